Context: an optimization exercise on an open-source flow, tuned for small area. The choices shown serve that exercise and are no tape-out recipe.
Where RTL was checked, it was by simulation tests only, not by an equivalence proof against the original.
Runs are listed by start time; runs that overlapped did not see each other's results, and the first one shown may already differ from the original design.
Not every run is shown, and edits may drop behaviour that the tests do not exercise.
Only the layout flow was run in runs 3, 4 and 9; the RTL was not checked for function there.

==> flow/design.v <==
`timescale 1ns / 1ps
module SincronizadorVGA(
  input wire clk,reset,
  output wire hsync,vsync,video_on,
  output wire [9:0] pixelx,pixely
  );
localparam HD=10'd640;  
localparam HF=10'd48; 
localparam HB=10'd16; 
localparam HR=10'd96; 
localparam VD=10'd480; 
localparam VF=10'd10; 
localparam VB=10'd33; 
localparam VR=10'd2; 
reg [1:0] mod4_reg;  
reg [9:0] hcount_reg,hcount_next; 
reg [9:0] vcount_reg,vcount_next; 
reg vsync_reg,hsync_reg;
wire vsync_next,hsync_next;
wire h_end,v_end; 
reg pixel_tick;
always @(posedge clk,posedge reset)
if (reset) 
begin
vcount_reg<=0;
hcount_reg<=0;
vsync_reg<=1'b0;
hsync_reg<=1'b0;
end
else 
begin
vcount_reg<=vcount_next;
hcount_reg<=hcount_next;
vsync_reg<=vsync_next;
hsync_reg<=hsync_next;
end
always @(posedge clk,posedge reset)
if (reset)
begin
pixel_tick<=0;
mod4_reg<=2'b00;
end
else if (mod4_reg== 2'b11) 
begin
pixel_tick<=0;
mod4_reg<=2'b00;
end
else 
begin
if (mod4_reg== 2'b10)
begin
pixel_tick<=~pixel_tick;  
mod4_reg<=mod4_reg+1;
end
else
begin
pixel_tick<=0;
mod4_reg<=mod4_reg+1;
end
end
assign h_end=(hcount_reg==(HD+HF+HB+HR-1)); 
assign v_end=(vcount_reg==(VD+VF+VB+VR-1)); 
always @*
if (pixel_tick) 
if (h_end)  
hcount_next=0;
else
hcount_next=hcount_reg+1; 
else
hcount_next=hcount_reg; 
always @*
if (pixel_tick & h_end) 
if (v_end)  
vcount_next=0;
else
vcount_next=vcount_reg+1; 
else
vcount_next=vcount_reg;  
assign hsync_next=~(hcount_reg>=(HD+HB) && hcount_reg<=(HD+HB+HR-1));
assign vsync_next=~(vcount_reg>=(VD+VB-23) && vcount_reg<=(VD+VB+VR-1-23));
assign video_on=(hcount_reg<HD) && (vcount_reg<VD); 
assign hsync=hsync_reg;
assign vsync=vsync_reg;
assign pixelx=hcount_reg;
assign pixely=vcount_reg;
endmodule
`timescale 1ns / 1ps
module ImpresionDatos
    (
    input wire clk,ProgramarCrono,
    input wire instrucciones,
    input wire [6:0] SegundosU,SegundosD,minutosU,minutosD,horasU,horasD,
    fechaU,mesU,anoU,diaSemanaU, numeroSemanaU,fechaD,mesD,anoD,diaSemanaD,
    numeroSemanaD,
    input wire [6:0] SegundosUT,minutosUT,horasUT,
    input wire [6:0] SegundosDT,minutosDT,horasDT,
    input wire Escribir, 
    input wire [7:0] cursor, 
    input wire [9:0] pixelx,  
    input wire [9:0] pixely, 
    output wire [18:0] rom_addr, 
    output wire [2:0] color_addro,  
    output wire dpo, 
    output wire graficosO 
 );
reg dp; 
reg [6:0] char_addr;  
reg [2:0] color_addr; 
reg [19:0] address; 
reg graficos; 
reg [5:0] contadorx;
reg [9:0] contadorxcambio;
reg [9:0] contadory;
reg numG;
reg numP;
reg cuadros;
reg sem;
reg cron;
reg dias;
reg anoo20;
reg instr;
parameter ancho_NumG=62;
parameter ancho_NumP=8;
parameter anchoCursor=124; 
parameter alto_NumG=105;  
parameter alto_NumP=15;  
localparam IsegundosD=10'd459; 
localparam IsegundosU=10'd524; 
localparam ARsegundos=10'd197; 
localparam IminutosD=10'd260;
localparam IminutosU=10'd324;
localparam ARminutos=10'd197;
localparam IhorasD=10'd59; 
localparam IhorasU=10'd123;
localparam ARhoras=10'd197;
localparam IdiaD=10'd448; 
localparam IanoD=488;
localparam IanoU=496;
localparam ARanoo=419;
localparam IsemanaD=10'd360;
localparam IsemanaU=10'd367;
localparam ARsemana=10'd14;
localparam IfechaD=464;
localparam IfechaU=471;
localparam ARfecha=10'd454;
localparam ImesD=496; 
localparam ImesU=503;
localparam cronoHoras=10'd127;
localparam cronoMinutos=10'd152;
localparam cronoSegundos=10'd176;
localparam textoSemana=10'd272;
localparam textoCronometro= 10'd19 ;
localparam ARano=433;
always @(posedge clk)
  if (pixely >= 244  && (pixely <= 247)) begin
        dp<=1'd1;color_addr<=3'd1;graficos<=1'd0;end
  else if ((pixelx >= IsegundosD) && (pixelx<=IsegundosD+ancho_NumG) && (pixely >= ARsegundos) & (pixely<=ARsegundos+alto_NumG))begin
        char_addr <= SegundosD;  
        graficos<=1'd1;
        numG<=1;
        dias<=0;
        anoo20<=0;
        instr<=0;
        dp<=1'd1; end
    else if ((pixelx >= IsegundosU) && (pixelx<=IsegundosU+ancho_NumG) && (pixely >= ARsegundos) && (pixely<=ARsegundos+alto_NumG))begin
        char_addr <= SegundosU;  
        graficos<=1'd1;
        numG<=1;
        dias<=0;
        anoo20<=0;
        instr<=0;
        dp<=1'd1;end
    else if ((cursor==8'h21) &&( Escribir) && (pixelx >= IsegundosD) && (pixelx<=IsegundosD+anchoCursor) && (pixely >= ARsegundos+alto_NumG + 10'd4) && (pixely<=ARsegundos+alto_NumG + 10'd6))begin
        color_addr<=4'd2; 
        graficos<=1'd0;
        dp<=1'd1;end
  else if ((pixelx >= IminutosD) && (pixelx<=IminutosD+ancho_NumG) && (pixely >= ARminutos) && (pixely<=ARminutos+alto_NumG))begin
      char_addr <= minutosD;  
      graficos<=1'd1;
      numG<=1;
      dias<=0;
      anoo20<=0;
      instr<=0;
      dp<=1'd1;end
  else if ((pixelx >= IminutosU) && (pixelx<=IminutosU+ancho_NumG) && (pixely >= ARminutos) && (pixely<=ARminutos+alto_NumG))begin
      char_addr <= minutosU;  
      graficos<=1'd1;
      numG<=1;
      dias<=0;
      anoo20<=0;
      instr<=0;
      dp<=1'd1;end
   else if ((cursor==8'h22) &&( Escribir) && (pixelx >= IminutosD) && (pixelx<=IminutosD+anchoCursor) && (pixely >= ARminutos+alto_NumG + 10'd4) && (pixely<=ARminutos+alto_NumG+ 10'd6))begin
      color_addr<=4'd2;
      graficos<=1'd0;
      dp<=1'd1;end
 else if ((pixelx >= IhorasD) && (pixelx<=IhorasD+ancho_NumG) && (pixely >= ARhoras) && (pixely<=ARhoras+alto_NumG))begin
    char_addr <= horasD;  
    graficos<=1'd1;
    numG<=1;
    dias<=0;
    anoo20<=0;
    instr<=0;
    dp<=1'd1; end
    else if ((pixelx >= IhorasU) && (pixelx<=IhorasU+ancho_NumG) && (pixely >= ARhoras) && (pixely<=ARhoras+alto_NumG))begin
        char_addr <= horasU; 
        graficos<=1'd1;
        numG<=1;
        dias<=0;
        anoo20<=0;
        instr<=0;
        dp<=1'd1;end
     else if ((cursor==8'h23) &&( Escribir) && (pixelx >= IhorasD) && (pixelx<=IhorasD+anchoCursor) && (pixely >= ARhoras+alto_NumG + 10'd4) && (pixely<=ARhoras+alto_NumG+ 10'd6))begin
        color_addr<=4'd2; 
        graficos<=1'd0;
        dp<=1'd1;end 
   else if ((pixelx >= IsemanaU) && (pixelx<=IsemanaU+ancho_NumP) && (pixely >= ARsemana) && (pixely<=ARsemana+alto_NumP))begin
        char_addr <= numeroSemanaU; 
        graficos<=1'd1;
        numG<=0;
        numP<=1;
        dias<=0;
        anoo20<=0;
        instr<=0;
        dp<=1'd1;end
   else if ((pixelx >= IsemanaD) && (pixelx<=IsemanaD+ancho_NumP) && (pixely >= ARsemana) && (pixely<=ARsemana+alto_NumP))begin
        char_addr <= numeroSemanaD; 
        graficos<=1'd1;
        numG<=0;
        numP<=1;
        dias<=0;
        anoo20<=0;
        instr<=0;
        dp<=1'd1;end
     else if ((cursor==8'h28) &&( Escribir) && (pixelx >= IsemanaD) && (pixelx<=IsemanaD+2*ancho_NumP) && (pixely >= ARsemana +alto_NumP+ 10'd2) && (pixely<=ARsemana +alto_NumP+ 10'd3))begin
        color_addr<=4'd2; 
        graficos<=1'd0;
        dp<=1'd1;end
else if ((pixelx >= textoSemana) && (pixelx<=textoSemana+63) && (pixely >= ARsemana) && (pixely<=ARsemana+14))begin
   graficos<=1'd1;
   numG<=0;
   numP<=0;
   cuadros<=0;
   sem<=1;
   dias<=0;
   anoo20<=0;
   instr<=0;
   dp<=1'd1; end
else if ((pixelx >= textoCronometro) && (pixelx<=textoCronometro+101) && (pixely >= ARano) && (pixely<=ARano+alto_NumP))begin
   graficos<=1'd1;
   numG<=0;
   cuadros<=0;
   numP<=0;
   sem<=0;
   cron<=1;
   dias<=0;
   anoo20<=0;
   instr<=0;
   dp<=1'd1; end
     else if ((pixelx >= 472) && (pixelx<=486) && (pixely >= ARanoo+1) && (pixely<=ARanoo+alto_NumP+1))begin
     char_addr <= 7'h30; 
       graficos<=1;
       numG<=0;
       cuadros<=0;
       numP<=0;
       sem<=0;
       cron<=0;
       dias<=0;
       anoo20<=1;
       instr<=0;
       dp<=1'd1;end 
 else if ((pixelx >= cronoHoras) && (pixelx<cronoHoras+ancho_NumP) && (pixely >= ARano+3) & (pixely<=ARano+alto_NumP))begin
     char_addr <= horasDT;  
     graficos<=1;
     numG<=0;
     cuadros<=0;
     sem<=0;
     numP<=1;
     dias<=0;
     anoo20<=0;
     instr<=0;
     dp<=1'd1; end
 else if ((pixelx >= cronoHoras+ancho_NumP) && (pixelx<cronoHoras+ 2*ancho_NumP) && (pixely >= ARano+3) && (pixely<=ARano+alto_NumP))begin
     char_addr <= horasUT;  
     graficos<=1;
     numG<=0;
     cuadros<=0;
     sem<=0;
     numP<=1;
     dias<=0;
     anoo20<=0;
     instr<=0;
     dp<=1'd1;end
  else if ((cursor==8'h43) &&( ProgramarCrono) && (pixelx >= cronoHoras) && (pixelx<=cronoHoras+ 2*ancho_NumP) && (pixely >= ARano+alto_NumP + 10'd2) && (pixely<=ARano+alto_NumP+ 10'd3))begin
     color_addr<=4'd2; 
     graficos<=1'd0;
     dp<=1'd1;end
else if ((pixelx >= cronoMinutos) && (pixelx<cronoMinutos+ancho_NumP) && (pixely >= ARano+3) && (pixely<=ARano+alto_NumP))begin
   char_addr <= minutosDT;  
   graficos<=1;
   numG<=0;
   cuadros<=0;
   sem<=0;
   numP<=1;
   dias<=0;
   anoo20<=0;
   instr<=0;
   dp<=1'd1;end
else if ((pixelx >= cronoMinutos+ancho_NumP ) && (pixelx<cronoMinutos+ 2*ancho_NumP) && (pixely >= ARano+3) && (pixely<=ARano+alto_NumP))begin
   char_addr <= minutosUT;  
   graficos<=1;
   numG<=0;
   cuadros<=0;
   sem<=0;
   numP<=1;
   dias<=0;
   anoo20<=0;
   instr<=0;
   dp<=1'd1;end
else if ((cursor==8'h42) && ( ProgramarCrono) && (pixelx >= cronoMinutos) && (pixelx<=cronoMinutos+ 2*ancho_NumP) && (pixely >= ARano+alto_NumP + 10'd2) && (pixely<=ARano+alto_NumP+ 10'd3))begin
   color_addr<=4'd2; 
   graficos<=1'd0;
   dp<=1'd1;end 
else if ((pixelx >= cronoSegundos ) && (pixelx<cronoSegundos+ancho_NumP) && (pixely >= ARano+3) && (pixely<=ARano+alto_NumP))begin
 char_addr <= SegundosDT;  
 graficos<=1;
 numG<=0;
 cuadros<=0;
 sem<=0;
 numP<=1;
 dias<=0;
 anoo20<=0;
 instr<=0;
 dp<=1'd1; end
 else if ((pixelx >= cronoSegundos+ancho_NumP ) && (pixelx<cronoSegundos+ 2*ancho_NumP) && (pixely >= ARano+3) && (pixely<=ARano+alto_NumP))begin
     char_addr <= SegundosUT; 
     graficos<=1;
     numG<=0;
     cuadros<=0;
     sem<=0;
     numP<=1;
     dias<=0;
     anoo20<=0;
     instr<=0;
     dp<=1'd1;end
     else if ((cursor==8'h41) &&( ProgramarCrono) && (pixelx >= cronoSegundos) && (pixelx<=cronoSegundos+ 2*ancho_NumP) && (pixely >= ARano+alto_NumP + 10'd2) && (pixely<=ARano+alto_NumP+ 10'd3))begin
     color_addr<=4'd2; 
     graficos<=1'd0;
     dp<=1'd1;end 
        else if ((pixelx >= IdiaD) && (pixelx<=IdiaD+64) && (pixely >= ARano) && (pixely<=ARano+alto_NumP))begin  
            char_addr <= diaSemanaU;
            graficos<=1;
            numG<=0;
            cuadros<=0;
            sem<=0;
            numP<=0;
            cron<=0;
            dias<=1;
            anoo20<=0;
            instr<=0;
            dp<=1'd1;end
      else if ((cursor==8'h27) &&( Escribir) && (pixelx >= IdiaD) && (pixelx<=533) && (pixely >= ARano+alto_NumP + 10'd2) && (pixely<=ARano+alto_NumP + 10'd3))begin
            color_addr<=4'd2; 
            graficos<=1'd0;
            dp<=1'd1;end
        else if ((pixelx >= IanoD) && (pixelx<=IanoD+ancho_NumP) && (pixely >= ARanoo) && (pixely<=ARanoo+alto_NumP-3))begin
            char_addr <= anoD; 
            graficos<=1;
            numG<=0;
            cuadros<=0;
            sem<=0;
            numP<=1;
            cron<=0;
            dias<=0;
            anoo20<=0;
            instr<=0;
            dp<=1'd1;end
        else if ((pixelx >= IanoU) && (pixelx<=IanoU+ancho_NumP) && (pixely >= ARanoo) && (pixely<=ARanoo+alto_NumP-3))begin
            char_addr <= anoU; 
            graficos<=1;
            numG<=0;
            cuadros<=0;
            sem<=0;
            numP<=1;
            cron<=0;
            dias<=0;
            anoo20<=0;
            instr<=0;
            dp<=1'd1;end
        else if ((cursor==8'h26) &&( Escribir) && (pixelx >= IanoD) && (pixelx<=IanoD +2*ancho_NumP) && (pixely >= ARanoo+alto_NumP + 10'd2) && (pixely<=ARanoo+alto_NumP + 10'd3))begin
            char_addr <= 7'h0a;  
            graficos<=1'd0;
            dp<=1'd1;end
          else if ((pixelx >= IfechaD) && (pixelx<=IfechaD+ancho_NumP) && (pixely >= ARfecha) && (pixely<=ARfecha+alto_NumP-3))begin
              char_addr <= fechaD; 
              graficos<=1;
              numG<=0;
              cuadros<=0;
              sem<=0;
              numP<=1;
              cron<=0;
              dias<=0;
              anoo20<=0;
              instr<=0;
              dp<=1'd1;end
          else if ((pixelx >= IfechaU) && (pixelx<=IfechaU+ancho_NumP) && (pixely >= ARfecha) && (pixely<=ARfecha+alto_NumP-3))begin
              char_addr <= fechaU; 
              graficos<=1;
              numG<=0;
              cuadros<=0;
              sem<=0;
              numP<=1;
              cron<=0;
              dias<=0;
              anoo20<=0;
              instr<=0;
              dp<=1'd1;end
          else if ((cursor==8'h24) &&( Escribir) && (pixelx >= IfechaD) && (pixelx<=IfechaD+2*ancho_NumP) && (pixely >= ARfecha+alto_NumP + 10'd2) && (pixely<=ARfecha+alto_NumP+ 10'd3))begin
               color_addr<=4'd2; 
               graficos<=1'd0;
               dp<=1'd1;end 
           else if ((pixelx >= ImesD) && (pixelx<=ImesD+ancho_NumP) && (pixely >= ARfecha) && (pixely<=ARfecha+alto_NumP-3))begin
               char_addr <=mesD; 
               graficos<=1;
               numG<=0;
               cuadros<=0;
               sem<=0;
               numP<=1;
               cron<=0;
               dias<=0;
               anoo20<=0;
               instr<=0;
               dp<=1'd1;end
           else if ((pixelx >= ImesU) && (pixelx<=ImesU+ancho_NumP) && (pixely >= ARfecha) && (pixely<=ARfecha+alto_NumP-3))begin
               char_addr <= mesU; 
               graficos<=1;
               numG<=0;
               cuadros<=0;
               sem<=0;
               numP<=1;
               cron<=0;
               dias<=0;
               anoo20<=0;
               instr<=0;
               dp<=1'd1;end
           else if ((cursor==8'h25) &&( Escribir) && (pixelx >= ImesD) && (pixelx<=ImesD+2*ancho_NumP) && (pixely >= ARfecha+alto_NumP + 10'd2) && (pixely<=ARfecha+alto_NumP + 10'd3))begin
               char_addr <= 7'h0a;  
               graficos<=1'd0;
               dp<=1'd1;end
 else
begin
if ((instrucciones) && (pixely >=50) && (pixely<=125) && (50<pixelx) && (pixelx<575) )begin
cuadros<=0;
numG<=0;
numP<=0;
sem<=0;
cron<=0;
dias<=0;
anoo20<=0;
graficos<=1'd1;
instr<=1;
dp<=1'd1; end
else if ((pixely >= 423) && (pixely<=466) && (pixelx>559))begin
cuadros<=0;
numG<=0;
numP<=0;
sem<=0;
dias<=0;
cron<=0;
anoo20<=0;
graficos<=1'd1;
instr<=1;
dp<=1'd1; end
else if ((pixely >= 10'd0) && (pixely<=10'd140))begin
color_addr<=4'd0; 
graficos<=1'd0;
dp<=1'd1; end
else if ((pixely >= 10'd141) && (pixely<=157))begin
cuadros<=1;
numG<=0;
numP<=0;
sem<=0;
cron<=0;
anoo20<=0;
graficos<=1'd1;
instr<=0;
dp<=1'd1; end
else if ((pixelx <=28) && (pixely >= 158) && (pixely <= 264))begin
dp<=1'd1;color_addr<=3'd1;graficos<=1'd0;end
else if ((pixelx <=29) && (pixely >= 158)  && (pixely <= 264)) begin
dp<=1'd1;color_addr<=3'd5;graficos<=1'd0;end
else if ((pixelx <=212) && (pixely >= 158)  && (pixely <= 264)) begin
dp<=1'd1;color_addr<=3'd3;graficos<=1'd0;end
else if ((pixelx <=213) && (pixely >= 158)  && (pixely <= 264)) begin
dp<=1'd1;color_addr<=3'd5;graficos<=1'd0;end
else if ((pixelx <=228) && (pixely >= 158)  && (pixely <= 264)) begin
dp<=1'd1;color_addr<=3'd1;graficos<=1'd0;end
else if ((pixelx <=229) && (pixely >= 158)  && (pixely <= 264)) begin
dp<=1'd1;color_addr<=3'd5;graficos<=1'd0;end
else if ((pixelx <=412) && (pixely >= 158 ) && (pixely <= 264)) begin
dp<=1'd1;color_addr<=3'd3;graficos<=1'd0;end
else if ((pixelx <=413) && (pixely >= 158)  && (pixely <= 264)) begin
dp<=1'd1;color_addr<=3'd5;graficos<=1'd0;end
else if ((pixelx <=428) && (pixely >= 158)  && (pixely <= 264)) begin
dp<=1'd1;color_addr<=3'd1;graficos<=1'd0;end
else if ((pixelx <=429) && (pixely >= 158)  && (pixely <= 264)) begin
dp<=1'd1;color_addr<=3'd5;graficos<=1'd0;end
else if ((pixelx <=612) && (pixely >= 158)  && (pixely <= 264)) begin
dp<=1'd1;color_addr<=3'd3;graficos<=1'd0;end
else if ((pixelx <=613) && (pixely >= 158)  && (pixely <= 264)) begin
dp<=1'd1;color_addr<=3'd5;graficos<=1'd0;end
else if ((pixelx <=800) && (pixely >= 158)  && (pixely <= 264)) begin
dp<=1'd1;color_addr<=3'd1;graficos<=1'd0;end
else if ((pixely >=265) && (pixely<=10'd348))begin
cuadros<=1;
numG<=0;
numP<=0;
sem<=0;
cron<=0;
anoo20<=0;
graficos<=1'd1;
instr<=0;
dp<=1'd1; end
else if ((pixely >= 10'd349) && (pixely<=10'd351))begin
color_addr<=4'd0; 
graficos<=1'd0;
dp<=1'd1; end
else if ((pixely >= 10'd352) && (pixely<=10'd353))begin
color_addr<=4'd1; 
graficos<=1'd0;
dp<=1'd1; end
else if ((pixely >= 10'd354) && (pixely<=10'd472))begin
color_addr<=4'd0; 
graficos<=1'd0;
dp<=1'd1; end
else if ((pixely >= 10'd473) && (pixely<= 10'd480))begin
color_addr<=4'd2; 
graficos<=1'd0;
dp<=1'd1; end
else begin
color_addr<=4'd0;
graficos<=1'd0;
numG<=0;
cuadros<=0;
numP<=0;
dp<=1'd0; end
end
always @*
if (dias) begin
contadorx=pixelx[5:0];
end
else if (numG)begin
 if (pixelx< 10'd212) begin
contadorx=(pixelx[5:0] + 6'd5);
end
else if (pixelx< 10'd412) begin
contadorx=(pixelx[5:0] - 6'd4);
end
else if (pixelx< 10'd640) begin
contadorx=(pixelx[5:0] - 6'd12);
end
else begin
contadorx=(pixelx[5:0] + 6'd5);  
end
end
else begin
contadorx=pixelx[2:0];
end
always @* begin
contadory=10'd0;
contadorxcambio=10'd0;
if (numG) begin
contadory=pixely-192;  
case (char_addr)
7'h30:contadorxcambio=0;
7'h31:contadorxcambio=67;
7'h32:contadorxcambio=127;
7'h33:contadorxcambio=192;
7'h34:contadorxcambio=253;
7'h35:contadorxcambio=320;
7'h36:contadorxcambio=383;
7'h37:contadorxcambio=450;
7'h38:contadorxcambio=511;
7'h39:contadorxcambio=576;
default: contadorxcambio = 0;
endcase
address=contadorx+(contadory*640)+contadorxcambio;
end
else if (numP) begin
if (pixely>=ARsemana && pixely<=ARsemana+alto_NumP)begin
contadory=pixely+312;  
end
else if (pixely>=436 && pixely<=453)begin
contadory=pixely-109;  
end
else if (pixely>=419 && pixely<=431) begin
contadory=pixely-93;  
  end
else if (pixely>=454 && pixely<=466) begin
contadory=pixely-128;  
end
case (char_addr)
7'h30:contadorxcambio=1;
7'h31:contadorxcambio=10;
7'h32:contadorxcambio=21;
7'h33:contadorxcambio=31;
7'h34:contadorxcambio=40;
7'h35:contadorxcambio=51;
7'h36:contadorxcambio=60;
7'h37:contadorxcambio=71;
7'h38:contadorxcambio=80;
7'h39:contadorxcambio=90;
default: contadorxcambio = 0;
endcase
address=contadorx+(contadory*640)+contadorxcambio;
end
else if (dias) begin
contadory=pixely-88;  
case (char_addr)
7'h30:contadorxcambio=0;
7'h31:contadorxcambio=81;
7'h32:contadorxcambio=170;
7'h33:contadorxcambio=279;
7'h34:contadorxcambio=365;
7'h35:contadorxcambio=458;
7'h36:contadorxcambio=554;
default: contadorxcambio = 0;
endcase
address=contadorx+(contadory*640)+contadorxcambio;
end
else if(cuadros) begin
contadory=pixely-29;
address=pixelx+(contadory*640); 
end
else if(sem) begin
contadory=pixely+313;
address=pixelx+(contadory*640)+72; 
end
else if(cron) begin
contadory=pixely-109; 
address=pixelx+(contadory*640)+90; 
end
else if(instr) begin
if (pixely >= 423) begin
contadory=pixely-254; 
address=pixelx+(contadory*640)+15; 
end
else begin
contadory=pixely+108; 
address=pixelx+(contadory*640-50); 
end
end
else if(anoo20) begin
contadory=pixely-93;
address=pixelx+(contadory*640)-44; 
end
else begin
address=0;
end
end
assign rom_addr = address;
assign graficosO=graficos;
assign dpo=dp;
assign color_addro=color_addr;
endmodule
`timescale 1ns / 1ps
module Interfaz(
    input wire clk,reset,
    input wire instrucciones,ProgramarCrono,ring, 
    input wire [7:0] cursor, 
    input wire Escribir, 
    output wire  [11:0] rgbO, 
    output wire hsync,vsync, 
    output wire video_on,
    input wire [7:0] datos0,datos1,datos2,datos3,datos4,datos5,datos6,datos7,datos8,
    datos9,datos10,
    output wire [18:0] mem_addr,
    output wire mem_en,
    input wire [11:0] mem_data
    );
wire [9:0] pixelx, pixely;
reg tick; 
reg [6:0] SegundosU, minutosU,horasU, fechaU,mesU,anoU,diaSemanaU, numeroSemanaU;
reg [6:0] SegundosD,minutosD,horasD,fechaD,mesD,anoD,diaSemanaD,numeroSemanaD;
reg [6:0] SegundosUT,minutosUT,horasUT;
reg [6:0] SegundosDT,minutosDT,horasDT;
wire [11:0] datoMemoria;    
wire [18:0] address;       
wire graficos;             
wire dp; 
wire [2:0] color_addr;     
reg [11:0] color;
reg [11:0] colorMux;
localparam [11:0] colorAlarma=12'hf00;
reg [11:0] rgb;
always @(posedge clk) 
if (pixely>=10'd480)  
begin
  tick<=1;
end
else
begin
  tick<=0;
end
always @(posedge clk, posedge reset)
if (reset)begin  
SegundosU <= 7'h00;
SegundosD<= 7'h00;
minutosU <= 7'h00;
minutosD <= 7'h00;
horasU <= 7'h00;
horasD <= 7'h00;
fechaU <= 7'h00;
fechaD <= 7'h00;
mesU <= 7'h00;
mesD <= 7'h00;
anoU <= 7'h00;
anoD <= 7'h00;
diaSemanaU <= 7'h00;
diaSemanaD <= 7'h00;
numeroSemanaU <= 7'h00;
numeroSemanaD <= 7'h00;
SegundosUT <= 7'h00;
SegundosDT <= 7'h00;
minutosUT <= 7'h00;
minutosDT <= 7'h00;
horasUT <= 7'h00;
horasDT <= 7'h00;
end
else begin
if (tick)begin  
SegundosU <= {4'h3,datos0[3:0]};
SegundosD <= {4'h3,datos0[7:4]};
minutosU <= {4'h3,datos1[3:0]};
minutosD <= {4'h3,datos1[7:4]};
horasU <= {4'h3,datos2[3:0]};
horasD <= {4'h3,datos2[7:4]};
fechaU <= {4'h3,datos3[3:0]};
fechaD <= {4'h3,datos3[7:4]};
mesU <= {4'h3,datos4[3:0]};
mesD <= {4'h3,datos4[7:4]};
anoU <= {4'h3,datos5[3:0]};
anoD <= {4'h3,datos5[7:4]};
diaSemanaU <= {4'h3,datos6[3:0]};
diaSemanaD <= {4'h3,datos6[7:4]};
numeroSemanaU <= {4'h3,datos7[3:0]};
numeroSemanaD <= {4'h3,datos7[7:4]};
SegundosUT <= {4'h3,datos8[3:0]};
SegundosDT <= {4'h3,datos8[7:4]};
minutosUT <= {4'h3,datos9[3:0]};
minutosDT <= {4'h3,datos9[7:4]};
horasUT <= {4'h3,datos10[3:0]};
horasDT <= {4'h3,datos10[7:4]};
end
else begin  
SegundosU <= SegundosU;
SegundosD <= SegundosD;
minutosU <= minutosU;
minutosD <= minutosD;
horasU <= horasU;
horasD <= horasD;
fechaU <= fechaU;
fechaD <= fechaD;
mesU <= mesU;
mesD <= mesD;
anoU <= anoU;
anoD <= anoD;
diaSemanaU <= diaSemanaU;
diaSemanaD <= diaSemanaD;
numeroSemanaU <= numeroSemanaU;
numeroSemanaD <= numeroSemanaD;
SegundosUT <= SegundosUT;
SegundosDT <= SegundosDT;
minutosUT <= minutosUT;
minutosDT <= minutosDT;
horasUT <= horasUT;
horasDT <= horasDT;
end
end
ImpresionDatos ImpresionDatos_unit
    (
    .clk(clk),.pixelx(pixelx),.pixely(pixely),.rom_addr(address),
    .color_addro(color_addr),
    .SegundosU(SegundosU),.SegundosD(SegundosD),.minutosU(minutosU)
    ,.minutosD(minutosD),.horasU(horasU),.horasD(horasD),.dpo(dp)
    ,.fechaU(fechaU),.mesU(mesU),.anoU(anoU),.diaSemanaU(diaSemanaU),
     .numeroSemanaU(numeroSemanaU),.fechaD(fechaD),.mesD(mesD),.anoD(anoD),.diaSemanaD(diaSemanaD),
     .numeroSemanaD(numeroSemanaD),.graficosO(graficos),
     .SegundosUT(SegundosUT),.minutosUT(minutosUT),.horasUT(horasUT),
     .SegundosDT(SegundosDT),.minutosDT(minutosDT),.horasDT(horasDT),.cursor(cursor)
     ,.Escribir(Escribir),.ProgramarCrono(ProgramarCrono),.instrucciones(instrucciones)
    );
     SincronizadorVGA SincronizadorVGA_unit(
               .clk(clk),.reset(reset),
               .hsync(hsync),.vsync(vsync),.video_on(video_on),
               .pixelx(pixelx),.pixely(pixely)
               );
assign mem_addr = address;
assign mem_en = graficos;
reg [11:0] douta_reg;
always @(posedge clk)
  if (reset)
    douta_reg <= 12'h000;
  else
    douta_reg <= mem_data;
assign datoMemoria = douta_reg;
always @*
case (color_addr)  
3'd0: color = 12'h032; 
3'd1:  color = 12'h000; 
3'd2: color = 12'hFFE; 
3'd3: color = 12'h111;
3'd4: color = 12'h222;
3'd5: color = 12'h333;
3'd6: color = 12'h032;
3'd7: color = 12'h120;
default: color = 12'h111;
endcase
always @*
if (graficos)begin
colorMux=datoMemoria;
end
else if (ring  && (pixely >= 10'd473) && (pixely<= 10'd480) ) begin
colorMux= colorAlarma; end  
else begin
colorMux=color;
end
always @(posedge clk)  
    if (video_on && dp)   
        rgb<=colorMux;
 else
    rgb <= 12'h0f7;
assign rgbO=rgb;
endmodule
==> flow/run.sh <==
#!/bin/bash
# synth_recipe.tcl (not shown) runs the flow's synth.tcl, then flattens the netlist and writes it again
# the make line also repeats each setting of config.mk as NAME=value (left out here)
make -C /OpenROAD-flow-scripts/flow DESIGN_CONFIG=/design/flow/config.mk WORK_HOME=/design/flow/orfs CLKGATE_MAP_FILE= SYNTH_SCRIPT=/design/flow/synth_recipe.tcl finish
==> flow/config.mk <==
export PLATFORM = sky130hd
export DESIGN_NAME = Interfaz
export DESIGN_NICKNAME = Interfaz
export VERILOG_FILES = /design/flow/design.v
export SDC_FILE = /design/flow/constraint.sdc
export NUM_CORES = 4
export LEC_CHECK = 0
export CAP_MARGIN = 20
export CORE_MARGIN = 2
export CORE_UTILIZATION = 40
export PLACE_DENSITY = 0.6
export SLEW_MARGIN = 20
==> flow/constraint.sdc <==
create_clock -name core_clock -period 10.0 [get_ports {clk}]
set_input_delay 2.0000 -clock core_clock [delete_from_list [all_inputs] [get_ports {clk}]]
set_output_delay 2.0000 -clock core_clock [all_outputs]
set_load 0.01 [all_outputs]
==> out/qor.yml, run 1 <==
drv_cap: 0
crit_path_top_delay_cell: "dfrtp_1"
syn-num-nets: 3103
grt_pass1_vias: 21400
pre_cts_ws_ps: 1150
clk_pin_slew_ps: 80
rrSetupSlack_ps: 4530
insertion_delay_ps: 470
ys_warn_count: 3
finalCritPeriodShare_pct: 93.9
fp.dieArea_um2: 56000
root_buffer: "clkbuf_16"
ant_nets: 0
seq_area_frac_synth_pct: 18.0
critPathArrivalTime_ps: 7390
synth_cells: 2721
cts_setup_buffers: 0
path_max_fanout: 16
cts_tree: "done"
grt.total_usage_pct: 29.2
clk_path_buf_depth: 2
post_cts_resized: 0
synth_top_cell_area_share_pct: 14.7
htreeDepth: 4
start_util_pct: 40.4
endpoint_kind: "output port"
r2r-end: "color[1]$_DFF_P_"
synth_largest_area_cell: "ha_1"
grt_antenna_before_repair: 0
hold_path_depth: 2
finalNetCount: 3183
layout.cells.non_filler: 3510
drc: 0
fin_skew_ps: 13.0
slowest_delay_ps: 820
cts_made_buffers: 17
grt_overflow_total: 0
die_x_um: 237
holdPathEnd: "rgb[2]$_SDFF_PN1_"
grt_max_degree: 68
viasPerCell: 6.23
vias: 21900
placementRows: 85
place_inst: 3478
hp-start: "douta_reg[2]$_SDFF_PP0_"
synth-async-reset-ratio_pct: 68.8
drive_gt1_share_pct: 8.56
yosysMostFrequentCell: "ha_1"
crit_path_start_kind: "register"
crit_type: "reg2out"
clkSinkCount: 160
synthTopCellsByCount: "ha_1, nand2_1, a21oi_1"
critPathRequiredTime_ps: 8000
area_growth_pct: 12.6
setup_viol: 0
wl_per_cell_um: 23.7
ys.flop_type: "dfrtp_1"
drt_iter0_markers: 1877
die_h_um: 237
ys_types: 106
critPathBufInv: 4
hold_class: "reg2reg"
synth.avg_cell_area_um2: 7.95
status: "finished clean"
fin_ws_ps: 605
io_buffers: 144
ctsHoldBuffers: 0
hpwl_um: 66100
synth_area_leaders: "ha_1, dfrtp_1, xnor2_1"
final_area_um2: 24400
crit_family: "compound AO/OA/AOI/OAI gates"
max_slew_margin_pct: 19.5
worst_pin_slew_ps: 1200
synth-edff-count: 13
antenna_cells: 0
routed_wl_um: 83000
tns_ps: 0
slew_violations: 0
ios: 149
reg2reg_depth: 12
fmax_ghz: 0.106
synth-seq-cells: 160
r2r-start: "SincronizadorVGA_unit.hcount_reg[0]$_DFFE_PP0P_"
grt_pass1_wl_um: 127000
hold_viol: 0
gp_congestion: 0.994
synth_area_um2: 21600
cp_common_cell: "o21ai_0"
rsz0062_at_grt: "no"
dpl_cell_area_um2: 23700
core_region_area_um2: 53600
dr.pass1.iters: 7
period_needed_ps: 9390
==> metal layers <==
| layer | GRT usage [%] | part of all wire [%] | vias to the layer above |
|---|---|---|---|
| met5 | 0 | 0 | - |
| met4 | 18.6 | 6.8 | 0 |
| met3 | 3.98 | 6.1 | 220 |
| met2 | 47.6 | 46 | 962 |
| met1 | 36.4 | 41 | 10500 |
| li1 | - | - | 10200 |
==> stage by stage <==
stage	util (%)	hold WS, ps
6_report	45.4	429
5_1_grt	45.4	464
4_1_cts	45.4	429
3_5_place_dp	44.3	412
3_3_place_gp	44.3	414
2_1_floorplan	-	404
==> worst max path at each step <==
stage                                                     from      endpoint  slack (ps)  depth (start not counted)
3_5_place_dp   SincronizadorVGA_unit.vcount_reg[7]$_DFFE_PP0P_  mem_addr[17]        1150                         25
2_1_floorplan  SincronizadorVGA_unit.hcount_reg[3]$_DFFE_PP0P_  mem_addr[16]        2620                         21
5_1_grt        SincronizadorVGA_unit.vcount_reg[7]$_DFFE_PP0P_  mem_addr[17]          90                         25
3_3_place_gp   SincronizadorVGA_unit.vcount_reg[7]$_DFFE_PP0P_  mem_addr[17]        1220                         25
4_1_cts        SincronizadorVGA_unit.vcount_reg[7]$_DFFE_PP0P_  mem_addr[17]         600                         25
6_report       SincronizadorVGA_unit.vcount_reg[7]$_DFFE_PP0P_  mem_addr[17]         610                         25
==> layout by cell type (no fill, tap or decap), types with 28 or more instances in the layout <==
cell               n
dfxtp_1           36
mux2_2            81
nor3_1            65
a21oi_1          200
nand2b_1          34
a211oi_1          35
a31oi_1           42
a21o_1            38
nand2_1          224
xor2_1            68
nor2b_1           50
o31ai_1           29
clkdlybuf4s50_1  144
xnor2_1          158
o21ai_0          151
ha_1             254
buf_4             57
dfrtp_1          110
and2_1            28
nand3_1           77
nor2_1           190
inv_1            139
==> layout make-up <==
| cell class | instances | area, um^2 |
|---|---|---|
| fill | 5405 | 29200 |
| multi-input combinational | 2275 | 16600 |
| sequential | 160 | 3890 |
| timing repair buffer | 201 | 1870 |
| tap | 696 | 871 |
| inverter | 146 | 553 |
| clock buffer | 18 | 450 |
| clock inverter | 14 | 163 |
==> cells by family after synthesis <==
family,share of synthesized area (%)
AO/OA/AOI/OAI,25.3
XOR/XNOR,9.26
adder cells (fa/ha/maj),16.0
buffers and inverters,5.46
flip-flops,18.0
multiplexers,5.28
AND/OR/NAND/NOR,20.8
==> worst min-delay path, stage by stage (launching register included) <==
cell and delay (ps):
dfxtp_1 310, nand2_1 40, nand2_1 50
Power of run 1 is not shown: the default activity estimate is doubtful for this run.
==> run 2, diff against run 1 <==
==> flow/design.v (replaced) <==
`timescale 1ns / 1ps
module SincronizadorVGA(
  input wire clk, reset,
  output reg hsync, vsync,
  output reg tick,            
  output wire video_on,
  output wire [9:0] pixelx, pixely
  );
reg [1:0] mod4_reg;
reg [9:0] hcount_reg, vcount_reg;
wire pixel_tick = &mod4_reg;
wire h_end = hcount_reg[9] & hcount_reg[8] & (&hcount_reg[4:0]);
wire v_end = vcount_reg[9] & vcount_reg[3] & vcount_reg[2];
always @(posedge clk, posedge reset)
  if (reset) begin
    mod4_reg <= 2'b00;
    hcount_reg <= 10'd0;
    vcount_reg <= 10'd0;
  end else begin
    mod4_reg <= mod4_reg + 2'd1;
    if (pixel_tick) begin
      hcount_reg <= h_end ? 10'd0 : hcount_reg + 10'd1;
      if (h_end)
        vcount_reg <= v_end ? 10'd0 : vcount_reg + 10'd1;
    end
  end
always @(posedge clk) begin
  hsync <= ~(hcount_reg >= 10'd656 && hcount_reg <= 10'd751);
  vsync <= ~(vcount_reg >= 10'd490 && vcount_reg <= 10'd491);
  tick  <= (vcount_reg >= 10'd480);
end
assign video_on = (hcount_reg < 10'd640) && (vcount_reg < 10'd480);
assign pixelx = hcount_reg;
assign pixely = vcount_reg;
endmodule
`timescale 1ns / 1ps
module ImpresionDatos(
    input wire clk,
    input wire [9:0] pixelx, pixely,
    input wire loaded,
    input wire [3:0] segU, segD, minU, minD, horU, horD, fecU, fecD, mesU, mesD,
                     anoU, anoD, diaU, semU, semD, segUT, segDT, minUT, minDT,
                     horUT, horDT,
    input wire [7:0] cursor,
    input wire Escribir, ProgramarCrono, instrucciones,
    output reg graficos,
    output reg [2:0] color,
    output wire [18:0] rom_addr
    );
localparam [3:0] M_GH=0, M_GM=1, M_GS=2, M_D=3, M_PSEM=4, M_PCRO=5, M_PANO=6,
                 M_PFEC=7, M_C=8, M_S=9, M_R=10, M_II=11, M_IT=12, M_A=13;
localparam [2:0] C_NEGRO=3'b000, C_VERDE=3'b001, C_111=3'b010, C_333=3'b011,
                 C_BLANCO=3'b100;
wire [9:0] x = pixelx, y = pixely;
reg g_n;
reg [3:0] m_n, d_n;
wire [2:0] c_n;
wire y_sem  = y >= 14 && y <= 29;
wire y_ins  = y >= 50 && y <= 125;
wire y_c1   = y >= 141 && y <= 157;
wire y_pc   = y >= 158 && y <= 264;
wire y_g    = y >= 197 && y <= 302;
wire y_raya = y >= 244 && y <= 247;
wire y_c2   = y >= 265 && y <= 348;
wire y_cur  = y >= 306 && y <= 308;
wire y_ano  = y >= 419 && y <= 431;
wire y_A    = y >= 420 && y <= 435;
wire y_RD   = y >= 433 && y <= 448;
wire y_cro  = y >= 436 && y <= 448;
wire y_tec  = y >= 423 && y <= 466;
wire y_fec  = y >= 454 && y <= 466;
wire x_hD = x >= 59 && x <= 121,  x_hU = x >= 123 && x <= 185;
wire x_mD = x >= 260 && x <= 322, x_mU = x >= 324 && x <= 386;
wire x_sD = x >= 459 && x <= 521, x_sU = x >= 524 && x <= 586;
wire x_G = x_hD | x_hU | x_mD | x_mU | x_sD | x_sU;
wire eE = Escribir, eP = ProgramarCrono;
wire curG = (cursor == 8'h21 && eE && x >= 459 && x <= 583) ||
            (cursor == 8'h22 && eE && x >= 260 && x <= 384) ||
            (cursor == 8'h23 && eE && x >= 59 && x <= 183);
wire x_cro = (x >= 127 && x <= 142) || (x >= 152 && x <= 167) || (x >= 176 && x <= 191);
always @* begin
  g_n = y_c1 | (y_c2 & !(y_cur & curG)) | (y_g & !y_raya & x_G)
      | (y_sem & ((x >= 360 && x <= 375) || (y <= 28 && x >= 272 && x <= 335)))
      | (instrucciones & y_ins & x >= 51 && x <= 574)
      | (y_tec & x >= 560)
      | (y_RD & ((x >= 19 && x <= 120) || (x >= 448 && x <= 512)))
      | (y_A & x >= 472 && x <= 486)
      | (y_cro & x_cro)
      | (y_ano & x >= 488 && x <= 504)
      | (y_fec & ((x >= 464 && x <= 479) || (x >= 496 && x <= 511)));
end
always @* begin
  d_n = diaU;
  if (y < 30) begin
    m_n = (x[6] & x[5]) ? M_PSEM : M_S;
    d_n = (x >= 367) ? semU : semD;
  end else if (y < 141) m_n = M_II;
  else if (y < 197) m_n = M_C;
  else if (y < 303) begin
    m_n = !x_G ? M_C : (x < 256) ? M_GH : (x < 448) ? M_GM : M_GS;
    d_n = (x < 122) ? horD : (x < 256) ? horU : (x < 323) ? minD : (x < 448) ? minU :
          (x < 523) ? segD : segU;
  end else if (y < 419) m_n = M_C;
  else if (x >= 560) m_n = M_IT;
  else if (x <= 120) m_n = M_R;
  else if (x < 448) begin
    m_n = M_PCRO;
    d_n = (x < 135) ? horDT : (x < 143) ? horUT : (x < 160) ? minDT : (x < 168) ? minUT :
          (x < 184) ? segDT : segUT;
  end
  else if (x >= 472 && x <= 486 && y <= 435) m_n = M_A;
  else if (y >= 454) begin
    m_n = M_PFEC;
    d_n = (x < 473) ? fecD : (x < 480) ? fecU : (x < 505) ? mesD : mesU;
  end
  else if (y >= 433) m_n = M_D;
  else begin
    m_n = M_PANO;
    d_n = (x >= 497) ? anoU : anoD;
  end
  if (!loaded) d_n = 4'hf;
end
wire cw = (y >= 473) | y_cur
        | (y >= 31 && y <= 32 && cursor == 8'h28 && eE && x >= 360 && x <= 376)
        | (y >= 450 && y <= 451 && ((cursor == 8'h43 && eP && x >= 127 && x <= 143) ||
                                     (cursor == 8'h42 && eP && x >= 152 && x <= 168) ||
                                     (cursor == 8'h41 && eP && x >= 176 && x <= 192) ||
                                     (cursor == 8'h27 && eE && x >= 448 && x <= 533)))
        | (y >= 471 && y <= 472 && cursor == 8'h24 && eE && x >= 464 && x <= 480);
wire pc = y_pc & !y_raya;
wire xb = x == 29 || x == 213 || x == 229 || x == 413 || x == 429 || x == 613;
wire xs = (x >= 29 && x <= 213) || (x >= 229 && x <= 413) || (x >= 429 && x <= 613);
wire cs = pc & xs;
wire ct = !(y_pc | (y >= 352 && y <= 353)) | (pc & xb);
assign c_n = {cw, cs, ct};
reg [3:0] modo, dig;
always @(posedge clk) begin
  graficos <= g_n;
  modo <= m_n;
  dig <= d_n;
  color <= c_n;
end
reg [9:0] xpart;
always @*
  case (modo)
    M_GH: xpart = {4'd0, x[5:0] + 6'd5};
    M_GM: xpart = {4'd0, x[5:0] - 6'd4};
    M_GS: xpart = {4'd0, x[5:0] - 6'd12};
    M_D:  xpart = {4'd0, x[5:0]};
    M_PSEM, M_PCRO, M_PANO, M_PFEC: xpart = {7'd0, x[2:0]};
    default: xpart = x;
  endcase
wire [9:0] cG = dig == 4'd0 ? 10'd0   : dig == 4'd1 ? 10'd67  : dig == 4'd2 ? 10'd127 :
                dig == 4'd3 ? 10'd192 : dig == 4'd4 ? 10'd253 : dig == 4'd5 ? 10'd320 :
                dig == 4'd6 ? 10'd383 : dig == 4'd7 ? 10'd450 : dig == 4'd8 ? 10'd511 :
                dig == 4'd9 ? 10'd576 : 10'd0;
wire [9:0] cP = dig == 4'd0 ? 10'd1   : dig == 4'd1 ? 10'd10  : dig == 4'd2 ? 10'd21  :
                dig == 4'd3 ? 10'd31  : dig == 4'd4 ? 10'd40  : dig == 4'd5 ? 10'd51  :
                dig == 4'd6 ? 10'd60  : dig == 4'd7 ? 10'd71  : dig == 4'd8 ? 10'd80  :
                dig == 4'd9 ? 10'd90  : 10'd0;
wire [9:0] cD = dig == 4'd0 ? 10'd0   : dig == 4'd1 ? 10'd81  : dig == 4'd2 ? 10'd170 :
                dig == 4'd3 ? 10'd279 : dig == 4'd4 ? 10'd365 : dig == 4'd5 ? 10'd458 :
                dig == 4'd6 ? 10'd554 : 10'd0;
reg [9:0] oy; reg [9:0] c;
always @*
  case (modo)
    M_GH, M_GM, M_GS: begin oy = -10'd192;  c = cG; end
    M_D:    begin oy = -10'd88;  c = cD; end
    M_PSEM: begin oy = 10'd312;  c = cP; end
    M_PCRO: begin oy = -10'd109;  c = cP; end
    M_PANO: begin oy = -10'd93;  c = cP; end
    M_PFEC: begin oy = -10'd128;  c = cP; end
    M_C:    begin oy = -10'd29;  c = 10'd0; end
    M_S:    begin oy = 10'd313;  c = 10'd72; end
    M_R:    begin oy = -10'd109;  c = 10'd90; end
    M_II:   begin oy = 10'd108;   c = -10'd50; end
    M_IT:   begin oy = -10'd254; c = 10'd15; end
    default: begin oy = -10'd93; c = -10'd44; end
  endcase
wire [9:0] L = xpart + c;
wire [9:0] Y = y + oy;
wire [11:0] Q = {2'b0, Y} + {Y, 2'b0} + L[9:7];
assign rom_addr = {Q, L[6:0]};
endmodule
`timescale 1ns / 1ps
module Interfaz(
    input wire clk,reset,
    input wire instrucciones,ProgramarCrono,ring,
    input wire [7:0] cursor,
    input wire Escribir,
    output wire  [11:0] rgbO,
    output wire hsync,vsync,
    output wire video_on,
    input wire [7:0] datos0,datos1,datos2,datos3,datos4,datos5,datos6,datos7,datos8,
    datos9,datos10,
    output wire [18:0] mem_addr,
    output wire mem_en,
    input wire [11:0] mem_data
    );
wire [9:0] pixelx, pixely;
wire tick;
SincronizadorVGA SincronizadorVGA_unit(
  .clk(clk), .reset(reset),
  .hsync(hsync), .vsync(vsync), .tick(tick), .video_on(video_on),
  .pixelx(pixelx), .pixely(pixely));
reg loaded;
always @(posedge clk, posedge reset)
  if (reset) loaded <= 1'b0;
  else if (tick) loaded <= 1'b1;
reg [3:0] segU, segD, minU, minD, horU, horD, fecU, fecD, mesU, mesD, anoU, anoD,
          diaU, semU, semD, segUT, segDT, minUT, minDT, horUT, horDT;
always @(posedge clk)
  if (tick) begin
    segU <= datos0[3:0];  segD <= datos0[7:4];
    minU <= datos1[3:0];  minD <= datos1[7:4];
    horU <= datos2[3:0];  horD <= datos2[7:4];
    fecU <= datos3[3:0];  fecD <= datos3[7:4];
    mesU <= datos4[3:0];  mesD <= datos4[7:4];
    anoU <= datos5[3:0];  anoD <= datos5[7:4];
    diaU <= datos6[3:0];
    semU <= datos7[3:0];  semD <= datos7[7:4];
    segUT <= datos8[3:0]; segDT <= datos8[7:4];
    minUT <= datos9[3:0]; minDT <= datos9[7:4];
    horUT <= datos10[3:0]; horDT <= datos10[7:4];
  end
wire graficos;
wire [2:0] color;    
wire [18:0] address;
ImpresionDatos ImpresionDatos_unit(
  .clk(clk), .pixelx(pixelx), .pixely(pixely), .loaded(loaded),
  .segU(segU), .segD(segD), .minU(minU), .minD(minD), .horU(horU), .horD(horD),
  .fecU(fecU), .fecD(fecD), .mesU(mesU), .mesD(mesD), .anoU(anoU), .anoD(anoD),
  .diaU(diaU), .semU(semU), .semD(semD), .segUT(segUT), .segDT(segDT),
  .minUT(minUT), .minDT(minDT), .horUT(horUT), .horDT(horDT),
  .cursor(cursor), .Escribir(Escribir), .ProgramarCrono(ProgramarCrono),
  .instrucciones(instrucciones),
  .graficos(graficos), .color(color), .rom_addr(address));
assign mem_addr = address;
assign mem_en = graficos;
reg [11:0] douta_reg;
always @(posedge clk)
  douta_reg <= mem_data;
wire cw = color[2], cs = color[1], ct = color[0];
wire [11:0] colorTab = {cw, cw, cw | (cs & ct), cw | cs,
                        cw, cw, cw | ct, cw | cs | ct,
                        cw, cw, cw | ct, cs};
wire alarm = ring && (pixely >= 10'd473) && (pixely <= 10'd480);
reg [11:0] rgb;
always @(posedge clk)
  if (video_on && !tick)
    rgb <= graficos ? douta_reg : alarm ? 12'hf00 : colorTab;
  else
    rgb <= 12'h0f7;
assign rgbO = rgb;
endmodule
==> out/qor.yml, run 2 <==
ys.flop_type: "edfxtp_1"
worst_pin_slew_ps: 1090
grt_overflow_total: 0
drc: 0
root_buffer: "clkbuf_16"
tns_ps: 0
grt_pass1_wl_um: 47700
synth_area_leaders: "edfxtp_1, dfxtp_1, ha_1"
finalCritPeriodShare_pct: 90.4
hold_viol: 0
hpwl_um: 22000
crit_type: "reg2out"
fin_util_pct: 49.8
path_max_fanout: 21
fin_ws_ps: 960
drive_gt1_share_pct: 5.28
rsz0062_at_grt: "no"
die_x_um: 161
ys_warn_count: 3
seq_area_frac_synth_pct: 39.5
critPathRequiredTime_ps: 8000
synth_cells: 1116
final_common_cell: "clkdlybuf4s50_1"
pre_cts_ws_ps: 1420
cts_made_buffers: 17
critPathArrivalTime_ps: 7040
start_util_pct: 40.5
routed_wl_um: 30200
regArea_um2: 3880
vias: 9225
fp.dieArea_um2: 25800
insertion_delay_ps: 430
dr.pass1.iters: 6
grt_antenna_before_repair: 1
endpoint_kind: "output port"
ant_nets: 0
clkSinkCount: 146
htreeDepth: 4
clk_path_buf_depth: 2
cts_setup_buffers: 0
synth_area_um2: 9830
crit_path_start_kind: "register"
n_fill_cell: 2347
period_needed_ps: 9040
synth_largest_area_cell: "edfxtp_1"
clk_pin_slew_ps: 70
max_slew_margin_pct: 27.2
grt.total_usage_pct: 23.3
fmax_ghz: 0.111
io_buffers: 144
cts_tree: "done"
ys_types: 80
synth-async-reset-ratio_pct: 15.8
wl_per_cell_um: 19.4
drt_iter0_markers: 982
grt_pass1_vias: 8774
multi_input_area_um2: 5510
synth-edff-count: 84
yosysMostFrequentCell: "nand2_1"
ios: 149
syn-num-nets: 1282
hold_class: "reg2reg"
area_growth_pct: 22.9
rrSetupSlack_ps: 6020
gp_congestion: 0.927
slew_violations: 0
synth_top_cell_area_share_pct: 25.7
status: "finished clean"
setup_viol: 0
synth.avg_cell_area_um2: 8.80
die_h_um: 161
viasPerCell: 5.93
drv_cap: 0
grt_max_degree: 87
finalNetCount: 1384
final_cell_mix: "clkdlybuf4s50_1, nand2_1, o21ai_0, a21oi_1, nor2_1"
ctsHoldBuffers: 0
placementRows: 57
post_cts_resized: 0
synthTopCellsByCount: "nand2_1, o21ai_0, a21oi_1"
core_region_area_um2: 24200
synth-seq-cells: 146
fin_skew_ps: 15.1
==> run 2: changes by cell type in the layout (fill, tap and decap cells not counted), moves of 49 or more <==
cell      delta
xnor2_1    -134
nor2_1     -105
xor2_1      -59
a21oi_1    -107
buf_4       -49
dfrtp_1     -87
edfxtp_1    +71
mux2_2      -78
nand2_1    -120
o21ai_0     -51
inv_1      -101
ha_1       -207
==> run 2: path summary, 6_finish.rpt <==
| kind | start | cells after the start | endpoint |
|---|---|---|---|
| worst max-delay path | ImpresionDatos_unit.modo[2]$_DFF_P_ | 25 | mem_addr[17] |
| worst min-delay path | douta_reg[2]$_DFF_P_ | 2 | rgb[2]$_SDFF_PN1_ |
| worst max register to register | SincronizadorVGA_unit.vcount_reg[1]$_DFFE_PP0P_ | 10 | ImpresionDatos_unit.dig[2]$_SDFF_PN1_ |
| worst min register to register | douta_reg[2]$_DFF_P_ | 2 | rgb[2]$_SDFF_PN1_ |
| max in group asynchronous | reset | 3 | loaded$_DFFE_PP0P_ |
| min in group asynchronous | reset | 2 | SincronizadorVGA_unit.hcount_reg[8]$_DFFE_PP0P_ |
==> run 2: layout make-up <==
cell class              instances  share of cell area [%]
flip-flops and latches        146                    32.1
diodes                          1                  0.0207
well taps                     324                    3.36
clock buffers                  18                    3.64
multi-input cells             859                    45.6
repair buffers                153                    12.7
inverters                      41                    1.27
clock inverters                14                    1.35
==> run 2: routing by layer <==
| layer | share of wire (%) | global-route usage [%] |
|---|---|---|
| met1 | 44 | 31.7 |
| met2 | 46 | 37.4 |
| met3 | 7.5 | 4.55 |
| met4 | 2.6 | 7.35 |
| met5 | 0.043 | 0 |
==> run 2: per-stage QoR <==
| stage | hold slack, ps | cells | cell area, um^2 |
|---|---|---|---|
| floorplan | 404 | 1116 | 9830 |
| global placement | 410 | 1522 | 11400 |
| detailed placement | 414 | 1522 | 11400 |
| CTS | 431 | 1554 | 12100 |
| global route | 449 | 1555 | 12100 |
| finish | 428 | 1556 | 12100 |
==> run 2: cells by family after synthesis <==
family	after synthesis	synth area share [%]
mux	21	2.18
buf+inv	111	4.50
compound gates	376	24.5
fa+ha+maj	52	7.00
xor+xnor	33	2.94
flops	146	39.5
simple gates	377	19.4
==> run 2: critical path, stage by stage (launching register included) <==
cell,delay (ps)
dfxtp_1,780
clkinv_1,470
nor3_1,470
o21ai_0,160
nand3_1,230
ha_1,260
a21o_1,150
a21oi_1,220
o21bai_1,90
a21oi_1,220
o21ai_0,220
a21o_1,220
a21oi_1,160
xnor2_1,100
fa_1,540
inv_1,60
ha_1,290
a21o_1,170
a21oi_1,210
o21ai_0,100
a21oi_1,230
o21ai_0,170
a21o_1,210
a21oi_1,170
xnor2_1,140
clkdlybuf4s50_1,550
Power of run 2 is not shown: the default activity estimate is doubtful for this run.
==> run 3, diff against run 2 <==
--- a/flow/design.v
+++ b/flow/design.v
@@ -8,7 +8,13 @@
   );
+function [11:0] inc12; input [11:0] a; input ci; integer i; reg c; begin
+  c = ci;
+  for (i = 0; i < 12; i = i + 1) begin inc12[i] = a[i] ^ c; c = a[i] & c; end
+end endfunction
 reg [1:0] mod4_reg;
 reg [9:0] hcount_reg, vcount_reg;
-wire pixel_tick = &mod4_reg;
 wire h_end = hcount_reg[9] & hcount_reg[8] & (&hcount_reg[4:0]);
 wire v_end = vcount_reg[9] & vcount_reg[3] & vcount_reg[2];
+wire [11:0] hm_inc = inc12({hcount_reg, mod4_reg}, 1'b1);
+wire [11:0] v_inc = inc12({2'b0, vcount_reg}, 1'b1);
+wire line_end = h_end & (&mod4_reg);
 always @(posedge clk, posedge reset)
@@ -19,8 +25,6 @@
   end else begin
-    mod4_reg <= mod4_reg + 2'd1;
-    if (pixel_tick) begin
-      hcount_reg <= h_end ? 10'd0 : hcount_reg + 10'd1;
-      if (h_end)
-        vcount_reg <= v_end ? 10'd0 : vcount_reg + 10'd1;
-    end
+    mod4_reg <= hm_inc[1:0];
+    hcount_reg <= line_end ? 10'd0 : hm_inc[11:2];
+    if (line_end)
+      vcount_reg <= v_end ? 10'd0 : v_inc[9:0];
   end
@@ -51,4 +55,2 @@
                  M_PFEC=7, M_C=8, M_S=9, M_R=10, M_II=11, M_IT=12, M_A=13;
-localparam [2:0] C_NEGRO=3'b000, C_VERDE=3'b001, C_111=3'b010, C_333=3'b011,
-                 C_BLANCO=3'b100;
 wire [9:0] x = pixelx, y = pixely;
@@ -92,32 +94,50 @@
 always @* begin
-  d_n = diaU;
-  if (y < 30) begin
-    m_n = (x[6] & x[5]) ? M_PSEM : M_S;
-    d_n = (x >= 367) ? semU : semD;
-  end else if (y < 141) m_n = M_II;
+  if (y < 30) m_n = (x[6] & x[5]) ? M_PSEM : M_S;
+  else if (y < 141) m_n = M_II;
   else if (y < 197) m_n = M_C;
-  else if (y < 303) begin
-    m_n = !x_G ? M_C : (x < 256) ? M_GH : (x < 448) ? M_GM : M_GS;
-    d_n = (x < 122) ? horD : (x < 256) ? horU : (x < 323) ? minD : (x < 448) ? minU :
-          (x < 523) ? segD : segU;
-  end else if (y < 419) m_n = M_C;
+  else if (y < 303) m_n = !x_G ? M_C : (x < 256) ? M_GH : (x < 448) ? M_GM : M_GS;
+  else if (y < 419) m_n = M_C;
   else if (x >= 560) m_n = M_IT;
   else if (x <= 120) m_n = M_R;
-  else if (x < 448) begin
-    m_n = M_PCRO;
-    d_n = (x < 135) ? horDT : (x < 143) ? horUT : (x < 160) ? minDT : (x < 168) ? minUT :
-          (x < 184) ? segDT : segUT;
-  end
+  else if (x < 448) m_n = M_PCRO;
   else if (x >= 472 && x <= 486 && y <= 435) m_n = M_A;
-  else if (y >= 454) begin
-    m_n = M_PFEC;
-    d_n = (x < 473) ? fecD : (x < 480) ? fecU : (x < 505) ? mesD : mesU;
-  end
+  else if (y >= 454) m_n = M_PFEC;
   else if (y >= 433) m_n = M_D;
-  else begin
-    m_n = M_PANO;
-    d_n = (x >= 497) ? anoU : anoD;
-  end
-  if (!loaded) d_n = 4'hf;
-end
+  else m_n = M_PANO;
+end
+wire b_sem = y < 30;
+wire b_g   = y >= 197 && y < 303;
+wire b_low = y >= 419;
+wire b_ano = b_low && y < 433;
+wire b_cro = b_low && y >= 433 && y < 454;
+wire b_fec = y >= 454;
+wire [20:0] sel;
+assign sel[0]  = b_sem & (x >= 367);             
+assign sel[1]  = b_sem & (x < 367);              
+assign sel[2]  = b_g & (x < 122);                
+assign sel[3]  = b_g & (x >= 122) & (x < 256);   
+assign sel[4]  = b_g & (x >= 256) & (x < 323);   
+assign sel[5]  = b_g & (x >= 323) & (x < 448);   
+assign sel[6]  = b_g & (x >= 448) & (x < 523);   
+assign sel[7]  = b_g & (x >= 523);               
+assign sel[8]  = b_cro & (x < 135);              
+assign sel[9]  = b_cro & (x >= 135) & (x < 143);
+assign sel[10] = b_cro & (x >= 143) & (x < 160);
+assign sel[11] = b_cro & (x >= 160) & (x < 168);
+assign sel[12] = b_cro & (x >= 168) & (x < 184);
+assign sel[13] = b_cro & (x >= 184) & (x < 448);
+assign sel[14] = b_cro & (x >= 448);             
+assign sel[15] = b_ano & (x < 497);              
+assign sel[16] = b_ano & (x >= 497);             
+assign sel[17] = b_fec & (x < 473);              
+assign sel[18] = b_fec & (x >= 473) & (x < 480);
+assign sel[19] = b_fec & (x >= 480) & (x < 505);
+assign sel[20] = b_fec & (x >= 505);             
+wire [3:0] dm = ({4{sel[0]}} & semU) | ({4{sel[1]}} & semD) | ({4{sel[2]}} & horD) |
+  ({4{sel[3]}} & horU) | ({4{sel[4]}} & minD) | ({4{sel[5]}} & minU) | ({4{sel[6]}} & segD) |
+  ({4{sel[7]}} & segU) | ({4{sel[8]}} & horDT) | ({4{sel[9]}} & horUT) | ({4{sel[10]}} & minDT) |
+  ({4{sel[11]}} & minUT) | ({4{sel[12]}} & segDT) | ({4{sel[13]}} & segUT) | ({4{sel[14]}} & diaU) |
+  ({4{sel[15]}} & anoD) | ({4{sel[16]}} & anoU) | ({4{sel[17]}} & fecD) | ({4{sel[18]}} & fecU) |
+  ({4{sel[19]}} & mesD) | ({4{sel[20]}} & mesU);
+always @* d_n = dm | {4{!loaded}};
 wire cw = (y >= 473) | y_cur
@@ -142,2 +162,15 @@
 end
+function [11:0] add12; input [11:0] p, q; integer i; reg c; reg [11:0] s; begin
+  c = 1'b0;
+  for (i = 0; i < 12; i = i + 1) begin
+    s[i] = p[i] ^ q[i] ^ c; c = (p[i] & q[i]) | (c & (p[i] ^ q[i])); end
+  add12 = s; end endfunction
+reg [5:0] off;
+always @*
+  case (modo)
+    M_GH: off = 6'd5;
+    M_GM: off = 6'd60;
+    default: off = 6'd52;
+  endcase
+wire [11:0] gx = add12({6'd0, x[5:0]}, {6'd0, off});
 reg [9:0] xpart;
@@ -145,5 +178,3 @@
   case (modo)
-    M_GH: xpart = {4'd0, x[5:0] + 6'd5};
-    M_GM: xpart = {4'd0, x[5:0] - 6'd4};
-    M_GS: xpart = {4'd0, x[5:0] - 6'd12};
+    M_GH, M_GM, M_GS: xpart = {4'd0, gx[5:0]};
     M_D:  xpart = {4'd0, x[5:0]};
@@ -179,5 +210,6 @@
   endcase
-wire [9:0] L = xpart + c;
-wire [9:0] Y = y + oy;
-wire [11:0] Q = {2'b0, Y} + {Y, 2'b0} + L[9:7];
+wire [11:0] L = add12({2'd0, xpart}, {2'd0, c});
+wire [11:0] Y = add12({2'd0, y}, {2'd0, oy});
+wire [11:0] Q5 = add12({2'd0, Y[9:0]}, {Y[9:0], 2'b0});
+wire [11:0] Q = add12(Q5, {9'd0, L[9:7]});
 assign rom_addr = {Q, L[6:0]};
==> flow/flow/run.sh (new file) <==
#!/bin/bash
# Standard ORFS layout with two changes: the port buffers use the smallest
# buffer cell, and clock tree synthesis adds no dummy loads and builds the
# tree from small clock buffers. Every tool's log stays under orfs/logs/.
set -euo pipefail
export BUFFER_PORTS_ARGS="-buffer_cell sky130_fd_sc_hd__buf_1"
export CTS_ARGS="-sink_clustering_enable -repair_clock_nets -dont_use_dummy_load -buf_list sky130_fd_sc_hd__clkbuf_8"
bash standard.sh finish > flow_make.log 2>&1
==> flow/standard.sh (new file) <==
#!/bin/bash
# synth_recipe.tcl (not shown) runs the flow's synth.tcl, then flattens the netlist and writes it again
# the make line also repeats each setting of config.mk as NAME=value (left out here)
make -C /OpenROAD-flow-scripts/flow DESIGN_CONFIG=/design/flow/config.mk WORK_HOME=/design/flow/orfs CLKGATE_MAP_FILE= SYNTH_SCRIPT=/design/flow/synth_recipe.tcl "${@:-finish}"
--- a/flow/config.mk
+++ b/flow/config.mk
@@ -10,2 +10,3 @@
 export CORE_UTILIZATION = 40
+export GPL_TIMING_DRIVEN = 0
 export PLACE_DENSITY = 0.6
removed: flow/run.sh
==> out/qor.yml, run 3 <==
gp_congestion: 0.996
cts_setup_buffers: 0
drv_cap: 0
max_slew_margin_pct: 32.8
wl_met3_um: 2100
synth_top_cell_area_share_pct: 26.6
met1_length_um: 12800
finalCritPeriodShare_pct: 95.7
drive_gt1_share_pct: 9.97
syn-num-nets: 1163
grt_max_degree: 60
path_max_fanout: 10
rsz0062_at_grt: "no"
grt_overflow_total: 0
hold_viol: 0
clk_path_buf_depth: 2
htreeDepth: 4
synth_cells: 986
ys_types: 94
period_needed_ps: 9570
critPathArrivalTime_ps: 7570
grt.total_usage_pct: 24.7
routed_wl_um: 30300
crit_path_top_delay_cell: "fa_1"
dpl_cell_area_um2: 10400
synth_largest_area_cell: "edfxtp_1"
synth-async-reset-ratio_pct: 15.8
ctsHoldBuffers: 0
setup_viol: 0
ys.flop_type: "edfxtp_1"
placementRows: 56
synthTopCellsByCount: "nand2_1, edfxtp_1, nor2_1"
root_buffer: "clkbuf_8"
crit_type: "reg2out"
synth-edff-count: 84
fp.dieArea_um2: 24900
seq_area_frac_synth_pct: 40.9
slowest_delay_ps: 490
cts_made_buffers: 17
grt_antenna_before_repair: 0
die_x_um: 158
finalNetCount: 1323
slew_violations: 0
worst_pin_slew_ps: 999
fin_skew_ps: 37.4
final_cell_mix: "buf_1, nand2_1, edfxtp_1, nor2_1, inv_1"
cts_tree: "done"
dr.pass1.iters: 6
wl_per_cell_um: 20.7
wl_met2_um: 14100
die_h_um: 158
synth_area_um2: 9480
grt_pass1_vias: 8285
final_area_um2: 10700
ant_nets: 0
synth-seq-cells: 146
ys_warn_count: 3
endpoint_kind: "output port"
n_fill_cell: 2311
antenna_cells: 0
io_buffers: 144
tns_ps: 0
grt_pass1_wl_um: 46300
crit_path_start_kind: "register"
synth.avg_cell_area_um2: 9.61
yosysMostFrequentCell: "nand2_1"
insertion_delay_ps: 450
ios: 149
area_growth_pct: 13.2
cp_common_cell: "ha_1"
drt_iter0_markers: 739
hpwl_um: 23500
core_region_area_um2: 23300
vias: 8545
clkSinkCount: 146
status: "finished clean"
hold_class: "reg2reg"
fmax_ghz: 0.105
start_util_pct: 40.6
viasPerCell: 5.84
critPathRequiredTime_ps: 8000
drc: 0
clk_pin_slew_ps: 90
top_layer_used: "met4"
final_common_cell: "buf_1"
synth_area_leaders: "edfxtp_1, dfxtp_1, dfrtp_1"
==> run 3: logic make-up (layout without fill, tap and decap cells) <==
family / after synthesis / count (layout) / synth area share, %
AO/OA/AOI/OAI: 266 / 266 / 20.1
flip-flops: 146 / 146 / 40.9
adder cells (fa/ha/maj): 63 / 63 / 10.5
AND/OR/NAND/NOR: 358 / 358 / 19.7
buffers and inverters: 125 / 283 / 5.93
multiplexers: 14 / 14 / 1.58
XOR/XNOR: 14 / 14 / 1.29
==> run 3: worst max-delay path, delay by kind of cell, from the launching register on <==
kind	cells	cell delay, ps
AO/OA/AOI/OAI	1	70
adder cells (fa/ha/maj)	20	5100
XOR/XNOR	2	310
flip-flops	1	370
AND/OR/NAND/NOR	2	450
buffers and inverters	9	840
==> run 3: path summary, 6_finish.rpt <==
check / end / depth (start not counted) / slack (ps) / from
setup / recovery: mem_addr[18] / 34 / 430 / ImpresionDatos_unit.modo[3]$_DFF_P_
hold / removal: rgb[2]$_SDFF_PN1_ / 1 / 410 / douta_reg[2]$_DFF_P_
setup reg to reg: ImpresionDatos_unit.dig[0]$_DFF_P_ / 9 / 6650 / SincronizadorVGA_unit.vcount_reg[1]$_DFFE_PP0P_
hold reg to reg: rgb[2]$_SDFF_PN1_ / 1 / 410 / douta_reg[2]$_DFF_P_
max in group asynchronous: SincronizadorVGA_unit.hcount_reg[0]$_DFF_PP0_ / 2 / 7700 / reset
min in group asynchronous: SincronizadorVGA_unit.vcount_reg[3]$_DFFE_PP0P_ / 2 / 1720 / reset
==> run 3: cell type report <==
type,instances,area (um^2),share of cell area [%]
inverter,55,206,1.92
sequential,146,3890,36.2
multi-input combinational,715,5080,47.3
timing repair buffer,145,569,5.31
tap,319,399,3.72
clock buffer,17,234,2.18
buffer,66,352,3.28
==> run 3: stage by stage <==
stage / worst slack (ps) / cells / util [%] / hold slack (ps)
after global routing: 13.1 / 1463 / 46.0 / 428
after global placement: 585 / 1449 / 44.6 / 411
after CTS: 44.9 / 1467 / 45.8 / 414
after floorplan: 1140 / 986 / - / 401
final: 432 / 1463 / 46.0 / 413
after detailed placement: 467 / 1450 / 44.8 / 414
==> run 3: timing repair <==
action,in CTS,in global routing
setup endpoints to repair,1,3
cloned,0,0
pin swaps,0,3
resized for setup,1,31
==> run 3: routing by layer <==
layer  track usage [%]  vias to the layer above
li1                  -                     3976
met3              4.57                       88
met4              11.7                        0
met1              32.6                     4068
met2              39.4                      413
met5                 0                        -
Power of run 3 is not shown: the default activity estimate is doubtful for this run.
==> run 4, diff against run 3 <==
==> flow/flow/run.sh (replaced) <==
#!/bin/bash
# Standard ORFS layout with these changes:
#  - synthesis is the standard flow's own script, except that ABC maps the logic with an
#    area-oriented script (flow/abc_area.script); registers are untouched;
#  - the port buffers use the smallest buffer cell;
#  - clock tree synthesis adds no dummy loads and uses small clock buffers.
# Every tool's log stays under orfs/logs/; make's output goes to flow_make.log.
set -euo pipefail
W=$(pwd)
{
  head -n 1 synth_recipe.tcl
  cat <<EOT
proc abc {args} {
  set i [lsearch -exact \$args -script]
  if {\$i >= 0} { lset args [expr {\$i + 1}] $W/flow/abc_area.script }
  yosys abc {*}\$args
}
EOT
  tail -n +2 synth_recipe.tcl
} > own_synth.tcl
sed "s|SYNTH_SCRIPT=[^ ]*|SYNTH_SCRIPT=$W/own_synth.tcl|" standard.sh > own_standard.sh
export BUFFER_PORTS_ARGS="-buffer_cell sky130_fd_sc_hd__buf_1"
export CTS_ARGS="-sink_clustering_enable -repair_clock_nets -dont_use_dummy_load -buf_list sky130_fd_sc_hd__clkbuf_8"
bash own_standard.sh finish > flow_make.log 2>&1
==> flow/flow/abc_area.script (new file) <==
&get -n
&st
&deepsyn -T 60
&st
&dch -f
&nf -R 1000
&put
--- a/flow/config.mk
+++ b/flow/config.mk
@@ -7,7 +7,6 @@
 export LEC_CHECK = 0
-export CAP_MARGIN = 20
+export CAP_MARGIN = 0
 export CORE_MARGIN = 2
 export CORE_UTILIZATION = 40
-export GPL_TIMING_DRIVEN = 0
 export PLACE_DENSITY = 0.6
-export SLEW_MARGIN = 20
+export SLEW_MARGIN = 0
==> out/qor.yml, run 4 <==
synth_cells: 782
path_max_fanout: 3
crit_path_top_delay_cell: "fa_1"
clkSinkCount: 146
hold_viol: 0
worst_pin_slew_ps: 1230
insertion_delay_ps: 460
grt_antenna_before_repair: 0
die_h_um: 145
grt_pass1_vias: 6430
slew_violations: 0
seq_area_frac_synth_pct: 48.9
synthTopCellsByCount: "nand2_1, edfxtp_1, nor2_1"
ant_nets: 0
final_cell_mix: "buf_1, nand2_1, edfxtp_1, nor2_1, clkinv_1"
period_needed_ps: 9810
finalNetCount: 1169
htreeDepth: 4
synth-edff-count: 84
ios: 149
cts_tree: "done"
final_common_cell: "buf_1"
grt.busiest_layer: "met2"
synth_top_cell_area_share_pct: 31.8
cts_made_buffers: 17
viasPerCell: 5.56
setup_viol: 0
pre_cts_ws_ps: 127
synth-seq-cells: 146
r2r-start: "SincronizadorVGA_unit.vcount_reg[3]$_DFFE_PP0P_"
gp_congestion: 0.987
hp-start: "douta_reg[11]$_DFF_P_"
antenna_cells: 0
synth_area_leaders: "edfxtp_1, dfxtp_1, dfrtp_1"
ys.flop_type: "edfxtp_1"
fin_util_pct: 49.3
fmax_ghz: 0.102
finalCritPeriodShare_pct: 98.1
status: "finished clean"
n_fill_cell: 1877
critPathBufInv: 21
grt_pass1_wl_um: 35500
syn-num-nets: 959
synth-async-reset-ratio_pct: 15.8
critPathArrivalTime_ps: 7810
synth.avg_cell_area_um2: 10.1
grt_max_degree: 88
hpwl_um: 17900
area_growth_pct: 21.0
ys_types: 49
drive_gt1_share_pct: 10.6
use_met1_pct: 30.4
root_buffer: "clkbuf_8"
io_buffers: 144
critPathRequiredTime_ps: 8000
clk_path_buf_depth: 2
wl_per_cell_um: 19.0
crit_path_start_kind: "register"
hold_class: "reg2reg"
vias: 6975
ys_warn_count: 3
fin_ws_ps: 190
synth_area_um2: 7930
drc: 0
routed_wl_um: 23900
slowest_delay_ps: 560
drv_cap: 0
max_slew_margin_pct: 17.7
grt.total_usage_pct: 22.7
fin_skew_ps: 51.6
gr-usage-met2_pct: 37.0
clk_pin_slew_ps: 100
start_util_pct: 40.7
synth_largest_area_cell: "edfxtp_1"
die_x_um: 145
crit_type: "reg2out"
grt_overflow_total: 0
gr-usage-met3_pct: 4.21
endpoint_kind: "output port"
drt_iter0_markers: 727
rsz0062_at_grt: "yes"
placementRows: 51
cp_common_cell: "buf_4"
fp.dieArea_um2: 21000
ctsHoldBuffers: 0
core_region_area_um2: 19500
yosysMostFrequentCell: "nand2_1"
dr.pass1.iters: 6
crit_family: "adder cells"
startpoint: "ImpresionDatos_unit.dig[3]$_DFF_P_"
## run 4: cell types whose count changed in the layout (fill, tap and decap cells not counted), moves of 15 or more
cell and change:
o21ai_0 -15, clkbuf_1 -21, inv_1 -53, buf_4 +37, clkinv_1 +48, a22oi_1 +19
nand2_1 -19, buf_2 -22
## run 4: worst paths after layout
kind / to / slack, ps / cells after the start
worst max-delay path: mem_addr[18] / 190 / 46
max in group asynchronous: SincronizadorVGA_unit.hcount_reg[7]$_DFF_PP0_ / 8000 / 2
worst max register to register: ImpresionDatos_unit.dig[0]$_DFF_P_ / 5880 / 8
worst min register to register: rgb[11]$_SDFF_PN0_ / 430 / 2
min in group asynchronous: SincronizadorVGA_unit.vcount_reg[6]$_DFFE_PP0P_ / 1590 / 2
worst min-delay path: rgb[11]$_SDFF_PN0_ / 430 / 2
## run 4: area by class of cell
| cell class | instances | area [um^2] | area share (%) |
|---|---|---|---|
| clock buffers | 17 | 234 | 2.44 |
| inverters | 55 | 206 | 2.15 |
| multi-input cells | 581 | 4030 | 42.1 |
| flip-flops and latches | 146 | 3890 | 40.6 |
| well taps | 265 | 332 | 3.46 |
| repair buffers | 191 | 895 | 9.33 |
## run 4: stage by stage
stage / setup TNS, ps / std cells / area (um^2) / hold slack [ps]
finish: 0 / 1255 / 9590 / 432
global route: -79.0 / 1255 / 9590 / 448
CTS: 0 / 1250 / 9400 / 434
detailed placement: 0 / 1213 / 8970 / 420
global placement: 0 / 1213 / 8970 / 409
floorplan: 0 / 782 / 7930 / 404
## run 4: timing repair
item	CTS	global route
cloned	0	0
setup buffers	20	5
resized for setup	16	41
endpoints found under the setup margin	2	3
pin swaps	3	18
## run 4: tightest hold or removal path: stages (launching register included)
cell	delay (ps)
dfxtp_1	310
clkinv_1	30
a21oi_1	50
## run 4: kinds of logic after synthesis
| logic type | count (synthesis) | synth area share [%] |
|---|---|---|
| multiplexers | 1 | 0.142 |
| buffers and inverters | 55 | 2.60 |
| AND/OR/NAND/NOR | 326 | 19.9 |
| flip-flops | 146 | 48.9 |
| adder cells (fa/ha/maj) | 63 | 12.5 |
| XOR/XNOR | 12 | 1.33 |
| AO/OA/AOI/OAI | 179 | 14.6 |
## run 4: layer usage
layer	share of wire, %	vias up
met4	2.9	0
met5	0	-
met2	48	390
met3	7.7	66
met1	42	3229
li1	-	3290
Power of run 4 is not shown: the default activity estimate is doubtful for this run.
==> run 5, diff against run 4 <==
--- a/flow/design.v
+++ b/flow/design.v
@@ -213,3 +213,14 @@
 wire [11:0] Q5 = add12({2'd0, Y[9:0]}, {Y[9:0], 2'b0});
-wire [11:0] Q = add12(Q5, {9'd0, L[9:7]});
+wire [11:0] Qlo = add12({9'd0, Q5[2:0]}, {9'd0, L[9:7]});
+reg [11:0] Q;
+reg pa;
+integer qi;
+always @* begin
+  Q[2:0] = Qlo[2:0];
+  pa = Qlo[3];
+  for (qi = 3; qi < 12; qi = qi + 1) begin
+    Q[qi] = Q5[qi] ^ pa;
+    pa = pa & Q5[qi];
+  end
+end
 assign rom_addr = {Q, L[6:0]};
==> out/qor.yml, run 5 <==
grt_max_degree: 88
ys.flop_type: "edfxtp_1"
fp.dieArea_um2: 20800
cts_made_buffers: 17
final_common_cell: "buf_1"
crit_path_start_kind: "register"
synth_cells: 752
max_slew_margin_pct: 26.8
synth_area_um2: 7870
wl_per_cell_um: 18.9
clk_path_buf_depth: 2
holdPathEnd: "rgb[5]$_SDFF_PN1_"
synth-simple-area-share_pct: 18.6
gp_congestion: 0.958
dpl_cell_area_um2: 8930
rsz0062_at_grt: "yes"
finalCritPeriodShare_pct: 97.1
synth-seq-cells: 146
synthTopCellsByCount: "nand2_1, edfxtp_1, clkinv_1, nor2_1, dfxtp_1"
period_needed_ps: 9710
final_area_um2: 9480
drive_gt1_share_pct: 10.4
worst_pin_slew_ps: 1080
r2r-start: "SincronizadorVGA_unit.vcount_reg[4]$_DFFE_PP0P_"
slew_violations: 0
critPathBufInv: 8
critPathArrivalTime_ps: 7710
critPathRequiredTime_ps: 8000
rrSetupSlack_ps: 6260
clkSinkCount: 146
io_buffers: 144
core_region_area_um2: 19400
root_buffer: "clkbuf_8"
path_max_fanout: 7
die_x_um: 144
setup_viol: 0
hold_class: "reg2reg"
area_growth_pct: 20.5
hpwl_um: 17100
ctsHoldBuffers: 0
tns_ps: 0
grt_overflow_total: 0
ant_nets: 0
synth-async-reset-ratio_pct: 15.8
synth_top_cell_area_share_pct: 32.1
fmax_ghz: 0.103
synth-edff-count: 84
ys_warn_count: 3
status: "finished clean"
yosysMostFrequentCell: "nand2_1"
grt_pass1_wl_um: 35500
synth_fa_ha_area_share_pct: 12.6
hold_path_depth: 2
drt_iter0_markers: 614
hp-start: "douta_reg[5]$_DFF_P_"
grt_pass1_vias: 6574
placementRows: 51
vias: 6740
ys_types: 53
grt_antenna_before_repair: 0
fin_skew_ps: 30.5
viasPerCell: 5.56
r2r-end: "ImpresionDatos_unit.dig[0]$_DFF_P_"
htreeDepth: 4
cts_tree: "done"
insertion_delay_ps: 460
yosys.area_share.xor_xnor_pct: 1.11
die_h_um: 144
synth_top_family_by_area: "simple AND/OR/NAND/NOR gates"
crit_path_top_delay_cell: "fa_1"
crit_type: "reg2out"
reg2reg_depth: 10
endpoint_kind: "output port"
slowest_delay_ps: 510
whs_ps: 428
finalNetCount: 1127
synth_compound_area_share_pct: 15.2
syn-num-nets: 929
seq_area_frac_synth_pct: 49.3
hold_viol: 0
synth_area_leaders: "edfxtp_1, dfxtp_1, dfrtp_1"
grt.total_usage_pct: 22.6
antenna_cells: 0
dr.pass1.iters: 6
start_util_pct: 40.5
drv_cap: 0
drc: 0
final_cell_mix: "buf_1, nand2_1, edfxtp_1, nor2_1, clkinv_1"
synthMuxAreaShare_pct: 0.541
clk_pin_slew_ps: 80
synth_largest_area_cell: "edfxtp_1"
ios: 149
synth.avg_cell_area_um2: 10.5
cp_common_cell: "fa_2"
routed_wl_um: 22900
crit_family: "adder cells"
run 5: cells by family (layout without fill, tap and decap cells):
logic type / Yosys count / count (layout)
compound gates: 175 / 175
xor+xnor: 10 / 10
mux: 4 / 4
simple gates: 299 / 299
buf+inv: 55 / 251
flops: 146 / 146
fa+ha+maj: 63 / 63
run 5: what timing repair did:
item	4_1_cts	5_1_grt
pin swaps	24	23
setup endpoints to repair	3	3
setup buffers	5	5
gates cloned	0	0
resized for setup	54	15
run 5: routing by layer:
layer  GRT usage [%]  share of wire (%)
met2            36.0                 47
met1            29.5                 43
met3            4.67                6.1
met5               0                  0
met4            11.0                3.8
run 5: how the worst max path moves through the flow:
stage / startpoint / endpoint / slack, ps / cells past startpoint
after floorplan: ImpresionDatos_unit.modo[3]$_DFF_P_ / mem_addr[18] / 340 / 37
after global placement: ImpresionDatos_unit.modo[2]$_DFF_P_ / mem_addr[18] / 30 / 40
after detailed placement: ImpresionDatos_unit.modo[2]$_DFF_P_ / mem_addr[18] / -10 / 40
after CTS: ImpresionDatos_unit.modo[2]$_DFF_P_ / mem_addr[18] / -40 / 40
after global routing: ImpresionDatos_unit.modo[3]$_DFF_P_ / mem_addr[18] / -8 / 40
final: ImpresionDatos_unit.modo[3]$_DFF_P_ / mem_addr[18] / 290 / 40
run 5: area by class of cell:
class / instances / area [um^2]
fillers: 1869 / 9920
multi-input cells: 551 / 3990
flip-flops and latches: 146 / 3900
repair buffers: 179 / 805
well taps: 265 / 332
clock buffers: 17 / 234
inverters: 55 / 218
run 5: worst min-delay path, stage by stage, from the launching register on:
cell     delay (ps)
dfxtp_1         310
nand2_1          40
nand2_1          50
run 5: stage by stage:
stage / setup slack, ps / utilization, % / std cells
finish: 291 / 48.9 / 1213
global route: -7.75 / 48.9 / 1213
CTS: -36.3 / 48.4 / 1208
detailed placement: -14.9 / 46.0 / 1186
global placement: 28.9 / 46.0 / 1186
floorplan: 340 / - / 752
Power of run 5 is not shown: the default activity estimate is doubtful for this run.
==> run 6, diff against run 5 <==
--- a/flow/design.v
+++ b/flow/design.v
@@ -45,4 +45,5 @@
     input wire [3:0] segU, segD, minU, minD, horU, horD, fecU, fecD, mesU, mesD,
-                     anoU, anoD, diaU, semU, semD, segUT, segDT, minUT, minDT,
+                     anoU, anoD, semU, semD, segUT, segDT, minUT, minDT,
                      horUT, horDT,
+    input wire [2:0] diaU,           
     input wire [7:0] cursor,
@@ -50,3 +51,3 @@
     output reg graficos,
-    output reg [2:0] color,
+    output wire [2:0] color,
     output wire [18:0] rom_addr
@@ -138,3 +139,3 @@
   ({4{sel[7]}} & segU) | ({4{sel[8]}} & horDT) | ({4{sel[9]}} & horUT) | ({4{sel[10]}} & minDT) |
-  ({4{sel[11]}} & minUT) | ({4{sel[12]}} & segDT) | ({4{sel[13]}} & segUT) | ({4{sel[14]}} & diaU) |
+  ({4{sel[11]}} & minUT) | ({4{sel[12]}} & segDT) | ({4{sel[13]}} & segUT) | ({4{sel[14]}} & {1'b0, diaU}) |
   ({4{sel[15]}} & anoD) | ({4{sel[16]}} & anoU) | ({4{sel[17]}} & fecD) | ({4{sel[18]}} & fecU) |
@@ -158,6 +159,6 @@
   graficos <= g_n;
-  modo <= m_n;
+  modo <= g_n ? m_n : {1'b0, c_n};
   dig <= d_n;
-  color <= c_n;
-end
+end
+assign color = modo[2:0];
 function [11:0] add12; input [11:0] p, q; integer i; reg c; reg [11:0] s; begin
@@ -252,4 +253,5 @@
   else if (tick) loaded <= 1'b1;
+reg [2:0] diaU;    
 reg [3:0] segU, segD, minU, minD, horU, horD, fecU, fecD, mesU, mesD, anoU, anoD,
-          diaU, semU, semD, segUT, segDT, minUT, minDT, horUT, horDT;
+          semU, semD, segUT, segDT, minUT, minDT, horUT, horDT;
 always @(posedge clk)
@@ -262,3 +264,3 @@
     anoU <= datos5[3:0];  anoD <= datos5[7:4];
-    diaU <= datos6[3:0];
+    diaU <= (datos6[3] | (&datos6[2:0])) ? 3'd7 : datos6[2:0];
     semU <= datos7[3:0];  semD <= datos7[7:4];
--- a/flow/flow/run.sh
+++ b/flow/flow/run.sh
@@ -22,3 +22,3 @@
 export BUFFER_PORTS_ARGS="-buffer_cell sky130_fd_sc_hd__buf_1"
-export CTS_ARGS="-sink_clustering_enable -repair_clock_nets -dont_use_dummy_load -buf_list sky130_fd_sc_hd__clkbuf_8"
+export CTS_ARGS="-sink_clustering_enable -repair_clock_nets -dont_use_dummy_load -buf_list sky130_fd_sc_hd__clkbuf_8 -sink_clustering_size 24 -sink_clustering_max_diameter 120"
 bash own_standard.sh finish > flow_make.log 2>&1
--- a/flow/config.mk
+++ b/flow/config.mk
@@ -10,2 +10,3 @@
 export CORE_UTILIZATION = 40
+export GPL_TIMING_DRIVEN = 0
 export PLACE_DENSITY = 0.6
==> out/qor.yml, run 6 <==
htreeDepth: 4
root_buffer: "clkbuf_8"
synth_area_um2: 7830
r2r-start: "SincronizadorVGA_unit.hcount_reg[3]$_DFF_PP0_"
ys_warn_count: 3
grt.total_usage_pct: 21.5
use_met1_pct: 29.5
hpwl_um: 16500
holdPathEnd: "rgb[8]$_SDFF_PN0_"
rrSetupSlack_ps: 6330
finalCritPeriodShare_pct: 96.2
dr.pass1.iters: 5
die_x_um: 144
crit_type: "reg2out"
grt_pass1_vias: 6327
synth_top_cell_area_share_pct: 31.9
critPathArrivalTime_ps: 7620
grt_antenna_before_repair: 0
cts_tree: "done"
grt_overflow_total: 0
synth-seq-cells: 142
critPathRequiredTime_ps: 8000
hold_viol: 0
final_common_cell: "buf_1"
gr-usage-met2_pct: 35.0
start_util_pct: 40.5
insertion_delay_ps: 450
area_growth_pct: 16.1
io_buffers: 144
period_needed_ps: 9620
clk_pin_slew_ps: 50
drv_cap: 0
synth-edff-count: 83
fmax_ghz: 0.104
crit_path_top_delay_cell: "fa_1"
ant_nets: 0
cts_made_buffers: 17
grt_pass1_wl_um: 33800
final_cell_mix: "buf_1, nand2_1, edfxtp_1, nor2_1, clkinv_1"
endpoint_kind: "output port"
clk_path_buf_depth: 2
seq_area_frac_synth_pct: 48.4
synth_area_leaders: "edfxtp_1, dfxtp_1, dfrtp_1"
die_h_um: 144
ys.flop_type: "edfxtp_1"
syn-num-nets: 942
synth_largest_area_cell: "edfxtp_1"
fin_skew_ps: 35.3
placementRows: 51
synthTopCellsByCount: "nand2_1, edfxtp_1, nor2_1"
crit_path_start_kind: "register"
reg2reg_depth: 12
gr-usage-met3_pct: 3.63
slowest_delay_ps: 490
vias: 6700
setup_viol: 0
drive_gt1_share_pct: 5.04
hold_path_depth: 2
core_region_area_um2: 19300
drc: 0
cp_common_cell: "ha_1"
ios: 149
path_max_fanout: 6
rsz0062_at_grt: "no"
max_slew_margin_pct: 21.3
synth-async-reset-ratio_pct: 16.2
gp_congestion: 0.961
viasPerCell: 5.59
ctsHoldBuffers: 0
tns_ps: 0
grt.busiest_layer: "met2"
hp-start: "douta_reg[8]$_DFF_P_"
grt_max_degree: 49
synth_cells: 765
drt_iter0_markers: 565
synth.avg_cell_area_um2: 10.2
worst_pin_slew_ps: 1170
fp.dieArea_um2: 20700
routed_wl_um: 21600
r2r-end: "ImpresionDatos_unit.modo[2]$_DFF_P_"
status: "finished clean"
slew_violations: 0
yosysMostFrequentCell: "nand2_1"
ys_types: 50
hold_class: "reg2reg"
n_fill_cell: 1917
antenna_cells: 0
wl_per_cell_um: 18.0
finalNetCount: 1112
clkSinkCount: 142
-- run 6: cell types whose count changed after synthesis, moves of 4 or more --
cell / before / now
or4_1: 4 / 0
nand2_1: 96 / 86
o22ai_1: 1 / 6
nand4_1: 18 / 8
a21oi_1: 37 / 54
a22oi_1: 19 / 14
a221oi_1: 8 / 13
o21a_1: 0 / 5
a21boi_0: 4 / 0
o21bai_1: 4 / 0
nor4_1: 5 / 10
and3_1: 5 / 10
o41ai_1: 0 / 5
nor2_1: 55 / 73
-- run 6: cell type report --
class	count	area [um^2]	area share (%)
clock buffer	17	234	2.58
inverter	55	206	2.27
multi-input combinational	568	3890	42.9
sequential	142	3800	41.9
tap	265	332	3.65
timing repair buffer	151	614	6.76
-- run 6: kinds of logic after synthesis --
kind of cell | count (synthesis) | synth area share [%]
adder cells (fa/ha/maj) | 63 | 12.7
AO/OA/AOI/OAI | 196 | 16.6
XOR/XNOR | 12 | 1.34
flip-flops | 142 | 48.4
buffers and inverters | 55 | 2.64
AND/OR/NAND/NOR | 293 | 17.8
multiplexers | 4 | 0.560
-- run 6: timing repair --
item / 4_1_cts / 5_1_grt
endpoints found under the setup margin: 3 / 3
pin swaps: 0 / 5
gates resized for setup: 10 / 20
buffers inserted: 0 / 6
-- run 6: worst max-delay path by stage --
stage,startpoint,end,slack (ps)
6_report,ImpresionDatos_unit.modo[3]$_SDFF_PP0_,mem_addr[18],380
5_1_grt,ImpresionDatos_unit.dig[2]$_DFF_P_,mem_addr[18],20
2_1_floorplan,ImpresionDatos_unit.modo[2]$_DFF_P_,mem_addr[18],930
3_5_place_dp,ImpresionDatos_unit.modo[1]$_DFF_P_,mem_addr[18],8
4_1_cts,ImpresionDatos_unit.modo[2]$_DFF_P_,mem_addr[18],1
3_3_place_gp,ImpresionDatos_unit.modo[1]$_DFF_P_,mem_addr[18],10
-- run 6: per-stage QoR --
stage	util, %	setup slack, ps	instances	hold WS (ps)	cell area (um^2)
after global placement	45.0	11.9	1174	413	8700
after CTS	46.4	1.13	1192	424	8980
after detailed placement	45.1	8.47	1175	415	8730
after global routing	47.0	19.1	1198	439	9080
final	47.0	381	1198	423	9080
after floorplan	-	926	765	403	7830
-- run 6: layer usage --
metal	share of wire (%)	vias to the layer above
met4	1.8	0
met2	48	300
met1	44	3187
li1	-	3182
met5	0	-
met3	6.4	31
-- run 6: critical path, delay by kind of cell, from the launching register on --
| family | cells | cell delay [ps] |
|---|---|---|
| adder cells (fa/ha/maj) | 20 | 5000 |
| AND/OR/NAND/NOR | 3 | 820 |
| buffers and inverters | 8 | 650 |
| flip-flops | 1 | 350 |
| XOR/XNOR | 2 | 310 |
| AO/OA/AOI/OAI | 1 | 80 |
Power of run 6 is not shown: the default activity estimate is doubtful for this run.
==> run 7, diff against run 6 <==
--- a/flow/flow/run.sh
+++ b/flow/flow/run.sh
@@ -22,3 +22,3 @@
 export BUFFER_PORTS_ARGS="-buffer_cell sky130_fd_sc_hd__buf_1"
-export CTS_ARGS="-sink_clustering_enable -repair_clock_nets -dont_use_dummy_load -buf_list sky130_fd_sc_hd__clkbuf_8 -sink_clustering_size 24 -sink_clustering_max_diameter 120"
+export CTS_ARGS="-sink_clustering_enable -repair_clock_nets -dont_use_dummy_load -buf_list sky130_fd_sc_hd__clkbuf_8"
 bash own_standard.sh finish > flow_make.log 2>&1
==> flow/flow/abc_area.script (replaced) <==
&get -n
&st
&deepsyn -J 200 -T 900
&st
&dch -f
&nf -R 1000
&put
--- a/flow/config.mk
+++ b/flow/config.mk
@@ -9,5 +9,5 @@
 export CORE_MARGIN = 2
-export CORE_UTILIZATION = 40
+export CORE_UTILIZATION = 65
 export GPL_TIMING_DRIVEN = 0
-export PLACE_DENSITY = 0.6
+export PLACE_DENSITY = 0.8
 export SLEW_MARGIN = 0
==> out/qor.yml, run 7 <==
core_region_area_um2: 11900
pre_cts_ws_ps: 44.6
wl_per_cell_um: 20.0
crit_path_top_delay_cell: "fa_1"
syn-num-nets: 942
synth-simple-area-share_pct: 17.8
synth-edff-count: 83
cts_tree: "done"
grt_max_degree: 85
drc: 0
synth_cells: 765
reg2reg_depth: 11
crit_type: "reg2out"
final_cell_mix: "buf_1, nand2_1, edfxtp_1, nor2_1"
grt_pass1_wl_um: 33300
clk_pin_slew_ps: 70
final_common_cell: "buf_1"
ys_types: 50
fin_ws_ps: 329
fmax_ghz: 0.103
antenna_cells: 0
routed_wl_um: 21700
placementRows: 40
grt.total_usage_pct: 33.8
n_fill_cell: 821
rrSetupSlack_ps: 6240
drt_iter0_markers: 945
synth_top_family_by_area: "simple AND/OR/NAND/NOR gates"
dr.pass1.iters: 8
crit_path_start_kind: "register"
synth_fa_ha_area_share_pct: 12.7
r2r-end: "ImpresionDatos_unit.modo[3]$_SDFF_PP0_"
cts_made_buffers: 17
slew_violations: 0
synthMuxAreaShare_pct: 0.560
path_max_fanout: 6
drv_cap: 0
finalNetCount: 1117
finalCritPeriodShare_pct: 96.7
die_x_um: 114
period_needed_ps: 9670
die_h_um: 114
clkSinkCount: 142
synth_area_um2: 7830
synth.avg_cell_area_um2: 10.2
gp_congestion: 1.04
endpoint_kind: "output port"
r2r-start: "SincronizadorVGA_unit.hcount_reg[1]$_DFF_PP0_"
max_slew_margin_pct: 15.2
ys_warn_count: 3
synth_top_cell_area_share_pct: 31.9
worst_pin_slew_ps: 1260
critPathArrivalTime_ps: 7670
start_util_pct: 66.0
synth-seq-cells: 142
clk_path_buf_depth: 2
hold_viol: 0
status: "finished clean"
cp_common_cell: "ha_1"
ant_nets: 0
vias: 7057
holdPathEnd: "rgb[8]$_SDFF_PN0_"
synth-async-reset-ratio_pct: 16.2
grt_antenna_before_repair: 0
area_growth_pct: 14.7
seq_area_frac_synth_pct: 48.4
hp-start: "douta_reg[8]$_DFF_P_"
hold_class: "reg2reg"
startpoint: "ImpresionDatos_unit.modo[3]$_SDFF_PP0_"
io_buffers: 144
htreeDepth: 4
grt_overflow_total: 0
slowest_delay_ps: 510
synthTopCellsByCount: "nand2_1, edfxtp_1, nor2_1"
ios: 149
hold_path_depth: 2
yosysMostFrequentCell: "nand2_1"
synth_largest_area_cell: "edfxtp_1"
grt_pass1_vias: 6673
critPathRequiredTime_ps: 8000
hpwl_um: 15900
root_buffer: "clkbuf_8"
fp.dieArea_um2: 12900
setup_viol: 0
insertion_delay_ps: 440
viasPerCell: 6.50
ys.flop_type: "edfxtp_1"
fin_skew_ps: 28.4
drive_gt1_share_pct: 5.76
synth_compound_area_share_pct: 16.6
yosys.area_share.xor_xnor_pct: 1.34
synth_area_leaders: "edfxtp_1, dfxtp_1, dfrtp_1"
## run 7: cell counts after synthesis
Identical to the previous run, type by type.
## run 7: how the worst max path moves through the flow
| stage | to | slack [ps] | cells after the start |
|---|---|---|---|
| after detailed placement | mem_addr[18] | 40 | 34 |
| after floorplan | mem_addr[18] | 930 | 33 |
| final | mem_addr[18] | 330 | 34 |
| after global routing | mem_addr[18] | -30 | 35 |
| after CTS | mem_addr[18] | 8 | 34 |
| after global placement | mem_addr[18] | 230 | 34 |
## run 7: per-stage QoR
stage                     utilization, %  setup TNS [ps]  hold slack [ps]  cell area, um^2  cells
after floorplan                        -               0              403             7830    765
after global placement              72.1               0              408             8550   1056
after detailed placement            72.3               0              420             8580   1057
after CTS                           74.5               0              430             8840   1074
after global routing                75.7           -27.8              444             8980   1085
final                               75.7               0              428             8980   1085
## run 7: kinds of logic after synthesis
| logic type | count (synthesis) |
|---|---|
| compound gates | 196 |
| fa+ha+maj | 63 |
| xor+xnor | 12 |
| flops | 142 |
| mux | 4 |
| simple gates | 293 |
| buf+inv | 55 |
## run 7: critical path: cells and delay by family (launching register included)
family,cells,cell delay (ps)
DFF,1,370
buffers and inverters,8,620
xor gates and xnor gates,2,350
adders and majority gates,20,5060
AOI/OAI and AO/OA,1,80
and+or+nand+nor,3,780
## run 7: final cells by class
type                       count  area [um^2]  area share (%)
timing repair buffer         156          652            7.26
clock buffer                  17          234            2.61
inverter                      55          206            2.30
tap                          147          184            2.05
multi-input combinational    568         3900            43.4
sequential                   142         3800            42.4
## run 7: layer usage
layer | vias up | GRT usage, % | part of all wire [%]
met1 | 3342 | 42.4 | 38
met4 | 0 | 18.5 | 4.9
met2 | 450 | 55.6 | 48
li1 | 3186 | - | -
met3 | 79 | 6.70 | 8.5
met5 | - | 0 | 0
## run 7: what timing repair did
action / 4_1_cts / 5_1_grt
gates resized for setup: 12 / 19
setup buffers: 0 / 11
hold buffers: 0 / 0
endpoints found under the hold margin: 0 / 0
endpoints found under the setup margin: 3 / 2
pin swaps: 0 / 10
Power of run 7 is not shown: the default activity estimate is doubtful for this run.
==> run 8, diff against run 7 <==
--- a/flow/flow/run.sh
+++ b/flow/flow/run.sh
@@ -22,3 +22,3 @@
 export BUFFER_PORTS_ARGS="-buffer_cell sky130_fd_sc_hd__buf_1"
-export CTS_ARGS="-sink_clustering_enable -repair_clock_nets -dont_use_dummy_load -buf_list sky130_fd_sc_hd__clkbuf_8"
+export CTS_ARGS="-sink_clustering_enable -repair_clock_nets -dont_use_dummy_load -root_buf sky130_fd_sc_hd__clkbuf_8 -buf_list sky130_fd_sc_hd__clkbuf_4"
 bash own_standard.sh finish > flow_make.log 2>&1
==> out/qor.yml, run 8 <==
endpoint_kind: "output port"
synth_top_cell_area_share_pct: 31.9
start_util_pct: 66.0
wl_met2_um: 10300
gp_congestion: 1.04
cts_tree: "done"
synth-async-reset-ratio_pct: 16.2
synth-seq-cells: 142
whs_ps: 435
antenna_cells: 0
yosysMostFrequentCell: "nand2_1"
drv_cap: 0
synth_area_um2: 7830
crit_path_start_kind: "register"
placementRows: 40
io_buffers: 144
ios: 149
crit_family: "adder cells"
critPathBufInv: 7
insertion_delay_ps: 440
synth_area_leaders: "edfxtp_1, dfxtp_1, dfrtp_1"
synthTopCellsByCount: "nand2_1, edfxtp_1, nor2_1"
tns_ps: 0
cts_made_buffers: 17
rsz0062_at_grt: "no"
viasPerCell: 6.45
clk_pin_slew_ps: 100
synth_largest_area_cell: "edfxtp_1"
critPathRequiredTime_ps: 8000
hold_viol: 0
routed_wl_um: 21300
path_max_fanout: 11
syn-num-nets: 942
status: "finished clean"
met1_length_um: 8310
grt_max_degree: 85
hold_path_depth: 2
worst_pin_slew_ps: 1220
seq_area_frac_synth_pct: 48.4
crit_path_top_delay_cell: "dfxtp_2"
wl_per_cell_um: 19.7
grt_pass1_wl_um: 32900
grt_pass1_vias: 6696
finalCritPeriodShare_pct: 96.8
fp.dieArea_um2: 12900
core_region_area_um2: 11900
vias: 6993
htreeDepth: 4
cp_common_cell: "ha_1"
synth_cells: 765
finalNetCount: 1117
ys_warn_count: 3
ys_types: 50
fmax_ghz: 0.103
period_needed_ps: 9680
drc: 0
max_slew_margin_pct: 18.2
final_common_cell: "buf_1"
setup_viol: 0
synth.avg_cell_area_um2: 10.2
dr.pass1.iters: 9
area_growth_pct: 13.4
fin_skew_ps: 41.6
drive_gt1_share_pct: 5.44
drt_iter0_markers: 909
path_depth: 34
clkSinkCount: 142
slowest_delay_ps: 450
top_layer_used: "met4"
root_buffer: "clkbuf_8"
grt.total_usage_pct: 33.4
crit_type: "reg2out"
slew_violations: 0
grt_overflow_total: 0
final_cell_mix: "buf_1, nand2_1, edfxtp_1, nor2_1"
die_x_um: 114
critPathArrivalTime_ps: 7680
hold_class: "reg2reg"
synth-edff-count: 83
hpwl_um: 15900
reg2reg_depth: 11
ys.flop_type: "edfxtp_1"
grt_antenna_before_repair: 0
ant_nets: 0
die_h_um: 114
rrSetupSlack_ps: 6240
wl_met3_um: 1870
clk_path_buf_depth: 2
-- run 8: final timing paths --
check | start | end
max | ImpresionDatos_unit.modo[0]$_DFF_P_ | mem_addr[18]
min | douta_reg[8]$_DFF_P_ | rgb[8]$_SDFF_PN0_
max reg2reg | SincronizadorVGA_unit.hcount_reg[1]$_DFF_PP0_ | ImpresionDatos_unit.modo[3]$_SDFF_PP0_
min reg2reg | douta_reg[8]$_DFF_P_ | rgb[8]$_SDFF_PN0_
max in group asynchronous | reset | SincronizadorVGA_unit.vcount_reg[0]$_DFFE_PP0P_
min in group asynchronous | reset | SincronizadorVGA_unit.hcount_reg[7]$_DFF_PP0_
-- run 8: metal layers --
metal	GRT usage (%)	vias to the layer above
met1	42.1	3317
met5	0	-
li1	-	3188
met3	7.44	75
met2	55.1	413
met4	16.3	0
-- run 8: metrics by stage --
step           worst slack [ps]  std cells  cell area [um^2]  util, %
3_5_place_dp               44.6       1057              8580     72.3
4_1_cts                    27.4       1074              8740     73.7
5_1_grt                    5.65       1085              8880     74.8
3_3_place_gp                230       1056              8550     72.1
2_1_floorplan               926        765              7830        -
6_report                    316       1085              8880     74.8
-- run 8: layout make-up --
type | instances | area (um^2)
multi-input combinational | 568 | 3890
sequential | 142 | 3810
fill | 831 | 2990
timing repair buffer | 156 | 657
inverter | 55 | 206
tap | 147 | 184
clock buffer | 17 | 134
-- run 8: kinds of logic (layout without fill, tap and decap cells) --
| family | after synthesis | after routing | share of synthesized area, % |
|---|---|---|---|
| xor+xnor | 12 | 12 | 1.34 |
| compound gates | 196 | 196 | 16.6 |
| simple gates | 293 | 293 | 17.8 |
| fa+ha+maj | 63 | 63 | 12.7 |
| buf+inv | 55 | 228 | 2.64 |
| mux | 4 | 4 | 0.560 |
| flops | 142 | 142 | 48.4 |
-- run 8: repair_timing --
action | in CTS | in global routing
resized for setup | 13 | 16
hold endpoints to repair | 0 | 0
hold buffers | 0 | 0
setup endpoints to repair | 3 | 2
setup buffers | 0 | 11
pin swaps | 0 | 11
-- run 8: tightest hold or removal path: stages (launching register included) --
cell	delay, ps
dfxtp_1	310
clkinv_1	30
a21oi_1	50
Power of run 8 is not shown: the default activity estimate is doubtful for this run.
==> run 9, diff against run 8 <==
--- a/flow/design.v
+++ b/flow/design.v
@@ -168,10 +168,4 @@
   add12 = s; end endfunction
-reg [5:0] off;
-always @*
-  case (modo)
-    M_GH: off = 6'd5;
-    M_GM: off = 6'd60;
-    default: off = 6'd52;
-  endcase
-wire [11:0] gx = add12({6'd0, x[5:0]}, {6'd0, off});
+wire gw = (modo == M_GH) ? (x[5:0] >= 6'd59) : (modo == M_GM) ? (x[5:0] >= 6'd4) :
+          (x[5:0] >= 6'd12);
 reg [9:0] xpart;
@@ -179,4 +173,3 @@
   case (modo)
-    M_GH, M_GM, M_GS: xpart = {4'd0, gx[5:0]};
-    M_D:  xpart = {4'd0, x[5:0]};
+    M_GH, M_GM, M_GS, M_D: xpart = {4'd0, x[5:0]};
     M_PSEM, M_PCRO, M_PANO, M_PFEC: xpart = {7'd0, x[2:0]};
@@ -184,6 +177,64 @@
   endcase
-wire [9:0] cG = dig == 4'd0 ? 10'd0   : dig == 4'd1 ? 10'd67  : dig == 4'd2 ? 10'd127 :
-                dig == 4'd3 ? 10'd192 : dig == 4'd4 ? 10'd253 : dig == 4'd5 ? 10'd320 :
-                dig == 4'd6 ? 10'd383 : dig == 4'd7 ? 10'd450 : dig == 4'd8 ? 10'd511 :
-                dig == 4'd9 ? 10'd576 : 10'd0;
+wire [9:0] cGH0 = dig == 4'd0 ? 10'd5 :
+                dig == 4'd1 ? 10'd72 :
+                dig == 4'd2 ? 10'd132 :
+                dig == 4'd3 ? 10'd197 :
+                dig == 4'd4 ? 10'd258 :
+                dig == 4'd5 ? 10'd325 :
+                dig == 4'd6 ? 10'd388 :
+                dig == 4'd7 ? 10'd455 :
+                dig == 4'd8 ? 10'd516 :
+                dig == 4'd9 ? 10'd581 : 10'd5;
+wire [9:0] cGH1 = dig == 4'd0 ? 10'd965 :
+                dig == 4'd1 ? 10'd8 :
+                dig == 4'd2 ? 10'd68 :
+                dig == 4'd3 ? 10'd133 :
+                dig == 4'd4 ? 10'd194 :
+                dig == 4'd5 ? 10'd261 :
+                dig == 4'd6 ? 10'd324 :
+                dig == 4'd7 ? 10'd391 :
+                dig == 4'd8 ? 10'd452 :
+                dig == 4'd9 ? 10'd517 : 10'd965;
+wire [9:0] cGM0 = dig == 4'd0 ? 10'd60 :
+                dig == 4'd1 ? 10'd127 :
+                dig == 4'd2 ? 10'd187 :
+                dig == 4'd3 ? 10'd252 :
+                dig == 4'd4 ? 10'd313 :
+                dig == 4'd5 ? 10'd380 :
+                dig == 4'd6 ? 10'd443 :
+                dig == 4'd7 ? 10'd510 :
+                dig == 4'd8 ? 10'd571 :
+                dig == 4'd9 ? 10'd636 : 10'd60;
+wire [9:0] cGM1 = dig == 4'd0 ? 10'd1020 :
+                dig == 4'd1 ? 10'd63 :
+                dig == 4'd2 ? 10'd123 :
+                dig == 4'd3 ? 10'd188 :
+                dig == 4'd4 ? 10'd249 :
+                dig == 4'd5 ? 10'd316 :
+                dig == 4'd6 ? 10'd379 :
+                dig == 4'd7 ? 10'd446 :
+                dig == 4'd8 ? 10'd507 :
+                dig == 4'd9 ? 10'd572 : 10'd1020;
+wire [9:0] cGS0 = dig == 4'd0 ? 10'd52 :
+                dig == 4'd1 ? 10'd119 :
+                dig == 4'd2 ? 10'd179 :
+                dig == 4'd3 ? 10'd244 :
+                dig == 4'd4 ? 10'd305 :
+                dig == 4'd5 ? 10'd372 :
+                dig == 4'd6 ? 10'd435 :
+                dig == 4'd7 ? 10'd502 :
+                dig == 4'd8 ? 10'd563 :
+                dig == 4'd9 ? 10'd628 : 10'd52;
+wire [9:0] cGS1 = dig == 4'd0 ? 10'd1012 :
+                dig == 4'd1 ? 10'd55 :
+                dig == 4'd2 ? 10'd115 :
+                dig == 4'd3 ? 10'd180 :
+                dig == 4'd4 ? 10'd241 :
+                dig == 4'd5 ? 10'd308 :
+                dig == 4'd6 ? 10'd371 :
+                dig == 4'd7 ? 10'd438 :
+                dig == 4'd8 ? 10'd499 :
+                dig == 4'd9 ? 10'd564 : 10'd1012;
+wire [9:0] cG = (modo == M_GH) ? (gw ? cGH1 : cGH0) : (modo == M_GM) ? (gw ? cGM1 : cGM0) :
+                (gw ? cGS1 : cGS0);
 wire [9:0] cP = dig == 4'd0 ? 10'd1   : dig == 4'd1 ? 10'd10  : dig == 4'd2 ? 10'd21  :
--- a/flow/flow/run.sh
+++ b/flow/flow/run.sh
@@ -22,3 +22,3 @@
 export BUFFER_PORTS_ARGS="-buffer_cell sky130_fd_sc_hd__buf_1"
-export CTS_ARGS="-sink_clustering_enable -repair_clock_nets -dont_use_dummy_load -root_buf sky130_fd_sc_hd__clkbuf_8 -buf_list sky130_fd_sc_hd__clkbuf_4"
+export CTS_ARGS="-sink_clustering_enable -repair_clock_nets -dont_use_dummy_load -buf_list sky130_fd_sc_hd__clkbuf_8"
 bash own_standard.sh finish > flow_make.log 2>&1
--- a/flow/config.mk
+++ b/flow/config.mk
@@ -9,5 +9,5 @@
 export CORE_MARGIN = 2
-export CORE_UTILIZATION = 65
+export CORE_UTILIZATION = 55
 export GPL_TIMING_DRIVEN = 0
-export PLACE_DENSITY = 0.8
+export PLACE_DENSITY = 0.75
 export SLEW_MARGIN = 0
==> out/qor.yml, run 9 <==
multi_input_area_um2: 4100
setup_viol: 1
fp.dieArea_um2: 15200
dr.pass1.iters: 6
r2r-start: "SincronizadorVGA_unit.hcount_reg[5]$_DFF_PP0_"
core_region_area_um2: 13900
grt_pass1_wl_um: 34000
crit_family: "adder cells"
grt_antenna_before_repair: 0
crit_path_start_kind: "register"
hold_viol: 0
yosysMostFrequentCell: "nand2_1"
finalCritPeriodShare_pct: 101
ant_nets: 0
drc: 0
period_needed_ps: 10130
synth_area_um2: 7810
root_buffer: "clkbuf_8"
clkSinkCount: 142
hpwl_um: 15400
grt_overflow_total: 0
synth-async-reset-ratio_pct: 16.2
tns_ps: -134
final_cell_mix: "buf_1, nand2_1, edfxtp_1, nor2_1, a21oi_1"
routed_wl_um: 21900
fin_skew_ps: 23.3
fmax_ghz: 0.0987
crit_type: "reg2out"
vias: 7062
wl_per_cell_um: 19.4
io_buffers: 144
hold_class: "reg2reg"
hold_path_depth: 2
synth_cells: 764
status: "failed layout checks"
ctsHoldBuffers: 0
final_common_cell: "buf_1"
critPathBufInv: 8
rsz0062_at_grt: "yes"
die_h_um: 123
insertion_delay_ps: 460
cts_tree: "done"
ios: 149
grt.total_usage_pct: 29.6
gp_congestion: 1.05
regArea_um2: 3820
endpoint_kind: "output port"
synth_area_leaders: "edfxtp_1, dfxtp_1, dfrtp_1"
cts_made_buffers: 17
synthTopCellsByCount: "nand2_1, edfxtp_1, nor2_1"
grt_max_degree: 81
die_x_um: 123
clk_pin_slew_ps: 70
finalNetCount: 1125
drv_cap: 0
grt_pass1_vias: 6802
ys_warn_count: 3
critPathRequiredTime_ps: 8000
n_fill_cell: 1107
startpoint: "ImpresionDatos_unit.dig[1]$_DFF_P_"
start_util_pct: 56.2
synth_top_cell_area_share_pct: 31.9
synth_largest_area_cell: "edfxtp_1"
synth-seq-cells: 142
slowest_delay_ps: 530
htreeDepth: 4
so_faults: "setup timing"
viasPerCell: 6.24
synth-edff-count: 83
hp-start: "douta_reg[11]$_DFF_P_"
syn-num-nets: 936
clk_path_buf_depth: 2
synth.avg_cell_area_um2: 10.2
ys.flop_type: "edfxtp_1"
drt_iter0_markers: 822
ys_types: 55
fin_ws_ps: -134
crit_path_top_delay_cell: "fa_1"
drive_gt1_share_pct: 10.5
worst_pin_slew_ps: 894
slew_violations: 0
seq_area_frac_synth_pct: 48.5
area_growth_pct: 19.8
critPathArrivalTime_ps: 8130
path_max_fanout: 6
max_slew_margin_pct: 40.4
path_depth: 38
placementRows: 43
reg2reg_depth: 12
cp_common_cell: "fa_2"
antenna_cells: 0
## run 9: path summary, 6_finish.rpt
path | slack, ps | endpoint
worst max-delay path | -130 | mem_addr[18]
worst min-delay path | 420 | rgb[11]$_SDFF_PN0_
worst max register to register | 5990 | ImpresionDatos_unit.dig[2]$_DFF_P_
worst min register to register | 420 | rgb[11]$_SDFF_PN0_
max in group asynchronous | 8020 | SincronizadorVGA_unit.hcount_reg[2]$_DFF_PP0_
min in group asynchronous | 1580 | SincronizadorVGA_unit.vcount_reg[4]$_DFFE_PP0P_
## run 9: logic make-up (layout without fill, tap and decap cells)
family                     after synthesis  in the layout  synth area share [%]
and+or+nand+nor                        306            306                  18.8
AOI/OAI and AO/OA                      193            193                  17.0
DFF                                    142            142                  48.5
adders and majority gates               58             58                  11.7
buffers and inverters                   51            238                  2.45
xor gates and xnor gates                14             14                  1.57
## run 9: worst reg2reg max path, stage by stage (launching register included)
cell and delay (ps):
dfrtp_1 830, and2_0 540, nand2_1 100, a21oi_1 250
nor2_1 80, nor2_1 180, nor2_1 120, a21oi_1 210
nor2_1 130, a222oi_1 380, nand3_1 120, a2111oi_0 730
nand3_1 200
## run 9: layout make-up
cell class,instances,share of cell area (%)
clock buffer,17,2.50
multi-input combinational,571,43.8
timing repair buffer,170,8.22
sequential,142,40.8
inverter,51,2.18
tap,180,2.41
## run 9: stage by stage
stage                     hold slack, ps  cells  instance area, um^2  util [%]  worst slack [ps]
final                                425   1131                 9350      67.4              -134
after global routing                 448   1131                 9350      67.4              -361
after detailed placement             412   1089                 8610      62.0              -898
after floorplan                      403    764                 7810         -              61.4
after CTS                            423   1125                 9250      66.7              -351
after global placement               408   1088                 8570      61.8              -906
## run 9: timing repair
item / CTS / global route
gates resized for setup: 76 / 12
endpoints found under the setup margin: 8 / 5
pin swaps: 27 / 29
buffers inserted: 19 / 6
## run 9: metal layers
metal / GRT usage (%) / routed length [um]
met5: 0 / 0
met4: 14.6 / 958
met3: 6.60 / 1800
met2: 47.4 / 10400
met1: 38.2 / 8770
Power of run 9 is not shown: the default activity estimate is doubtful for this run.
==> run 10, diff against run 9 <==
==> flow/design.v: back to that of run 6 <==
--- a/flow/flow/run.sh
+++ b/flow/flow/run.sh
@@ -22,3 +22,3 @@
 export BUFFER_PORTS_ARGS="-buffer_cell sky130_fd_sc_hd__buf_1"
-export CTS_ARGS="-sink_clustering_enable -repair_clock_nets -dont_use_dummy_load -buf_list sky130_fd_sc_hd__clkbuf_8"
+export CTS_ARGS="-sink_clustering_enable -repair_clock_nets -dont_use_dummy_load -buf_list sky130_fd_sc_hd__clkbuf_8 -sink_clustering_size 24 -sink_clustering_max_diameter 120"
 bash own_standard.sh finish > flow_make.log 2>&1
--- a/flow/config.mk
+++ b/flow/config.mk
@@ -9,5 +9,5 @@
 export CORE_MARGIN = 2
-export CORE_UTILIZATION = 55
+export CORE_UTILIZATION = 40
 export GPL_TIMING_DRIVEN = 0
-export PLACE_DENSITY = 0.75
+export PLACE_DENSITY = 0.6
 export SLEW_MARGIN = 0
==> out/qor.yml, run 10 <==
cts_made_buffers: 17
synth_largest_area_cell: "edfxtp_1"
synth_area_um2: 7830
core_region_area_um2: 19300
finalCritPeriodShare_pct: 96.2
status: "finished clean"
endpoint_kind: "output port"
syn-num-nets: 942
cts_tree: "done"
path_max_fanout: 6
root_buffer: "clkbuf_8"
crit_family: "adder cells"
grt_pass1_wl_um: 33800
met1_length_um: 9500
crit_path_top_delay_cell: "fa_1"
drv_cap: 0
multi_input_area_um2: 3890
grt.total_usage_pct: 21.5
synth-seq-cells: 142
yosysMostFrequentCell: "nand2_1"
synth_cells: 765
wl_met2_um: 10300
wl_per_cell_um: 18.0
gp_congestion: 0.961
final_common_cell: "buf_1"
die_h_um: 144
crit_type: "reg2out"
drt_iter0_markers: 565
ios: 149
synth-edff-count: 83
io_buffers: 144
hold_class: "reg2reg"
clk_pin_slew_ps: 50
fin_skew_ps: 35.3
antenna_cells: 0
ys_warn_count: 3
top_layer_used: "met4"
cp_common_cell: "ha_1"
vias: 6700
wl_met3_um: 1370
period_needed_ps: 9620
synth.avg_cell_area_um2: 10.2
n_fill_cell: 1917
critPathRequiredTime_ps: 8000
rsz0062_at_grt: "no"
grt_overflow_total: 0
crit_path_start_kind: "register"
max_slew_margin_pct: 21.3
insertion_delay_ps: 450
hpwl_um: 16500
hp-start: "douta_reg[8]$_DFF_P_"
final_cell_mix: "buf_1, nand2_1, edfxtp_1, nor2_1, clkinv_1"
grt_max_degree: 49
clk_path_buf_depth: 2
finalNetCount: 1112
tns_ps: 0
slew_violations: 0
slowest_delay_ps: 490
grt_pass1_vias: 6327
regArea_um2: 3800
fp.dieArea_um2: 20700
synth-async-reset-ratio_pct: 16.2
viasPerCell: 5.59
ant_nets: 0
fmax_ghz: 0.104
synth_top_cell_area_share_pct: 31.9
ctsHoldBuffers: 0
drc: 0
routed_wl_um: 21600
start_util_pct: 40.5
critPathBufInv: 8
grt_antenna_before_repair: 0
clkSinkCount: 142
dr.pass1.iters: 5
critPathArrivalTime_ps: 7620
synth_area_leaders: "edfxtp_1, dfxtp_1, dfrtp_1"
setup_viol: 0
die_x_um: 144
placementRows: 51
htreeDepth: 4
area_growth_pct: 16.1
hold_viol: 0
synthTopCellsByCount: "nand2_1, edfxtp_1, nor2_1"
startpoint: "ImpresionDatos_unit.modo[3]$_SDFF_PP0_"
r2r-start: "SincronizadorVGA_unit.hcount_reg[3]$_DFF_PP0_"
worst_pin_slew_ps: 1170
seq_area_frac_synth_pct: 48.4
drive_gt1_share_pct: 5.04
ys_types: 50
ys.flop_type: "edfxtp_1"
[run 10: worst reg2reg max path, delay by kind of cell, from the launching register on]
kind,cells,cell delay [ps]
DFF,1,770
AOI/OAI and AO/OA,8,1810
buffers and inverters,1,470
and+or+nand+nor,3,520
[run 10: stage by stage]
step	area, um^2	hold slack, ps	std cells	util, %	setup WS, ps
finish	9080	423	1198	47.0	381
global route	9080	439	1198	47.0	19.1
CTS	8980	424	1192	46.4	1.13
detailed placement	8730	415	1175	45.1	8.47
global placement	8700	413	1174	45.0	11.9
floorplan	7830	403	765	-	926
[run 10: cell families (layout without fill, tap and decap cells)]
logic type                 after synthesis  count (layout)  share of synthesized area, %
muxes                                    4               4                         0.560
adders and majority gates               63              63                          12.7
and+or+nand+nor                        293             293                          17.8
DFF                                    142             142                          48.4
buffers and inverters                   55             223                          2.64
AOI/OAI and AO/OA                      196             196                          16.6
xor gates and xnor gates                12              12                          1.34
[run 10: repair_timing]
item / CTS / global route
resized for setup: 10 / 20
setup endpoints to repair: 3 / 3
pin swaps: 0 / 5
buffers inserted: 0 / 6
[run 10: worst paths after layout]
check | cells after the start | slack (ps) | endpoint
setup / recovery | 34 | 380 | mem_addr[18]
hold / removal | 2 | 420 | rgb[8]$_SDFF_PN0_
setup reg to reg | 12 | 6330 | ImpresionDatos_unit.modo[2]$_DFF_P_
hold reg to reg | 2 | 420 | rgb[8]$_SDFF_PN0_
max in group asynchronous | 2 | 7930 | SincronizadorVGA_unit.hcount_reg[8]$_DFF_PP0_
min in group asynchronous | 2 | 1620 | SincronizadorVGA_unit.vcount_reg[1]$_DFFE_PP0P_
[run 10: final cells by class]
type | instances | area share, %
multi-input combinational | 568 | 42.9
tap | 265 | 3.65
inverter | 55 | 2.27
timing repair buffer | 151 | 6.76
sequential | 142 | 41.9
clock buffer | 17 | 2.58
[run 10: routing by layer]
| layer | vias to the layer above | GRT usage, % |
|---|---|---|
| li1 | 3182 | - |
| met1 | 3187 | 29.5 |
| met2 | 300 | 35.0 |
| met3 | 31 | 3.63 |
| met4 | 0 | 6.19 |
| met5 | - | 0 |
Power of run 10 is not shown: the default activity estimate is doubtful for this run.
==> run 11, diff against run 10 <==
--- a/flow/design.v
+++ b/flow/design.v
@@ -16,6 +16,6 @@
 wire v_end = vcount_reg[9] & vcount_reg[3] & vcount_reg[2];
+wire line_end = h_end & (&mod4_reg);
 wire [11:0] hm_inc = inc12({hcount_reg, mod4_reg}, 1'b1);
-wire [11:0] v_inc = inc12({2'b0, vcount_reg}, 1'b1);
-wire line_end = h_end & (&mod4_reg);
-always @(posedge clk, posedge reset)
+wire [11:0] v_inc = inc12({2'b0, vcount_reg}, line_end);
+always @(posedge clk)
   if (reset) begin
@@ -27,4 +27,3 @@
     hcount_reg <= line_end ? 10'd0 : hm_inc[11:2];
-    if (line_end)
-      vcount_reg <= v_end ? 10'd0 : v_inc[9:0];
+    vcount_reg <= (line_end & v_end) ? 10'd0 : v_inc[9:0];
   end
@@ -250,5 +249,4 @@
 reg loaded;
-always @(posedge clk, posedge reset)
-  if (reset) loaded <= 1'b0;
-  else if (tick) loaded <= 1'b1;
+always @(posedge clk)
+  loaded <= !reset & (loaded | tick);
 reg [2:0] diaU;    
--- a/flow/config.mk
+++ b/flow/config.mk
@@ -10,3 +10,2 @@
 export CORE_UTILIZATION = 40
-export GPL_TIMING_DRIVEN = 0
 export PLACE_DENSITY = 0.6
==> out/qor.yml, run 11 <==
status: "finished clean"
worst_pin_slew_ps: 897
dr.pass1.iters: 8
cts_tree: "done"
wl_per_cell_um: 18.4
insertion_delay_ps: 460
io_buffers: 144
synth-seq-cells: 142
final_common_cell: "buf_1"
die_x_um: 141
drt_iter0_markers: 576
synth-async-reset-ratio_pct: 0
grt_max_degree: 77
synth_largest_area_cell: "edfxtp_1"
cts_made_buffers: 17
cp_common_cell: "fa_2"
layout.cells.non_filler: 1162
ios: 149
ys.flop_type: "edfxtp_1"
max_slew_margin_pct: 40.2
syn-num-nets: 907
rsz0062_at_grt: "yes"
fin_skew_ps: 31.9
drv_cap: 0
synth_top_cell_area_share_pct: 33.1
synthTopCellsByCount: "edfxtp_1, nand2_1, nor2_1"
clk_path_buf_depth: 2
synth_area_um2: 7540
core_region_area_um2: 18600
seq_area_frac_synth_pct: 48.7
setup_viol: 0
drive_gt1_share_pct: 10.3
clkSinkCount: 142
hold_class: "reg2reg"
placementRows: 50
die_h_um: 141
path_max_fanout: 2
slew_violations: 0
crit_type: "reg2out"
critPathRequiredTime_ps: 8000
grt_pass1_wl_um: 33600
htreeDepth: 4
hpwl_um: 16200
start_util_pct: 40.6
clk_pin_slew_ps: 80
drc: 0
synth.avg_cell_area_um2: 10.3
ant_nets: 0
antenna_cells: 0
synth_cells: 731
endpoint_kind: "output port"
place_inst: 1141
gp_congestion: 1.02
period_needed_ps: 9930
critPathArrivalTime_ps: 7930
crit_path_top_delay_cell: "or4_4"
tns_ps: 0
area_growth_pct: 20.5
r2r-start: "SincronizadorVGA_unit.vcount_reg[4]$_SDFF_PP0_"
grt_overflow_total: 0
slowest_delay_ps: 550
crit_path_start_kind: "register"
finalNetCount: 1106
ys_types: 52
vias: 6566
grt_pass1_vias: 6341
routed_wl_um: 21400
startpoint: "ImpresionDatos_unit.dig[2]$_DFF_P_"
final_cell_mix: "buf_1, edfxtp_1, nand2_1, nor2_1, dfxtp_1"
yosysMostFrequentCell: "edfxtp_1"
fmax_ghz: 0.101
finalCritPeriodShare_pct: 99.3
ys_warn_count: 3
grt_antenna_before_repair: 0
fp.dieArea_um2: 20000
rrSetupSlack_ps: 6200
hp-start: "douta_reg[8]$_DFF_P_"
hold_viol: 0
root_buffer: "clkbuf_8"
synth-edff-count: 83
grt.total_usage_pct: 21.8
synth_area_leaders: "edfxtp_1, dfxtp_1, fa_1"
viasPerCell: 5.65
[run 11: final timing paths]
path	cells past startpoint	endpoint
min reg2reg	2	rgb[8]$_SDFF_PN0_
max reg2reg	11	ImpresionDatos_unit.modo[0]$_DFF_P_
max	38	mem_addr[18]
min	2	rgb[8]$_SDFF_PN0_
[run 11: metrics by stage]
step / area [um^2] / hold slack, ps / worst slack [ps] / util, %
after CTS: 8940 / 418 / -34.1 / 48.1
after floorplan: 7540 / 390 / 468 / -
after global placement: 8620 / 398 / 146 / 46.4
final: 9080 / 415 / 65.2 / 48.9
after global routing: 9080 / 429 / -241 / 48.9
after detailed placement: 8620 / 409 / 157 / 46.4
[run 11: layout make-up]
| type | count | area, um^2 |
|---|---|---|
| Clock buffer | 17 | 234 |
| Inverter | 50 | 191 |
| Fill cell | 1766 | 9500 |
| Tap cell | 234 | 293 |
| Multi-Input combinational cell | 539 | 3870 |
| Sequential cell | 142 | 3680 |
| Timing Repair Buffer | 180 | 812 |
[run 11: what timing repair did]
action,4_1_cts,5_1_grt
resized for setup,25,27
endpoints found under the setup margin,2,2
pin swaps,8,21
setup buffers,1,3
hold buffers,0,0
[run 11: cell families (layout without fill, tap and decap cells)]
kind of cell | Yosys count | after routing | share of synthesized area (%)
AND/OR/NAND/NOR | 288 | 288 | 18.3
adder cells (fa/ha/maj) | 62 | 62 | 13.0
buffers and inverters | 50 | 247 | 2.49
AO/OA/AOI/OAI | 175 | 175 | 15.9
flip-flops | 142 | 142 | 48.7
XOR/XNOR | 14 | 14 | 1.63
[run 11: routing by layer]
metal  track usage, %  up-vias  wire length (um)
li1                 -     3120                 -
met1             30.0     3083              9610
met2             34.6      318              9830
met3             3.95       45              1350
met4             8.32        0               629
met5                0        -                 0
[run 11: worst max-delay path, delay by kind of cell, from the launching register on]
family          cells  cell delay [ps]
compound gates      6              900
xor+xnor            3              470
fa+ha+maj          18             4380
buf+inv             8              620
flops               1              340
simple gates        3              770
Power of run 11 is not shown: the default activity estimate is doubtful for this run.
==> run 12, diff against run 11 <==
--- a/flow/design.v
+++ b/flow/design.v
@@ -213,14 +213,9 @@
 wire [11:0] Q5 = add12({2'd0, Y[9:0]}, {Y[9:0], 2'b0});
+function [8:0] inc9; input [8:0] a; integer i; reg c; begin
+  c = 1'b1;
+  for (i = 0; i < 9; i = i + 1) begin inc9[i] = a[i] ^ c; c = a[i] & c; end
+end endfunction
 wire [11:0] Qlo = add12({9'd0, Q5[2:0]}, {9'd0, L[9:7]});
-reg [11:0] Q;
-reg pa;
-integer qi;
-always @* begin
-  Q[2:0] = Qlo[2:0];
-  pa = Qlo[3];
-  for (qi = 3; qi < 12; qi = qi + 1) begin
-    Q[qi] = Q5[qi] ^ pa;
-    pa = pa & Q5[qi];
-  end
-end
+wire [8:0] Qinc = inc9(Q5[11:3]);
+wire [11:0] Q = {Qlo[3] ? Qinc : Q5[11:3], Qlo[2:0]};
 assign rom_addr = {Q, L[6:0]};
--- a/flow/config.mk
+++ b/flow/config.mk
@@ -10,2 +10,3 @@
 export CORE_UTILIZATION = 40
+export GPL_TIMING_DRIVEN = 0
 export PLACE_DENSITY = 0.6
==> out/qor.yml, run 12 <==
status: "finished clean"
final_common_cell: "buf_1"
ctsHoldBuffers: 0
start_util_pct: 40.8
tns_ps: 0
period_needed_ps: 9500
path_max_fanout: 11
clk_pin_slew_ps: 50
placementRows: 50
hpwl_um: 15900
htreeDepth: 4
grt_antenna_before_repair: 0
synth_top_cell_area_share_pct: 32.5
synth-edff-count: 83
root_buffer: "clkbuf_8"
regArea_um2: 3690
cts_setup_buffers: 0
crit_type: "reg2out"
io_buffers: 144
rrSetupSlack_ps: 6120
hold_class: "reg2reg"
synth_area_um2: 7670
ys_warn_count: 3
core_region_area_um2: 18800
slowest_delay_ps: 490
slew_violations: 0
cts_tree: "done"
fin_skew_ps: 23.8
grt_pass1_vias: 6296
drv_cap: 0
synth.avg_cell_area_um2: 10.3
die_x_um: 142
cp_common_cell: "fa_1"
synth-async-reset-ratio_pct: 0
setup_viol: 0
synth-seq-cells: 142
clkSinkCount: 142
grt.total_usage_pct: 21.3
antenna_cells: 0
endpoint_kind: "output port"
synth_cells: 745
finalNetCount: 1084
startpoint: "ImpresionDatos_unit.dig[1]$_DFF_P_"
critPathArrivalTime_ps: 7500
grt_pass1_wl_um: 33400
n_fill_cell: 1829
fp.dieArea_um2: 20300
ys.flop_type: "edfxtp_1"
hold_viol: 0
dr.pass1.iters: 5
routed_wl_um: 21200
synthTopCellsByCount: "edfxtp_1, nand2_1, nor2_1"
seq_area_frac_synth_pct: 47.9
cp-endpoint: "mem_addr[18]"
ant_nets: 0
ios: 149
die_h_um: 142
yosysMostFrequentCell: "edfxtp_1"
gp_congestion: 0.971
synth_largest_area_cell: "edfxtp_1"
finalCritPeriodShare_pct: 95.0
multi_input_area_um2: 3830
worst_pin_slew_ps: 1060
fmax_ghz: 0.105
ys_types: 56
vias: 6604
insertion_delay_ps: 450
final_cell_mix: "buf_1, edfxtp_1, nand2_1, nor2_1, dfxtp_1"
max_slew_margin_pct: 28.7
r2r-start: "SincronizadorVGA_unit.vcount_reg[2]$_SDFF_PP0_"
synth_area_leaders: "edfxtp_1, dfxtp_1, fa_1"
rsz0062_at_grt: "no"
drive_gt1_share_pct: 3.42
grt_max_degree: 77
reg2reg_depth: 9
drc: 0
area_growth_pct: 14.9
wl_per_cell_um: 18.6
drt_iter0_markers: 621
crit_path_start_kind: "register"
r2r-end: "ImpresionDatos_unit.dig[1]$_DFF_P_"
clk_path_buf_depth: 2
syn-num-nets: 920
viasPerCell: 5.79
critPathRequiredTime_ps: 8000
crit_path_top_delay_cell: "dfxtp_1"
cts_made_buffers: 17
grt_overflow_total: 0
[run 12: worst max-delay path: cells and delay by family, from the launching register on]
family / cells / cell delay, ps
compound gates: 4 / 740
simple gates: 7 / 1140
xor+xnor: 3 / 570
flops: 1 / 490
fa+ha+maj: 11 / 3400
buf+inv: 9 / 740
[run 12: repair_timing]
item                       4_1_cts  5_1_grt
setup endpoints to repair        8       10
gates resized for setup          2       16
cloned                           0        0
pin swaps                        0        0
[run 12: worst min-delay path by stage]
| stage | slack [ps] | endpoint | depth (start not counted) | startpoint |
|---|---|---|---|---|
| final | 420 | SincronizadorVGA_unit.mod4_reg[0]$_SDFF_PP0_ | 1 | SincronizadorVGA_unit.mod4_reg[0]$_SDFF_PP0_ |
| after global routing | 440 | rgb[1]$_SDFF_PN1_ | 2 | douta_reg[1]$_DFF_P_ |
| after CTS | 420 | rgb[5]$_SDFF_PN1_ | 2 | douta_reg[5]$_DFF_P_ |
| after detailed placement | 410 | rgb[1]$_SDFF_PN1_ | 2 | douta_reg[1]$_DFF_P_ |
| after global placement | 400 | SincronizadorVGA_unit.mod4_reg[0]$_SDFF_PP0_ | 1 | SincronizadorVGA_unit.mod4_reg[0]$_SDFF_PP0_ |
| after floorplan | 390 | SincronizadorVGA_unit.mod4_reg[0]$_SDFF_PP0_ | 1 | SincronizadorVGA_unit.mod4_reg[0]$_SDFF_PP0_ |
[run 12: metrics by stage]
stage                     worst slack (ps)  hold WS (ps)  instances  instance area [um^2]  utilization, %
after CTS                             9.70           418       1141                  8770            46.7
after floorplan                       1380           390        745                  7670               -
final                                  500           416       1141                  8800            46.9
after detailed placement               233           409       1124                  8530            45.5
after global routing                  24.3           437       1141                  8800            46.9
after global placement                 151           399       1123                  8500            45.3
[run 12: routing by layer]
layer	up-vias	share of wire [%]	wire (um)	global-route usage [%]
met5	-	0	0	0
met4	0	3.1	664	7.82
met3	63	7.8	1670	4.58
met2	355	46	9700	32.8
met1	3067	43	9200	29.6
li1	3119	-	-	-
[run 12: final cells by class]
| type | instances | share of cell area, % |
|---|---|---|
| Clock buffer | 17 | 2.66 |
| Inverter | 51 | 2.17 |
| Multi-Input combinational cell | 552 | 43.5 |
| Sequential cell | 142 | 41.9 |
| Tap cell | 234 | 3.33 |
| Timing Repair Buffer | 145 | 6.45 |
[run 12: cell families after synthesis]
logic type | Yosys count | synth area share, %
AOI/OAI and AO/OA | 181 | 16.1
xor gates and xnor gates | 12 | 1.37
adders and majority gates | 61 | 12.6
buffers and inverters | 51 | 2.50
DFF | 142 | 47.9
muxes | 6 | 0.865
and+or+nand+nor | 292 | 18.6
Power of run 12 is not shown: the default activity estimate is doubtful for this run.
==> run 13, diff against run 12 <==
--- a/flow/design.v
+++ b/flow/design.v
@@ -167,10 +167,4 @@
   add12 = s; end endfunction
-reg [5:0] off;
-always @*
-  case (modo)
-    M_GH: off = 6'd5;
-    M_GM: off = 6'd60;
-    default: off = 6'd52;
-  endcase
-wire [11:0] gx = add12({6'd0, x[5:0]}, {6'd0, off});
+wire gw = (modo == M_GH) ? (x[5:0] >= 6'd59) : (modo == M_GM) ? (x[5:0] >= 6'd4) :
+          (x[5:0] >= 6'd12);
 reg [9:0] xpart;
@@ -178,4 +172,3 @@
   case (modo)
-    M_GH, M_GM, M_GS: xpart = {4'd0, gx[5:0]};
-    M_D:  xpart = {4'd0, x[5:0]};
+    M_GH, M_GM, M_GS, M_D: xpart = {4'd0, x[5:0]};
     M_PSEM, M_PCRO, M_PANO, M_PFEC: xpart = {7'd0, x[2:0]};
@@ -183,6 +176,64 @@
   endcase
-wire [9:0] cG = dig == 4'd0 ? 10'd0   : dig == 4'd1 ? 10'd67  : dig == 4'd2 ? 10'd127 :
-                dig == 4'd3 ? 10'd192 : dig == 4'd4 ? 10'd253 : dig == 4'd5 ? 10'd320 :
-                dig == 4'd6 ? 10'd383 : dig == 4'd7 ? 10'd450 : dig == 4'd8 ? 10'd511 :
-                dig == 4'd9 ? 10'd576 : 10'd0;
+wire [9:0] cGH0 = dig == 4'd0 ? 10'd5 :
+                  dig == 4'd1 ? 10'd72 :
+                  dig == 4'd2 ? 10'd132 :
+                  dig == 4'd3 ? 10'd197 :
+                  dig == 4'd4 ? 10'd258 :
+                  dig == 4'd5 ? 10'd325 :
+                  dig == 4'd6 ? 10'd388 :
+                  dig == 4'd7 ? 10'd455 :
+                  dig == 4'd8 ? 10'd516 :
+                  dig == 4'd9 ? 10'd581 : 10'd5;
+wire [9:0] cGH1 = dig == 4'd0 ? 10'd965 :
+                  dig == 4'd1 ? 10'd8 :
+                  dig == 4'd2 ? 10'd68 :
+                  dig == 4'd3 ? 10'd133 :
+                  dig == 4'd4 ? 10'd194 :
+                  dig == 4'd5 ? 10'd261 :
+                  dig == 4'd6 ? 10'd324 :
+                  dig == 4'd7 ? 10'd391 :
+                  dig == 4'd8 ? 10'd452 :
+                  dig == 4'd9 ? 10'd517 : 10'd965;
+wire [9:0] cGM0 = dig == 4'd0 ? 10'd60 :
+                  dig == 4'd1 ? 10'd127 :
+                  dig == 4'd2 ? 10'd187 :
+                  dig == 4'd3 ? 10'd252 :
+                  dig == 4'd4 ? 10'd313 :
+                  dig == 4'd5 ? 10'd380 :
+                  dig == 4'd6 ? 10'd443 :
+                  dig == 4'd7 ? 10'd510 :
+                  dig == 4'd8 ? 10'd571 :
+                  dig == 4'd9 ? 10'd636 : 10'd60;
+wire [9:0] cGM1 = dig == 4'd0 ? 10'd1020 :
+                  dig == 4'd1 ? 10'd63 :
+                  dig == 4'd2 ? 10'd123 :
+                  dig == 4'd3 ? 10'd188 :
+                  dig == 4'd4 ? 10'd249 :
+                  dig == 4'd5 ? 10'd316 :
+                  dig == 4'd6 ? 10'd379 :
+                  dig == 4'd7 ? 10'd446 :
+                  dig == 4'd8 ? 10'd507 :
+                  dig == 4'd9 ? 10'd572 : 10'd1020;
+wire [9:0] cGS0 = dig == 4'd0 ? 10'd52 :
+                  dig == 4'd1 ? 10'd119 :
+                  dig == 4'd2 ? 10'd179 :
+                  dig == 4'd3 ? 10'd244 :
+                  dig == 4'd4 ? 10'd305 :
+                  dig == 4'd5 ? 10'd372 :
+                  dig == 4'd6 ? 10'd435 :
+                  dig == 4'd7 ? 10'd502 :
+                  dig == 4'd8 ? 10'd563 :
+                  dig == 4'd9 ? 10'd628 : 10'd52;
+wire [9:0] cGS1 = dig == 4'd0 ? 10'd1012 :
+                  dig == 4'd1 ? 10'd55 :
+                  dig == 4'd2 ? 10'd115 :
+                  dig == 4'd3 ? 10'd180 :
+                  dig == 4'd4 ? 10'd241 :
+                  dig == 4'd5 ? 10'd308 :
+                  dig == 4'd6 ? 10'd371 :
+                  dig == 4'd7 ? 10'd438 :
+                  dig == 4'd8 ? 10'd499 :
+                  dig == 4'd9 ? 10'd564 : 10'd1012;
+wire [9:0] cG = (modo == M_GH) ? (gw ? cGH1 : cGH0) : (modo == M_GM) ? (gw ? cGM1 : cGM0) :
+                (gw ? cGS1 : cGS0);
 wire [9:0] cP = dig == 4'd0 ? 10'd1   : dig == 4'd1 ? 10'd10  : dig == 4'd2 ? 10'd21  :
==> out/qor.yml, run 13 <==
clk_path_buf_depth: 2
n_fill_cell: 1831
crit_path_start_kind: "register"
dr.pass1.iters: 5
setup_viol: 0
final_cell_mix: "buf_1, nand2_1, edfxtp_1, nor2_1, dfxtp_1"
vias: 6729
antenna_cells: 0
ant_nets: 0
ys_types: 54
grt_pass1_wl_um: 33400
synth_area_um2: 7670
syn-num-nets: 941
core_region_area_um2: 18800
reg2reg_depth: 10
seq_area_frac_synth_pct: 47.9
fin_util_pct: 46.7
critPathRequiredTime_ps: 8000
drive_gt1_share_pct: 2.14
crit_family: "adder cells"
rsz0062_at_grt: "no"
use_met1_pct: 28.9
die_x_um: 142
insertion_delay_ps: 440
r2r-end: "ImpresionDatos_unit.modo[2]$_DFF_P_"
synthTopCellsByCount: "nand2_1, edfxtp_1, nor2_1"
startpoint: "ImpresionDatos_unit.modo[2]$_DFF_P_"
endpoint_kind: "output port"
hold_viol: 0
cts_made_buffers: 17
drt_iter0_markers: 658
cts_tree: "done"
drc: 0
clk_pin_slew_ps: 60
regArea_um2: 3680
grt.total_usage_pct: 21.2
wl_per_cell_um: 18.3
r2r-start: "SincronizadorVGA_unit.vcount_reg[4]$_SDFF_PP0_"
start_util_pct: 40.9
slew_violations: 0
ys.flop_type: "edfxtp_1"
routed_wl_um: 21400
crit_type: "reg2out"
dpl_cell_area_um2: 8530
cp_common_cell: "fa_1"
period_needed_ps: 9470
fp.dieArea_um2: 20300
multi_input_area_um2: 3820
finalCritPeriodShare_pct: 94.7
htreeDepth: 4
grt.busiest_layer: "met2"
gr-usage-met2_pct: 33.7
viasPerCell: 5.77
yosysMostFrequentCell: "nand2_1"
worst_pin_slew_ps: 1170
cp-endpoint: "mem_addr[18]"
final_common_cell: "buf_1"
status: "finished clean"
pre_cts_ws_ps: 867
root_buffer: "clkbuf_8"
synth_top_cell_area_share_pct: 32.5
die_h_um: 142
ios: 149
max_slew_margin_pct: 21.2
grt_antenna_before_repair: 0
final_area_um2: 8770
fmax_ghz: 0.106
critPathBufInv: 7
critPathArrivalTime_ps: 7470
slowest_delay_ps: 780
synth_largest_area_cell: "edfxtp_1"
fin_ws_ps: 526
io_buffers: 144
finalNetCount: 1105
synth.avg_cell_area_um2: 9.95
grt_overflow_total: 0
clkSinkCount: 142
gp_congestion: 0.998
drv_cap: 0
tns_ps: 0
path_max_fanout: 21
synth_cells: 771
grt_max_degree: 78
rrSetupSlack_ps: 6080
ys_warn_count: 3
synth-async-reset-ratio_pct: 0
area_growth_pct: 14.3
synth-edff-count: 83
synth_area_leaders: "edfxtp_1, dfxtp_1, fa_1"
crit_path_top_delay_cell: "dfxtp_1"
ctsHoldBuffers: 0
path_depth: 26
gr-usage-met3_pct: 4.10
hpwl_um: 16100
placementRows: 50
fin_skew_ps: 27.5
grt_pass1_vias: 6320
hold_class: "reg2reg"
synth-seq-cells: 142
[run 13: cell count changes in the layout (fill, tap and decap cells not counted), moves of 5 or more]
cell | previous run | this run
nand2_1 | 79 | 90
nand4_1 | 9 | 21
nor3_1 | 18 | 32
a41oi_1 | 6 | 1
nor2_1 | 66 | 76
a31oi_1 | 5 | 15
a222oi_1 | 14 | 6
a21oi_1 | 43 | 48
nand3_1 | 28 | 17
[run 13: kinds of logic after synthesis]
logic type,after synthesis,synth area share (%)
AO/OA/AOI/OAI,187,16.0
XOR/XNOR,10,1.14
adder cells (fa/ha/maj),56,11.6
buffers and inverters,48,2.35
flip-flops,142,47.9
multiplexers,2,0.294
AND/OR/NAND/NOR,326,20.7
[run 13: how the worst min path moves through the flow]
stage | from | endpoint | slack [ps] | depth (start not counted)
global route | douta_reg[2]$_DFF_P_ | rgb[2]$_SDFF_PN1_ | 440 | 2
floorplan | SincronizadorVGA_unit.mod4_reg[0]$_SDFF_PP0_ | SincronizadorVGA_unit.mod4_reg[0]$_SDFF_PP0_ | 390 | 1
finish | SincronizadorVGA_unit.mod4_reg[0]$_SDFF_PP0_ | SincronizadorVGA_unit.mod4_reg[0]$_SDFF_PP0_ | 420 | 1
global placement | SincronizadorVGA_unit.mod4_reg[0]$_SDFF_PP0_ | SincronizadorVGA_unit.mod4_reg[0]$_SDFF_PP0_ | 400 | 1
CTS | SincronizadorVGA_unit.mod4_reg[0]$_SDFF_PP0_ | SincronizadorVGA_unit.mod4_reg[0]$_SDFF_PP0_ | 420 | 1
detailed placement | douta_reg[2]$_DFF_P_ | rgb[2]$_SDFF_PN1_ | 410 | 2
[run 13: worst reg2reg max path, cell delays in order (launching register included)]
cell and delay, ps:
dfxtp_1 690, or2_0 280, nor2_1 80, a2111oi_0 390, a31oi_1 250, nor4b_1 1050
a211o_1 280, o21ai_0 120, nand4_1 230, o21ai_0 220, o32a_1 230
[run 13: layer usage]
| metal | up-vias | part of all wire (%) |
|---|---|---|
| li1 | 3200 | - |
| met3 | 47 | 6.8 |
| met4 | 0 | 3.1 |
| met2 | 350 | 46 |
| met1 | 3132 | 44 |
| met5 | - | 0 |
[run 13: repair_timing]
action	4_1_cts	5_1_grt
resized for setup	0	1
endpoints found under the setup margin	0	1
buffers inserted	0	0
[run 13: per-stage QoR]
| stage | instances | hold WS, ps |
|---|---|---|
| after floorplan | 771 | 390 |
| after global placement | 1149 | 404 |
| after detailed placement | 1150 | 413 |
| after CTS | 1167 | 422 |
| after global routing | 1167 | 443 |
| final | 1167 | 417 |
[run 13: area by class of cell]
cell class | count | area share [%]
sequential | 142 | 41.9
multi-input combinational | 581 | 43.5
tap | 234 | 3.34
timing repair buffer | 145 | 6.48
inverter | 48 | 2.05
clock buffer | 17 | 2.67
Power of run 13 is not shown: the default activity estimate is doubtful for this run.
==> run 14, diff against run 13 <==
--- a/flow/design.v
+++ b/flow/design.v
@@ -19,3 +19,3 @@
 wire [11:0] v_inc = inc12({2'b0, vcount_reg}, line_end);
-always @(posedge clk)
+always @(posedge clk, posedge reset)
   if (reset) begin
@@ -295,4 +295,5 @@
 reg loaded;
-always @(posedge clk)
-  loaded <= !reset & (loaded | tick);
+always @(posedge clk, posedge reset)
+  if (reset) loaded <= 1'b0;
+  else loaded <= loaded | tick;
 reg [2:0] diaU;    
==> out/qor.yml, run 14 <==
ctsHoldBuffers: 0
r2r-end: "SincronizadorVGA_unit.vcount_reg[9]$_DFF_PP0_"
clk_path_buf_depth: 2
cts_setup_buffers: 0
cts_made_buffers: 17
synth-seq-cells: 142
critPathArrivalTime_ps: 7460
path_max_fanout: 12
holdPathEnd: "rgb[5]$_SDFF_PN1_"
final_common_cell: "buf_1"
post_cts_resized: 0
clk_pin_slew_ps: 80
grt.total_usage_pct: 21.3
setup_viol: 0
tns_ps: 0
slowest_delay_ps: 500
hold_path_depth: 2
finalCritPeriodShare_pct: 94.6
ys_types: 57
htreeDepth: 4
path_depth: 33
placementRows: 50
place_inst: 1170
hpwl_um: 16400
die_x_um: 143
ys_warn_count: 3
final_cell_mix: "buf_1, nand2_1, edfxtp_1, nor2_1, clkinv_1"
rrSetupSlack_ps: 5960
critPathBufInv: 9
layout.cells.non_filler: 1187
drt_iter0_markers: 578
period_needed_ps: 9460
hold_viol: 0
yosysMostFrequentCell: "nand2_1"
status: "finished clean"
n_fill_cell: 1886
area_growth_pct: 14.9
grt_max_degree: 68
synth-async-reset-ratio_pct: 16.2
synth_largest_area_cell: "edfxtp_1"
finalNetCount: 1099
antenna_cells: 0
grt_pass1_wl_um: 33300
reg2reg_depth: 15
synth_cells: 765
drive_gt1_share_pct: 3.67
crit_family: "adder cells"
insertion_delay_ps: 430
seq_area_frac_synth_pct: 48.8
clkSinkCount: 142
wl_per_cell_um: 18.1
crit_type: "reg2out"
synth.avg_cell_area_um2: 10.2
io_buffers: 144
cts_tree: "done"
fmax_ghz: 0.106
synthTopCellsByCount: "nand2_1, edfxtp_1, nor2_1"
die_h_um: 143
worst_pin_slew_ps: 994
drc: 0
synth_area_um2: 7770
r2r-start: "SincronizadorVGA_unit.hcount_reg[3]$_DFF_PP0_"
max_slew_margin_pct: 32.9
final_area_um2: 8930
syn-num-nets: 935
fp.dieArea_um2: 20600
synth_top_cell_area_share_pct: 32.1
hold_class: "reg2reg"
rsz0062_at_grt: "no"
slew_violations: 0
fin_skew_ps: 31.3
dr.pass1.iters: 7
vias: 6587
gp_congestion: 0.982
ant_nets: 0
dpl_cell_area_um2: 8670
synth-edff-count: 83
ys.flop_type: "edfxtp_1"
grt_antenna_before_repair: 0
endpoint_kind: "output port"
crit_path_top_delay_cell: "fa_1"
drv_cap: 0
core_region_area_um2: 18900
start_util_pct: 41.1
cp_common_cell: "fa_1"
critPathRequiredTime_ps: 8000
crit_path_start_kind: "register"
synth_area_leaders: "edfxtp_1, dfxtp_1, dfrtp_1"
hp-start: "douta_reg[5]$_DFF_P_"
grt_overflow_total: 0
grt_pass1_vias: 6174
routed_wl_um: 21500
root_buffer: "clkbuf_8"
ios: 149
whs_ps: 421
viasPerCell: 5.55
run 14: cell types whose count changed after synthesis, sizes merged, moves of 9 or more:
cell	change
dfrtp	+23
nand2	+14
nor2	-9
dfxtp	-23
nand3	+15
run 14: metal layers:
layer | GRT usage, % | share of wire (%) | vias up
met5 | 0 | 0 | -
met4 | 6.45 | 1.7 | 0
met3 | 3.73 | 7.2 | 27
met2 | 32.8 | 46 | 306
met1 | 30.9 | 45 | 3094
li1 | - | - | 3160
run 14: worst register-to-register path: stages, from the launching register on:
cell	delay [ps]
dfrtp_1	640
and2_0	440
nand3_1	260
or2_0	400
clkinv_1	230
ha_1	230
ha_1	180
ha_1	180
ha_1	190
ha_1	180
ha_1	180
ha_1	180
ha_1	170
ha_1	180
xor2_1	140
and2_0	160
run 14: final cells by class:
class                           instances  area, um^2  share of cell area, %
Multi-Input combinational cell        571        3810                   42.6
Clock buffer                           17         234                   2.62
Tap cell                              260         325                   3.64
Timing Repair Buffer                  145         568                   6.36
Inverter                               52         195                   2.19
Sequential cell                       142        3800                   42.6
run 14: worst max-delay path by stage:
| stage | start | slack, ps | to |
|---|---|---|---|
| floorplan | ImpresionDatos_unit.modo[2]$_DFF_P_ | 1520 | mem_addr[18] |
| global placement | ImpresionDatos_unit.modo[2]$_DFF_P_ | 530 | mem_addr[18] |
| detailed placement | ImpresionDatos_unit.modo[2]$_DFF_P_ | 540 | mem_addr[18] |
| CTS | ImpresionDatos_unit.modo[2]$_DFF_P_ | 40 | mem_addr[18] |
| global route | ImpresionDatos_unit.dig[1]$_DFF_P_ | 5 | mem_addr[18] |
| finish | ImpresionDatos_unit.dig[1]$_DFF_P_ | 540 | mem_addr[18] |
run 14: cell families (layout without fill, tap and decap cells):
| group | count (synthesis) | in the layout | synth area share, % |
|---|---|---|---|
| simple gates | 328 | 328 | 20.1 |
| compound gates | 172 | 172 | 15.3 |
| mux | 6 | 6 | 0.853 |
| buf+inv | 52 | 214 | 2.51 |
| flops | 142 | 142 | 48.8 |
| fa+ha+maj | 56 | 56 | 11.4 |
| xor+xnor | 9 | 9 | 1.01 |
run 14: stage by stage:
step	utilization (%)	setup slack, ps
2_1_floorplan	-	1520
3_3_place_gp	45.7	535
3_5_place_dp	45.9	537
4_1_cts	47.1	41.0
5_1_grt	47.3	4.55
6_report	47.3	541
Power of run 14 is not shown: the default activity estimate is doubtful for this run.

## port drivers added, routing unchanged
Ports are ideal in the flow. The routed layouts listed here were re-timed in OpenROAD. Step 1 assumes that a clkbuf_16 drives the clock port and a buf_2 every other input. Step 2 adds t to the input delays and takes it off the output delays; t is the mean of the earliest and latest rising clock arrival at the registers after step 1. Input paths then give back, and output paths get back, about the clock's delay inside the block. Slacks: ideal / step 1 / step 2; pairs: ideal / step 1.
run	t, ns	slack for setup (ns)	latest minus earliest clock arrival (ns)	worst register clock-pin slew, ns
run 1	0.518	0.605 / 0.550 / 1.068	0.014 / 0.013	0.08 / 0.08
run 2	0.473	0.960 / 0.912 / 1.385	0.016 / 0.015	0.07 / 0.07
run 3	0.471	0.432 / 0.393 / 0.864	0.037 / 0.038	0.09 / 0.09
run 4	0.467	0.190 / 0.155 / 0.622	0.052 / 0.052	0.10 / 0.10
run 5	0.484	0.291 / 0.249 / 0.732	0.040 / 0.039	0.09 / 0.09
run 6	0.464	0.381 / 0.341 / 0.805	0.043 / 0.042	0.09 / 0.09
run 7	0.466	0.329 / 0.289 / 0.755	0.028 / 0.028	0.08 / 0.08
run 8	0.463	0.316 / 0.276 / 0.739	0.042 / 0.042	0.12 / 0.12
run 9	0.480	-0.134 / -0.171 / 0.309	0.039 / 0.038	0.09 / 0.09
run 10	0.464	0.381 / 0.341 / 0.805	0.043 / 0.042	0.09 / 0.09
run 11	0.479	0.065 / 0.026 / 0.504	0.036 / 0.037	0.09 / 0.09
run 12	0.475	0.500 / 0.463 / 0.938	0.025 / 0.025	0.08 / 0.08
run 13	0.463	0.526 / 0.488 / 0.951	0.034 / 0.034	0.08 / 0.08
run 14	0.461	0.541 / 0.501 / 0.962	0.038 / 0.038	0.09 / 0.09
